Background: an optimization exercise with open tools, aiming at small area. Do not read the settings as production practice. Only simulation tests tie the RTL to the original design; equivalence was not proved. The runs stand in the order in which they began. Some may have run side by side, so a run need not build on the results above it, and the first need not be the original design. Some runs may be left out. An edit can pass the tests and still lose a function that they never use. Power is estimated from default activity; no workload was simulated.

`run.sh`:
```
#!/bin/bash
# synth_recipe.tcl (not shown) runs the flow's synth.tcl, then flattens the netlist and writes it again
# the make line also repeats each setting of config.mk as NAME=value (left out here)
make -C /OpenROAD-flow-scripts/flow DESIGN_CONFIG=/design/flow/config.mk WORK_HOME=/design/flow/orfs CLKGATE_MAP_FILE= SYNTH_SCRIPT=/design/flow/synth_recipe.tcl finish
```
`config.mk`:
```
export PLATFORM = sky130hd
export DESIGN_NAME = BobTop
export DESIGN_NICKNAME = BobTop
export VERILOG_FILES = /design/flow/design.v
export SDC_FILE = /design/flow/constraint.sdc
export NUM_CORES = 4
export LEC_CHECK = 0
export CAP_MARGIN = 20
export CORE_MARGIN = 2
export CORE_UTILIZATION = 45
export SLEW_MARGIN = 20
```
`constraint.sdc`:
```
create_clock -name core_clock -period 40.0 [get_ports {clock}]
set_input_delay 8.0000 -clock core_clock [delete_from_list [all_inputs] [get_ports {clock}]]
set_output_delay 8.0000 -clock core_clock [all_outputs]
set_load 0.01 [all_outputs]
```
`design.v`:
```
`default_nettype none
module BobTop (
	clock,
	reset,
	rx,
	runway_override,
	emergency_override,
	tx,
	framing_error,
	runway_active,
	emergency,
	receiving,
	sending
);
	input wire clock;
	input wire reset;
	input wire rx;
	input wire [1:0] runway_override;
	input wire emergency_override;
	output wire tx;
	output wire framing_error;
	output wire [1:0] runway_active;
	output wire emergency;
	output wire receiving;
	output wire sending;
	wire [7:0] uart_rx_data;
	wire [7:0] uart_tx_data;
	wire uart_rx_valid;
	wire uart_tx_ready;
	wire uart_tx_send;
	UartRX #(
		.CLK_HZ(25000000),
		.BAUD_RATE(115200)
	) receiver(
		.clock(clock),
		.reset(reset),
		.rx(rx),
		.data(uart_rx_data),
		.done(uart_rx_valid),
		.framing_error(framing_error),
		.receiving(receiving)
	);
	UartTX #(
		.CLK_HZ(25000000),
		.BAUD_RATE(115200)
	) transmitter(
		.clock(clock),
		.reset(reset),
		.send(uart_tx_send),
		.data(uart_tx_data),
		.tx(tx),
		.ready(uart_tx_ready),
		.sending(sending)
	);
	reg [1:0] ro_temp;
	reg [1:0] ro_sync;
	reg eo_temp;
	reg eo_sync;
	always @(posedge clock) begin
		ro_temp <= runway_override;
		eo_temp <= emergency_override;
		ro_sync <= ro_temp;
		eo_sync <= eo_temp;
	end
	Bob bobby(
		.clock(clock),
		.reset(reset),
		.uart_rx_data(uart_rx_data),
		.uart_rx_valid(uart_rx_valid),
		.uart_tx_data(uart_tx_data),
		.uart_tx_ready(uart_tx_ready),
		.uart_tx_send(uart_tx_send),
		.runway_active(runway_active),
		.runway_override(ro_sync),
		.emergency_out(emergency),
		.emergency_override(eo_sync)
	);
endmodule
module Bob (
	clock,
	reset,
	uart_rx_data,
	uart_rx_valid,
	runway_override,
	emergency_override,
	uart_tx_data,
	uart_tx_ready,
	uart_tx_send,
	runway_active,
	emergency_out
);
	input wire clock;
	input wire reset;
	input wire [7:0] uart_rx_data;
	input wire uart_rx_valid;
	input wire [1:0] runway_override;
	input wire emergency_override;
	output wire [7:0] uart_tx_data;
	input wire uart_tx_ready;
	output wire uart_tx_send;
	output wire [1:0] runway_active;
	output wire emergency_out;
	wire [7:0] uart_request;
	wire uart_rd_request;
	wire uart_empty;
	wire runway_id;
	wire lock;
	wire unlock;
	reg [3:0] cleared_id_to_lock;
	wire sel_takeoff_id_lock;
	wire [9:0] runway;
	wire queue_takeoff_plane;
	wire unqueue_takeoff_plane;
	wire [3:0] cleared_takeoff_id;
	wire takeoff_fifo_full;
	wire takeoff_fifo_empty;
	wire queue_landing_plane;
	wire unqueue_landing_plane;
	wire [3:0] cleared_landing_id;
	wire landing_fifo_full;
	wire landing_fifo_empty;
	wire send_hold;
	wire send_say_ag;
	wire send_divert;
	wire send_divert_landing;
	wire send_valid_id;
	wire send_invalid_id;
	wire [1:0] send_clear;
	reg [7:0] reply_to_send;
	wire send_reply;
	wire queue_reply;
	wire reply_fifo_full;
	wire reply_fifo_empty;
	reg emergency;
	wire set_emergency;
	wire unset_emergency;
	reg [3:0] emergency_id;
	FIFO #(
		.WIDTH(8),
		.DEPTH(4)
	) uart_requests(
		.clock(clock),
		.reset(reset),
		.data_in(uart_rx_data),
		.we(uart_rx_valid),
		.re(uart_rd_request),
		.data_out({uart_request[7-:4], uart_request[3-:3], uart_request[0]}),
		.full(),
		.empty(uart_empty)
	);
	FIFO #(
		.WIDTH(4),
		.DEPTH(8)
	) takeoff_fifo(
		.clock(clock),
		.reset(reset),
		.data_in(uart_request[7-:4]),
		.we(queue_takeoff_plane),
		.re(unqueue_takeoff_plane),
		.data_out(cleared_takeoff_id),
		.full(takeoff_fifo_full),
		.empty(takeoff_fifo_empty)
	);
	FIFO #(
		.WIDTH(4),
		.DEPTH(8)
	) landing_fifo(
		.clock(clock),
		.reset(reset),
		.data_in(uart_request[7-:4]),
		.we(queue_landing_plane),
		.re(unqueue_landing_plane),
		.data_out(cleared_landing_id),
		.full(landing_fifo_full),
		.empty(landing_fifo_empty)
	);
	wire [3:0] new_id;
	reg [3:0] id_in;
	wire sel_diverted_id;
	wire take_id;
	wire release_id;
	wire id_full;
	wire [15:0] all_id;
	always @(*)
		if (sel_diverted_id)
			id_in = cleared_landing_id;
		else
			id_in = uart_request[7-:4];
	AircraftIDManager id_manager(
		.clock(clock),
		.reset(reset),
		.id_in(id_in),
		.release_id(release_id),
		.take_id(take_id),
		.id_out(new_id),
		.all_id(all_id),
		.full(id_full)
	);
	ReadRequestFsm fsm(
		.emergency(emergency_out),
		.clock(clock),
		.reset(reset),
		.uart_empty(uart_empty),
		.uart_request(uart_request),
		.takeoff_fifo_full(takeoff_fifo_full),
		.landing_fifo_full(landing_fifo_full),
		.takeoff_fifo_empty(takeoff_fifo_empty),
		.landing_fifo_empty(landing_fifo_empty),
		.reply_fifo_full(reply_fifo_full),
		.runway_active(runway_active),
		.all_id(all_id),
		.id_full(id_full),
		.emergency_id(emergency_id),
		.runway(runway),
		.uart_rd_request(uart_rd_request),
		.queue_takeoff_plane(queue_takeoff_plane),
		.queue_landing_plane(queue_landing_plane),
		.unqueue_takeoff_plane(unqueue_takeoff_plane),
		.unqueue_landing_plane(unqueue_landing_plane),
		.send_clear(send_clear),
		.send_hold(send_hold),
		.send_say_ag(send_say_ag),
		.send_divert(send_divert),
		.send_divert_landing(send_divert_landing),
		.send_invalid_id(send_invalid_id),
		.send_valid_id(send_valid_id),
		.queue_reply(queue_reply),
		.lock(lock),
		.unlock(unlock),
		.runway_id(runway_id),
		.set_emergency(set_emergency),
		.unset_emergency(unset_emergency),
		.take_id(take_id),
		.release_id(release_id),
		.sel_takeoff_id_lock(sel_takeoff_id_lock),
		.sel_diverted_id(sel_diverted_id)
	);
	always @(posedge clock)
		if (reset)
			reply_to_send <= 0;
		else if (send_clear[0] ^ send_clear[1]) begin
			if (send_clear[0]) begin
				reply_to_send[7-:4] <= cleared_takeoff_id;
				reply_to_send[3-:3] <= 3'b011;
				reply_to_send[0] <= runway_id;
			end
			else if (send_clear[1]) begin
				reply_to_send[7-:4] <= cleared_landing_id;
				reply_to_send[3-:3] <= 3'b011;
				reply_to_send[0] <= runway_id;
			end
		end
		else if (send_hold) begin
			reply_to_send[7-:4] <= uart_request[7-:4];
			reply_to_send[3-:3] <= 3'b100;
			reply_to_send[0] <= 1'b0;
		end
		else if (send_say_ag) begin
			reply_to_send[7-:4] <= uart_request[7-:4];
			reply_to_send[3-:3] <= 3'b101;
			reply_to_send[0] <= 1'b0;
		end
		else if (send_divert) begin
			reply_to_send[7-:4] <= uart_request[7-:4];
			reply_to_send[3-:3] <= 3'b110;
			reply_to_send[0] <= 1'b0;
		end
		else if (send_divert_landing) begin
			reply_to_send[7-:4] <= cleared_landing_id;
			reply_to_send[3-:3] <= 3'b110;
			reply_to_send[0] <= 1'b0;
		end
		else if (send_invalid_id) begin
			reply_to_send[7-:4] <= 4'd0;
			reply_to_send[3-:3] <= 3'b111;
			reply_to_send[0] <= 1'b1;
		end
		else if (send_valid_id) begin
			reply_to_send[7-:4] <= new_id;
			reply_to_send[3-:3] <= 3'b111;
			reply_to_send[0] <= 1'b0;
		end
	FIFO #(
		.WIDTH(8),
		.DEPTH(4)
	) uart_replies(
		.clock(clock),
		.reset(reset),
		.data_in(reply_to_send),
		.we(queue_reply),
		.re(send_reply),
		.data_out(uart_tx_data),
		.full(reply_fifo_full),
		.empty(reply_fifo_empty)
	);
	SendReplyFsm reply_fsm(
		.clock(clock),
		.reset(reset),
		.uart_tx_ready(uart_tx_ready),
		.reply_fifo_empty(reply_fifo_empty),
		.send_reply(send_reply),
		.uart_tx_send(uart_tx_send)
	);
	always @(*)
		if (sel_takeoff_id_lock)
			cleared_id_to_lock = cleared_takeoff_id;
		else
			cleared_id_to_lock = cleared_landing_id;
	RunwayManager runway_manager(
		.clock(clock),
		.reset(reset),
		.plane_id_unlock(uart_request[7-:4]),
		.plane_id_lock(cleared_id_to_lock),
		.runway_id(runway_id),
		.lock(lock),
		.unlock(unlock),
		.runway_active(runway_active),
		.runway_override(runway_override),
		.runway(runway)
	);
	always @(posedge clock)
		if (reset) begin
			emergency_id <= 4'd0;
			emergency <= 1'b0;
		end
		else if (set_emergency) begin
			emergency_id <= uart_request[7-:4];
			emergency <= 1'b1;
		end
		else if (unset_emergency)
			emergency <= 1'b0;
	assign emergency_out = emergency | emergency_override;
endmodule
module ReadRequestFsm (
	clock,
	reset,
	uart_empty,
	uart_request,
	takeoff_fifo_full,
	landing_fifo_full,
	takeoff_fifo_empty,
	landing_fifo_empty,
	reply_fifo_full,
	runway_active,
	emergency,
	all_id,
	id_full,
	emergency_id,
	runway,
	uart_rd_request,
	queue_takeoff_plane,
	queue_landing_plane,
	unqueue_takeoff_plane,
	unqueue_landing_plane,
	send_clear,
	send_hold,
	send_say_ag,
	send_divert,
	send_divert_landing,
	send_invalid_id,
	send_valid_id,
	queue_reply,
	lock,
	unlock,
	runway_id,
	set_emergency,
	unset_emergency,
	take_id,
	release_id,
	sel_takeoff_id_lock,
	sel_diverted_id
);
	input wire clock;
	input wire reset;
	input wire uart_empty;
	input wire [7:0] uart_request;
	input wire takeoff_fifo_full;
	input wire landing_fifo_full;
	input wire takeoff_fifo_empty;
	input wire landing_fifo_empty;
	input wire reply_fifo_full;
	input wire [1:0] runway_active;
	input wire emergency;
	input wire [15:0] all_id;
	input wire id_full;
	input wire [3:0] emergency_id;
	input wire [9:0] runway;
	output reg uart_rd_request;
	output reg queue_takeoff_plane;
	output reg queue_landing_plane;
	output reg unqueue_takeoff_plane;
	output reg unqueue_landing_plane;
	output reg [1:0] send_clear;
	output reg send_hold;
	output reg send_say_ag;
	output reg send_divert;
	output reg send_divert_landing;
	output reg send_invalid_id;
	output reg send_valid_id;
	output reg queue_reply;
	output reg lock;
	output reg unlock;
	output reg runway_id;
	output reg set_emergency;
	output reg unset_emergency;
	output reg take_id;
	output reg release_id;
	output reg sel_takeoff_id_lock;
	output reg sel_diverted_id;
	wire [3:0] plane_id;
	wire [2:0] msg_type;
	wire [1:0] msg_action;
	reg takeoff_first;
	reg reverse_takeoff_first;
	assign plane_id = uart_request[7-:4];
	assign msg_type = uart_request[3-:3];
	assign msg_action = uart_request[0];
	reg [2:0] state;
	reg [2:0] next_state;
	always @(*) begin
		uart_rd_request = 1'b0;
		queue_takeoff_plane = 1'b0;
		queue_landing_plane = 1'b0;
		unqueue_takeoff_plane = 1'b0;
		unqueue_landing_plane = 1'b0;
		send_clear = 2'b00;
		send_hold = 1'b0;
		send_say_ag = 1'b0;
		send_divert = 1'b0;
		send_divert_landing = 1'b0;
		send_invalid_id = 1'b0;
		send_valid_id = 1'b0;
		queue_reply = 1'b0;
		lock = 1'b0;
		unlock = 1'b0;
		runway_id = 1'b0;
		set_emergency = 1'b0;
		unset_emergency = 1'b0;
		take_id = 1'b0;
		release_id = 1'b0;
		sel_takeoff_id_lock = 1'b0;
		sel_diverted_id = 1'b0;
		reverse_takeoff_first = 1'b0;
		next_state = 3'b000;
		case (state)
			3'b000:
				if (uart_empty) begin
					if (emergency) begin
						if (!landing_fifo_empty) begin
							next_state = 3'b110;
							unqueue_landing_plane = 1'b1;
						end
						else
							next_state = 3'b000;
					end
					else if (runway_active != 2'b11) begin
						if (!takeoff_fifo_empty && !landing_fifo_empty) begin
							if (takeoff_first) begin
								next_state = 3'b100;
								unqueue_takeoff_plane = 1'b1;
							end
							else begin
								next_state = 3'b101;
								unqueue_landing_plane = 1'b1;
							end
						end
						else if (!takeoff_fifo_empty) begin
							next_state = 3'b100;
							unqueue_takeoff_plane = 1'b1;
						end
						else if (!landing_fifo_empty) begin
							next_state = 3'b101;
							unqueue_landing_plane = 1'b1;
						end
						else
							next_state = 3'b000;
					end
					else
						next_state = 3'b000;
				end
				else begin
					next_state = 3'b001;
					uart_rd_request = 1'b1;
				end
			3'b001:
				if (msg_type == 3'b000) begin
					if (all_id[plane_id]) begin
						next_state = 3'b010;
						if (msg_action == 1'b0) begin
							if (takeoff_fifo_full) begin
								send_divert = 1'b1;
								release_id = 1'b1;
							end
							else begin
								queue_takeoff_plane = 1'b1;
								send_hold = 1'b1;
							end
						end
						else if (msg_action == 1'b1) begin
							if (landing_fifo_full || emergency) begin
								send_divert = 1'b1;
								release_id = 1'b1;
							end
							else begin
								queue_landing_plane = 1'b1;
								send_hold = 1'b1;
							end
						end
					end
					else
						next_state = 3'b011;
				end
				else if (msg_type == 3'b001) begin
					if (all_id[plane_id]) begin
						next_state = 3'b011;
						if (!msg_action) begin
							if ((runway[4-:4] == plane_id) && runway[0])
								release_id = 1'b1;
							unlock = 1'b1;
							runway_id = 1'b0;
						end
						else if (msg_action) begin
							if ((runway[9-:4] == plane_id) && runway[5])
								release_id = 1'b1;
							unlock = 1'b1;
							runway_id = 1'b1;
						end
					end
					else
						next_state = 3'b011;
				end
				else if (msg_type == 3'b010) begin
					if (msg_action == 1'b1) begin
						if (!landing_fifo_empty) begin
							next_state = 3'b110;
							unqueue_landing_plane = 1'b1;
						end
						else
							next_state = 3'b000;
						set_emergency = 1'b1;
					end
					else if (msg_action == 1'b0) begin
						next_state = 3'b011;
						if (emergency_id == plane_id)
							unset_emergency = 1'b1;
						release_id = 1'b1;
					end
				end
				else if (msg_type == 3'b111) begin
					next_state = 3'b010;
					if (id_full)
						send_invalid_id = 1'b1;
					else begin
						send_valid_id = 1'b1;
						take_id = 1'b1;
					end
				end
				else begin
					next_state = 3'b010;
					send_say_ag = 1'b1;
				end
			3'b010:
				if (reply_fifo_full)
					next_state = 3'b010;
				else begin
					next_state = 3'b011;
					queue_reply = 1'b1;
				end
			3'b011:
				if (emergency) begin
					if (!landing_fifo_empty) begin
						next_state = 3'b110;
						unqueue_landing_plane = 1'b1;
					end
					else
						next_state = 3'b000;
				end
				else if (runway_active != 2'b11) begin
					if (!takeoff_fifo_empty && !landing_fifo_empty) begin
						if (takeoff_first) begin
							next_state = 3'b100;
							unqueue_takeoff_plane = 1'b1;
							reverse_takeoff_first = 1'b1;
						end
						else begin
							next_state = 3'b101;
							unqueue_landing_plane = 1'b1;
							reverse_takeoff_first = 1'b1;
						end
					end
					else if (!takeoff_fifo_empty) begin
						next_state = 3'b100;
						unqueue_takeoff_plane = 1'b1;
					end
					else if (!landing_fifo_empty) begin
						next_state = 3'b101;
						unqueue_landing_plane = 1'b1;
					end
					else
						next_state = 3'b000;
				end
				else
					next_state = 3'b000;
			3'b100: begin
				next_state = 3'b111;
				sel_takeoff_id_lock = 1'b1;
				if (!runway_active[0]) begin
					runway_id = 1'b0;
					lock = 1'b1;
					send_clear = 2'b01;
				end
				else if (!runway_active[1]) begin
					runway_id = 1'b1;
					lock = 1'b1;
					send_clear = 2'b01;
				end
			end
			3'b101: begin
				next_state = 3'b111;
				if (!runway_active[0]) begin
					runway_id = 1'b0;
					lock = 1'b1;
					send_clear = 2'b10;
				end
				else if (!runway_active[1]) begin
					runway_id = 1'b1;
					lock = 1'b1;
					send_clear = 2'b10;
				end
			end
			3'b110: begin
				next_state = 3'b111;
				send_divert_landing = 1'b1;
				sel_diverted_id = 1'b1;
				release_id = 1'b1;
			end
			3'b111: begin
				next_state = 3'b000;
				queue_reply = 1'b1;
			end
			default: next_state = 3'b000;
		endcase
	end
	always @(posedge clock)
		if (reset)
			state <= 3'b000;
		else
			state <= next_state;
	always @(posedge clock)
		if (reset)
			takeoff_first <= 1'b0;
		else if (reverse_takeoff_first)
			takeoff_first <= ~takeoff_first;
endmodule
module SendReplyFsm (
	clock,
	reset,
	uart_tx_ready,
	reply_fifo_empty,
	send_reply,
	uart_tx_send
);
	input wire clock;
	input wire reset;
	input wire uart_tx_ready;
	input wire reply_fifo_empty;
	output reg send_reply;
	output reg uart_tx_send;
	reg state;
	reg next_state;
	always @(*) begin
		send_reply = 1'b0;
		uart_tx_send = 1'b0;
		case (state)
			1'd0:
				if (reply_fifo_empty || !uart_tx_ready)
					next_state = 1'd0;
				else begin
					next_state = 1'd1;
					send_reply = 1'b1;
				end
			1'd1: begin
				next_state = 1'd0;
				uart_tx_send = 1'b1;
			end
			default: next_state = 1'd0;
		endcase
	end
	always @(posedge clock)
		if (reset)
			state <= 1'd0;
		else
			state <= next_state;
endmodule
module FIFO (
	clock,
	reset,
	data_in,
	we,
	re,
	data_out,
	full,
	empty
);
	parameter signed [31:0] WIDTH = 8;
	parameter signed [31:0] DEPTH = 4;
	input wire clock;
	input wire reset;
	input wire [WIDTH - 1:0] data_in;
	input wire we;
	input wire re;
	output reg [WIDTH - 1:0] data_out;
	output wire full;
	output wire empty;
	reg [(DEPTH * WIDTH) - 1:0] queue;
	reg [$clog2(DEPTH):0] count;
	reg [$clog2(DEPTH) - 1:0] put_ptr;
	reg [$clog2(DEPTH) - 1:0] get_ptr;
	assign empty = count == 0;
	assign full = count == DEPTH;
	always @(posedge clock)
		if (reset) begin
			count <= 0;
			get_ptr <= 0;
			put_ptr <= 0;
			data_out <= 0;
		end
		else if ((re && !empty) && we) begin
			data_out <= queue[get_ptr * WIDTH+:WIDTH];
			get_ptr <= get_ptr + 1;
			queue[put_ptr * WIDTH+:WIDTH] <= data_in;
			put_ptr <= put_ptr + 1;
		end
		else if (re && !empty) begin
			data_out <= queue[get_ptr * WIDTH+:WIDTH];
			get_ptr <= get_ptr + 1;
			count <= count - 1;
		end
		else if (we && !full) begin
			queue[put_ptr * WIDTH+:WIDTH] <= data_in;
			put_ptr <= put_ptr + 1;
			count <= count + 1;
		end
endmodule
module RunwayManager (
	clock,
	reset,
	plane_id_unlock,
	plane_id_lock,
	runway_id,
	lock,
	unlock,
	runway_override,
	runway_active,
	runway
);
	input wire clock;
	input wire reset;
	input wire [3:0] plane_id_unlock;
	input wire [3:0] plane_id_lock;
	input wire runway_id;
	input wire lock;
	input wire unlock;
	input wire [1:0] runway_override;
	output wire [1:0] runway_active;
	output reg [9:0] runway;
	assign runway_active[0] = runway[0] | runway_override[0];
	assign runway_active[1] = runway[5] | runway_override[1];
	always @(posedge clock)
		if (reset)
			runway <= 1'sb0;
		else if (lock && !unlock) begin
			if (runway_id) begin
				runway[9-:4] <= plane_id_lock;
				runway[5] <= 1'b1;
			end
			else begin
				runway[4-:4] <= plane_id_lock;
				runway[0] <= 1'b1;
			end
		end
		else if (!lock && unlock) begin
			if (runway_id) begin
				if (plane_id_unlock == runway[9-:4])
					runway[5] <= 1'b0;
			end
			else if (plane_id_unlock == runway[4-:4])
				runway[0] <= 1'b0;
		end
endmodule
module AircraftIDManager (
	clock,
	reset,
	id_in,
	release_id,
	take_id,
	id_out,
	all_id,
	full
);
	input wire clock;
	input wire reset;
	input wire [3:0] id_in;
	input wire release_id;
	input wire take_id;
	output wire [3:0] id_out;
	output wire [15:0] all_id;
	output wire full;
	reg [15:0] taken_id;
	reg [3:0] id_avail;
	assign all_id = taken_id;
	assign id_out = id_avail;
	assign full = taken_id == 16'hffff;
	always @(*) begin
		id_avail = 4'd0;
		case (1'b0)
			taken_id[0]: id_avail = 4'd0;
			taken_id[1]: id_avail = 4'd1;
			taken_id[2]: id_avail = 4'd2;
			taken_id[3]: id_avail = 4'd3;
			taken_id[4]: id_avail = 4'd4;
			taken_id[5]: id_avail = 4'd5;
			taken_id[6]: id_avail = 4'd6;
			taken_id[7]: id_avail = 4'd7;
			taken_id[8]: id_avail = 4'd8;
			taken_id[9]: id_avail = 4'd9;
			taken_id[10]: id_avail = 4'd10;
			taken_id[11]: id_avail = 4'd11;
			taken_id[12]: id_avail = 4'd12;
			taken_id[13]: id_avail = 4'd13;
			taken_id[14]: id_avail = 4'd14;
			taken_id[15]: id_avail = 4'd15;
			default: id_avail = 4'd0;
		endcase
	end
	always @(posedge clock)
		if (reset)
			taken_id <= 1'sb0;
		else if (release_id)
			taken_id[id_in] <= 1'b0;
		else if (take_id && !full)
			taken_id[id_avail] <= 1'b1;
endmodule
`default_nettype none
module UartRX (
	clock,
	reset,
	rx,
	data,
	done,
	framing_error,
	receiving
);
	parameter signed [31:0] CLK_HZ = 25000000;
	parameter signed [31:0] BAUD_RATE = 115200;
	input wire clock;
	input wire reset;
	input wire rx;
	output reg [7:0] data;
	output wire done;
	output wire framing_error;
	output wire receiving;
	wire start;
	wire tick;
	BaudRateGenerator #(
		.CLK_HZ(CLK_HZ),
		.BAUD_RATE(BAUD_RATE)
	) conductor(
		.clock(clock),
		.reset(reset),
		.start_rx(start),
		.start_tx(1'b0),
		.tick(tick)
	);
	wire collect_data;
	wire en_data_counter;
	wire clear_data_counter;
	reg [3:0] data_counter;
	wire done_data;
	always @(posedge clock)
		if (reset)
			data <= 1'sb0;
		else if (collect_data && tick) begin
			data <= data >> 1;
			data[7] <= rx;
		end
	assign done_data = data_counter == 4'd8;
	always @(posedge clock)
		if (reset || clear_data_counter)
			data_counter <= 1'sb0;
		else if (en_data_counter && tick)
			data_counter <= data_counter + 1'b1;
	UartRXFsm fsm(
		.clock(clock),
		.reset(reset),
		.tick(tick),
		.rx(rx),
		.done_data(done_data),
		.start(start),
		.collect_data(collect_data),
		.en_data_counter(en_data_counter),
		.clear_data_counter(clear_data_counter),
		.framing_error(framing_error),
		.done(done),
		.receiving(receiving)
	);
endmodule
module UartRXFsm (
	clock,
	reset,
	tick,
	rx,
	done_data,
	start,
	collect_data,
	en_data_counter,
	clear_data_counter,
	framing_error,
	done,
	receiving
);
	input wire clock;
	input wire reset;
	input wire tick;
	input wire rx;
	input wire done_data;
	output reg start;
	output reg collect_data;
	output reg en_data_counter;
	output reg clear_data_counter;
	output reg framing_error;
	output reg done;
	output reg receiving;
	reg [1:0] state;
	reg [1:0] next_state;
	always @(*) begin
		start = 1'b0;
		collect_data = 1'b0;
		en_data_counter = 1'b0;
		clear_data_counter = 1'b0;
		framing_error = 1'b0;
		done = 1'b0;
		receiving = 1'b0;
		next_state = 2'd0;
		case (state)
			2'd0:
				if (!rx) begin
					next_state = 2'd1;
					start = 1'b1;
				end
				else
					next_state = 2'd0;
			2'd1:
				if (tick && rx)
					next_state = 2'd0;
				else if (tick && !rx)
					next_state = 2'd2;
				else
					next_state = 2'd1;
			2'd2: begin
				if (tick && !done_data) begin
					next_state = 2'd2;
					collect_data = 1'b1;
					en_data_counter = 1'b1;
				end
				else if (tick && done_data) begin
					if (!rx) begin
						next_state = 2'd3;
						framing_error = 1'b1;
					end
					else begin
						next_state = 2'd0;
						clear_data_counter = 1'b1;
						done = 1'b1;
					end
				end
				else
					next_state = 2'd2;
				receiving = 1'b1;
			end
			2'd3: begin
				if (tick && rx) begin
					next_state = 2'd0;
					clear_data_counter = 1'b1;
				end
				else if (tick && !rx)
					next_state = 2'd3;
				framing_error = 1'b1;
			end
			default: next_state = 2'd0;
		endcase
	end
	always @(posedge clock)
		if (reset)
			state <= 2'd0;
		else
			state <= next_state;
endmodule
`default_nettype none
module UartTX (
	clock,
	reset,
	send,
	data,
	tx,
	ready,
	sending
);
	parameter signed [31:0] CLK_HZ = 25000000;
	parameter signed [31:0] BAUD_RATE = 115200;
	input wire clock;
	input wire reset;
	input wire send;
	input wire [7:0] data;
	output reg tx;
	output wire ready;
	output wire sending;
	wire start;
	wire tick;
	BaudRateGenerator #(
		.CLK_HZ(CLK_HZ),
		.BAUD_RATE(BAUD_RATE)
	) conductor(
		.clock(clock),
		.reset(reset),
		.start_rx(1'b0),
		.start_tx(start),
		.tick(tick)
	);
	wire en_data_counter;
	reg [3:0] data_counter;
	wire done_data;
	wire clear_data_counter;
	assign done_data = data_counter == 4'd8;
	always @(posedge clock)
		if (reset || clear_data_counter)
			data_counter <= 1'sb0;
		else if (en_data_counter && tick)
			data_counter <= data_counter + 1;
	reg [7:0] saved_data;
	reg data_bit;
	wire send_data;
	always @(posedge clock)
		if (reset)
			saved_data <= 1'sb0;
		else if (start)
			saved_data <= data;
		else if (send_data && tick)
			saved_data <= saved_data >> 1;
	always @(posedge clock)
		if (reset || start)
			data_bit <= 1'b0;
		else if (send_data && tick)
			data_bit <= saved_data[0];
	wire send_start_bit;
	wire send_stop_bit;
	always @(posedge clock)
		if (reset)
			tx <= 1'b1;
		else if (send_start_bit)
			tx <= 1'b0;
		else if (send_data)
			tx <= data_bit;
		else if (send_stop_bit)
			tx <= 1'b1;
		else
			tx <= 1'b1;
	UartTXFsm fsm(
		.clock(clock),
		.reset(reset),
		.send(send),
		.tick(tick),
		.done_data(done_data),
		.start(start),
		.send_start_bit(send_start_bit),
		.send_data(send_data),
		.send_stop_bit(send_stop_bit),
		.en_data_counter(en_data_counter),
		.clear_data_counter(clear_data_counter),
		.ready(ready),
		.sending(sending)
	);
endmodule
module UartTXFsm (
	clock,
	reset,
	send,
	tick,
	done_data,
	start,
	send_start_bit,
	send_data,
	send_stop_bit,
	en_data_counter,
	clear_data_counter,
	ready,
	sending
);
	input wire clock;
	input wire reset;
	input wire send;
	input wire tick;
	input wire done_data;
	output reg start;
	output reg send_start_bit;
	output reg send_data;
	output reg send_stop_bit;
	output reg en_data_counter;
	output reg clear_data_counter;
	output reg ready;
	output reg sending;
	reg [1:0] state;
	reg [1:0] next_state;
	always @(*) begin
		start = 1'b0;
		send_start_bit = 1'b0;
		send_data = 1'b0;
		send_stop_bit = 1'b0;
		en_data_counter = 1'b0;
		clear_data_counter = 1'b0;
		ready = 1'b0;
		sending = 1'b0;
		next_state = 2'd0;
		case (state)
			2'd0:
				if (send) begin
					next_state = 2'd1;
					start = 1'b1;
					send_start_bit = 1'b1;
				end
				else begin
					next_state = 2'd0;
					ready = 1'b1;
				end
			2'd1: begin
				if (tick) begin
					next_state = 2'd2;
					send_data = 1'b1;
					en_data_counter = 1'b1;
				end
				else begin
					next_state = 2'd1;
					send_start_bit = 1'b1;
				end
				sending = 1'b1;
			end
			2'd2: begin
				if (tick && done_data) begin
					next_state = 2'd3;
					send_stop_bit = 1'b1;
					clear_data_counter = 1'b1;
				end
				else begin
					next_state = 2'd2;
					send_data = 1'b1;
					en_data_counter = 1'b1;
				end
				sending = 1'b1;
			end
			2'd3: begin
				if (tick) begin
					next_state = 2'd0;
					ready = 1'b1;
				end
				else begin
					next_state = 2'd3;
					send_stop_bit = 1'b1;
				end
				sending = 1'b1;
			end
			default: next_state = 2'd0;
		endcase
	end
	always @(posedge clock)
		if (reset)
			state <= 2'd0;
		else
			state <= next_state;
endmodule
`default_nettype none
module BaudRateGenerator (
	clock,
	reset,
	start_rx,
	start_tx,
	tick
);
	parameter signed [31:0] CLK_HZ = 25000000;
	parameter signed [31:0] BAUD_RATE = 115200;
	input wire clock;
	input wire reset;
	input wire start_rx;
	input wire start_tx;
	output wire tick;
	parameter signed [31:0] DIVISOR = CLK_HZ / BAUD_RATE;
	reg [$clog2(DIVISOR) + 1:0] clockCount;
	assign tick = clockCount == DIVISOR;
	always @(posedge clock)
		if (reset | tick)
			clockCount <= 1'sb0;
		else if (start_rx)
			clockCount <= DIVISOR / 2;
		else if (start_tx)
			clockCount <= 1'sb0;
		else
			clockCount <= clockCount + 1'b1;
endmodule
```
==> reports/qor.csv, run 1 <==
metric,value,unit
status,timing/DRC/antenna clean,
DIE HEIGHT,185,um
average size of a mapped cell,10.2,sq um
Final WS setup,22.61,ns
MaxCap Viol Count,0,
pwr dens,48.7,nW/um^2
Inserted Clock Buffers,34,
CTS Root Buffer Type,clkbuf_16,
"Max stage delay cell, worst path",clkdlybuf4s50_1,
Die W,185,um
Cells on Worst Hold Path,0,
P_leak,5.89,nW
post-CTS setup buffers,0,
cts hold-fix bufs,0,
reg2reg setup slack,36.06,ns
synthesized cell area,14700,sq um
post-synthesis cell type count,88,
Final Max Slew Viols,0,
core outline area,32400,sq um
CTS tree,done,
worst min path class,reg -> reg,
most numerous cell in the Yosys netlist,dfxtp_1,
kind of critical path,in -> out,
cell area after layout,16300,sq um
CTS Sinks,286,
WP data arrival,9.39,ns
first-pass GRT wire length,54000,um
fmax,0.0575,GHz
Worst Setup Start Kind,input port,
I/O pin count,13,
post-cts gate resize count,0,
ANT nets after route,0,
Worst Clk Skew,0.0202,ns
Diodes inserted,0,
vias,10597,
"EDFF count, synth",128,
site row count,66,
Synth area leader,edfxtp_1,
GRT overflow,0,
Post-DP HPWL,22000,um
Starting Density,45.6,%
R2R depth,9,
Synth Instances,1447,
Synthesized Nets,1501,
H-tree levels,2,
Initial DRC Count,702,
dpl ws,22.61,ns
fillers,3019,
final cell count without fillers,1912,
worst-path fanout max,7,
R2R Path Start,bobby.fsm.state[0]$_SDFF_PP0_,
"Clk Latency, worst-skew pair",0.52,ns
warning count from the yosys run,13,
total track usage,19.6,%
die footprint,34200,sq um
first-pass iteration count of the detailed router,5,
register area,7010,sq um
Slew HR,24.3,%
nature of the critical path endpoint,output pin,
top post-synthesis cells by area,"edfxtp_1 26%, dfxtp_1 21%, mux4_2 5.5%, nor2_1 3.7%, a22o_1 3.7%",
layout cells sized above 1,10.4,%
Syn-to-layout area delta,10.9,%
antenna violations before repair,0,
worst-margin pin slew,1.13,ns
post-synth top area share,26.1,%
Peak VDD IR,0.0266,mV
CP peak stage delay,0.53,ns
placed cells,1853,
setup TNS,0,ns
Worst-path clk slew,0.05,ns
clk buf depth,3,
largest net degree at the start of global routing,68,
DRC errors left,0,
RSZ-0062 raised after global routing,false,
period utilization,43.5,%
register area share after synthesis,47.5,%
Synth Register Bits,286,
Hold Crit Endpoint,ro_sync[1]$_DFF_P_,
Placer Congestion,0.846,
multi-input logic area,7050,sq um
vias in the first global route,10136,
DR vias/cell,5.54,
CP Cell Sequence,clkdlybuf4s50_1 -> nor3_1 -> o21a_1 -> clkdlybuf4s50_1,
Critical Path Most Common Cell,clkdlybuf4s50_1,
Tmin final,17.39,ns
Avg WL per Cell,17.2,um
Routed WL,32800,um
# nets final,1501,
"Data required, critical path",32.00,ns
Placed Instance Area,15200,sq um
Hold Crit Start,ro_temp[1]$_DFF_P_,
final setup fails,0,
Final Hold Fails,0,
Worst R2R End,bobby.landing_fifo.count[3]$_SDFFE_PP0P_,
Commonest cells post-synth,"158 x dfxtp_1, 147 x nor2_1, 143 x nand2_1, 128 x edfxtp_1, 115 x inv_1",
Most used DFF post-synth,dfxtp_1,
Post-synth ARST share,0,%
IO Port Bufs,12,
==> area by class of cell <==
cell class                      count  share of cell area [%]
Timing Repair Buffer               24                    1.27
Clock inverter                      8                   0.283
Sequential cell                   286                    42.9
Multi-Input combinational cell    980                    43.1
Inverter                          121                    2.78
Clock buffer                       51                    6.28
Tap cell                          442                    3.38
==> critical path, delay by kind of cell <==
family | cells | cell delay (ns)
compound gates | 1 | 0.13
buf+inv | 2 | 1.04
simple gates | 1 | 0.22
==> power by group <==
part           internal [W]  total (W)  switching [W]
clock network      0.000177   0.000295       0.000118
registers          0.000327   0.000357      0.0000296
logic             0.0000630   0.000144      0.0000806
==> layout by cell type, fill, tap and decap left out, drive strengths merged, types with 17 or more instances in the layout <==
master  count
xnor2      39
dfxtp     158
clkbuf     51
nor2      154
nor3       37
mux2i      52
o21ai      81
xor2       26
edfxtp    128
inv       121
a211oi     27
a22o       63
nand4      17
mux4       36
a21oi      48
nand3      51
ha         44
nand2     144
==> through the flow <==
step | utilization (%) | hold WS [ns] | total power (W)
after global placement | 47.1 | 0.312 | 0.000503
after floorplan | - | 0.310 | 0.000475
after global routing | 50.5 | 0.332 | 0.000836
after detailed placement | 47.1 | 0.313 | 0.000506
after CTS | 50.4 | 0.326 | 0.000804
final | 50.5 | 0.327 | 0.000796
==> logic make-up after synthesis <==
logic type	Yosys count	share of synthesized area, %
adders and majority gates	48	4.28
DFF	286	47.5
muxes	92	9.33
xor gates and xnor gates	65	3.96
buffers and inverters	181	4.90
AOI/OAI and AO/OA	291	14.2
and+or+nand+nor	484	15.8
==> how the worst max path moves through the flow <==
stage / start / end
after global routing: rx / framing_error
final: rx / framing_error
after CTS: rx / framing_error
after floorplan: rx / framing_error
after detailed placement: rx / framing_error
after global placement: rx / framing_error
==> sequential cells by signal, indices dropped and copies added, names as in the netlist, 4 cells and up <==
register,cells
bobby.landing_fifo.queue,32
bobby.takeoff_fifo.queue,32
bobby.uart_replies.queue,32
bobby.uart_requests.queue,32
bobby.id_manager.taken_id,16
bobby.runway_manager.runway,10
receiver.conductor.clockCount,10
transmitter.conductor.clockCount,10
bobby.reply_to_send,8
bobby.uart_replies.data_out,8
bobby.uart_requests.data_out,8
receiver.data,8
transmitter.saved_data,8
bobby.emergency_id,4
bobby.landing_fifo.count,4
bobby.landing_fifo.data_out,4
bobby.takeoff_fifo.count,4
bobby.takeoff_fifo.data_out,4
receiver.data_counter,4
transmitter.data_counter,4
==> routing by layer <==
metal / global-route usage [%] / share of wire [%]
met5: 0 / 0
met4: 5.17 / 1.8
met3: 2.87 / 3.8
met2: 31.1 / 46
met1: 28.1 / 49
==> inputs of run 2 (changes only) <==
==> design.v (replaced) <==
`default_nettype none
module BobTop (
	clock,
	reset,
	rx,
	runway_override,
	emergency_override,
	tx,
	framing_error,
	runway_active,
	emergency,
	receiving,
	sending
);
	input wire clock;
	input wire reset;
	input wire rx;
	input wire [1:0] runway_override;
	input wire emergency_override;
	output reg tx;
	output wire framing_error;
	output wire [1:0] runway_active;
	output wire emergency;
	output wire receiving;
	output wire sending;
	reg [1:0] ro_temp;
	reg [1:0] ro_sync;
	reg eo_temp;
	reg eo_sync;
	always @(posedge clock) begin
		ro_temp <= runway_override;
		eo_temp <= emergency_override;
		ro_sync <= ro_temp;
		eo_sync <= eo_temp;
	end
	localparam [7:0] B0 = 8'h00;
	localparam [7:0] B108 = 8'h48;
	localparam [7:0] B217 = 8'h73;
	localparam [3:0] R_IDLE = 4'd0;
	localparam [3:0] R_START = 4'd1;
	localparam [3:0] R_D0 = 4'd2;
	localparam [3:0] R_D7 = 4'd9;
	localparam [3:0] R_STOP = 4'd10;
	localparam [3:0] R_FERR = 4'd11;
	localparam [3:0] R_IDLE8 = 4'd12;
	localparam [3:0] R_START8 = 4'd13;
	reg [7:0] rxb;
	reg [3:0] rph;
	reg [7:0] rdata;
	wire rtick = rxb == B217;
	wire r_idle = (rph == R_IDLE) | (rph == R_IDLE8);
	wire r_data = (rph >= R_D0) && (rph <= R_D7);
	wire r_stop = rph == R_STOP;
	wire r_ferr = rph == R_FERR;
	always @(posedge clock)
		if (reset | rtick)
			rxb <= B0;
		else if (r_idle & ~rx)
			rxb <= B108;
		else
			rxb <= {rxb[6:0], ~(rxb[7] ^ rxb[5] ^ rxb[4] ^ rxb[3])};
	always @(posedge clock)
		if (reset)
			rph <= R_IDLE;
		else
			case (rph)
				R_IDLE:
					if (~rx)
						rph <= R_START;
				R_IDLE8:
					if (~rx)
						rph <= R_START8;
				R_START:
					if (rtick)
						rph <= rx ? R_IDLE : R_D0;
				R_START8:
					if (rtick)
						rph <= rx ? R_IDLE8 : R_STOP;
				R_STOP:
					if (rtick)
						rph <= rx ? R_IDLE : R_FERR;
				R_FERR:
					if (~rtick)
						rph <= R_IDLE8;
					else if (rx)
						rph <= R_IDLE;
				default:
					if (rtick)
						rph <= rph + 4'd1;
			endcase
	always @(posedge clock)
		if (r_data & rtick)
			rdata <= {rx, rdata[7:1]};
	wire rdone = r_stop & rtick & rx;
	assign framing_error = r_ferr | (r_stop & rtick & ~rx);
	assign receiving = r_data | r_stop;
	localparam [2:0] S_IDLE = 3'b000;
	localparam [2:0] S_DECODE = 3'b001;
	localparam [2:0] S_QUEUE = 3'b010;
	localparam [2:0] S_SCHED = 3'b011;
	localparam [2:0] S_CLR_T = 3'b100;
	localparam [2:0] S_CLR_L = 3'b101;
	localparam [2:0] S_DIV_L = 3'b110;
	localparam [2:0] S_Q2 = 3'b111;
	reg [2:0] state;
	wire st_idle = state == S_IDLE;
	wire st_decode = state == S_DECODE;
	wire st_queue = state == S_QUEUE;
	wire st_sched = state == S_SCHED;
	wire st_clr_t = state == S_CLR_T;
	wire st_clr_l = state == S_CLR_L;
	wire st_div_l = state == S_DIV_L;
	wire st_q2 = state == S_Q2;
	reg [31:0] rq;
	reg [2:0] qc;
	reg qpend;
	wire q_empty = qc == 3'd0;
	wire q_full = qc[2];
	wire q_pop = st_idle & ~q_empty;
	wire q_push = rdone & (~q_full | q_pop);
	always @(posedge clock)
		if (reset)
			qc <= 3'd0;
		else
			qc <= qc + {2'b00, q_push} - {2'b00, q_pop};
	always @(posedge clock)
		qpend <= q_push;
	always @(posedge clock)
		if (qpend)
			rq <= {rq[23:0], rdata};
	wire [1:0] q_rd = qc[1:0] - {1'b0, qpend};
	wire [7:0] req = rq[q_rd * 8+:8];
	wire [3:0] req_id = req[7:4];
	wire [2:0] req_type = req[3:1];
	wire req_act = req[0];
	reg [31:0] tq;
	reg [3:0] tc;
	reg [31:0] lq;
	reg [3:0] lc;
	wire t_ne = tc != 4'd0;
	wire l_ne = lc != 4'd0;
	wire t_full = tc[3];
	wire l_full = lc[3];
	wire [3:0] t_id = tq[tc[2:0] * 4+:4];
	wire [3:0] l_id = lq[lc[2:0] * 4+:4];
	reg [15:0] taken;
	wire id_full = &taken;
	reg [3:0] id_avail;
	integer i;
	always @(*) begin
		id_avail = 4'd0;
		for (i = 15; i >= 0; i = i - 1)
			if (!taken[i])
				id_avail = i;
	end
	wire held = taken[req_id];
	reg [1:0] rw_act;
	reg [3:0] rw_id0;
	reg [3:0] rw_id1;
	assign runway_active = rw_act | ro_sync;
	wire [3:0] rw_id_sel = req_act ? rw_id1 : rw_id0;
	wire rw_match = rw_id_sel == req_id;
	wire rw_act_sel = req_act ? rw_act[1] : rw_act[0];
	reg emerg;
	reg [3:0] emerg_id;
	assign emergency = emerg | eo_sync;
	reg tfirst;
	reg [27:0] pq;
	reg [2:0] pc;
	wire p_full = pc[2];
	wire p_ne = pc != 3'd0;
	reg [6:0] rts;
	wire is_req = req_type == 3'b000;
	wire is_decl = req_type == 3'b001;
	wire is_emer = req_type == 3'b010;
	wire is_idp = req_type == 3'b111;
	wire ra_free = runway_active != 2'b11;
	reg [2:0] nstate;
	reg pop_t;
	reg pop_l;
	reg push_t;
	reg push_l;
	reg toggle;
	reg release_id;
	reg take_id;
	reg set_em;
	reg unset_em;
	reg unlock;
	reg lock;
	reg lock_rw;
	reg queue_reply;
	reg set_rts;
	reg [6:0] new_rts;
	always @(*) begin
		nstate = S_IDLE;
		pop_t = 1'b0;
		pop_l = 1'b0;
		push_t = 1'b0;
		push_l = 1'b0;
		toggle = 1'b0;
		release_id = 1'b0;
		take_id = 1'b0;
		set_em = 1'b0;
		unset_em = 1'b0;
		unlock = 1'b0;
		lock = 1'b0;
		lock_rw = runway_active[0];
		queue_reply = 1'b0;
		set_rts = 1'b0;
		new_rts = {req_id, 3'b100};
		case (state)
			S_IDLE, S_SCHED:
				if (st_idle & ~q_empty)
					nstate = S_DECODE;
				else if (emergency) begin
					if (l_ne) begin
						nstate = S_DIV_L;
						pop_l = 1'b1;
					end
				end
				else if (ra_free) begin
					if (t_ne & l_ne) begin
						toggle = st_sched;
						if (tfirst) begin
							nstate = S_CLR_T;
							pop_t = 1'b1;
						end
						else begin
							nstate = S_CLR_L;
							pop_l = 1'b1;
						end
					end
					else if (t_ne) begin
						nstate = S_CLR_T;
						pop_t = 1'b1;
					end
					else if (l_ne) begin
						nstate = S_CLR_L;
						pop_l = 1'b1;
					end
				end
			S_DECODE:
				if (is_req) begin
					if (held) begin
						nstate = S_QUEUE;
						set_rts = 1'b1;
						if (req_act ? (l_full | emergency) : t_full) begin
							new_rts = {req_id, 3'b110};
							release_id = 1'b1;
						end
						else begin
							new_rts = {req_id, 3'b100};
							push_t = ~req_act;
							push_l = req_act;
						end
					end
					else
						nstate = S_SCHED;
				end
				else if (is_decl) begin
					nstate = S_SCHED;
					if (held) begin
						unlock = rw_match;
						release_id = rw_match & rw_act_sel;
					end
				end
				else if (is_emer) begin
					if (req_act) begin
						set_em = 1'b1;
						if (l_ne) begin
							nstate = S_DIV_L;
							pop_l = 1'b1;
						end
					end
					else begin
						nstate = S_SCHED;
						unset_em = emerg_id == req_id;
						release_id = 1'b1;
					end
				end
				else if (is_idp) begin
					nstate = S_QUEUE;
					set_rts = 1'b1;
					if (id_full)
						new_rts = 7'b0000_001;
					else begin
						new_rts = {id_avail, 3'b111};
						take_id = 1'b1;
					end
				end
				else begin
					nstate = S_QUEUE;
					set_rts = 1'b1;
					new_rts = {req_id, 3'b101};
				end
			S_QUEUE:
				if (p_full)
					nstate = S_QUEUE;
				else begin
					nstate = S_SCHED;
					queue_reply = 1'b1;
				end
			S_CLR_T, S_CLR_L: begin
				nstate = S_Q2;
				lock = ra_free;
				set_rts = ra_free;
				new_rts = {(st_clr_t ? t_id : l_id), 2'b01, runway_active[0]};
			end
			S_DIV_L: begin
				nstate = S_Q2;
				set_rts = 1'b1;
				new_rts = {l_id, 3'b110};
				release_id = 1'b1;
			end
			S_Q2: begin
				nstate = S_IDLE;
				queue_reply = 1'b1;
			end
		endcase
	end
	always @(posedge clock)
		if (reset)
			state <= S_IDLE;
		else
			state <= nstate;
	always @(posedge clock)
		if (reset)
			tfirst <= 1'b0;
		else if (toggle)
			tfirst <= ~tfirst;
	always @(posedge clock)
		if (reset)
			tc <= 4'd0;
		else if (push_t)
			tc <= tc + 4'd1;
		else if (pop_t)
			tc <= tc - 4'd1;
	always @(posedge clock)
		if (push_t)
			tq <= {tq[27:0], req_id};
	always @(posedge clock)
		if (reset)
			lc <= 4'd0;
		else if (push_l)
			lc <= lc + 4'd1;
		else if (pop_l)
			lc <= lc - 4'd1;
	always @(posedge clock)
		if (push_l)
			lq <= {lq[27:0], req_id};
	wire [3:0] rel_id = st_div_l ? l_id : req_id;
	always @(posedge clock)
		if (reset)
			taken <= 16'd0;
		else if (release_id)
			taken[rel_id] <= 1'b0;
		else if (take_id)
			taken[id_avail] <= 1'b1;
	always @(posedge clock)
		if (reset)
			rw_act <= 2'b00;
		else if (lock)
			rw_act[lock_rw] <= 1'b1;
		else if (unlock)
			rw_act[req_act] <= 1'b0;
	always @(posedge clock)
		if (lock & ~lock_rw)
			rw_id0 <= st_clr_t ? t_id : l_id;
	always @(posedge clock)
		if (lock & lock_rw)
			rw_id1 <= st_clr_t ? t_id : l_id;
	always @(posedge clock)
		if (reset)
			emerg <= 1'b0;
		else if (set_em)
			emerg <= 1'b1;
		else if (unset_em)
			emerg <= 1'b0;
	always @(posedge clock)
		if (set_em)
			emerg_id <= req_id;
	always @(posedge clock)
		if (reset)
			rts <= 7'd0;
		else if (set_rts)
			rts <= new_rts;
	localparam [3:0] T_IDLE = 4'd0;
	localparam [3:0] T_LOAD = 4'd1;
	localparam [3:0] T_START = 4'd2;
	localparam [3:0] T_D0 = 4'd3;
	localparam [3:0] T_D7 = 4'd10;
	localparam [3:0] T_STOP = 4'd11;
	reg [7:0] txb;
	reg [3:0] tph;
	reg [6:0] tsave;
	wire ttick = txb == B217;
	wire t_idle = tph == T_IDLE;
	wire t_load = tph == T_LOAD;
	wire t_start = tph == T_START;
	wire t_data = (tph >= T_D0) && (tph <= T_D7);
	wire t_stop = tph == T_STOP;
	wire p_pop = (t_idle | (t_stop & ttick)) & p_ne;
	wire p_push = queue_reply & (~p_full | p_pop);
	always @(posedge clock)
		if (reset)
			pc <= 3'd0;
		else
			pc <= pc + {2'b00, p_push} - {2'b00, p_pop};
	always @(posedge clock)
		if (p_push)
			pq <= {pq[20:0], rts};
	wire [1:0] p_rd = pc[1:0] - 2'd1;
	always @(posedge clock)
		if (p_pop)
			tsave <= pq[p_rd * 7+:7];
	always @(posedge clock)
		if (t_idle | t_load | ttick)
			txb <= B0;
		else
			txb <= {txb[6:0], ~(txb[7] ^ txb[5] ^ txb[4] ^ txb[3])};
	always @(posedge clock)
		if (reset)
			tph <= T_IDLE;
		else if (t_idle) begin
			if (p_pop)
				tph <= T_LOAD;
		end
		else if (t_load)
			tph <= T_START;
		else if (ttick) begin
			if (t_stop)
				tph <= p_pop ? T_LOAD : T_IDLE;
			else
				tph <= tph + 4'd1;
		end
	wire [2:0] tcode = tsave[2:0];
	wire [2:0] ttype = tcode[2] ? tcode : (tcode[1] ? 3'b011 : {3{tcode[0]}});
	wire [7:0] tbyte = {tsave[6:3], ttype, ~tcode[2] & tcode[0]};
	wire [2:0] tbit = tph[2:0] - T_D0[2:0];
	always @(posedge clock)
		if (reset)
			tx <= 1'b1;
		else if (t_load | t_start)
			tx <= 1'b0;
		else if (t_data & ~((tph == T_D7) & ttick))
			tx <= tbyte[tbit];
		else
			tx <= 1'b1;
	assign sending = ~(t_idle | t_load);
endmodule
==> run 2 against run 1 <==
Still clean on timing, DRC and antenna. Critical path depth increased by 2. Cell count decreased by 42%. Global-route usage decreased by 1.9 points. Utilization increased by 0.23 points. Setup slack got worse by 0.12 ns. Clock skew decreased by 0.0032 ns. Register-to-register slack got worse by 0.57 ns. Routed wire length decreased by 36%. Power decreased by 6.2%. Area after synthesis decreased by 30%. Critical path type unchanged. Critical endpoint unchanged.
==> reports/qor.csv, run 2 <==
metric,value,unit,change
biggest regs,"lq: 32 flops, rq: 32 flops, tq: 32 flops",,
Peak VDD IR,0.0316,mV,was 0.0266 mV
Hold Crit Endpoint,ro_sync[1]$_DFF_P_,,unchanged
clk buf depth,3,,unchanged
antenna violations before repair,0,,unchanged
layout cells sized above 1,12.6,%,was 10.4%
"Clk Latency, worst-skew pair",0.52,ns,about the same
register area share after synthesis,58.9,%,was 47.5%
Most used DFF post-synth,edfxtp_1,,was dfxtp_1
Diodes inserted,0,,unchanged
sw frac,31.6,%,was 28.7%
I/O pin count,13,,unchanged
R2R depth,14,,was 9
Routed WL,21100,um,was 32800 um
vias,6439,,was 10597
post-synth top area share,44.1,%,was 26.1%
CTS tree,done,,unchanged
IO Port Bufs,12,,unchanged
synthesized cell area,10300,sq um,was 14700 sq um
Syn-to-layout area delta,11.3,%,was 10.9%
most numerous cell in the Yosys netlist,edfxtp_1,,was dfxtp_1
vias in the first global route,6540,,was 10136
Final Max Slew Viols,0,,unchanged
Avg WL per Cell,19.2,um,was 17.2 um
met2 Resource Use GR,30.2,%,was 31.1%
Hold Crit Start,ro_temp[1]$_DFF_P_,,unchanged
worst-margin pin slew,1.04,ns,was 1.13 ns
P_sw,0.000236,W,was 0.000228 W
Sequential Power Share,41.5,%,was 44.8%
Synth area leader,edfxtp_1,,unchanged
cts hold-fix bufs,0,,unchanged
MaxCap Viol Count,0,,unchanged
R2R Path Start,qpend$_DFF_P_,,was bobby.fsm.state[0]$_SDFF_PP0_
Placer Congestion,0.905,,was 0.846
cell-internal power,0.000511,W,was 0.000568 W
Worst Setup Start Kind,input port,,unchanged
Worst R2R End,tc[3]$_SDFFE_PP0P_,,was bobby.landing_fifo.count[3]$_SDFFE_PP0P_
post-CTS setup buffers,0,,unchanged
first-pass GRT wire length,34600,um,was 54000 um
WP data arrival,9.51,ns,was 9.39 ns
worst min path class,reg -> reg,,unchanged
simple-gate share of the synthesized area,10.7,%,was 15.8%
"leading cell type in the layout, fill and taps excluded",edfxtp_1,,was dfxtp_1
Synth Instances,793,,was 1447
top post-synthesis cells by area,"edfxtp_1 44%, dfxtp_1 15%, mux4_2 7.0%, mux2i_1 2.9%, ha_1 2.8%",,"was edfxtp_1 26%, dfxtp_1 21%, mux4_2 5.5%, nor2_1 3.7%, a22o_1 3.7%"
DIE HEIGHT,155,um,was 185 um
CTS Root Buffer Type,clkbuf_16,,unchanged
post-synthesis xor/xnor area fraction,2.74,%,was 3.96%
Worst Clk Skew,0.0170,ns,was 0.0202 ns
post-synthesis cell type count,76,,was 88
mux cell area share after synthesis,10.5,%,was 9.33%
met3 Use GR,2.42,%,was 2.87%
combinational group share of total power,27.3,%,was 18.1%
fmax,0.0571,GHz,was 0.0575 GHz
Starting Density,45.6,%,about the same
final setup fails,0,,unchanged
kind of critical path,in -> out,,unchanged
area fraction in compound gates after synthesis,10.6,%,was 14.2%
status,timing/DRC/antenna clean,,unchanged
Tmin final,17.51,ns,was 17.39 ns
adder-cell share of the synthesized area,3.58,%,was 4.28%
reg2reg setup slack,35.49,ns,was 36.06 ns
CTS Sinks,227,,was 286
largest family of logic cells by synthesized area,simple AND/OR/NAND/NOR gates,,unchanged
clock share of power,31.2,%,was 37.1%
total track usage,17.8,%,was 19.6%
ANT nets after route,0,,unchanged
Final Hold Fails,0,,unchanged
Die W,155,um,was 185 um
DRC errors left,0,,unchanged
Cells on Worst Hold Path,0,,unchanged
DR vias/cell,5.84,,was 5.54
Worst-path clk slew,0.06,ns,was 0.05 ns
"EDFF count, synth",151,,was 128
die footprint,24100,sq um,was 34200 sq um
met1 Track Usage GR,23.9,%,was 28.1%
Commonest cells post-synth,"151 x edfxtp_1, 76 x dfxtp_1, 57 x nor2_1, 43 x nand2_1, 38 x a21oi_1",,"was 158 x dfxtp_1, 147 x nor2_1, 143 x nand2_1, 128 x edfxtp_1, 115 x inv_1"
pwr dens,65.2,nW/um^2,was 48.7 nW/um^2
first-pass iteration count of the detailed router,5,,unchanged
Inserted Clock Buffers,25,,was 34
"Data required, critical path",32.00,ns,about the same
period utilization,43.8,%,was 43.5%
RSZ-0062 raised after global routing,false,,unchanged
core outline area,22600,sq um,was 32400 sq um
largest net degree at the start of global routing,48,,was 68
# nets final,831,,was 1501
GRT overflow,0,,unchanged
nature of the critical path endpoint,output pin,,unchanged
worst-path fanout max,6,,was 7
Slew HR,30.7,%,was 24.3%
warning count from the yosys run,1,,was 13
Initial DRC Count,508,,was 702
Synthesized Nets,826,,was 1501
Post-synth ARST share,0,%,unchanged
"commonest cells after routing, fill and taps aside","151 x edfxtp_1, 76 x dfxtp_1, 57 x nor2_1",,"was 158 x dfxtp_1, 144 x nor2_1, 143 x nand2_1"
Post-DP HPWL,14300,um,was 22000 um
post-cts gate resize count,0,,unchanged
Synth Register Bits,227,,was 286
cell area after layout,11500,sq um,was 16300 sq um
GR peak layer,met2,,unchanged
setup TNS,0,ns,unchanged
average size of a mapped cell,13.0,sq um,was 10.2 sq um
P_leak,3.92,nW,was 5.89 nW
site row count,55,,was 66
Placed Instance Area,10600,sq um,was 15200 sq um
H-tree levels,1,,was 2
run 2: cell type report:
type                    count  area (sq um)
well taps                 285           357
repair buffers             15           138
multi-input cells         495          3930
clock inverters            10           106
inverters                  34           128
flip-flops and latches    227          6060
clock buffers              36           743
fillers                  1939         11100
run 2: how the worst max path moves through the flow:
stage                          endpoint  start  cells after the start
after detailed placement  framing_error     rx                      6
final                     framing_error     rx                      6
after global placement    framing_error     rx                      6
after CTS                 framing_error     rx                      6
after floorplan           framing_error     rx                      4
after global routing      framing_error     rx                      6
run 2: cells by family after synthesis:
logic type | count (synthesis)
DFF | 227
and+or+nand+nor | 216
AOI/OAI and AO/OA | 155
buffers and inverters | 71
muxes | 67
xor gates and xnor gates | 30
adders and majority gates | 27
run 2: worst max-delay path, cell delays in order:
cell and delay (ns):
clkdlybuf4s50_1 0.49, inv_1 0.19, nand2_1 0.09, nor2_1 0.09
o21a_1 0.12, clkdlybuf4s50_1 0.53
run 2: power groups by stage:
stage	clock network [W]	registers, W	logic (W)
6_report	0.000233	0.000310	0.000204
5_1_grt	0.000248	0.000315	0.000226
3_3_place_gp	0	0.000313	0.000197
3_5_place_dp	0	0.000315	0.000203
2_1_floorplan	0	0.000299	0.000167
4_1_cts	0.000239	0.000310	0.000204
run 2: stage by stage:
step                      setup slack [ns]  power (W)  hold WS (ns)  util (%)  instances
after CTS                            22.50   0.000753         0.340      50.7       1102
after detailed placement             22.50   0.000518         0.312      47.0       1056
final                                22.49   0.000747         0.337      50.7       1102
after global placement               22.52   0.000510         0.320      47.0       1056
after global routing                 22.41   0.000788         0.346      50.7       1102
after floorplan                      23.60   0.000466         0.310         -        793
run 2: metal layers:
layer,wire length [um],part of all wire [%]
met4,552,2.6
met5,0,0
met1,9410,45
met2,10400,49
met3,787,3.7
==> inputs of run 3 (changes only) <==
--- a/config.mk
+++ b/config.mk
@@ -9,3 +9,6 @@
 export CORE_MARGIN = 2
 export CORE_UTILIZATION = 45
+export CTS_BUF_LIST = sky130_fd_sc_hd__clkbuf_8
+export CTS_CLUSTER_DIAMETER = 60
+export CTS_CLUSTER_SIZE = 16
 export SLEW_MARGIN = 20
==> run 3 against run 2 <==
Still clean. Non-clock buffer count grew 1. Synthesized cell count stayed put. Critical endpoint unchanged. Cell count is 0.73% lower. Clock skew up 0.0067 ns. Critical path type unchanged.
==> reports/qor.csv, run 3 <==
metric,value,unit,change
DR vias/cell,5.81,,was 5.84
Cells on Worst Hold Path,0,,unchanged
clock share of power,22.2,%,was 31.2%
P_leak,3.75,nW,was 3.92 nW
period utilization,43.8,%,about the same
cell-internal power,0.000435,W,was 0.000511 W
DIE HEIGHT,155,um,unchanged
nature of the critical path endpoint,output pin,,unchanged
RSZ-0062 raised after global routing,false,,unchanged
H-tree levels,1,,unchanged
IO Port Bufs,12,,unchanged
post-cts gate resize count,0,,unchanged
"Max stage delay cell, worst path",clkdlybuf4s50_1,,unchanged
CP Cell Sequence,clkdlybuf4s50_1 -> inv_1 -> nand2_1 -> nor2_1 -> o21a_1 -> clkdlybuf4s50_1,,unchanged
"Clk Latency, worst-skew pair",0.55,ns,was 0.52 ns
vias,6357,,was 6439
Synth Register Bits,227,,unchanged
ANT nets after route,0,,unchanged
final cell count without fillers,1094,,was 1102
DRC errors left,0,,unchanged
warning count from the yosys run,1,,unchanged
post-CTS setup buffers,0,,unchanged
largest net degree at the start of global routing,48,,unchanged
final setup fails,0,,unchanged
Post-synth ARST share,0,%,unchanged
worst min path class,reg -> reg,,unchanged
Syn-to-layout area delta,7.63,%,was 11.3%
Diodes inserted,0,,unchanged
Worst Setup Start Kind,input port,,unchanged
# nets final,828,,was 831
worst-path fanout max,6,,unchanged
crit path buf inv count,3,,unchanged
MaxCap Viol Count,0,,unchanged
biggest regs,"lq: 32 flops, rq: 32 flops, tq: 32 flops",,unchanged
number of stages on the worst setup path,6,,unchanged
"EDFF count, synth",151,,unchanged
pwr dens,59.8,nW/um^2,was 65.2 nW/um^2
WHS,0.349,ns,was 0.337 ns
I/O pin count,13,,unchanged
fmax,0.0571,GHz,about the same
cts hold-fix bufs,0,,unchanged
CP peak stage delay,0.53,ns,about the same
post-synthesis cell type count,76,,unchanged
Tmin final,17.51,ns,about the same
post-synth top area share,44.1,%,unchanged
average size of a mapped cell,13.0,sq um,unchanged
total track usage,17.6,%,was 17.8%
"Data required, critical path",32.00,ns,about the same
site row count,55,,unchanged
Commonest cells post-synth,"151 x edfxtp_1, 76 x dfxtp_1, 57 x nor2_1, 43 x nand2_1, 38 x a21oi_1",,unchanged
Routed WL,20800,um,was 21100 um
kind of cell adding the most delay to the critical path,buffers and inverters,,unchanged
status,timing/DRC/antenna clean,,unchanged
antenna violations before repair,0,,unchanged
sw frac,34.3,%,was 31.6%
Sequential Power Share,46.7,%,was 41.5%
"commonest cells after routing, fill and taps aside","151 x edfxtp_1, 76 x dfxtp_1, 57 x nor2_1",,unchanged
layout cells sized above 1,11.5,%,was 12.6%
kind of critical path,in -> out,,unchanged
Peak VDD IR,0.0309,mV,was 0.0316 mV
"leading cell type in the layout, fill and taps excluded",edfxtp_1,,unchanged
first-pass iteration count of the detailed router,5,,unchanged
Pwr Total,0.000662,W,was 0.000747 W
most numerous cell in the Yosys netlist,edfxtp_1,,unchanged
Inserted Clock Buffers,21,,was 25
Worst-path clk slew,0.10,ns,was 0.06 ns
R2R depth,14,,unchanged
Avg WL per Cell,19.0,um,was 19.2 um
Most used DFF post-synth,edfxtp_1,,unchanged
Finished Core Util,49.0,%,was 50.7%
top post-synthesis cells by area,"edfxtp_1 44%, dfxtp_1 15%, mux4_2 7.0%, mux2i_1 2.9%, ha_1 2.8%",,unchanged
Worst Clk Skew,0.0236,ns,was 0.0170 ns
Slew HR,39.2,%,was 30.7%
setup TNS,0,ns,unchanged
CTS tree,done,,unchanged
Post-DP HPWL,14300,um,unchanged
GRT overflow,0,,unchanged
register area share after synthesis,58.9,%,unchanged
Synth area leader,edfxtp_1,,unchanged
die footprint,24100,sq um,unchanged
CTS Sinks,227,,unchanged
Final Max Slew Viols,0,,unchanged
Placer Congestion,0.905,,unchanged
vias in the first global route,6461,,was 6540
synthesized cell area,10300,sq um,unchanged
combinational group share of total power,31.1,%,was 27.3%
WP data arrival,9.51,ns,about the same
Final Hold Fails,0,,unchanged
Synthesized Nets,826,,unchanged
P_sw,0.000227,W,was 0.000236 W
placed cells,1056,,unchanged
Initial DRC Count,523,,was 508
Starting Density,45.6,%,unchanged
CTS Root Buffer Type,clkbuf_8,,was clkbuf_16
first-pass GRT wire length,34200,um,was 34600 um
Die W,155,um,unchanged
worst-margin pin slew,0.902,ns,was 1.04 ns
Synth Instances,793,,unchanged
clk buf depth,3,,unchanged
Critical Path Most Common Cell,clkdlybuf4s50_1,,unchanged
core outline area,22600,sq um,unchanged
==> run 3: power by group through the flow <==
stage	Clock [W]	Sequential, W	Combinational, W
final	0.000147	0.000309	0.000206
after global routing	0.000161	0.000314	0.000229
after CTS	0.000153	0.000310	0.000204
after detailed placement	0	0.000315	0.000203
after global placement	0	0.000313	0.000197
after floorplan	0	0.000299	0.000167
==> run 3: cell type report <==
type / instances / area [sq um]
fill: 1985 / 11500
inverter: 34 / 128
sequential: 227 / 6060
multi-input combinational: 495 / 3930
tap: 285 / 357
clock buffer: 21 / 289
clock inverter: 16 / 151
timing repair buffer: 16 / 165
==> run 3: worst register-to-register path, stage by stage (launching register included) <==
cell	delay (ns)
dfxtp_1	0.30
buf_4	0.25
ha_1	0.64
mux4_2	0.81
mux2i_1	0.22
mux2_2	0.29
a2bb2oi_2	0.20
a21oi_4	0.30
nand3_1	0.28
ha_1	0.38
a21o_1	0.18
a21oi_1	0.18
and2_1	0.17
a21oi_1	0.07
o31a_1	0.13
==> run 3: per-layer routing <==
layer  GRT usage [%]  routed length [um]
met1            23.4                9330
met2            30.6               10300
met3            2.40                 810
met4            4.67                 327
met5               0                   0
==> run 3: path summary, 6_finish.rpt <==
path / start / to / slack [ns]
worst max-delay path: rx / framing_error / 22.49
worst min-delay path: ro_temp[1]$_DFF_P_ / ro_sync[1]$_DFF_P_ / 0.35
worst max register to register: qpend$_DFF_P_ / tc[3]$_SDFFE_PP0P_ / 35.51
worst min register to register: ro_temp[1]$_DFF_P_ / ro_sync[1]$_DFF_P_ / 0.35
==> run 3: stage by stage <==
step | setup slack [ns] | instance area [sq um]
2_1_floorplan | 23.60 | 10300
3_3_place_gp | 22.52 | 10600
3_5_place_dp | 22.50 | 10600
4_1_cts | 22.50 | 11000
5_1_grt | 22.41 | 11100
6_report | 22.49 | 11100
==> run 3: cells by family (layout without fill, tap and decap cells) <==
| family | Yosys count | in the layout | share of synthesized area [%] |
|---|---|---|---|
| compound gates | 155 | 155 | 10.6 |
| xor+xnor | 30 | 30 | 2.74 |
| fa+ha+maj | 27 | 27 | 3.58 |
| buf+inv | 71 | 87 | 2.97 |
| flops | 227 | 227 | 58.9 |
| mux | 67 | 67 | 10.5 |
| simple gates | 216 | 216 | 10.7 |
==> inputs of run 4 (changes only) <==
--- a/config.mk
+++ b/config.mk
@@ -9,6 +9,6 @@
 export CORE_MARGIN = 2
 export CORE_UTILIZATION = 45
-export CTS_BUF_LIST = sky130_fd_sc_hd__clkbuf_8
-export CTS_CLUSTER_DIAMETER = 60
-export CTS_CLUSTER_SIZE = 16
+export CTS_BUF_LIST = sky130_fd_sc_hd__clkbuf_4
+export CTS_CLUSTER_DIAMETER = 50
+export CTS_CLUSTER_SIZE = 10
 export SLEW_MARGIN = 20
==> run 4 against run 3 <==
Still clean on timing, DRC and antenna. Area after synthesis unchanged. Global-route usage increased by 0.13 points. Combinational power about the same. Clock-buffer cell count is 22 higher. Routed wire length up 1.8%. Critical endpoint unchanged.
==> reports/qor.csv, run 4 <==
metric,value,unit,change
CP peak stage delay,0.53,ns,about the same
period utilization,43.7,%,was 43.8%
ANT nets after route,0,,unchanged
die footprint,24100,sq um,unchanged
Final Max Slew Viols,0,,unchanged
Finished Core Util,48.9,%,was 49.0%
IO Port Bufs,12,,unchanged
post-CTS setup buffers,0,,unchanged
largest net degree at the start of global routing,48,,unchanged
layout cells sized above 1,13.6,%,was 11.5%
average size of a mapped cell,13.0,sq um,unchanged
DR vias/cell,5.80,,was 5.81
Die W,155,um,unchanged
placed cells,1056,,unchanged
vias,6449,,was 6357
fmax,0.0572,GHz,was 0.0571 GHz
Syn-to-layout area delta,7.29,%,was 7.63%
WHS,0.353,ns,was 0.349 ns
"commonest cells after routing, fill and taps aside","151 x edfxtp_1, 76 x dfxtp_1, 57 x nor2_1",,unchanged
most numerous cell in the Yosys netlist,edfxtp_1,,unchanged
vias in the first global route,6545,,was 6461
CTS Sinks,227,,unchanged
H-tree levels,1,,unchanged
I/O pin count,13,,unchanged
Tmin final,17.50,ns,was 17.51 ns
Synth area leader,edfxtp_1,,unchanged
worst-margin pin slew,0.904,ns,was 0.902 ns
post-cts gate resize count,0,,unchanged
# nets final,836,,was 828
Placer Congestion,0.905,,unchanged
P_leak,3.74,nW,was 3.75 nW
Commonest cells post-synth,"151 x edfxtp_1, 76 x dfxtp_1, 57 x nor2_1, 43 x nand2_1, 38 x a21oi_1",,unchanged
register area share after synthesis,58.9,%,unchanged
Avg WL per Cell,19.0,um,about the same
biggest regs,"lq: 32 flops, rq: 32 flops, tq: 32 flops",,unchanged
post-synth top area share,44.1,%,unchanged
Post-synth ARST share,0,%,unchanged
"EDFF count, synth",151,,unchanged
Synth Instances,793,,unchanged
"leading cell type in the layout, fill and taps excluded",edfxtp_1,,unchanged
warning count from the yosys run,1,,unchanged
final cell count without fillers,1112,,was 1094
cts hold-fix bufs,0,,unchanged
fillers,1983,,was 1985
Placed Instance Area,10600,sq um,unchanged
Synthesized Nets,826,,unchanged
Critical Path Most Common Cell,clkdlybuf4s50_1,,unchanged
Inserted Clock Buffers,29,,was 21
kind of critical path,in -> out,,unchanged
Synth Register Bits,227,,unchanged
DRC errors left,0,,unchanged
Worst Setup Start Kind,input port,,unchanged
cell area after layout,11000,sq um,was 11100 sq um
RSZ-0062 raised after global routing,false,,unchanged
nature of the critical path endpoint,output pin,,unchanged
status,timing/DRC/antenna clean,,unchanged
CTS tree,done,,unchanged
GRT overflow,0,,unchanged
Post-DP HPWL,14300,um,unchanged
Worst Clk Skew,0.0248,ns,was 0.0236 ns
WP data arrival,9.50,ns,was 9.51 ns
pwr dens,59.0,nW/um^2,was 59.8 nW/um^2
"Clk Latency, worst-skew pair",0.68,ns,was 0.55 ns
Slew HR,39.1,%,was 39.2%
worst-path fanout max,6,,unchanged
Final Hold Fails,0,,unchanged
Worst-path clk slew,0.10,ns,about the same
worst min path class,reg -> reg,,unchanged
"Data required, critical path",32.00,ns,about the same
setup TNS,0,ns,unchanged
first-pass GRT wire length,34500,um,was 34200 um
Routed WL,21200,um,was 20800 um
total track usage,17.7,%,was 17.6%
top post-synthesis cells by area,"edfxtp_1 44%, dfxtp_1 15%, mux4_2 7.0%, mux2i_1 2.9%, ha_1 2.8%",,unchanged
Starting Density,45.6,%,unchanged
Peak VDD IR,0.0227,mV,was 0.0309 mV
CP Cell Sequence,clkdlybuf4s50_1 -> inv_1 -> nand2_1 -> nor2_1 -> o21a_1 -> clkdlybuf4s50_1,,unchanged
MaxCap Viol Count,0,,unchanged
DIE HEIGHT,155,um,unchanged
synthesized cell area,10300,sq um,unchanged
antenna violations before repair,1,,was 0
site row count,55,,unchanged
Most used DFF post-synth,edfxtp_1,,unchanged
crit path buf inv count,3,,unchanged
first-pass iteration count of the detailed router,6,,was 5
Initial DRC Count,505,,was 523
"Max stage delay cell, worst path",clkdlybuf4s50_1,,unchanged
final setup fails,0,,unchanged
kind of cell adding the most delay to the critical path,buffers and inverters,,unchanged
core outline area,22600,sq um,unchanged
CTS Root Buffer Type,clkbuf_4,,was clkbuf_8
clk buf depth,3,,unchanged
post-synthesis cell type count,76,,unchanged
[run 4: cell counts after synthesis]
Identical to the previous run, type by type.
[run 4: worst paths after layout]
| check | startpoint | end | slack (ns) | cells after the start |
|---|---|---|---|---|
| max | rx | framing_error | 22.50 | 6 |
| min | eo_temp$_DFF_P_ | eo_sync$_DFF_P_ | 0.35 | 0 |
| max reg2reg | qpend$_DFF_P_ | tc[3]$_SDFFE_PP0P_ | 35.45 | 14 |
| min reg2reg | eo_temp$_DFF_P_ | eo_sync$_DFF_P_ | 0.35 | 0 |
[run 4: layout make-up]
type                    count  area, sq um  area share [%]
well taps                 285          357            3.23
clock buffers              43          323            2.93
diodes                      1         2.50          0.0227
repair buffers             16          165            1.50
multi-input cells         495         3930            35.6
clock inverters            11         80.1           0.726
flip-flops and latches    227         6060            54.9
inverters                  34          128            1.16
[run 4: metal layers]
metal | global-route usage (%) | part of all wire (%)
met3 | 2.45 | 3.9
met5 | 0 | 0
met4 | 5.20 | 2.5
met2 | 30.3 | 49
met1 | 23.8 | 45
[run 4: where the power goes]
part	switching (W)	total, W	internal (W)
clock network	0.0000794	0.000136	0.0000566
logic	0.000119	0.000206	0.0000876
registers	0.0000270	0.000309	0.000282
[run 4: stage by stage]
stage               total power (W)  setup slack [ns]
finish                     0.000652             22.50
global route               0.000693             22.41
CTS                        0.000656             22.50
detailed placement         0.000518             22.50
global placement           0.000510             22.52
floorplan                  0.000466             23.60
[run 4: worst reg2reg max path, delay by kind of cell, from the launching register on]
kind            cells  cell delay (ns)
buf+inv             1             0.25
flops               1             0.31
compound gates      6             1.08
fa+ha+maj           2             1.02
mux                 3             1.33
simple gates        2             0.46
[run 4: cell families (layout without fill, tap and decap cells)]
group	Yosys count	count (layout)	synth area share (%)
buf+inv	71	104	2.97
simple gates	216	216	10.7
mux	67	67	10.5
xor+xnor	30	30	2.74
fa+ha+maj	27	27	3.58
compound gates	155	155	10.6
flops	227	227	58.9
other cells	0	1	0
==> inputs of run 5 (changes only) <==
==> flow/run.sh (new file) <==
#!/bin/bash
# Own flow: the standard synthesis, then an area-oriented re-mapping of its
# combinational logic (registers kept as they are), then the standard layout.
# Each tool's output goes to a log file of its own in this folder.
set -euo pipefail
W=$(pwd)
R=$W/orfs/results/${FLOW_PLATFORM}/BobTop/base
L=$W/orfs/logs/${FLOW_PLATFORM}/BobTop/base
LIB=$FLOW_HOME/platforms/${FLOW_PLATFORM}/lib/sky130_fd_sc_hd__tt_025C_1v80.lib
YOSYS=$FLOW_HOME/../tools/install/yosys/bin/yosys
[[ -x $YOSYS ]] || YOSYS=yosys

bash standard.sh synth > $W/flow_synth.log 2>&1

# re-map the combinational logic for area
cp $R/1_2_yosys.v $W/synth_standard.v
DU=$(grep -m1 "abc -script" $L/1_2_yosys.log | grep -o -- "-dont_use [^ ]*" | tr '\n' ' ')
sed "s|@LIB@|$LIB|g; s|@DU@|$DU|g; s|@IN@|$W/synth_standard.v|g; s|@OUT@|$W/synth_resyn.v|g; s|@ABC@|$W/flow/area.abc|g" \
  flow/resyn.ys > $W/resyn.ys
$YOSYS -s $W/resyn.ys > $W/flow_resyn.log 2>&1
cp $W/synth_resyn.v $R/1_2_yosys.v

bash standard.sh finish > $W/flow_finish.log 2>&1
==> flow/area.abc (new file) <==
strash
&get -n
&deepsyn -T 60
&put
dch -f
map -a
==> flow/resyn.ys (new file) <==
read_liberty -ignore_miss_func @LIB@
blackbox sky130_fd_sc_hd__*df* sky130_fd_sc_hd__*dl* sky130_fd_sc_hd__conb*
read_verilog @IN@
hierarchy -top BobTop
stat -liberty @LIB@
flatten
opt -purge
abc -liberty @LIB@ @DU@ -script @ABC@
read_liberty -lib -overwrite @LIB@
hierarchy -top BobTop
opt_clean -purge
hilomap -singleton -hicell sky130_fd_sc_hd__conb_1 HI -locell sky130_fd_sc_hd__conb_1 LO
insbuf -buf sky130_fd_sc_hd__buf_4 A X
splitnets
opt_clean -purge
check -assert
stat -liberty @LIB@
write_verilog -noattr -noexpr -nohex -nodec @OUT@
==> standard.sh (new file) <==
#!/bin/bash
# synth_recipe.tcl (not shown) runs the flow's synth.tcl, then flattens the netlist and writes it again
# the make line also repeats each setting of config.mk as NAME=value (left out here)
make -C /OpenROAD-flow-scripts/flow DESIGN_CONFIG=/design/flow/config.mk WORK_HOME=/design/flow/orfs CLKGATE_MAP_FILE= SYNTH_SCRIPT=/design/flow/synth_recipe.tcl "${@:-finish}"
removed: run.sh
==> run 5 against run 4 <==
First-iteration DRC count down 33%. Clock skew rose by 0.0088 ns. Critical path type unchanged. Still clean on timing, DRC and antenna. Via count grew 0.26%. Sequential share of layout area rose by 4.8 points.
==> reports/qor.csv, run 5 <==
metric,value,unit,change
Inserted Clock Buffers,28,,was 29
"Data required, critical path",32.00,ns,about the same
kind of critical path,in -> out,,unchanged
synthesized cell area,9190,sq um,was 10300 sq um
fmax,0.0571,GHz,was 0.0572 GHz
nature of the critical path endpoint,output pin,,unchanged
DRC errors left,0,,unchanged
site row count,52,,was 55
sw frac,31.8,%,was 34.6%
CTS Sinks,227,,unchanged
Slew HR,28.2,%,was 39.1%
first-pass iteration count of the detailed router,5,,was 6
H-tree levels,1,,unchanged
Final Hold Fails,0,,unchanged
Synthesized Nets,878,,was 826
RSZ-0062 raised after global routing,false,,unchanged
MaxCap Viol Count,0,,unchanged
clock share of power,24.6,%,was 20.9%
Initial DRC Count,336,,was 505
WP data arrival,9.53,ns,was 9.50 ns
CTS tree,done,,unchanged
DR vias/cell,5.32,,was 5.80
Avg WL per Cell,15.7,um,was 19.0 um
DIE HEIGHT,147,um,was 155 um
average size of a mapped cell,10.5,sq um,was 13.0 sq um
Sequential Power Share,53.7,%,was 47.5%
Placer Congestion,0.893,,was 0.905
Final Max Slew Viols,0,,unchanged
Worst-path clk slew,0.11,ns,was 0.10 ns
antenna violations before repair,1,,unchanged
Post-DP HPWL,13400,um,was 14300 um
multi-input logic area,2680,sq um,was 3930 sq um
ANT nets after route,0,,unchanged
biggest regs,"lq: 32 flops, rq: 32 flops, tq: 32 flops",,unchanged
"Clk Latency, worst-skew pair",0.67,ns,was 0.68 ns
fillers,1876,,was 1983
P_leak,3.36,nW,was 3.74 nW
met2 wire len,8560,um,was 10400 um
Pwr Total,0.000553,W,was 0.000652 W
Worst Setup Start Kind,input port,,unchanged
pwr dens,54.5,nW/um^2,was 59.0 nW/um^2
worst-margin pin slew,1.06,ns,was 0.904 ns
clk buf depth,3,,unchanged
cts hold-fix bufs,0,,unchanged
worst min path class,reg -> reg,,unchanged
core outline area,20200,sq um,was 22600 sq um
Die W,147,um,was 155 um
cell-internal power,0.000377,W,was 0.000426 W
vias,6466,,was 6449
Syn-to-layout area delta,10.5,%,was 7.29%
I/O pin count,13,,unchanged
Tmin final,17.53,ns,was 17.50 ns
IO Port Bufs,12,,unchanged
warning count from the yosys run,1,,unchanged
Routed WL,19100,um,was 21200 um
first-pass GRT wire length,31700,um,was 34500 um
vias in the first global route,6308,,was 6545
M1 WL,8990,um,was 9450 um
Starting Density,45.6,%,about the same
CTS Root Buffer Type,clkbuf_4,,unchanged
"leading cell type in the layout, fill and taps excluded",edfxtp_1,,unchanged
GRT overflow,0,,unchanged
Met3 Wirelength,949,um,was 816 um
Worst Clk Skew,0.0336,ns,was 0.0248 ns
register area,6060,sq um,unchanged
post-CTS setup buffers,0,,unchanged
# nets final,928,,was 836
P_sw,0.000176,W,was 0.000225 W
Highest Signal Layer,met4,,unchanged
layout cells sized above 1,7.52,%,was 13.6%
period utilization,43.8,%,was 43.7%
"commonest cells after routing, fill and taps aside","151 x edfxtp_1, 143 x nor2_1, 123 x clkinv_1",,"was 151 x edfxtp_1, 76 x dfxtp_1, 57 x nor2_1"
largest net degree at the start of global routing,36,,was 48
Synth Instances,872,,was 793
setup TNS,0,ns,unchanged
status,timing/DRC/antenna clean,,unchanged
worst-path fanout max,5,,was 6
total track usage,18.1,%,was 17.7%
Peak VDD IR,0.0225,mV,was 0.0227 mV
combinational group share of total power,21.7,%,was 31.7%
die footprint,21600,sq um,was 24100 sq um
post-cts gate resize count,0,,unchanged
final setup fails,0,,unchanged
[run 5: final timing paths]
kind,from,end,slack [ns],cells past startpoint
setup / recovery,rx,framing_error,22.47,4
hold / removal,ro_temp[0]$_DFF_P_,ro_sync[0]$_DFF_P_,0.34,0
setup reg to reg,qpend$_DFF_P_,tc[0]$_SDFFE_PP0P_,34.64,23
hold reg to reg,ro_temp[0]$_DFF_P_,ro_sync[0]$_DFF_P_,0.34,0
[run 5: metal layers]
metal / GRT usage [%] / vias to the layer above
met5: 0 / -
met4: 5.82 / 0
met3: 3.11 / 45
met2: 28.7 / 139
met1: 25.5 / 3053
li1: - / 3229
[run 5: through the flow]
stage	hold WS, ns	util (%)	area, sq um	std cells	setup WS [ns]
floorplan	0.310	-	9190	872	23.42
global placement	0.313	48.2	9720	1161	22.48
detailed placement	0.312	48.3	9740	1162	22.49
CTS	0.340	50.3	10100	1214	22.47
global route	0.349	50.3	10200	1216	22.36
finish	0.338	50.3	10200	1216	22.47
[run 5: worst max-delay path, stage by stage]
cell and delay, ns:
clkdlybuf4s50_1 0.47, or2_2 0.33, a21boi_0 0.17, clkdlybuf4s50_1 0.56
[run 5: layout make-up]
type / instances / area share (%)
Clock buffer: 46 / 3.40
Timing Repair Buffer: 22 / 2.12
Inverter: 121 / 4.47
Tap cell: 270 / 3.33
Antenna cell: 2 / 0.0493
Sequential cell: 227 / 59.7
Clock inverter: 6 / 0.555
Multi-Input combinational cell: 522 / 26.4
[run 5: power groups by stage]
stage	Clock [W]	Sequential, W	Combinational, W
floorplan	0	0.000298	0.0000842
finish	0.000136	0.000297	0.000120
CTS	0.000141	0.000297	0.000119
global placement	0	0.000302	0.000118
global route	0.000149	0.000300	0.000136
detailed placement	0	0.000303	0.000119
==> inputs of run 6 (changes only) <==
--- a/flow/run.sh
+++ b/flow/run.sh
@@ -21,3 +21,8 @@
 cp $W/synth_resyn.v $R/1_2_yosys.v
 
-bash standard.sh finish > $W/flow_finish.log 2>&1
+# clock tree of small buffers without dummy loads; port buffers of the
+# smallest buffer
+CTS="-sink_clustering_enable -repair_clock_nets -dont_use_dummy_load"
+CTS="$CTS -sink_clustering_size 10 -sink_clustering_max_diameter 50"
+CTS="$CTS -buf_list sky130_fd_sc_hd__clkbuf_4"
+bash standard.sh "CTS_ARGS=$CTS" "BUFFER_PORTS_ARGS=-buffer_cell sky130_fd_sc_hd__buf_1" finish > $W/flow_finish.log 2>&1
==> flow/area.abc (replaced) <==
strash
dc2
&get -n
&deepsyn -T 60 -S 7
&dch -f
&nf -a -R 2000 -E 1000
&put
==> run 6 against run 5 <==
Still clean. Via count is 5.1% lower. Sequential share of layout area is 2.8 points higher. Clock skew is 0.0087 ns lower. Utilization is 0.99 points lower. Worst hold slack better by 0.0073 ns. Largest power group unchanged.
==> reports/qor.csv, run 6 <==
metric,value,unit,change
status,timing/DRC/antenna clean,,unchanged
worst-path fanout max,8,,was 5
layout cells sized above 1,4.53,%,was 7.52%
reg2reg setup slack,34.44,ns,was 34.64 ns
M1 WL,8690,um,was 8990 um
Post-DP HPWL,12600,um,was 13400 um
"commonest cells after routing, fill and taps aside","151 x edfxtp_1, 88 x nor2_1, 76 x dfxtp_1",,"was 151 x edfxtp_1, 143 x nor2_1, 123 x clkinv_1"
fmax,0.0605,GHz,was 0.0571 GHz
cts hold-fix bufs,0,,unchanged
clk buf depth,3,,unchanged
warning count from the yosys run,1,,unchanged
Avg WL per Cell,17.8,um,was 15.7 um
H-tree levels,1,,unchanged
Tmin final,16.53,ns,was 17.53 ns
first-pass iteration count of the detailed router,5,,unchanged
biggest regs,"lq: 32 flops, rq: 32 flops, tq: 32 flops",,unchanged
MaxCap Viol Count,0,,unchanged
WP data arrival,8.53,ns,was 9.53 ns
DR vias/cell,5.79,,was 5.32
"Clk Latency, worst-skew pair",0.65,ns,was 0.67 ns
site row count,51,,was 52
vias,6137,,was 6466
average size of a mapped cell,12.1,sq um,was 10.5 sq um
Synthesized Nets,757,,was 878
end of the critical path,framing_error,,unchanged
kind of critical path,in -> out,,unchanged
R2R depth,18,,was 23
period utilization,41.3,%,was 43.8%
I/O pin count,13,,unchanged
pwr dens,48.4,nW/um^2,was 54.5 nW/um^2
ANT nets after route,0,,unchanged
Worst Clk Skew,0.0249,ns,was 0.0336 ns
critical path launch point,rx,,unchanged
Die W,146,um,was 147 um
Final Max Slew Viols,0,,unchanged
first-pass GRT wire length,31100,um,was 31700 um
Worst Setup Start Kind,input port,,unchanged
die footprint,21300,sq um,was 21600 sq um
Final WS setup,23.47,ns,was 22.47 ns
"Max stage delay cell, worst path",o22ai_1,,was clkdlybuf4s50_1
CTS Root Buffer Type,clkbuf_4,,unchanged
antenna violations before repair,1,,unchanged
R2R Path Start,qpend$_DFF_P_,,unchanged
core outline area,19700,sq um,was 20200 sq um
"leading cell type in the layout, fill and taps excluded",edfxtp_1,,unchanged
"Data required, critical path",32.00,ns,about the same
CTS Sinks,227,,unchanged
# nets final,802,,was 928
synthesized cell area,9080,sq um,was 9190 sq um
met2 wire len,8970,um,was 8560 um
P_leak,3.10,nW,was 3.36 nW
Pwr Total,0.000470,W,was 0.000553 W
dpl ws,23.47,ns,was 22.49 ns
Worst-path clk slew,0.09,ns,was 0.11 ns
Slew HR,30.3,%,was 28.2%
worst min path class,reg -> reg,,unchanged
total track usage,17.8,%,was 18.1%
CP peak stage delay,0.21,ns,was 0.56 ns
largest net degree at the start of global routing,51,,was 36
DRC errors left,0,,unchanged
Highest Signal Layer,met4,,unchanged
Worst R2R End,taken[14]$_SDFFE_PP0P_,,was tc[0]$_SDFFE_PP0P_
nature of the critical path endpoint,output pin,,unchanged
post-cts gate resize count,0,,unchanged
Met3 Wirelength,705,um,was 949 um
post-CTS setup buffers,0,,unchanged
vias in the first global route,6019,,was 6308
final setup fails,0,,unchanged
CP Cell Sequence,buf_1 -> o22ai_1 -> buf_1,,was clkdlybuf4s50_1 -> or2_2 -> a21boi_0 -> clkdlybuf4s50_1
Syn-to-layout area delta,6.79,%,was 10.5%
setup TNS,0,ns,unchanged
Routed WL,18800,um,was 19100 um
Peak VDD IR,0.0201,mV,was 0.0225 mV
Inserted Clock Buffers,28,,unchanged
Final Hold Fails,0,,unchanged
GRT overflow,0,,unchanged
Critical Path Most Common Cell,buf_1,,was clkdlybuf4s50_1
RSZ-0062 raised after global routing,false,,unchanged
CTS tree,done,,unchanged
Placer Congestion,0.873,,was 0.893
IO Port Bufs,12,,unchanged
worst-margin pin slew,1.05,ns,was 1.06 ns
Synth Instances,751,,was 872
DIE HEIGHT,146,um,was 147 um
Starting Density,46.2,%,was 45.6%
Initial DRC Count,424,,was 336
==> run 6: final cells by class <==
| class | count | area [sq um] |
|---|---|---|
| fillers | 1814 | 9960 |
| flip-flops and latches | 227 | 6060 |
| multi-input cells | 497 | 2920 |
| well taps | 265 | 332 |
| clock buffers | 28 | 210 |
| inverters | 25 | 93.8 |
| repair buffers | 17 | 83.8 |
| diodes | 1 | 2.50 |
==> run 6: worst min-delay path by stage <==
stage / end / cells past startpoint / slack [ns] / from
finish: ro_sync[1]$_DFF_P_ / 0 / 0.35 / ro_temp[1]$_DFF_P_
global route: ro_sync[1]$_DFF_P_ / 0 / 0.36 / ro_temp[1]$_DFF_P_
CTS: ro_sync[1]$_DFF_P_ / 0 / 0.35 / ro_temp[1]$_DFF_P_
detailed placement: eo_sync$_DFF_P_ / 0 / 0.33 / eo_temp$_DFF_P_
global placement: ro_sync[1]$_DFF_P_ / 0 / 0.31 / ro_temp[1]$_DFF_P_
floorplan: eo_sync$_DFF_P_ / 0 / 0.31 / eo_temp$_DFF_P_
==> run 6: power breakdown <==
group          internal (W)  switching, W
registers          0.000277     0.0000159
clock network     0.0000321     0.0000701
logic             0.0000248     0.0000496
==> run 6: metrics by stage <==
stage	utilization [%]	cell area [sq um]	std cells	hold slack, ns
after CTS	49.3	9690	1059	0.350
after detailed placement	48.3	9480	1031	0.327
after floorplan	-	9080	751	0.310
after global placement	48.3	9480	1031	0.312
after global routing	49.3	9700	1060	0.358
final	49.3	9700	1060	0.346
==> run 6: layer usage <==
metal	up-vias	track usage (%)
li1	2960	-
met1	3002	24.2
met2	135	29.5
met3	40	2.81
met4	0	5.63
met5	-	0
==> run 6: critical path: cells and delay by family <==
family / cells / cell delay [ns]
AOI/OAI and AO/OA: 1 / 0.21
buffers and inverters: 2 / 0.32
==> inputs of run 7 (changes only) <==
--- a/design.v
+++ b/design.v
@@ -112,5 +112,5 @@
 	wire st_div_l = state == S_DIV_L;
 	wire st_q2 = state == S_Q2;
-	reg [31:0] rq;
+	reg [27:0] rq;
 	reg [2:0] qc;
 	reg qpend;
@@ -125,12 +125,15 @@
 			qc <= qc + {2'b00, q_push} - {2'b00, q_pop};
 	always @(posedge clock)
-		qpend <= q_push;
-	always @(posedge clock)
-		if (qpend)
-			rq <= {rq[23:0], rdata};
-	wire [1:0] q_rd = qc[1:0] - {1'b0, qpend};
-	wire [7:0] req = rq[q_rd * 8+:8];
-	wire [3:0] req_id = req[7:4];
-	wire [2:0] req_type = req[3:1];
+		qpend <= rdone & q_full & q_pop;
+	wire [2:0] r_type = rdata[3:1];
+	wire r_other = r_type[2] | (r_type[1] & r_type[0]);
+	wire [6:0] r_ent = {rdata[7:4], r_other ? 2'b11 : r_type[1:0], r_other ? &r_type : rdata[0]};
+	always @(posedge clock)
+		if ((rdone & ~q_full) | qpend)
+			rq <= {rq[20:0], r_ent};
+	wire [1:0] q_rd = qc[1:0] | {2{qpend}};
+	wire [6:0] req = rq[q_rd * 7+:7];
+	wire [3:0] req_id = req[6:3];
+	wire [1:0] req_cls = req[2:1];
 	wire req_act = req[0];
 	reg [31:0] tq;
@@ -171,8 +174,8 @@
 	wire p_ne = pc != 3'd0;
 	reg [6:0] rts;
-	wire is_req = req_type == 3'b000;
-	wire is_decl = req_type == 3'b001;
-	wire is_emer = req_type == 3'b010;
-	wire is_idp = req_type == 3'b111;
+	wire is_req = req_cls == 2'b00;
+	wire is_decl = req_cls == 2'b01;
+	wire is_emer = req_cls == 2'b10;
+	wire is_idp = req_act;
 	wire ra_free = runway_active != 2'b11;
 	reg [2:0] nstate;
@@ -381,7 +384,5 @@
 			emerg_id <= req_id;
 	always @(posedge clock)
-		if (reset)
-			rts <= 7'd0;
-		else if (set_rts)
+		if (set_rts)
 			rts <= new_rts;
 	localparam [3:0] T_IDLE = 4'd0;
==> run 7 against run 6 <==
Clock-buffer cell count rose by 2. Utilization barely moved. Die area fell by 1.1%. First-iteration DRC count rose by 17%. Largest cell class unchanged.
==> reports/qor.csv, run 7 <==
metric,value,unit,change
first-pass iteration count of the detailed router,14,,was 5
"Clk Latency, worst-skew pair",0.69,ns,was 0.65 ns
Worst Clk Skew,0.0698,ns,was 0.0249 ns
multi-input logic area,2870,sq um,was 2920 sq um
total track usage,18.0,%,was 17.8%
fillers,1762,,was 1814
average size of a mapped cell,12.5,sq um,was 12.1 sq um
kind of cell adding the most delay to the critical path,buffers and inverters,,unchanged
warning count from the yosys run,1,,unchanged
RSZ-0062 raised after global routing,false,,unchanged
"commonest cells after routing, fill and taps aside","154 x edfxtp_1, 70 x nor2_1, 69 x dfxtp_1",,"was 151 x edfxtp_1, 88 x nor2_1, 76 x dfxtp_1"
die footprint,21100,sq um,was 21300 sq um
pwr dens,52.7,nW/um^2,was 48.4 nW/um^2
Syn-to-layout area delta,7.25,%,was 6.79%
Post-DP HPWL,12900,um,was 12600 um
post-CTS setup buffers,0,,unchanged
DR vias/cell,5.85,,was 5.79
combinational group share of total power,19.9,%,was 15.9%
WP data arrival,8.45,ns,was 8.53 ns
DIE HEIGHT,145,um,was 146 um
crit path buf inv count,2,,unchanged
kind of critical path,in -> out,,unchanged
clock share of power,20.5,%,was 21.8%
Hold Crit Start,eo_temp$_DFF_P_,,was ro_temp[1]$_DFF_P_
Synthesized Nets,727,,was 757
GRT overflow,0,,unchanged
CTS Sinks,223,,was 227
CTS tree,done,,unchanged
Starting Density,46.0,%,was 46.2%
# nets final,776,,was 802
final setup fails,0,,unchanged
IO Port Bufs,12,,unchanged
Worst-path clk slew,0.10,ns,was 0.09 ns
DRC errors left,0,,unchanged
I/O pin count,13,,unchanged
worst-margin pin slew,1.09,ns,was 1.05 ns
vias in the first global route,5945,,was 6019
Tmin final,16.45,ns,was 16.53 ns
biggest regs,"lq: 32 flops, tq: 32 flops",,"was lq: 32 flops, rq: 32 flops, tq: 32 flops"
Final Max Slew Viols,0,,unchanged
vias,6052,,was 6137
P_sw,0.000154,W,was 0.000136 W
worst min path class,reg -> reg,,unchanged
clk buf depth,3,,unchanged
cell-internal power,0.000353,W,was 0.000334 W
synthesized cell area,8980,sq um,was 9080 sq um
period utilization,41.1,%,was 41.3%
Inserted Clock Buffers,30,,was 28
Final Hold Fails,0,,unchanged
register area,6010,sq um,was 6060 sq um
"Data required, critical path",32.00,ns,about the same
Avg WL per Cell,18.5,um,was 17.8 um
Peak VDD IR,0.0229,mV,was 0.0201 mV
setup TNS,0,ns,unchanged
MaxCap Viol Count,0,,unchanged
worst-path fanout max,6,,was 8
Synth Instances,721,,was 751
CP peak stage delay,0.16,ns,was 0.21 ns
critical path launch point,rx,,unchanged
core outline area,19500,sq um,was 19700 sq um
Die W,145,um,was 146 um
CTS Root Buffer Type,clkbuf_4,,unchanged
cts hold-fix bufs,0,,unchanged
P_leak,3.07,nW,was 3.10 nW
post-cts gate resize count,0,,unchanged
CP Cell Sequence,buf_1 -> a21oi_1 -> buf_1,,was buf_1 -> o22ai_1 -> buf_1
largest net degree at the start of global routing,37,,was 51
H-tree levels,1,,unchanged
Routed WL,19100,um,was 18800 um
Worst Setup Start Kind,input port,,unchanged
"leading cell type in the layout, fill and taps excluded",edfxtp_1,,unchanged
Slew HR,26.8,%,was 30.3%
"Max stage delay cell, worst path",buf_1,,was o22ai_1
Sequential Power Share,59.7,%,was 62.4%
antenna violations before repair,1,,unchanged
status,timing/DRC/antenna clean,,unchanged
fmax,0.0608,GHz,was 0.0605 GHz
ANT nets after route,0,,unchanged
first-pass GRT wire length,31000,um,was 31100 um
Placer Congestion,0.952,,was 0.873
layout cells sized above 1,6.12,%,was 4.53%
WHS,0.337,ns,was 0.346 ns
sw frac,30.4,%,was 28.9%
R2R Path Start,qc[0]$_SDFF_PP0_,,was qpend$_DFF_P_
Critical Path Most Common Cell,buf_1,,unchanged
Initial DRC Count,495,,was 424
site row count,51,,unchanged
nature of the critical path endpoint,output pin,,unchanged
run 7: per-layer routing:
layer  part of all wire (%)  up-vias  global-route usage (%)
met3                    4.7       52                    3.08
li1                       -     2870                       -
met4                    2.7        0                    5.93
met5                      0        -                       0
met1                     44     2951                    23.9
met2                     48      179                    30.0
run 7: area by class of cell:
| class | count | share of cell area (%) |
|---|---|---|
| Clock buffer | 30 | 2.34 |
| Timing Repair Buffer | 19 | 1.01 |
| Inverter | 26 | 1.01 |
| Tap cell | 265 | 3.44 |
| Sequential cell | 223 | 62.4 |
| Antenna cell | 1 | 0.0260 |
| Multi-Input combinational cell | 470 | 29.8 |
run 7: path summary, 6_finish.rpt:
| check | to | slack, ns | cells past startpoint |
|---|---|---|---|
| max | framing_error | 23.55 | 3 |
| min reg2reg | eo_sync$_DFF_P_ | 0.34 | 0 |
| max reg2reg | taken[12]$_SDFFE_PP0P_ | 34.97 | 17 |
| min | eo_sync$_DFF_P_ | 0.34 | 0 |
run 7: power by group through the flow:
stage	registers (W)	logic, W	clock network (W)
5_1_grt	0.000307	0.000111	0.000117
6_report	0.000303	0.000101	0.000104
3_3_place_gp	0.000306	0.0000955	0
3_5_place_dp	0.000308	0.0000988	0
4_1_cts	0.000303	0.0000992	0.000108
2_1_floorplan	0.000301	0.0000725	0
run 7: per-stage QoR:
| step | utilization [%] | worst slack [ns] | power, W | cells | instance area (sq um) |
|---|---|---|---|---|---|
| finish | 49.3 | 23.55 | 0.000507 | 1034 | 9630 |
| detailed placement | 48.1 | 23.54 | 0.000407 | 1003 | 9400 |
| global placement | 48.1 | 23.56 | 0.000402 | 1003 | 9400 |
| global route | 49.3 | 23.49 | 0.000534 | 1034 | 9630 |
| floorplan | - | 23.80 | 0.000374 | 721 | 8980 |
| CTS | 49.3 | 23.53 | 0.000510 | 1033 | 9620 |
run 7: worst reg2reg max path, delay by kind of cell (launching register included):
family | cells | cell delay, ns
compound gates | 5 | 1.36
buf+inv | 1 | 0.36
flops | 1 | 0.49
simple gates | 11 | 2.69
==> inputs of run 8 (changes only) <==
--- a/flow/run.sh
+++ b/flow/run.sh
@@ -16,7 +16,21 @@
 cp $R/1_2_yosys.v $W/synth_standard.v
 DU=$(grep -m1 "abc -script" $L/1_2_yosys.log | grep -o -- "-dont_use [^ ]*" | tr '\n' ' ')
-sed "s|@LIB@|$LIB|g; s|@DU@|$DU|g; s|@IN@|$W/synth_standard.v|g; s|@OUT@|$W/synth_resyn.v|g; s|@ABC@|$W/flow/area.abc|g" \
-  flow/resyn.ys > $W/resyn.ys
-$YOSYS -s $W/resyn.ys > $W/flow_resyn.log 2>&1
+# three runs of the re-mapping with different deepsyn seeds; keep the smallest
+for k in 1 2 3; do
+  sed "s|-S 7|-S $k|" flow/area.abc > $W/area_$k.abc
+  sed "s|@LIB@|$LIB|g; s|@DU@|$DU|g; s|@IN@|$W/synth_standard.v|g; s|@OUT@|$W/synth_resyn_$k.v|g; s|@ABC@|$W/area_$k.abc|g" \
+    flow/resyn.ys > $W/resyn_$k.ys
+  $YOSYS -s $W/resyn_$k.ys > $W/flow_resyn_$k.log 2>&1 &
+done
+wait
+best=""; best_area=""
+for k in 1 2 3; do
+  a=$(grep "Chip area for module" $W/flow_resyn_$k.log | tail -1 | awk '{print $NF}')
+  if [[ -n "$a" && -s $W/synth_resyn_$k.v ]] && grep -q "Found and reported 0 problems" $W/flow_resyn_$k.log; then
+    if [[ -z "$best" ]] || awk -v a="$a" -v b="$best_area" 'BEGIN{exit !(a<b)}'; then best=$k; best_area=$a; fi
+  fi
+done
+echo "re-mapping runs: best $best with area $best_area" > $W/flow_resyn_choice.log
+cp $W/synth_resyn_$best.v $W/synth_resyn.v
 cp $W/synth_resyn.v $R/1_2_yosys.v
 
==> run 8 against run 7 <==
Clock power is essentially flat. Highest routed layer unchanged. Synthesized cell count shrank 0.14%. Clock skew rose by 0.0090 ns.
==> reports/qor.csv, run 8 <==
metric,value,unit,change
status,timing/DRC/antenna clean,,unchanged
Final Max Slew Viols,0,,unchanged
H-tree levels,1,,unchanged
setup TNS,0,ns,unchanged
Final WS setup,23.19,ns,was 23.55 ns
R2R depth,16,,was 17
MaxCap Viol Count,0,,unchanged
vias,6062,,was 6052
cell area after layout,9600,sq um,was 9630 sq um
P_leak,3.04,nW,was 3.07 nW
critical path launch point,rx,,unchanged
Worst Clk Skew,0.0788,ns,was 0.0698 ns
sw frac,33.6,%,was 30.4%
worst-margin pin slew,1.14,ns,was 1.09 ns
# nets final,772,,was 776
first-pass GRT wire length,30700,um,was 31000 um
cts hold-fix bufs,0,,unchanged
worst min path class,reg -> reg,,unchanged
Worst-path clk slew,0.10,ns,about the same
period utilization,42.0,%,was 41.1%
layout cells sized above 1,5.63,%,was 6.12%
dpl ws,23.19,ns,was 23.54 ns
warning count from the yosys run,1,,unchanged
Peak VDD IR,0.0226,mV,was 0.0229 mV
post-CTS setup buffers,0,,unchanged
kind of critical path,in -> out,,unchanged
Worst Setup Start Kind,input port,,unchanged
site row count,51,,unchanged
I/O pin count,13,,unchanged
P_sw,0.000184,W,was 0.000154 W
largest net degree at the start of global routing,40,,was 37
Synthesized Nets,726,,was 727
worst-path fanout max,6,,unchanged
Die W,145,um,about the same
Hold Crit Start,ro_temp[1]$_DFF_P_,,was eo_temp$_DFF_P_
Starting Density,45.9,%,was 46.0%
clock share of power,18.3,%,was 20.5%
fillers,1763,,was 1762
"commonest cells after routing, fill and taps aside","154 x edfxtp_1, 81 x nor2_1, 69 x dfxtp_1",,"was 154 x edfxtp_1, 70 x nor2_1, 69 x dfxtp_1"
Avg WL per Cell,18.4,um,was 18.5 um
RSZ-0062 raised after global routing,false,,unchanged
DIE HEIGHT,145,um,about the same
DRC errors left,0,,unchanged
CTS Root Buffer Type,clkbuf_4,,unchanged
post-cts gate resize count,0,,unchanged
Final Hold Fails,0,,unchanged
WP data arrival,8.81,ns,was 8.45 ns
WHS,0.336,ns,was 0.337 ns
Initial DRC Count,489,,was 495
Placed Instance Area,9380,sq um,was 9400 sq um
antenna violations before repair,1,,unchanged
Slew HR,23.9,%,was 26.8%
GR peak layer,met2,,unchanged
die footprint,21100,sq um,about the same
Sequential Power Share,55.6,%,was 59.7%
GRT overflow,0,,unchanged
first-pass iteration count of the detailed router,6,,was 14
combinational group share of total power,26.0,%,was 19.9%
register area,6010,sq um,unchanged
average size of a mapped cell,12.5,sq um,about the same
met3 Use GR,2.96,%,was 3.08%
final setup fails,0,,unchanged
Placer Congestion,0.951,,was 0.952
Cells on Worst Hold Path,0,,unchanged
total track usage,17.8,%,was 18.0%
Routed WL,18900,um,was 19100 um
fmax,0.0595,GHz,was 0.0608 GHz
ANT nets after route,0,,unchanged
"Data required, critical path",32.00,ns,about the same
vias in the first global route,5956,,was 5945
Syn-to-layout area delta,6.97,%,was 7.25%
"Clk Latency, worst-skew pair",0.66,ns,was 0.69 ns
core outline area,19500,sq um,unchanged
met1 Track Usage GR,24.2,%,was 23.9%
Synth Instances,720,,was 721
CTS tree,done,,unchanged
"leading cell type in the layout, fill and taps excluded",edfxtp_1,,unchanged
synthesized cell area,8970,sq um,was 8980 sq um
R2R Path Start,qc[0]$_SDFF_PP0_,,unchanged
cell-internal power,0.000365,W,was 0.000353 W
biggest regs,"lq: 32 flops, tq: 32 flops",,unchanged
IO Port Bufs,12,,unchanged
pwr dens,57.2,nW/um^2,was 52.7 nW/um^2
multi-input logic area,2880,sq um,was 2870 sq um
nature of the critical path endpoint,output pin,,unchanged
Post-DP HPWL,12800,um,was 12900 um
met2 Resource Use GR,27.9,%,was 30.0%
Inserted Clock Buffers,28,,was 30
Tmin final,16.81,ns,was 16.45 ns
CTS Sinks,223,,unchanged
DR vias/cell,5.89,,was 5.85
clk buf depth,3,,unchanged
-- run 8: layer usage --
metal / share of wire, % / vias up
met3: 5.4 / 49
met1: 46 / 2952
met4: 3.5 / 0
met2: 45 / 180
met5: 0 / -
li1: - / 2881
-- run 8: metrics by stage --
stage / std cells / utilization [%] / total power (W)
2_1_floorplan: 720 / - / 0.000404
3_3_place_gp: 1001 / 48.1 / 0.000449
3_5_place_dp: 1001 / 48.1 / 0.000452
4_1_cts: 1029 / 49.1 / 0.000552
5_1_grt: 1030 / 49.1 / 0.000583
6_report: 1030 / 49.1 / 0.000549
-- run 8: power groups by stage --
stage | clock (W) | sequential [W] | combinational [W]
after floorplan | 0 | 0.000304 | 0.000100
after global placement | 0 | 0.000309 | 0.000139
after detailed placement | 0 | 0.000311 | 0.000142
after CTS | 0.000105 | 0.000305 | 0.000142
after global routing | 0.000114 | 0.000310 | 0.000158
final | 0.000101 | 0.000305 | 0.000143
-- run 8: final cells by class --
class | instances | share of cell area [%]
Antenna cell | 1 | 0.0261
Inverter | 21 | 0.821
Tap cell | 265 | 3.46
Timing Repair Buffer | 18 | 0.952
Sequential cell | 223 | 62.6
Clock buffer | 28 | 2.19
Multi-Input combinational cell | 474 | 30.0
-- run 8: path summary, 6_finish.rpt --
kind | endpoint | slack [ns]
hold / removal | ro_sync[1]$_DFF_P_ | 0.34
setup reg to reg | taken[7]$_SDFFE_PP0P_ | 34.03
setup / recovery | framing_error | 23.19
hold reg to reg | ro_sync[1]$_DFF_P_ | 0.34
-- run 8: worst max-delay path, stage by stage --
cell,delay [ns]
buf_1,0.13
or3_1,0.42
o21ai_0,0.09
buf_1,0.17
==> inputs of run 9 (changes only) <==
==> flow/run.sh (replaced) <==
#!/bin/bash
# Own flow: the standard synthesis, then an area-oriented re-mapping of its
# combinational logic (registers kept as they are), then the standard layout.
# Each tool's output goes to a log file of its own in this folder.
set -euo pipefail
W=$(pwd)
R=$W/orfs/results/${FLOW_PLATFORM}/BobTop/base
L=$W/orfs/logs/${FLOW_PLATFORM}/BobTop/base
LIB=$FLOW_HOME/platforms/${FLOW_PLATFORM}/lib/sky130_fd_sc_hd__tt_025C_1v80.lib
YOSYS=$FLOW_HOME/../tools/install/yosys/bin/yosys
[[ -x $YOSYS ]] || YOSYS=yosys

bash standard.sh synth > $W/flow_synth.log 2>&1

# re-map the combinational logic for area
cp $R/1_2_yosys.v $W/synth_standard.v
DU=$(grep -m1 "abc -script" $L/1_2_yosys.log | grep -o -- "-dont_use [^ ]*" | tr '\n' ' ')
# two rounds of three re-mapping runs with different deepsyn seeds; each
# round starts from the smallest result so far
IN=$W/synth_standard.v
for r in 1 2; do
  for k in 1 2 3; do
    sed "s|-S 7|-S $((k + 3 * r))|" flow/area.abc > $W/area_${r}_$k.abc
    sed "s|@LIB@|$LIB|g; s|@DU@|$DU|g; s|@IN@|$IN|g; s|@OUT@|$W/synth_resyn_${r}_$k.v|g; s|@ABC@|$W/area_${r}_$k.abc|g" \
      flow/resyn.ys > $W/resyn_${r}_$k.ys
    $YOSYS -s $W/resyn_${r}_$k.ys > $W/flow_resyn_${r}_$k.log 2>&1 &
  done
  wait
  for k in 1 2 3; do
    a=$(grep "Chip area for module" $W/flow_resyn_${r}_$k.log | tail -1 | awk '{print $NF}')
    if [[ -n "$a" && -s $W/synth_resyn_${r}_$k.v ]] && grep -q "Found and reported 0 problems" $W/flow_resyn_${r}_$k.log; then
      if [[ -z "${best_area:-}" ]] || awk -v a="$a" -v b="$best_area" 'BEGIN{exit !(a<b)}'; then IN=$W/synth_resyn_${r}_$k.v; best_area=$a; fi
    fi
  done
  echo "round $r: best $IN with area ${best_area:-none}" >> $W/flow_resyn_choice.log
done
[[ $IN != $W/synth_standard.v ]]
cp $IN $W/synth_resyn.v
cp $W/synth_resyn.v $R/1_2_yosys.v

# clock tree of small buffers without dummy loads; port buffers of the
# smallest buffer
CTS="-sink_clustering_enable -repair_clock_nets -dont_use_dummy_load"
CTS="$CTS -sink_clustering_size 11 -sink_clustering_max_diameter 45"
CTS="$CTS -buf_list sky130_fd_sc_hd__clkbuf_4"
bash standard.sh "CTS_ARGS=$CTS" "BUFFER_PORTS_ARGS=-buffer_cell sky130_fd_sc_hd__buf_1" finish > $W/flow_finish.log 2>&1
--- a/config.mk
+++ b/config.mk
@@ -8,7 +8,4 @@
 export CAP_MARGIN = 20
 export CORE_MARGIN = 2
-export CORE_UTILIZATION = 45
-export CTS_BUF_LIST = sky130_fd_sc_hd__clkbuf_4
-export CTS_CLUSTER_DIAMETER = 50
-export CTS_CLUSTER_SIZE = 10
+export CORE_UTILIZATION = 65
 export SLEW_MARGIN = 20
==> run 9 against run 8 <==
Flip-flop and latch count is the same. Sequential power is essentially flat. Critical path depth is the same. Final area shrank 1.8%. Clock power shrank 7%. Highest routed layer unchanged.
==> reports/qor.csv, run 9 <==
metric,value,unit,change
status,timing/DRC/antenna clean,,unchanged
kind of critical path,in -> out,,unchanged
Final Hold Fails,0,,unchanged
Worst Setup Start Kind,input port,,unchanged
Worst Clk Skew,0.0459,ns,was 0.0788 ns
CTS tree,done,,unchanged
P_leak,3.01,nW,was 3.04 nW
Slew HR,37.4,%,was 23.9%
R2R Path Start,qc[0]$_SDFF_PP0_,,unchanged
Critical Path Most Common Cell,buf_1,,unchanged
layout cells sized above 1,5.49,%,was 5.63%
site row count,42,,was 51
register area,6010,sq um,unchanged
warning count from the yosys run,1,,unchanged
Routed WL,17700,um,was 18900 um
"commonest cells after routing, fill and taps aside","154 x edfxtp_1, 89 x nor2_1, 69 x dfxtp_1",,"was 154 x edfxtp_1, 81 x nor2_1, 69 x dfxtp_1"
nature of the critical path endpoint,output pin,,unchanged
# nets final,773,,was 772
MaxCap Viol Count,0,,unchanged
Initial DRC Count,602,,was 489
"leading cell type in the layout, fill and taps excluded",edfxtp_1,,unchanged
CTS Sinks,223,,unchanged
die footprint,14700,sq um,was 21100 sq um
vias,6041,,was 6062
I/O pin count,13,,unchanged
kind of cell adding the most delay to the critical path,simple AND/OR/NAND/NOR gates,,unchanged
"Max stage delay cell, worst path",or3_1,,unchanged
Syn-to-layout area delta,5.53,%,was 6.97%
CTS Root Buffer Type,clkbuf_4,,unchanged
first-pass iteration count of the detailed router,6,,unchanged
vias in the first global route,5689,,was 5956
post-CTS setup buffers,0,,unchanged
H-tree levels,1,,unchanged
crit path buf inv count,2,,unchanged
Post-DP HPWL,12200,um,was 12800 um
total track usage,24.9,%,was 17.8%
GRT overflow,0,,unchanged
critical path launch point,rx,,unchanged
fillers,969,,was 1763
Die W,121,um,was 145 um
Worst-path clk slew,0.11,ns,was 0.10 ns
biggest regs,"lq: 32 flops, tq: 32 flops",,unchanged
Final Max Slew Viols,0,,unchanged
fmax,0.0595,GHz,about the same
pwr dens,58.6,nW/um^2,was 57.2 nW/um^2
worst min path class,reg -> reg,,unchanged
dpl ws,23.19,ns,about the same
synthesized cell area,8930,sq um,was 8970 sq um
CP peak stage delay,0.38,ns,was 0.42 ns
DRC errors left,0,,unchanged
DR vias/cell,6.42,,was 5.89
clk buf depth,3,,unchanged
"Data required, critical path",32.00,ns,about the same
Tmin final,16.82,ns,was 16.81 ns
Peak VDD IR,0.0300,mV,was 0.0226 mV
DIE HEIGHT,121,um,was 145 um
Hold Crit Start,ro_temp[0]$_DFF_P_,,was ro_temp[1]$_DFF_P_
Placer Congestion,0.951,,about the same
"Clk Latency, worst-skew pair",0.63,ns,was 0.66 ns
RSZ-0062 raised after global routing,false,,unchanged
Final WS setup,23.18,ns,was 23.19 ns
first-pass GRT wire length,29100,um,was 30700 um
multi-input logic area,2830,sq um,was 2880 sq um
setup TNS,0,ns,unchanged
average size of a mapped cell,12.3,sq um,was 12.5 sq um
Avg WL per Cell,18.9,um,was 18.4 um
CP Cell Sequence,buf_1 -> or3_1 -> a21oi_1 -> buf_1,,was buf_1 -> or3_1 -> o21ai_0 -> buf_1
antenna violations before repair,0,,was 1
Synth Instances,724,,was 720
largest net degree at the start of global routing,35,,was 40
worst-margin pin slew,0.930,ns,was 1.14 ns
post-cts gate resize count,0,,unchanged
Synthesized Nets,730,,was 726
cts hold-fix bufs,0,,unchanged
Starting Density,66.9,%,was 45.9%
final setup fails,0,,unchanged
worst-path fanout max,6,,unchanged
placed cells,916,,was 1001
period utilization,42.0,%,about the same
Inserted Clock Buffers,25,,was 28
final cell count without fillers,941,,was 1030
IO Port Bufs,12,,unchanged
WP data arrival,8.82,ns,was 8.81 ns
ANT nets after route,0,,unchanged
core outline area,13300,sq um,was 19500 sq um
Diodes inserted,0,,was 1
## run 9: power by group
part	internal [W]	total (W)	switching, W
registers	0.000283	0.000302	0.0000199
clock network	0.0000288	0.0000939	0.0000651
logic	0.0000507	0.000156	0.000105
total	0.000362	0.000552	0.000190
## run 9: worst paths after layout
path | to | slack, ns | cells after the start
min | ro_sync[0]$_DFF_P_ | 0.34 | 0
min reg2reg | ro_sync[0]$_DFF_P_ | 0.34 | 0
max | framing_error | 23.18 | 4
max reg2reg | tc[3]$_SDFFE_PP0P_ | 34.77 | 17
## run 9: cell type report
type	instances	share of cell area (%)
well taps	176	2.34
flip-flops and latches	223	63.7
repair buffers	18	0.956
inverters	23	0.916
multi-input cells	476	30.1
clock buffers	25	1.99
## run 9: routing by layer
layer / global-route usage (%) / vias up / share of wire [%]
li1: - / 2860 / -
met1: 37.3 / 2895 / 44
met2: 39.0 / 257 / 46
met3: 3.90 / 29 / 7.6
met4: 5.89 / 0 / 1.7
met5: 0 / - / 0
## run 9: through the flow
| stage | power (W) | hold slack (ns) | instance area, sq um | util, % |
|---|---|---|---|---|
| after floorplan | 0.000410 | 0.310 | 8930 | - |
| after global placement | 0.000455 | 0.312 | 9240 | 69.2 |
| after detailed placement | 0.000461 | 0.324 | 9240 | 69.2 |
| after CTS | 0.000554 | 0.346 | 9420 | 70.6 |
| after global routing | 0.000584 | 0.338 | 9420 | 70.6 |
| final | 0.000552 | 0.341 | 9420 | 70.6 |
==> inputs of run 10 (changes only) <==
--- a/flow/run.sh
+++ b/flow/run.sh
@@ -16,8 +16,8 @@
 cp $R/1_2_yosys.v $W/synth_standard.v
 DU=$(grep -m1 "abc -script" $L/1_2_yosys.log | grep -o -- "-dont_use [^ ]*" | tr '\n' ' ')
-# two rounds of three re-mapping runs with different deepsyn seeds; each
+# three rounds of three re-mapping runs with different deepsyn seeds; each
 # round starts from the smallest result so far
 IN=$W/synth_standard.v
-for r in 1 2; do
+for r in 1 2 3; do
   for k in 1 2 3; do
     sed "s|-S 7|-S $((k + 3 * r))|" flow/area.abc > $W/area_${r}_$k.abc
@@ -42,5 +42,5 @@
 # smallest buffer
 CTS="-sink_clustering_enable -repair_clock_nets -dont_use_dummy_load"
-CTS="$CTS -sink_clustering_size 11 -sink_clustering_max_diameter 45"
+CTS="$CTS -sink_clustering_size 10 -sink_clustering_max_diameter 50"
 CTS="$CTS -buf_list sky130_fd_sc_hd__clkbuf_4"
 bash standard.sh "CTS_ARGS=$CTS" "BUFFER_PORTS_ARGS=-buffer_cell sky130_fd_sc_hd__buf_1" finish > $W/flow_finish.log 2>&1
==> flow/area.abc (replaced) <==
strash
dc2
&get -n
&deepsyn -T 120 -S 7
&dch -f
&nf -a -R 2000 -E 1000
&put
==> run 10 against run 9 <==
Setup slack better by 0.34 ns. Utilization is 0.36 points higher. Sequential power hardly changed. Die area is 0.31% lower. First-iteration DRC count is 4.2% lower. Area after synthesis is 0.32% lower. Power is 1.2% lower. Non-clock buffer count is 2 higher. Maximum frequency is 2.1% higher. Clock skew is 0.028 ns higher. Critical endpoint unchanged. Highest routed layer unchanged.
==> reports/qor.csv, run 10 <==
metric,value,unit,change
"Clk Latency, worst-skew pair",0.65,ns,was 0.63 ns
I/O pin count,13,,unchanged
Peak VDD IR,0.0301,mV,was 0.0300 mV
WP data arrival,8.47,ns,was 8.82 ns
Critical Path Most Common Cell,buf_1,,unchanged
Final Hold Fails,0,,unchanged
worst-margin pin slew,1.08,ns,was 0.930 ns
DRC errors left,0,,unchanged
layout cells sized above 1,5.22,%,was 5.49%
CP Cell Sequence,buf_1 -> o21ai_0 -> buf_1,,was buf_1 -> or3_1 -> a21oi_1 -> buf_1
Final Max Slew Viols,0,,unchanged
DIE HEIGHT,121,um,about the same
CTS Root Buffer Type,clkbuf_4,,unchanged
WHS,0.339,ns,was 0.341 ns
GR peak layer,met2,,unchanged
R2R Path Start,qc[0]$_SDFF_PP0_,,unchanged
biggest regs,"lq: 32 flops, tq: 32 flops",,unchanged
# nets final,774,,was 773
ANT nets after route,0,,unchanged
post-cts gate resize count,0,,unchanged
first-pass iteration count of the detailed router,9,,was 6
Worst R2R End,taken[12]$_SDFFE_PP0P_,,was tc[3]$_SDFFE_PP0P_
fmax,0.0607,GHz,was 0.0595 GHz
worst-path fanout max,5,,was 6
setup TNS,0,ns,unchanged
antenna violations before repair,1,,was 0
Worst Setup Start Kind,input port,,unchanged
Starting Density,66.9,%,about the same
CP peak stage delay,0.19,ns,was 0.38 ns
R2R depth,16,,was 17
Pwr Total,0.000546,W,was 0.000552 W
Post-DP HPWL,12500,um,was 12200 um
DR vias/cell,6.45,,was 6.42
Cells on Worst Hold Path,0,,unchanged
Hold Crit Start,ro_temp[1]$_DFF_P_,,was ro_temp[0]$_DFF_P_
Synth Instances,722,,was 724
Synthesized Nets,728,,was 730
largest net degree at the start of global routing,36,,was 35
die footprint,14600,sq um,was 14700 sq um
Worst-path clk slew,0.09,ns,was 0.11 ns
CTS tree,done,,unchanged
post-CTS setup buffers,0,,unchanged
Placer Congestion,0.917,,was 0.951
GRT overflow,0,,unchanged
final setup fails,0,,unchanged
"Data required, critical path",32.00,ns,about the same
kind of critical path,in -> out,,unchanged
vias in the first global route,5984,,was 5689
CTS Sinks,223,,unchanged
IO Port Bufs,12,,unchanged
Worst Clk Skew,0.0736,ns,was 0.0459 ns
MaxCap Viol Count,0,,unchanged
Syn-to-layout area delta,6.00,%,was 5.53%
worst min path class,reg -> reg,,unchanged
RSZ-0062 raised after global routing,false,,unchanged
P_leak,3.05,nW,was 3.01 nW
met1 Track Usage GR,34.6,%,was 37.3%
pwr dens,57.9,nW/um^2,was 58.6 nW/um^2
reg2reg setup slack,35.18,ns,was 34.77 ns
average size of a mapped cell,12.3,sq um,about the same
site row count,42,,unchanged
nature of the critical path endpoint,output pin,,unchanged
total track usage,25.9,%,was 24.9%
Die W,121,um,about the same
"commonest cells after routing, fill and taps aside","154 x edfxtp_1, 86 x nor2_1, 69 x dfxtp_1",,"was 154 x edfxtp_1, 89 x nor2_1, 69 x dfxtp_1"
vias,6089,,was 6041
met2 Resource Use GR,43.6,%,was 39.0%
Hold Crit Endpoint,ro_sync[1]$_DFF_P_,,was ro_sync[0]$_DFF_P_
clk buf depth,3,,unchanged
status,timing/DRC/antenna clean,,unchanged
core outline area,13300,sq um,about the same
synthesized cell area,8900,sq um,was 8930 sq um
met3 Use GR,4.37,%,was 3.90%
Inserted Clock Buffers,26,,was 25
"Max stage delay cell, worst path",o21ai_0,,was or3_1
Avg WL per Cell,19.4,um,was 18.9 um
Finished Core Util,71.0,%,was 70.6%
Routed WL,18300,um,was 17700 um
cts hold-fix bufs,0,,unchanged
Tmin final,16.47,ns,was 16.82 ns
"leading cell type in the layout, fill and taps excluded",edfxtp_1,,unchanged
Slew HR,28.0,%,was 37.4%
period utilization,41.2,%,was 42.0%
H-tree levels,1,,unchanged
Initial DRC Count,577,,was 602
warning count from the yosys run,1,,unchanged
first-pass GRT wire length,30000,um,was 29100 um
==> run 10: worst max-delay path by stage <==
stage	from	to	slack [ns]	cells after the start
2_1_floorplan	rx	framing_error	23.72	1
3_3_place_gp	rx	framing_error	23.56	3
3_5_place_dp	rx	framing_error	23.52	3
4_1_cts	rx	framing_error	23.51	3
5_1_grt	rx	framing_error	23.48	3
6_report	rx	framing_error	23.53	3
==> run 10: layout make-up <==
class                      instances  area (sq um)
antenna                            2          5.00
clock buffer                      26           195
fill                             948          3860
inverter                          20          75.1
multi-input combinational        477          2830
sequential                       223          6010
tap                              176           220
timing repair buffer              20           105
==> run 10: layer usage <==
metal  vias to the layer above  wire length [um]
met1                      2958              7770
met2                       227              8950
met4                         0               460
met3                        35              1100
li1                       2869                 -
met5                         -                 0
==> run 10: power by group <==
part | internal [W] | switching, W
sequential | 0.000284 | 0.0000207
clock | 0.0000300 | 0.0000662
combinational | 0.0000486 | 0.0000964
==> run 10: stage by stage <==
stage | setup WS (ns) | instances | cell area (sq um)
after global routing | 23.48 | 944 | 9440
after CTS | 23.51 | 942 | 9430
after floorplan | 23.72 | 722 | 8900
after global placement | 23.56 | 916 | 9240
after detailed placement | 23.52 | 916 | 9240
final | 23.53 | 944 | 9440
==> run 10: critical path, delay by kind of cell <==
| family | cells | cell delay (ns) |
|---|---|---|
| AO/OA/AOI/OAI | 1 | 0.19 |
| buffers and inverters | 2 | 0.28 |
==> inputs of run 11 (changes only) <==
--- a/flow/run.sh
+++ b/flow/run.sh
@@ -19,5 +19,5 @@
 # round starts from the smallest result so far
 IN=$W/synth_standard.v
-for r in 1 2 3; do
+for r in 1; do
   for k in 1 2 3; do
     sed "s|-S 7|-S $((k + 3 * r))|" flow/area.abc > $W/area_${r}_$k.abc
@@ -42,5 +42,5 @@
 # smallest buffer
 CTS="-sink_clustering_enable -repair_clock_nets -dont_use_dummy_load"
-CTS="$CTS -sink_clustering_size 10 -sink_clustering_max_diameter 50"
-CTS="$CTS -buf_list sky130_fd_sc_hd__clkbuf_4"
+CTS="$CTS -sink_clustering_size 30 -sink_clustering_max_diameter 60"
+CTS="$CTS -buf_list sky130_fd_sc_hd__clkbuf_16"
 bash standard.sh "CTS_ARGS=$CTS" "BUFFER_PORTS_ARGS=-buffer_cell sky130_fd_sc_hd__buf_1" finish > $W/flow_finish.log 2>&1
==> flow/area.abc (replaced) <==
strash
dc2
&get -n
&deepsyn -T 30 -S 7
&dch -f
&nf -a -R 2000 -E 1000
&put
==> run 11 against run 10 <==
Still clean. Via count grew 2.1%. Power is 3.8% higher. Worst hold slack gained 0.0038 ns. Combinational power down 6%. Maximum frequency about the same. Utilization grew 1.5 points. Global-route usage is 0.38 points lower. Routed wire length is 0.99% higher. Largest cell class unchanged. Largest power group unchanged.
==> reports/qor.csv, run 11 <==
metric,value,unit,change
post-CTS setup buffers,0,,unchanged
average size of a mapped cell,12.1,sq um,was 12.3 sq um
nature of the critical path endpoint,output pin,,unchanged
Worst Clk Skew,0.0417,ns,was 0.0736 ns
period utilization,41.2,%,about the same
Diodes inserted,0,,was 2
worst-path fanout max,6,,was 5
worst-margin pin slew,1.05,ns,was 1.08 ns
sw frac,31.5,%,was 33.6%
MaxCap Viol Count,0,,unchanged
P_sw,0.000179,W,was 0.000183 W
die footprint,14800,sq um,was 14600 sq um
Die W,122,um,was 121 um
DIE HEIGHT,122,um,was 121 um
Final Max Slew Viols,0,,unchanged
WP data arrival,8.49,ns,was 8.47 ns
final setup fails,0,,unchanged
synthesized cell area,8990,sq um,was 8900 sq um
RSZ-0062 raised after global routing,false,,unchanged
setup TNS,0,ns,unchanged
site row count,42,,unchanged
DR vias/cell,6.54,,was 6.45
cts hold-fix bufs,0,,unchanged
clk buf depth,3,,unchanged
CTS Sinks,223,,unchanged
warning count from the yosys run,1,,unchanged
Slew HR,30.2,%,was 28.0%
"leading cell type in the layout, fill and taps excluded",edfxtp_1,,unchanged
vias in the first global route,5936,,was 5984
CTS Root Buffer Type,clkbuf_16,,was clkbuf_4
Starting Density,67.3,%,was 66.9%
Initial DRC Count,713,,was 577
cell-internal power,0.000388,W,was 0.000363 W
Post-DP HPWL,12500,um,about the same
Sequential Power Share,52.7,%,was 55.8%
"commonest cells after routing, fill and taps aside","154 x edfxtp_1, 83 x nor2_1, 69 x dfxtp_1",,"was 154 x edfxtp_1, 86 x nor2_1, 69 x dfxtp_1"
CTS tree,done,,unchanged
GRT overflow,0,,unchanged
Syn-to-layout area delta,7.60,%,was 6.00%
Synthesized Nets,747,,was 728
"Clk Latency, worst-skew pair",0.48,ns,was 0.65 ns
IO Port Bufs,12,,unchanged
post-cts gate resize count,0,,unchanged
Finished Core Util,72.4,%,was 71.0%
total track usage,25.5,%,was 25.9%
core outline area,13300,sq um,about the same
worst min path class,reg -> reg,,unchanged
biggest regs,"lq: 32 flops, tq: 32 flops",,unchanged
Tmin final,16.49,ns,was 16.47 ns
first-pass GRT wire length,29800,um,was 30000 um
pwr dens,58.6,nW/um^2,was 57.9 nW/um^2
H-tree levels,1,,unchanged
Routed WL,18500,um,was 18300 um
reg2reg setup slack,34.90,ns,was 35.18 ns
end of the critical path,framing_error,,unchanged
Synth Instances,741,,was 722
critical path launch point,rx,,unchanged
Final Hold Fails,0,,unchanged
clock share of power,23.2,%,was 17.6%
combinational group share of total power,24.1,%,was 26.6%
Peak VDD IR,0.0380,mV,was 0.0301 mV
Placer Congestion,0.936,,was 0.917
antenna violations before repair,0,,was 1
ANT nets after route,0,,unchanged
# nets final,782,,was 774
Worst Setup Start Kind,input port,,unchanged
kind of critical path,in -> out,,unchanged
Inserted Clock Buffers,14,,was 26
Worst-path clk slew,0.10,ns,was 0.09 ns
Worst R2R End,taken[4]$_SDFFE_PP0P_,,was taken[12]$_SDFFE_PP0P_
R2R depth,15,,was 16
largest net degree at the start of global routing,38,,was 36
fmax,0.0607,GHz,about the same
Avg WL per Cell,19.4,um,about the same
"Data required, critical path",32.00,ns,about the same
first-pass iteration count of the detailed router,5,,was 9
R2R Path Start,qc[1]$_SDFF_PP0_,,was qc[0]$_SDFF_PP0_
status,timing/DRC/antenna clean,,unchanged
DRC errors left,0,,unchanged
I/O pin count,13,,unchanged
P_leak,3.13,nW,was 3.05 nW
layout cells sized above 1,3.49,%,was 5.22%
vias,6214,,was 6089
## run 11: cell types whose count changed in the layout (fill, tap and decap cells not counted), moves of 6 or more
| cell | change |
|---|---|
| clkbuf_4 | -26 |
| o22a_1 | +6 |
| a22o_1 | +6 |
| a31oi_1 | -7 |
| o22ai_1 | +9 |
| clkbuf_16 | +14 |
| a21oi_1 | +7 |
## run 11: power groups by stage
| stage | clock network, W | registers [W] | logic, W |
|---|---|---|---|
| 2_1_floorplan | 0 | 0.000298 | 0.0000949 |
| 3_3_place_gp | 0 | 0.000301 | 0.000130 |
| 3_5_place_dp | 0 | 0.000303 | 0.000133 |
| 4_1_cts | 0.000133 | 0.000298 | 0.000134 |
| 5_1_grt | 0.000141 | 0.000302 | 0.000150 |
| 6_report | 0.000132 | 0.000299 | 0.000137 |
## run 11: cell type report
cell class / instances / area (sq um)
clock buffers: 14 / 350
multi-input cells: 494 / 2900
inverters: 22 / 82.6
fillers: 927 / 3680
well taps: 176 / 220
flip-flops and latches: 223 / 6010
repair buffers: 21 / 113
## run 11: critical path: stages
cell,delay (ns)
buf_1,0.14
o21ai_0,0.18
buf_1,0.17
## run 11: worst min path at each step
stage	to	from	cells past startpoint	slack, ns
floorplan	eo_sync$_DFF_P_	eo_temp$_DFF_P_	0	0.31
CTS	eo_sync$_DFF_P_	eo_temp$_DFF_P_	0	0.34
global placement	ro_sync[0]$_DFF_P_	ro_temp[0]$_DFF_P_	0	0.31
global route	eo_sync$_DFF_P_	eo_temp$_DFF_P_	0	0.36
detailed placement	ro_sync[1]$_DFF_P_	ro_temp[1]$_DFF_P_	0	0.31
finish	eo_sync$_DFF_P_	eo_temp$_DFF_P_	0	0.34
## run 11: routing by layer
metal / track usage, % / part of all wire [%] / vias up
met4: 7.83 / 3.2 / 0
met2: 42.6 / 48 / 251
met1: 35.5 / 42 / 3003
met3: 3.37 / 6.8 / 54
met5: 0 / 0 / -
li1: - / - / 2906
## run 11: through the flow
step	std cells	area (sq um)	worst slack, ns	total power [W]	hold WS (ns)
2_1_floorplan	741	8990	23.72	0.000393	0.310
3_3_place_gp	936	9320	23.54	0.000431	0.314
3_5_place_dp	936	9320	23.53	0.000436	0.312
4_1_cts	950	9670	23.52	0.000566	0.340
5_1_grt	950	9670	23.46	0.000592	0.355
6_report	950	9670	23.51	0.000567	0.343
==> inputs of run 12 (changes only) <==
--- a/flow/run.sh
+++ b/flow/run.sh
@@ -42,5 +42,5 @@
 # smallest buffer
 CTS="-sink_clustering_enable -repair_clock_nets -dont_use_dummy_load"
-CTS="$CTS -sink_clustering_size 30 -sink_clustering_max_diameter 60"
-CTS="$CTS -buf_list sky130_fd_sc_hd__clkbuf_16"
+CTS="$CTS -sink_clustering_size 18 -sink_clustering_max_diameter 55"
+CTS="$CTS -buf_list sky130_fd_sc_hd__clkbuf_8"
 bash standard.sh "CTS_ARGS=$CTS" "BUFFER_PORTS_ARGS=-buffer_cell sky130_fd_sc_hd__buf_1" finish > $W/flow_finish.log 2>&1
==> run 12 against run 11 <==
Maximum frequency is essentially flat. Synthesized cell count unchanged. Power is 5.0% lower. Utilization fell by 0.87 points. Non-clock buffer count unchanged. Routed wire length down 1.7%. Clock power is about 20% lower. Clock-buffer cell count up 3. First-iteration DRC count decreased by 7.4%. Final area down 1.2%. Flip-flop and latch count stayed put. Clock skew is 0.0035 ns lower.
==> reports/qor.csv, run 12 <==
metric,value,unit,change
status,timing/DRC/antenna clean,,unchanged
I/O pin count,13,,unchanged
first-pass iteration count of the detailed router,5,,unchanged
site row count,42,,unchanged
"leading cell type in the layout, fill and taps excluded",edfxtp_1,,unchanged
Diodes inserted,0,,unchanged
CTS tree,done,,unchanged
DR vias/cell,6.46,,was 6.54
Syn-to-layout area delta,6.31,%,was 7.60%
biggest regs,"lq: 32 flops, tq: 32 flops",,unchanged
dpl ws,23.53,ns,unchanged
DRC errors left,0,,unchanged
P_leak,3.08,nW,was 3.13 nW
Initial DRC Count,660,,was 713
clk buf depth,3,,unchanged
Final WS setup,23.51,ns,about the same
Starting Density,67.3,%,unchanged
Die W,122,um,unchanged
Inserted Clock Buffers,17,,was 14
worst-path fanout max,6,,unchanged
vias,6154,,was 6214
Worst Setup Start Kind,input port,,unchanged
vias in the first global route,5976,,was 5936
average size of a mapped cell,12.1,sq um,unchanged
synthesized cell area,8990,sq um,unchanged
worst-margin pin slew,1.02,ns,was 1.05 ns
# nets final,785,,was 782
Synth Instances,741,,unchanged
post-CTS setup buffers,0,,unchanged
Final Max Slew Viols,0,,unchanged
CTS Sinks,223,,unchanged
cell area after layout,9550,sq um,was 9670 sq um
Final Hold Fails,0,,unchanged
post-cts gate resize count,0,,unchanged
die footprint,14800,sq um,unchanged
antenna violations before repair,0,,unchanged
WP data arrival,8.49,ns,about the same
period utilization,41.2,%,about the same
worst min path class,reg -> reg,,unchanged
"Clk Latency, worst-skew pair",0.51,ns,was 0.48 ns
Placed Instance Area,9320,sq um,unchanged
DIE HEIGHT,122,um,unchanged
Post-DP HPWL,12500,um,unchanged
Slew HR,32.0,%,was 30.2%
Worst-path clk slew,0.10,ns,about the same
warning count from the yosys run,1,,unchanged
kind of critical path,in -> out,,unchanged
Placer Congestion,0.936,,unchanged
layout cells sized above 1,3.86,%,was 3.49%
cts hold-fix bufs,0,,unchanged
Avg WL per Cell,19.0,um,was 19.4 um
GRT overflow,0,,unchanged
IO Port Bufs,12,,unchanged
nature of the critical path endpoint,output pin,,unchanged
first-pass GRT wire length,29600,um,was 29800 um
Peak VDD IR,0.0371,mV,was 0.0380 mV
Synthesized Nets,747,,unchanged
Routed WL,18100,um,was 18500 um
H-tree levels,1,,unchanged
setup TNS,0,ns,unchanged
"commonest cells after routing, fill and taps aside","154 x edfxtp_1, 83 x nor2_1, 69 x dfxtp_1",,unchanged
Pwr Total,0.000539,W,was 0.000567 W
core outline area,13300,sq um,unchanged
RSZ-0062 raised after global routing,false,,unchanged
Worst Clk Skew,0.0382,ns,was 0.0417 ns
MaxCap Viol Count,0,,unchanged
Finished Core Util,71.6,%,was 72.4%
ANT nets after route,0,,unchanged
CTS Root Buffer Type,clkbuf_8,,was clkbuf_16
largest net degree at the start of global routing,38,,unchanged
Tmin final,16.49,ns,about the same
"Data required, critical path",32.00,ns,about the same
total track usage,25.2,%,was 25.5%
final setup fails,0,,unchanged
pwr dens,56.4,nW/um^2,was 58.6 nW/um^2
fmax,0.0606,GHz,was 0.0607 GHz
## run 12: cell count changes in the layout (fill, tap and decap cells not counted)
cell / before / now
clkbuf_8: 0 / 17
clkbuf_16: 14 / 0
## run 12: routing by layer
metal	track usage (%)	up-vias	share of wire, %
li1	-	2915	-
met1	35.7	2963	44
met2	41.6	230	47
met3	3.23	46	5.6
met4	7.61	0	3.1
met5	0	-	0
## run 12: critical path: stages
cell and delay (ns):
buf_1 0.14, o21ai_0 0.19, buf_1 0.17
## run 12: final timing paths
kind | startpoint | endpoint | slack (ns) | depth (start not counted)
hold reg to reg | eo_temp$_DFF_P_ | eo_sync$_DFF_P_ | 0.34 | 0
setup reg to reg | qc[1]$_SDFF_PP0_ | taken[4]$_SDFFE_PP0P_ | 34.98 | 15
setup / recovery | rx | framing_error | 23.51 | 3
hold / removal | eo_temp$_DFF_P_ | eo_sync$_DFF_P_ | 0.34 | 0
## run 12: final cells by class
| class | count | area [sq um] |
|---|---|---|
| Multi-Input combinational cell | 494 | 2900 |
| Sequential cell | 223 | 6010 |
| Tap cell | 176 | 220 |
| Clock buffer | 17 | 234 |
| Timing Repair Buffer | 21 | 113 |
| Fill cell | 949 | 3790 |
| Inverter | 22 | 82.6 |
## run 12: report_power, final
| part | internal, W | switching (W) | leakage (nW) |
|---|---|---|---|
| Combinational | 0.0000452 | 0.0000907 | 1.00 |
| Sequential | 0.000280 | 0.0000180 | 1.95 |
| Clock | 0.0000385 | 0.0000661 | 0.122 |
| Total | 0.000364 | 0.000175 | 3.08 |
## run 12: per-stage QoR
| stage | std cells | hold slack, ns |
|---|---|---|
| final | 953 | 0.344 |
| after global routing | 953 | 0.356 |
| after CTS | 953 | 0.341 |
| after detailed placement | 936 | 0.312 |
| after global placement | 936 | 0.314 |
| after floorplan | 741 | 0.310 |
==> inputs of run 13 (changes only) <==
--- a/flow/run.sh
+++ b/flow/run.sh
@@ -16,10 +16,10 @@
 cp $R/1_2_yosys.v $W/synth_standard.v
 DU=$(grep -m1 "abc -script" $L/1_2_yosys.log | grep -o -- "-dont_use [^ ]*" | tr '\n' ' ')
-# three rounds of three re-mapping runs with different deepsyn seeds; each
+# three rounds of four re-mapping runs with different deepsyn seeds; each
 # round starts from the smallest result so far
 IN=$W/synth_standard.v
-for r in 1; do
-  for k in 1 2 3; do
-    sed "s|-S 7|-S $((k + 3 * r))|" flow/area.abc > $W/area_${r}_$k.abc
+for r in 1 2 3; do
+  for k in 1 2 3 4; do
+    sed "s|-S 7|-S $((k + 4 * r))|" flow/area.abc > $W/area_${r}_$k.abc
     sed "s|@LIB@|$LIB|g; s|@DU@|$DU|g; s|@IN@|$IN|g; s|@OUT@|$W/synth_resyn_${r}_$k.v|g; s|@ABC@|$W/area_${r}_$k.abc|g" \
       flow/resyn.ys > $W/resyn_${r}_$k.ys
@@ -27,5 +27,5 @@
   done
   wait
-  for k in 1 2 3; do
+  for k in 1 2 3 4; do
     a=$(grep "Chip area for module" $W/flow_resyn_${r}_$k.log | tail -1 | awk '{print $NF}')
     if [[ -n "$a" && -s $W/synth_resyn_${r}_$k.v ]] && grep -q "Found and reported 0 problems" $W/flow_resyn_${r}_$k.log; then
@@ -42,5 +42,5 @@
 # smallest buffer
 CTS="-sink_clustering_enable -repair_clock_nets -dont_use_dummy_load"
-CTS="$CTS -sink_clustering_size 18 -sink_clustering_max_diameter 55"
-CTS="$CTS -buf_list sky130_fd_sc_hd__clkbuf_8"
+CTS="$CTS -sink_clustering_size 10 -sink_clustering_max_diameter 50"
+CTS="$CTS -buf_list sky130_fd_sc_hd__clkbuf_4"
 bash standard.sh "CTS_ARGS=$CTS" "BUFFER_PORTS_ARGS=-buffer_cell sky130_fd_sc_hd__buf_1" finish > $W/flow_finish.log 2>&1
==> flow/area.abc (replaced) <==
strash
dc2
&get -n
&deepsyn -T 240 -S 7
&dch -f
&nf -a -R 2000 -E 1000
&put
==> run 13 against run 12 <==
Clock skew shrank 0.013 ns. Clock-buffer cell count grew 9. Clock power shrank 9%.
==> reports/qor.csv, run 13 <==
metric,value,unit,change
status,timing/DRC/antenna clean,,unchanged
Syn-to-layout area delta,5.71,%,was 6.31%
Final Hold Fails,0,,unchanged
cell-internal power,0.000354,W,was 0.000364 W
P_sw,0.000164,W,was 0.000175 W
CTS Root Buffer Type,clkbuf_4,,was clkbuf_8
Avg WL per Cell,19.0,um,about the same
period utilization,41.7,%,was 41.2%
fmax,0.0599,GHz,was 0.0606 GHz
DR vias/cell,6.46,,about the same
multi-input logic area,2870,sq um,was 2900 sq um
post-CTS setup buffers,0,,unchanged
Placer Congestion,0.927,,was 0.936
final setup fails,0,,unchanged
Peak VDD IR,0.0286,mV,was 0.0371 mV
# nets final,777,,was 785
Post-DP HPWL,12200,um,was 12500 um
WP data arrival,8.68,ns,was 8.49 ns
Slew HR,38.9,%,was 32.0%
Synth Instances,725,,was 741
Worst-path clk slew,0.10,ns,about the same
Inserted Clock Buffers,26,,was 17
Starting Density,67.1,%,was 67.3%
kind of critical path,in -> out,,unchanged
core outline area,13300,sq um,unchanged
Worst Clk Skew,0.0254,ns,was 0.0382 ns
met2 Resource Use GR,40.1,%,was 41.6%
die footprint,14700,sq um,was 14800 sq um
sw frac,31.7,%,was 32.4%
met1 Track Usage GR,34.9,%,was 35.7%
H-tree levels,1,,unchanged
placed cells,919,,was 936
"Data required, critical path",32.00,ns,about the same
layout cells sized above 1,4.94,%,was 3.86%
first-pass GRT wire length,29000,um,was 29600 um
combinational group share of total power,22.9,%,was 25.2%
nature of the critical path endpoint,output pin,,unchanged
Final Max Slew Viols,0,,unchanged
worst min path class,reg -> reg,,unchanged
worst-path fanout max,6,,unchanged
dpl ws,23.34,ns,was 23.53 ns
Routed WL,17900,um,was 18100 um
cts hold-fix bufs,0,,unchanged
largest net degree at the start of global routing,36,,was 38
site row count,42,,unchanged
Die W,121,um,was 122 um
IO Port Bufs,12,,unchanged
CTS Sinks,223,,unchanged
P_leak,3.07,nW,was 3.08 nW
antenna violations before repair,1,,was 0
worst-margin pin slew,0.917,ns,was 1.02 ns
Worst Setup Start Kind,input port,,unchanged
total track usage,24.9,%,was 25.2%
CTS tree,done,,unchanged
first-pass iteration count of the detailed router,5,,unchanged
synthesized cell area,8960,sq um,was 8990 sq um
setup TNS,0,ns,unchanged
warning count from the yosys run,1,,unchanged
GR peak layer,met2,,unchanged
DIE HEIGHT,121,um,was 122 um
"Clk Latency, worst-skew pair",0.63,ns,was 0.51 ns
"leading cell type in the layout, fill and taps excluded",edfxtp_1,,unchanged
final cell count without fillers,946,,was 953
GRT overflow,0,,unchanged
fillers,970,,was 949
Initial DRC Count,705,,was 660
pwr dens,54.7,nW/um^2,was 56.4 nW/um^2
clk buf depth,3,,unchanged
DRC errors left,0,,unchanged
vias,6109,,was 6154
Synthesized Nets,731,,was 747
average size of a mapped cell,12.4,sq um,was 12.1 sq um
"commonest cells after routing, fill and taps aside","154 x edfxtp_1, 72 x nor2_1, 69 x dfxtp_1",,"was 154 x edfxtp_1, 83 x nor2_1, 69 x dfxtp_1"
register area,6010,sq um,unchanged
Final WS setup,23.32,ns,was 23.51 ns
biggest regs,"lq: 32 flops, tq: 32 flops",,unchanged
Pwr Total,0.000518,W,was 0.000539 W
vias in the first global route,5834,,was 5976
I/O pin count,13,,unchanged
MaxCap Viol Count,0,,unchanged
clock share of power,18.5,%,was 19.4%
Sequential Power Share,58.6,%,was 55.4%
met3 Use GR,3.90,%,was 3.23%
post-cts gate resize count,0,,unchanged
Tmin final,16.68,ns,was 16.49 ns
ANT nets after route,0,,unchanged
RSZ-0062 raised after global routing,false,,unchanged
run 13: power groups by stage:
stage | Sequential [W] | Clock [W] | Combinational, W
3_5_place_dp | 0.000309 | 0 | 0.000117
6_report | 0.000304 | 0.0000959 | 0.000119
3_3_place_gp | 0.000307 | 0 | 0.000113
5_1_grt | 0.000307 | 0.000107 | 0.000130
2_1_floorplan | 0.000303 | 0 | 0.0000835
4_1_cts | 0.000304 | 0.0000986 | 0.000117
run 13: layout make-up:
class / instances / share of cell area (%)
antenna: 1 / 0.0264
clock buffer: 26 / 2.06
inverter: 20 / 0.793
multi-input combinational: 480 / 30.3
sequential: 223 / 63.4
tap: 176 / 2.32
timing repair buffer: 20 / 1.11
run 13: worst max-delay path: stages:
cell,delay (ns)
buf_1,0.14
nor3_1,0.27
o21a_1,0.14
buf_1,0.14
run 13: path summary, 6_finish.rpt:
check,start,depth (start not counted),to,slack (ns)
setup / recovery,rx,4,framing_error,23.32
hold / removal,ro_temp[0]$_DFF_P_,0,ro_sync[0]$_DFF_P_,0.35
setup reg to reg,qc[0]$_SDFF_PP0_,17,taken[7]$_SDFFE_PP0P_,34.81
hold reg to reg,ro_temp[0]$_DFF_P_,0,ro_sync[0]$_DFF_P_,0.35
run 13: stage by stage:
| stage | util (%) | area [sq um] | hold WS (ns) |
|---|---|---|---|
| CTS | 70.9 | 9470 | 0.346 |
| global placement | 69.5 | 9270 | 0.318 |
| global route | 71.0 | 9470 | 0.338 |
| floorplan | - | 8960 | 0.310 |
| detailed placement | 69.5 | 9270 | 0.317 |
| finish | 71.0 | 9470 | 0.346 |
run 13: per-layer routing:
metal / part of all wire, % / vias up / wire length [um]
met5: 0 / - / 0
li1: - / 2885 / -
met4: 3.1 / 0 / 553
met1: 44 / 2947 / 7980
met2: 47 / 234 / 8380
met3: 5.7 / 43 / 1020

[re-timing with driven ports]
The results above use ideal ports. As a check the final layouts listed here were re-extracted and re-timed, cells and wires unchanged. Step 1, drivers: a clkbuf_16 drives clock and a buf_2 each remaining input, both assumed. Step 2, shift: input delay + t, output delay - t, t = (earliest + latest rising clock arrival at the registers) / 2. This alone moves slack from input paths to output paths. Three values: ideal, step 1, step 2; two values: the first two.
| run | t (ns) | slack for setup (ns) | clock arrival spread, ns | slew at the worst register clock pin (ns) |
|---|---|---|---|---|
| run 1 | 0.558 | 22.609 / 22.586 / 22.586 | 0.024 / 0.024 | 0.06 / 0.06 |
| run 2 | 0.560 | 22.486 / 22.467 / 22.467 | 0.017 / 0.017 | 0.06 / 0.06 |
| run 3 | 0.579 | 22.488 / 22.468 / 22.468 | 0.024 / 0.024 | 0.11 / 0.11 |
| run 4 | 0.704 | 22.504 / 22.485 / 22.485 | 0.025 / 0.025 | 0.12 / 0.12 |
| run 5 | 0.693 | 22.475 / 22.455 / 22.455 | 0.033 / 0.034 | 0.12 / 0.12 |
| run 6 | 0.679 | 23.468 / 23.449 / 23.449 | 0.030 / 0.030 | 0.11 / 0.11 |
| run 7 | 0.690 | 23.546 / 23.527 / 23.527 | 0.070 / 0.070 | 0.12 / 0.12 |
| run 8 | 0.656 | 23.188 / 23.164 / 23.164 | 0.079 / 0.079 | 0.11 / 0.11 |
| run 9 | 0.645 | 23.182 / 23.163 / 23.163 | 0.051 / 0.051 | 0.12 / 0.12 |
| run 10 | 0.649 | 23.526 / 23.507 / 23.507 | 0.074 / 0.074 | 0.11 / 0.11 |
| run 11 | 0.506 | 23.515 / 23.496 / 23.496 | 0.042 / 0.041 | 0.10 / 0.10 |
| run 12 | 0.522 | 23.511 / 23.492 / 23.492 | 0.039 / 0.039 | 0.11 / 0.11 |
| run 13 | 0.653 | 23.319 / 23.300 / 23.300 | 0.025 / 0.025 | 0.11 / 0.11 |
After both steps setup and hold are still met in every run listed. For run 8, which loses most, drivers alone change the setup slack by -0.024 ns; drivers and shift together by -0.024 ns.
